Context: an optimization exercise on an open-source flow, tuned for small area. The choices shown serve that exercise and are no tape-out recipe. The RTL was checked by simulation tests, not by an equivalence proof against the original design. Order is by start time. A run may have started before the one above it ended, and the first run may already hold edits. Not every run is shown, and edits may drop behaviour that the tests do not exercise. The clock port is modelled as an ideal driver, which makes a skipped or thinned clock tree look cheaper than it is; a real chip needs a root buffer or a tree.

$ cat flow/design.v
module hex_decoder(hex_digit, segments);
    input [3:0] hex_digit;
    output reg [6:0] segments;
    always @(*)
        case (hex_digit)
            4'h0: segments = 7'b100_0000;
            4'h1: segments = 7'b111_1001;
            4'h2: segments = 7'b010_0100;
            4'h3: segments = 7'b011_0000;
            4'h4: segments = 7'b001_1001;
            4'h5: segments = 7'b001_0010;
            4'h6: segments = 7'b000_0010;
            4'h7: segments = 7'b111_1000;
            4'h8: segments = 7'b000_0000;
            4'h9: segments = 7'b001_1000;
            4'hA: segments = 7'b000_1000;
            4'hB: segments = 7'b000_0011;
            4'hC: segments = 7'b100_0110;
            4'hD: segments = 7'b010_0001;
            4'hE: segments = 7'b000_0110;
            4'hF: segments = 7'b000_1110;   
            default: segments = 7'h7f;
        endcase
endmodule
module pulse_50000000(clock, reset, enable, pulse, q);
	input clock;
	input reset;
	input enable;
	output pulse;
	output reg [31:0] q;  
	always @(posedge clock)  
	begin
		if (reset == 1'b1)  
			q <= 32'd499;
		else if (q == 32'b00000000_00000000_00000000_00000000)
			q <= 32'd499;
		else if (enable == 1'b1)
			q <= q - 1'b1;  
	end
	assign pulse =  (q == 32'b00000000_00000000_00000000_00000000) ? 1 : 0;
endmodule
module pulse_2000mill(clock, reset, enable, pulse, q, sub);
	input clock;
	input reset;
	input enable;
	output pulse;
	input sub;
	output reg [30:0] q;  
	always @(posedge clock)  
	begin
		if (reset == 1'b1)  
			q <= 31'd20000;
		else if (q == 31'b0000000_00000000_00000000_00000000)  
			q <= 31'd20000;
		else if (enable == 1'b1)
			q <= q - 1'b1;  
		if (sub == 1'b1)
		begin
			if (q < 31'd1000)
				q <= 31'b0000000_00000000_00000000_00000000;
			else
				q <= q - 31'd1000;
		end
	end
	assign pulse =  (q == 31'b0000000_00000000_00000000_00000000) ? 1 : 0;
endmodule
module pulse_100mill(clock, reset, enable, pulse, q);
	input clock;
	input reset;
	input enable;
	output pulse;
	output reg [26:0] q;  
	always @(posedge clock)  
	begin
		if (reset == 1'b1)  
			q <= 27'd999;
		else if (q == 27'b000_00000000_00000000_00000000)  
			q <= 27'd999;
		else if (enable == 1'b1)
			q <= q - 1'b1;  
	end
	assign pulse =  (q == 27'b000_00000000_00000000_00000000) ? 1 : 0;
endmodule
module pulse_50mill(clock, reset, enable, pulse, q);
	input clock;
	input reset;
	input enable;
	output pulse;
	output reg [25:0] q;  
	always @(posedge clock)  
	begin
		if (reset == 1'b1)  
			q <= 26'd499;
		else if (q == 26'b00_00000000_00000000_00000000)  
			q <= 26'd499;
		else if (enable == 1'b1)
			q <= q - 1'b1;  
	end
	assign pulse =  (q == 26'b00_00000000_00000000_00000000) ? 1 : 0;
endmodule
module pulse_25mill(clock, reset, enable, pulse, q);
	input clock;
	input reset;
	input enable;
	output pulse;
	output reg [24:0] q;  
	always @(posedge clock)  
	begin
		if (reset == 1'b1)  
			q <= 25'd249;
		else if (q == 25'b0_00000000_00000000_00000000)  
			q <= 25'd249;
		else if (enable == 1'b1)
			q <= q - 1'b1;  
	end
	assign pulse =  (q == 25'b0_00000000_00000000_00000000) ? 1 : 0;
endmodule
module pulse_12mill500k(clock, reset, enable, pulse, q);
	input clock;
	input reset;
	input enable;
	output pulse;
	output reg [23:0] q;  
	always @(posedge clock)  
	begin
		if (reset == 1'b1)  
			q <= 24'd124;
		else if (q == 24'b00000000_00000000_00000000)  
			q <= 24'd124;
		else if (enable == 1'b1)
			q <= q - 1'b1;  
	end
	assign pulse =  (q == 24'b00000000_00000000_00000000) ? 1 : 0;
endmodule
module pulse_10mill(clock, reset, enable, pulse, q);
	input clock;
	input reset;
	input enable;
	output pulse;
	output reg [23:0] q;  
	always @(posedge clock)  
	begin
		if (reset == 1'b1)  
			q <= 24'd99;
		else if (q == 24'b00000000_00000000_00000000)  
			q <= 24'd99;
		else if (enable == 1'b1)
			q <= q - 1'b1;  
	end
	assign pulse =  (q == 24'b00000000_00000000_00000000) ? 1 : 0;
endmodule
module Panorama(SW, KEY, CLOCK_50, LEDR, HEX0, HEX1, HEX2, HEX3, HEX4, HEX5, HEX6, HEX7, LEDG);
    input [17:0] SW;
    input [3:0] KEY;
    input CLOCK_50;
    output [17:0] LEDR;
    output [6:0] HEX0, HEX1, HEX2, HEX3, HEX4, HEX5, HEX6, HEX7;
    output [7:0] LEDG;
    wire resetn;
    wire next;
    wire go;
    wire [7:0] data_result;
    assign next = ~KEY[1];
    assign resetn = KEY[0];
    assign go = ~KEY[3];
    wire [3:0] d3;
    wire [3:0] d2;
    wire [3:0] d1;
    wire [3:0] d0;
    wire [3:0] timer_tens;
    wire [3:0] timer_ones;
    wire [3:0] score_tens;
    wire [3:0] score_ones;
    part2 u0(
	.clk(CLOCK_50),
	.resetn(resetn),
	.next(next),
	.go(go),
	.check(go),
	.switches(SW[17:0]),
	.ledr(LEDR),
	.ledg(LEDG),
	.temp(),
	.temp2(),
	.hint(SW[17]),
	.timer_tens(timer_tens),
	.timer_ones(timer_ones),
	.score_tens(score_tens),
	.score_ones(score_ones),
	.d3(d3),
	.d2(d2),
	.d1(d1),
	.d0(d0)
    );
        hex_decoder H0(
        .hex_digit(d0), 
        .segments(HEX0)
        );
        hex_decoder H1(
        .hex_digit(d1), 
        .segments(HEX1)
        );
	hex_decoder H2(
	.hex_digit(d2), 
	.segments(HEX2)
	);
	hex_decoder H3(
	.hex_digit(d3), 
	.segments(HEX3)
	);
	hex_decoder H4(
	.hex_digit(timer_ones), 
	.segments(HEX4)
	);
	hex_decoder H5(
	.hex_digit(timer_tens), 
	.segments(HEX5)
	);
	hex_decoder H6(
	.hex_digit(score_ones), 
	.segments(HEX6)
	);
	hex_decoder H7(
	.hex_digit(score_tens), 
	.segments(HEX7)
	);
endmodule
module part2(
	input clk,
	input resetn,
	input next,
	input go,
	input check,
	input [17:0] switches,
	output [17:0] ledr,
	output [7:0] ledg,
	input hint,
	output [13:0] temp,
	output temp2,
	output [4:0] timer_tens,
	output [4:0] timer_ones,
	output [4:0] score_tens,
	output [4:0] score_ones,
	output [3:0] d3,
	output [3:0] d2,
	output [3:0] d1,
	output [3:0] d0
    );
	wire ld_dig3;
	wire ld_dig2;
	wire ld_dig1;
	wire ld_dig0;
	wire do_mult;
	wire chk_seq;
	wire chk_seq2;
	wire endtime;
	wire won;
	wire over;
	wire overwait;
	wire reset_digits;
	wire f_timer;
	wire f_duration;
	wire f_flash;
	wire f_check;
    control C0(
	.clk(clk),
	.resetn(resetn),
	.next(next),
	.go(go),
	.check(check),
	.endtime(endtime),
	.won(won),
	.over(over),
	.overwait(overwait),
	.f_timer(f_timer),
	.f_duration(f_duration),
	.f_flash(f_flash),
	.f_check(f_check),
	.reset_digits(reset_digits),
	.ld_dig3(ld_dig3),
	.ld_dig2(ld_dig2),
	.ld_dig1(ld_dig1),
	.ld_dig0(ld_dig0),
	.do_mult(do_mult),
	.chk_seq(chk_seq),
	.chk_seq2(chk_seq2)
    );
    datapath D0(
	.clk(clk),
	.resetn(resetn),
	.switches(switches),
	.ld_dig3(ld_dig3),
	.ld_dig2(ld_dig2),
	.ld_dig1(ld_dig1),
	.ld_dig0(ld_dig0),
	.do_mult(do_mult),
	.chk_seq(chk_seq),
	.chk_seq2(chk_seq2),
	.over(over),
	.overwait(overwait),
	.reset_digits(reset_digits),
	.f_timer(f_timer),
	.f_duration(f_duration),
	.f_flash(f_flash),
	.f_check(f_check),
	.temp(temp),
	.temp2(temp2),
	.ledr(ledr),
	.ledg(ledg),
	.hint(hint),
	.timer_tens(timer_tens),
	.timer_ones(timer_ones),
	.score_tens(score_tens),
	.score_ones(score_ones),
	.endtime(endtime),
	.won(won),
	.d3(d3),
	.d2(d2),
	.d1(d1),
	.d0(d0)
    );
 endmodule
module control(
	input clk,
	input resetn,
	input next,
	input go,
	input check,
	input endtime,
	input won,
	input f_timer,
	input f_duration,
	output reg f_flash,
	output reg f_check,
	output reg  ld_dig3,
	output reg  ld_dig2,
	output reg  ld_dig1,
	output reg  ld_dig0,
	output reg do_mult,
	output reg chk_seq,
	output reg chk_seq2,
	output reg over,
	output reg overwait,
	output reg reset_digits
    );
    reg [5:0] current_state, next_state;
    reg [5:0] current_state_flash, next_state_flash; 
    localparam  S_WAIT_DEC        = 5'd0,
                S_LOAD_DIGIT3   = 5'd1,
                S_LOAD_DIGIT2   = 5'd2,
                S_LOAD_DIGIT1   = 5'd3,
                S_LOAD_DIGIT0   = 5'd4,
		S_LOAD_DIGIT_WAIT   = 5'd5,
		S_WAIT_BIN_WAIT        = 5'd6,
		S_WAIT_BIN        = 5'd7,
		S_WAIT_BIN_CHECK = 5'd8,
		S_WAIT_BIN_CHECK_WAIT = 5'd9,
		S_GAMEOVER = 5'd10,
		S_GAMEOVER_WAIT = 5'd11,
		S_GAMEOVER_WAIT_WAIT = 5'd12,
		S_RESTART_WAIT = 5'd13;
    localparam  F_OFF        = 5'd0,
                F_ON   = 5'd1,
                F_CHECK   = 5'd2;
	wire gameover;
	assign gameover = (endtime || won);
    always@(*)
    begin: state_table 
            case (current_state)
		S_WAIT_DEC: next_state = next ? S_LOAD_DIGIT3 : (go ? S_WAIT_BIN_WAIT : S_WAIT_DEC);
                S_LOAD_DIGIT3: next_state = S_LOAD_DIGIT2;
                S_LOAD_DIGIT2: next_state = S_LOAD_DIGIT1;
                S_LOAD_DIGIT1: next_state = S_LOAD_DIGIT0;
                S_LOAD_DIGIT0: next_state = S_LOAD_DIGIT_WAIT;
                S_LOAD_DIGIT_WAIT: next_state = next ? S_LOAD_DIGIT_WAIT : S_WAIT_DEC;
                S_WAIT_BIN_WAIT: next_state = go ? S_WAIT_BIN_WAIT : S_WAIT_BIN;
		S_WAIT_BIN: next_state = gameover ? S_GAMEOVER : (check ? S_WAIT_BIN_CHECK : S_WAIT_BIN);
		S_WAIT_BIN_CHECK: next_state = gameover ? S_GAMEOVER : S_WAIT_BIN_CHECK_WAIT;
		S_WAIT_BIN_CHECK_WAIT: next_state = gameover ? S_GAMEOVER : (check ? S_WAIT_BIN_CHECK_WAIT : S_WAIT_BIN);
		S_GAMEOVER: next_state = S_GAMEOVER_WAIT;
		S_GAMEOVER_WAIT: next_state = go ? S_GAMEOVER_WAIT : S_GAMEOVER_WAIT_WAIT;
		S_GAMEOVER_WAIT_WAIT: next_state = go ? S_RESTART_WAIT : S_GAMEOVER_WAIT;
		S_RESTART_WAIT: next_state = go ? S_RESTART_WAIT : S_WAIT_DEC;
            default:     next_state = S_WAIT_DEC;
        endcase
	case (current_state_flash)
		F_OFF: next_state_flash = f_timer ? F_ON: F_OFF;
                F_ON: next_state_flash = f_duration ? F_CHECK : F_ON;
                F_CHECK: next_state_flash = F_OFF;
        default:     next_state_flash = F_OFF;
	endcase
    end
    always @(*)
    begin: enable_signals
        ld_dig3 = 1'b0;
        ld_dig2 = 1'b0;
        ld_dig1 = 1'b0;
        ld_dig0 = 1'b0;
	do_mult = 1'b0;
	chk_seq = 1'b0;
	chk_seq2 = 1'b0;
	over = 1'b0;
	overwait = 1'b0;
	reset_digits = 1'b0;
        case (current_state)
            S_LOAD_DIGIT3: begin
                ld_dig3 = 1'b1;
                end
            S_LOAD_DIGIT2: begin
                ld_dig2 = 1'b1;
                end
            S_LOAD_DIGIT1: begin
                ld_dig1 = 1'b1;
                end
            S_LOAD_DIGIT0: begin
                ld_dig0 = 1'b1;
                end
            S_WAIT_BIN_WAIT: begin
                do_mult = 1'b1;
                end
            S_WAIT_BIN: begin
                chk_seq = 1'b1;
                end
            S_WAIT_BIN_CHECK: begin
                chk_seq2 = 1'b1;
		chk_seq = 1'b1;
                end
            S_WAIT_BIN_CHECK_WAIT: begin
                chk_seq = 1'b1;
                end
            S_GAMEOVER: begin
                over = 1'b1;
                end
            S_GAMEOVER_WAIT: begin
                overwait = 1'b1;
                end
            S_GAMEOVER_WAIT_WAIT: begin
                overwait = 1'b1;
                end
            S_RESTART_WAIT: begin
                reset_digits = 1'b1;
                end
        endcase
	f_flash = 1'b0;
	f_check = 1'b0;
	case (current_state_flash)
            F_ON: begin
                f_flash = 1'b1;
                end
            F_CHECK: begin
                f_check = 1'b1;
                end
        endcase
    end
    always@(posedge clk)
    begin: state_FFs
        if(!resetn)
	begin
            current_state <= S_WAIT_DEC;
		current_state_flash <= F_OFF;
	end
        else
	begin
            current_state <= next_state;
		current_state_flash <= next_state_flash;
	end
    end  
endmodule	 
module datapath(
	input clk,
	input resetn,
	input [17:0] switches,
	input ld_dig3,
	input ld_dig2,
	input ld_dig1,
	input ld_dig0,
	input do_mult,
	input chk_seq,
	input chk_seq2,
	output [13:0] temp,
	output temp2,
	output [17:0] ledr,
	output [7:0] ledg,
	input hint,
	output [4:0] timer_tens,
	output [4:0] timer_ones,
	output [4:0] score_tens,
	output [4:0] score_ones,
	output f_timer,
	output f_duration,
	input f_flash,
	input f_check,
	output endtime,
	output won,
	input over,
	input overwait,
	input reset_digits,
	output reg [3:0] d3,
	output reg [3:0] d2,
	output reg [3:0] d1,
	output reg [3:0] d0
    );
        reg [13:0] answer;
	reg timeranout;
	reg t2000;
	reg t1000;
	reg t500;
	reg t250;
	wire [13:0] check;
	wire correct;
	wire [3:0] bin;
	assign temp = answer;
	reg result;
	reg [7:0] score;
	assign score_tens = score / 4'b1010;
	assign score_ones = score % 4'b1010;
    always@(posedge clk) begin
        if(!resetn || reset_digits) begin
            d3 <= 4'b0;
            d2 <= 4'b0; 
            d1 <= 4'b0; 
            d0 <= 4'b0;
	    timeranout <= 1'b0;
        end
	if (f_check)
	begin
		t2000 <= 1'b0;
		t1000 <= 1'b0;
		t500 <= 1'b0;
		t250 <= 1'b0;
		if (timer_tens <= 5'b00000)
			t250 <= 1'b1;
		else if (timer_tens <= 5'b00001)
			t500 <= 1'b1;
		else if (timer_tens <= 5'b00010)
			t1000 <= 1'b1;
		else if (timer_tens <= 5'b00011)
			t2000 <= 1'b1;
	end
	if (endtime)
		timeranout <= 1'b1;
	if (!resetn)
	begin
		score <= 8'b00000000;
		result <= 1'b0;
		t2000 <= 1'b1;
		t1000 <= 1'b0;
		t500 <= 1'b0;
		t250 <= 1'b0;
	end
        else begin
		if (do_mult)
			answer <= (d3 * 10'b11111_01000) + (d2 * 10'b00011_00100) + (d1 * 10'b00000_01010) + (d0 * 10'b00000_00001);
		if (bin != 4'b1111)
		begin
		    if(ld_dig3)
		        d3 <= d2;
		    if(ld_dig2)
		        d2 <= d1;
		    if(ld_dig1)
		        d1 <= d0;
		    if(ld_dig0)
			d0 <= bin;
		end
		if (over)
		begin
			result <= correct;
			if (correct && ~timeranout)
				score <= score + 1;
			else
				score <= 8'b00000000;
		end
        end
    end
	assign ledg = (result && overwait) ? 8'b11111111 : 8'b00000000;
	assign ledr[0] = (~result && overwait) || (hint && ~check[0] && chk_seq) || (~hint && f_flash && (chk_seq || chk_seq2));
	assign ledr[1] = (~result && overwait) || (hint && ~check[1] && chk_seq) || (~hint && f_flash && (chk_seq || chk_seq2));
	assign ledr[2] = (~result && overwait) || (hint && ~check[2] && chk_seq) || (~hint && f_flash && (chk_seq || chk_seq2));
	assign ledr[3] = (~result && overwait) || (hint && ~check[3] && chk_seq) || (~hint && f_flash && (chk_seq || chk_seq2));
	assign ledr[4] = (~result && overwait) || (hint && ~check[4] && chk_seq) || (~hint && f_flash && (chk_seq || chk_seq2));
	assign ledr[5] = (~result && overwait) || (hint && ~check[5] && chk_seq) || (~hint && f_flash && (chk_seq || chk_seq2));
	assign ledr[6] = (~result && overwait) || (hint && ~check[6] && chk_seq) || (~hint && f_flash && (chk_seq || chk_seq2));
	assign ledr[7] = (~result && overwait) || (hint && ~check[7] && chk_seq) || (~hint && f_flash && (chk_seq || chk_seq2));
	assign ledr[8] = (~result && overwait) || (hint && ~check[8] && chk_seq) || (~hint && f_flash && (chk_seq || chk_seq2));
	assign ledr[9] = (~result && overwait) || (hint && ~check[9] && chk_seq) || (~hint && f_flash && (chk_seq || chk_seq2));
	assign ledr[10] = (~result && overwait) || (hint && ~check[10] && chk_seq) || (~hint && f_flash && (chk_seq || chk_seq2));
	assign ledr[11] = (~result && overwait) || (hint && ~check[11] && chk_seq) || (~hint && f_flash && (chk_seq || chk_seq2));
	assign ledr[12] = (~result && overwait) || (hint && ~check[12] && chk_seq) || (~hint && f_flash && (chk_seq || chk_seq2));
	assign ledr[13] = (~result && overwait) || (hint && ~check[13] && chk_seq) || (~hint && f_flash && (chk_seq || chk_seq2));
	assign ledr[14] = (~result && overwait) || (f_flash && (chk_seq || chk_seq2));
	assign ledr[15] = (~result && overwait) || (f_flash && (chk_seq || chk_seq2));
	assign ledr[16] = (~result && overwait) || (f_flash && (chk_seq || chk_seq2));
	assign ledr[17] = (~result && overwait) || (f_flash && (chk_seq || chk_seq2));
	assign correct = (check == 14'b11111_11111_1111) && ~timeranout;
	assign check = ~(answer ^ switches[13:0]);
	assign temp2 = (correct && chk_seq);
	assign won = (correct && chk_seq2);
	sw_bin s(
		.switches(switches[9:0]),
		.bin(bin)
	);
	wire p1_wire;
	assign endtime = p1_wire;
	wire [30:0] q1;
	pulse_2000mill p1(
		.clock(clk),
		.reset(~(chk_seq || chk_seq2)),
		.enable(chk_seq || chk_seq2),
		.pulse(p1_wire),
		.sub(chk_seq2 && ~correct),
		.q(q1)
	);
	wire [5:0] timeleft = q1 / 26'd500;
	assign timer_tens = timeleft / 4'b1010;
	assign timer_ones = timeleft % 4'b1010;
	wire f2000;
	wire f1000;
	wire f500;
	wire f250;
	assign f_timer = (f2000 || f1000 || f500 || f250);
	pulse_100mill p100mill(
		.clock(clk),
		.reset(~((chk_seq || chk_seq2) && t2000)),
		.enable((chk_seq || chk_seq2) && t2000),
		.pulse(f2000),
		.q()
	);
	pulse_50mill p50mill(
		.clock(clk),
		.reset(~((chk_seq || chk_seq2) && t1000)),
		.enable((chk_seq || chk_seq2) && t1000),
		.pulse(f1000),
		.q()
	);
	pulse_25mill p25mill(
		.clock(clk),
		.reset(~((chk_seq || chk_seq2) && t500)),
		.enable((chk_seq || chk_seq2) && t500),
		.pulse(f500),
		.q()
	);
	pulse_12mill500k p12mill500k(
		.clock(clk),
		.reset(~((chk_seq || chk_seq2) && t250)),
		.enable((chk_seq || chk_seq2) && t250),
		.pulse(f250),
		.q()
	);
	pulse_10mill p10mill(
		.clock(clk),
		.reset(~((chk_seq || chk_seq2) && f_flash)),
		.enable((chk_seq || chk_seq2) && f_flash),
		.pulse(f_duration),
		.q()
	);
endmodule
module sw_bin(
	input [9:0] switches,
	output reg [3:0] bin
);
	always @(*)
    begin
        case (switches)
            10'b00000_00001: bin = 4'b0000;
            10'b00000_00010: bin = 4'b0001;
            10'b00000_00100: bin = 4'b0010;
            10'b00000_01000: bin = 4'b0011;
            10'b00000_10000: bin = 4'b0100;
            10'b00001_00000: bin = 4'b0101;
            10'b00010_00000: bin = 4'b0110;
            10'b00100_00000: bin = 4'b0111;
            10'b01000_00000: bin = 4'b1000;
            10'b10000_00000: bin = 4'b1001;
	    default: bin = 4'b1111;
        endcase
    end
endmodule
$ cat flow/run.sh
#!/bin/bash
# synth_recipe.tcl (not shown) runs the flow's synth.tcl, then flattens the netlist and writes it again
# the make line also repeats each setting of config.mk as NAME=value (left out here)
make -C /OpenROAD-flow-scripts/flow DESIGN_CONFIG=/design/flow/config.mk WORK_HOME=/design/flow/orfs CLKGATE_MAP_FILE= SYNTH_SCRIPT=/design/flow/synth_recipe.tcl finish
$ cat flow/config.mk
export PLATFORM = sky130hd
export DESIGN_NAME = Panorama
export DESIGN_NICKNAME = Panorama
export VERILOG_FILES = /design/flow/design.v
export SDC_FILE = /design/flow/constraint.sdc
export NUM_CORES = 4
export LEC_CHECK = 0
export CAP_MARGIN = 20
export CORE_MARGIN = 2
export CORE_UTILIZATION = 40
export SLEW_MARGIN = 20
$ cat flow/constraint.sdc
create_clock -name core_clock -period 25.0 [get_ports {CLOCK_50}]
set_input_delay 5.0000 -clock core_clock [delete_from_list [all_inputs] [get_ports {CLOCK_50}]]
set_output_delay 5.0000 -clock core_clock [all_outputs]
set_load 0.01 [all_outputs]
==> results of run 1 <==
-- metal layers --
metal	up-vias	part of all wire, %
met5	-	0.069
li1	10000	-
met4	6	1.9
met1	9329	46
met3	71	4.5
met2	400	47
-- registers in the layout, summed over array words and instances, names as in the netlist, 8 cells and up --
name	flops
u0.D0.p100mill.q	27
u0.D0.p10mill.q	24
u0.D0.p50mill.q	26
u0.D0.p12mill500k.q	24
u0.D0.answer	14
u0.D0.score	8
u0.D0.p1.q	31
u0.D0.p25mill.q	25
-- logic make-up (layout without fill, tap and decap cells) --
logic type | count (synthesis) | count (layout) | synth area share, %
AND/OR/NAND/NOR | 1050 | 1050 | 25.0
AO/OA/AOI/OAI | 729 | 729 | 25.6
buffers and inverters | 275 | 403 | 5.53
flip-flops | 245 | 245 | 24.0
XOR/XNOR | 213 | 213 | 8.87
adder cells (fa/ha/maj) | 130 | 130 | 8.25
multiplexers | 54 | 54 | 2.71
-- how the worst max path moves through the flow --
stage | endpoint
after floorplan | HEX4[0]
after global placement | HEX4[5]
after detailed placement | HEX4[6]
after CTS | HEX4[6]
after global routing | HEX4[6]
final | HEX4[6]
-- stage by stage --
stage | cells | hold slack [ns] | utilization (%)
detailed placement | 3447 | 0.384 | 44.0
finish | 3512 | 0.396 | 46.7
global route | 3512 | 0.430 | 46.7
global placement | 3447 | 0.378 | 44.0
CTS | 3497 | 0.398 | 46.0
floorplan | 2696 | 0.367 | -
-- what timing repair did --
action | 4_1_cts | 5_1_grt
hold buffers | 0 | 0
pin swaps | 0 | 10
gates resized for setup | 2 | 53
setup endpoints to repair | 8 | 14
setup buffers | 0 | 15
-- layout make-up --
type	instances	area, sq um
fillers	5083	27900
multi-input cells	2176	15200
flip-flops and latches	245	5080
repair buffers	200	1760
well taps	688	861
clock buffers	34	746
inverters	153	582
clock inverters	16	250
-- layout by cell type (no fill, tap or decap), types with 17 or more instances in the layout --
| cell | count |
|---|---|
| nor2_1 | 313 |
| nand2_1 | 248 |
| dfxtp_1 | 226 |
| inv_1 | 145 |
| xnor2_1 | 138 |
| o21ai_0 | 131 |
| a21oi_1 | 128 |
| ha_1 | 107 |
| clkdlybuf4s50_1 | 99 |
| buf_4 | 99 |
| nor3_1 | 86 |
| nand3_1 | 70 |
| xor2_1 | 69 |
| nor4_1 | 46 |
| and2_1 | 35 |
| mux2i_1 | 34 |
| o22ai_1 | 34 |
| a31oi_1 | 33 |
| and3_1 | 31 |
| nand2b_1 | 30 |
| or3_1 | 29 |
| o31ai_1 | 29 |
| clkbuf_16 | 27 |
| o211ai_1 | 25 |
| nor2b_1 | 23 |
| o21a_1 | 22 |
| o21ai_1 | 22 |
| a21o_1 | 21 |
| nand4_1 | 21 |
| a211oi_1 | 21 |
| or4_1 | 19 |
| or2_2 | 19 |
| fa_1 | 17 |
| edfxtp_1 | 17 |
-- synth_stat cells, types with 22 or more instances --
| cell type | instances | area (sq um) |
|---|---|---|
| o21a_1 | 22 | 165 |
| nand2b_1 | 30 | 188 |
| a21oi_1 | 130 | 651 |
| o31ai_1 | 30 | 225 |
| nor4_1 | 49 | 307 |
| o22ai_1 | 34 | 213 |
| o21ai_0 | 132 | 661 |
| dfxtp_1 | 228 | 4560 |
| nand3_1 | 70 | 350 |
| nor2_1 | 313 | 1170 |
| o211ai_1 | 25 | 188 |
| nor2b_1 | 23 | 144 |
| or3_1 | 30 | 188 |
| xor2_1 | 71 | 622 |
| xnor2_1 | 141 | 1230 |
| inv_1 | 145 | 544 |
| a211oi_1 | 23 | 173 |
| clkbuf_1 | 82 | 308 |
| nor3_1 | 88 | 440 |
| ha_1 | 107 | 1340 |
| nand2_1 | 248 | 931 |
| and2_1 | 34 | 213 |
| a31oi_1 | 35 | 219 |
| mux2i_1 | 38 | 380 |
| o21ai_1 | 22 | 110 |
| and3_1 | 31 | 194 |
==> results.py, run 1 <==
metrics = {
    "sta": {
        "fmax_mhz": 41.6,
        "setup_viol": 0,
        "drv_slew": 0,
        "min_period_over_period_pct": 96.1,
        "worst_pin_slew_ns": 1.01,
        "period_needed_ns": 24.02,
        "fin_worst_skew_ns": 0.0210,
        "setup_slack_ns": 0.977,
        "fin_setup_tns_ns": 0,
        "finalHoldViolCount": 0,
        "slew_headroom_pct": 32.1,
    },
    "place": {
        "dpl_cell_area_sq_mm": 0.0230,
        "dp_hpwl_um": 40800,
        "gp_congestion": 0.869,
        "post-place-ws_ns": 0.479,
        "portBuffers": 100,
    },
    "setup_path": {
        "cp_max_fo": 15,
        "r2r_slack_ns": 7.00,
        "timing.critical_path.buf_inv": 9,
        "cp-start-kind": "flop",
        "cp-end-kind": "output port",
        "setup.worst_path.start": "u0.D0.p1.q[4]",
        "cp_slowest_stage_delay_ns": 0.61,
        "required_ns": 20.00,
        "critPathMostFrequentCell": "buf_4",
        "cp.depth": 68,
        "cp.arrival_ns": 19.02,
        "cp_slowest_cell": "a211oi_1",
        "crit_type": "flop to output port",
        "r2r_start": "u0.D0.p1.q[4]",
        "r2r_end": "u0.D0.t1000",
        "path_delay_family": "compound AO/OA/AOI/OAI gates",
        "rr_worst_depth": 69,
    },
    "finish": {
        "postLayoutCellArea_sq_mm": 0.0244,
        "antennaDiodeCount": 0,
        "final_nets": 2950,
        "area_growth_pct": 15.8,
        "layout-drive-gt1-share_pct": 11.4,
    },
    "logic_synthesis": {
        "syn_nets": 2843,
        "synth_cell_types": 145,
        "ys.flop_type": "dfxtp_1",
        "synthCells": 2696,
        "synth.cell_area_sq_mm": 0.0211,
        "ys_seq_area_share_pct": 24.0,
        "ys_ff_latch": 245,
        "synth_edf_count": 17,
        "ys_async_sr_fraction_pct": 0,
        "yosysWarnings": 14,
        "syn_avg_cell_area_sq_um": 7.83,
    },
    "global_routing": {
        "grtUsageMet3_pct": 2.92,
        "grt-busiest-layer": "met2",
        "antenna_found_initial": 3,
        "overflow": 0,
        "track_usage_pct": 19.1,
        "grt_pass1_wl_um": 89200,
        "use_met1_pct": 24.8,
        "grt_pass1_vias": 18600,
        "gr-usage-met2_pct": 32.9,
        "grt_max_degree": 46,
    },
    "floorplanning": {
        "start_util_pct": 40.3,
        "io_pins": 105,
        "core_area_sq_mm": 0.0523,
        "die_h_um": 234,
        "die_w_um": 234,
        "std_cell_rows": 84,
        "fp.dieArea_sq_mm": 0.0546,
    },
    "cts": {
        "cts_buffer_depth": 3,
        "clock_latency_ns": 0.57,
        "root_buffer": "clkbuf_16",
        "cts_buffers": 27,
        "cts_max_level": 1,
        "cts.sinks": 245,
        "clk_pin_slew_ns": 0.06,
        "cts_tree": "built",
    },
    "min_path": {
        "hold_path_class": "flop to flop",
        "hold_end": "u0.D0.p25mill.q[0]",
        "worstHoldPathCells": 1,
        "hold_start": "u0.D0.p25mill.q[0]",
    },
    "route": {
        "drt_iter0_markers": 1374,
        "vias_per_cell": 5.65,
        "vias": 19800,
        "routedWlPerCell_um": 15.3,
        "drc": 0,
        "dr.pass1.iters": 5,
        "ant_nets": 0,
        "finalWirelength_um": 53900,
    },
    "run_status": {
        "status": "finished clean",
    },
    "run": {
        "cap_violations": 0,
    },
}
Power of run 1 is not shown: the default activity estimate is doubtful for this run.
==> run 2: changes to the inputs <==
==> flow/design.v (replaced) <==
module hex_full(h, s);
    input [3:0] h;
    output [6:0] s;
    assign s[0] = (~h[3] & ~h[2] & ~h[1] & h[0]) | (~h[3] & h[2] & ~h[1] & ~h[0]) | (h[3] & ~h[2] & h[1] & h[0]) | (h[3] & h[2] & ~h[1] & h[0]);
    assign s[1] = (~h[3] & h[2] & ~h[1] & h[0]) | (h[3] & h[2] & ~h[0]) | (h[3] & h[1] & h[0]) | (h[2] & h[1] & ~h[0]);
    assign s[2] = (~h[3] & ~h[2] & h[1] & ~h[0]) | (h[3] & h[2] & h[1]) | (h[3] & h[2] & ~h[0]);
    assign s[3] = (~h[3] & h[2] & ~h[1] & ~h[0]) | (h[3] & ~h[2] & h[1] & ~h[0]) | (~h[2] & ~h[1] & h[0]) | (h[2] & h[1] & h[0]);
    assign s[4] = (~h[3] & h[2] & ~h[1]) | (~h[3] & h[0]) | (~h[2] & ~h[1] & h[0]);
    assign s[5] = (~h[3] & ~h[2] & h[1]) | (~h[3] & ~h[2] & h[0]) | (~h[3] & h[1] & h[0]) | (h[3] & h[2] & ~h[1] & h[0]);
    assign s[6] = (~h[3] & ~h[2] & ~h[1]) | (~h[3] & h[2] & h[1] & h[0]) | (h[3] & h[2] & ~h[1] & ~h[0]);
endmodule
module hex_dec(h, s);
    input [3:0] h;
    output [6:0] s;
    assign s[0] = (~h[3] & ~h[2] & ~h[1] & h[0]) | (h[2] & ~h[1] & ~h[0]);
    assign s[1] = (h[2] & ~h[1] & h[0]) | (h[2] & h[1] & ~h[0]);
    assign s[2] = (~h[2] & h[1] & ~h[0]);
    assign s[3] = (~h[2] & ~h[1] & h[0]) | (h[2] & ~h[1] & ~h[0]) | (h[2] & h[1] & h[0]);
    assign s[4] = (h[2] & ~h[1]) | (h[0]);
    assign s[5] = (~h[3] & ~h[2] & h[0]) | (~h[2] & h[1]) | (h[1] & h[0]);
    assign s[6] = (~h[3] & ~h[2] & ~h[1]) | (h[2] & h[1] & h[0]);
endmodule
module hex_tens(h, s);
    input [2:0] h;
    output [6:0] s;
    assign s[0] = (h[2]) | (~h[1] & h[0]);
    assign s[1] = 1'b0;
    assign s[2] = (h[1] & ~h[0]);
    assign s[3] = (h[2]) | (~h[1] & h[0]);
    assign s[4] = (h[2]) | (h[0]);
    assign s[5] = (h[1]) | (h[0]);
    assign s[6] = (~h[2] & ~h[1]);
endmodule
module Panorama(SW, KEY, CLOCK_50, LEDR, HEX0, HEX1, HEX2, HEX3, HEX4, HEX5, HEX6, HEX7, LEDG);
    input [17:0] SW;
    input [3:0] KEY;
    input CLOCK_50;
    output [17:0] LEDR;
    output [6:0] HEX0, HEX1, HEX2, HEX3, HEX4, HEX5, HEX6, HEX7;
    output [7:0] LEDG;
    wire clk = CLOCK_50;
    wire resetn = KEY[0];
    wire next = ~KEY[1];
    wire go = ~KEY[3];
    wire hint = SW[17];
    localparam S_WAIT_DEC = 4'd0, S_LD3 = 4'd1, S_LD2 = 4'd2, S_LD1 = 4'd3,
               S_LD0 = 4'd4, S_LDW = 4'd5, S_BWW = 4'd6, S_WB = 4'd7,
               S_WBC = 4'd8, S_WBCW = 4'd9, S_GO = 4'd10, S_GOW = 4'd11,
               S_GOWW = 4'd12, S_RW = 4'd13;
    localparam F_OFF = 2'd0, F_ON = 2'd1, F_CHECK = 2'd2;
    reg [3:0] st;
    reg [1:0] fst;
    reg [3:0] d3, d2, d1, d0;
    reg [2:0] tt;
    reg [3:0] to;
    reg [8:0] rr;
    reg [2:0] ftn;
    reg [9:0] uc;
    reg ft;
    reg timeranout;
    reg result;
    reg [4:0] sct;
    reg [3:0] sco;
    wire chk = (st == S_WB) || (st == S_WBC) || (st == S_WBCW);
    wire chk2 = (st == S_WBC);
    wire over = (st == S_GO);
    wire overwait = (st == S_GOW) || (st == S_GOWW);
    wire reset_digits = (st == S_RW);
    wire [10:0] p3;
    assign p3[0] = (d3[0]);
    assign p3[1] = (d3[1]);
    assign p3[2] = (~d3[2] & d3[0]) | (d3[2] & ~d3[0]);
    assign p3[3] = (~d3[3] & ~d3[2] & ~d3[1] & d3[0]) | (d3[3] & ~d3[0]) | (d3[2] & d3[1]) | (d3[1] & ~d3[0]);
    assign p3[4] = (~d3[3] & ~d3[2] & d3[0]) | (~d3[2] & d3[1]) | (d3[2] & ~d3[1]);
    assign p3[5] = (d3[3]) | (d3[2]) | (d3[1]) | (d3[0]);
    assign p3[6] = (d3[3]) | (d3[2]) | (d3[1]) | (d3[0]);
    assign p3[7] = (d3[3] & ~d3[0]) | (d3[2] & ~d3[0]) | (d3[1] & ~d3[0]);
    assign p3[8] = (d3[3] & ~d3[0]) | (d3[2] & ~d3[1] & ~d3[0]) | (d3[1] & d3[0]);
    assign p3[9] = (d3[3] & ~d3[0]) | (d3[2] & d3[1]) | (d3[2] & d3[0]);
    assign p3[10] = (d3[3] & d3[0]);
    wire [7:0] p2;
    assign p2[0] = (d2[0]);
    assign p2[1] = (d2[1]);
    assign p2[2] = (d2[2]);
    assign p2[3] = (~d2[3] & d2[0]) | (d2[3] & ~d2[0]);
    assign p2[4] = (~d2[3] & ~d2[1] & d2[0]) | (d2[1] & ~d2[0]);
    assign p2[5] = (d2[3] & d2[0]) | (~d2[2] & d2[1] & ~d2[0]) | (d2[2] & ~d2[1]) | (d2[2] & d2[0]);
    assign p2[6] = (d2[3]) | (~d2[2] & d2[1] & d2[0]) | (d2[2] & ~d2[1]);
    assign p2[7] = (d2[3]) | (d2[2] & d2[1]);
    wire [5:0] p1;
    assign p1[0] = (d1[0]);
    assign p1[1] = (d1[1]);
    assign p1[2] = (~d1[2] & d1[0]) | (d1[2] & ~d1[0]);
    assign p1[3] = (d1[3]) | (~d1[2] & d1[1]) | (d1[2] & ~d1[1] & d1[0]) | (d1[1] & ~d1[0]);
    assign p1[4] = (d1[2] & ~d1[1]) | (d1[2] & ~d1[0]);
    assign p1[5] = (d1[3]) | (d1[2] & d1[1] & d1[0]);
    wire [13:0] answer = {p3, 3'b000} + {p2, 2'b00} + {p1, 1'b0} + d0;
    wire [13:0] diff = answer ^ SW[13:0];
    wire correct = (diff == 14'd0) && ~timeranout;
    wire endtime = (tt == 3'd0) && (to == 4'd0) && (rr == 9'd0);
    wire gameover = endtime || (correct && chk2);
    wire sub = chk2 && ~correct;
    wire [3:0] bin;
    assign bin[0] = SW[1] | SW[3] | SW[5] | SW[7] | SW[9];
    assign bin[1] = SW[2] | SW[3] | SW[6] | SW[7];
    assign bin[2] = SW[4] | SW[5] | SW[6] | SW[7];
    assign bin[3] = SW[8] | SW[9];
    reg any_sw, many_sw;
    integer i;
    always @(*) begin
        any_sw = 1'b0;
        many_sw = 1'b0;
        for (i = 0; i < 10; i = i + 1) begin
            many_sw = many_sw | (any_sw & SW[i]);
            any_sw = any_sw | SW[i];
        end
    end
    wire bin_ok = any_sw & ~many_sw;
    reg [3:0] st_n;
    always @(*) begin
        case (st)
            S_WAIT_DEC: st_n = next ? S_LD3 : (go ? S_BWW : S_WAIT_DEC);
            S_LD3: st_n = S_LD2;
            S_LD2: st_n = S_LD1;
            S_LD1: st_n = S_LD0;
            S_LD0: st_n = S_LDW;
            S_LDW: st_n = next ? S_LDW : S_WAIT_DEC;
            S_BWW: st_n = go ? S_BWW : S_WB;
            S_WB: st_n = gameover ? S_GO : (go ? S_WBC : S_WB);
            S_WBC: st_n = gameover ? S_GO : S_WBCW;
            S_WBCW: st_n = gameover ? S_GO : (go ? S_WBCW : S_WB);
            S_GO: st_n = S_GOW;
            S_GOW: st_n = go ? S_GOW : S_GOWW;
            S_GOWW: st_n = go ? S_RW : S_GOW;
            S_RW: st_n = go ? S_RW : S_WAIT_DEC;
            default: st_n = S_WAIT_DEC;
        endcase
    end
    always @(posedge clk)
        st <= resetn ? st_n : S_WAIT_DEC;
    always @(posedge clk) begin
        if (!resetn || reset_digits) begin
            d3 <= 4'd0;
            d2 <= 4'd0;
            d1 <= 4'd0;
            d0 <= 4'd0;
        end else if (bin_ok) begin
            if (st == S_LD3) d3 <= d2;
            if (st == S_LD2) d2 <= d1;
            if (st == S_LD1) d1 <= d0;
            if (st == S_LD0) d0 <= bin;
        end
    end
    always @(posedge clk) begin
        if (!chk || endtime) begin
            tt <= 3'd4;
            to <= 4'd0;
            rr <= 9'd0;
        end else if (rr == 9'd0) begin
            rr <= 9'd499;
            if (to == 4'd0) begin
                to <= 4'd9;
                tt <= tt - 3'd1;
            end else
                to <= to - 4'd1;
        end else
            rr <= rr - 9'd1;
        if (sub) begin
            if (tt == 3'd0 && to[3:1] == 3'd0) begin
                tt <= 3'd0;
                to <= 4'd0;
                rr <= 9'd0;
            end else if (to[3:1] == 3'd0) begin
                rr <= rr;
                to <= to + 4'd8;
                tt <= tt - 3'd1;
            end else begin
                rr <= rr;
                to <= to - 4'd2;
            end
        end
    end
    always @(posedge clk) begin
        if (endtime)
            timeranout <= 1'b1;
        else if (!resetn || reset_digits)
            timeranout <= 1'b0;
    end
    always @(posedge clk) begin
        if (!resetn) begin
            result <= 1'b0;
            sct <= 5'd0;
            sco <= 4'd0;
        end else if (over) begin
            result <= correct;
            if (!correct || (sct == 5'd25 && sco == 4'd5)) begin
                sct <= 5'd0;
                sco <= 4'd0;
            end else if (sco == 4'd9) begin
                sco <= 4'd0;
                sct <= sct + 5'd1;
            end else
                sco <= sco + 4'd1;
        end
    end
    wire f_dur = (uc == 10'd99);
    reg [9:0] uc_last;
    always @(*) begin
        case (ftn[1:0])
            2'd0: uc_last = 10'd123;
            2'd1: uc_last = 10'd248;
            2'd2: uc_last = 10'd498;
            default: uc_last = 10'd998;
        endcase
    end
    wire en = chk && !ftn[2];
    wire [2:0] ftn_n = !resetn ? 3'd3 : ((fst == F_CHECK) ? tt : ftn);
    wire fchg = (ftn_n != ftn);
    always @(posedge clk) begin
        ftn <= ftn_n;
        ft <= en && (uc == uc_last);
        if (!en || fchg || ft)
            uc <= 10'd0;
        else
            uc <= uc + 10'd1;
    end
    always @(posedge clk) begin
        if (!resetn)
            fst <= F_OFF;
        else case (fst)
            F_OFF: fst <= ft ? F_ON : F_OFF;
            F_ON: fst <= f_dur ? F_CHECK : F_ON;
            default: fst <= F_OFF;
        endcase
    end
    wire lose = ~result && overwait;
    wire flash = (fst == F_ON) && chk;
    assign LEDG = {8{result && overwait}};
    assign LEDR[13:0] = {14{lose}} | ({14{hint && chk}} & diff) | {14{~hint && flash}};
    assign LEDR[17:14] = {4{lose || flash}};
    hex_dec H0(.h(d0), .s(HEX0));
    hex_dec H1(.h(d1), .s(HEX1));
    hex_dec H2(.h(d2), .s(HEX2));
    hex_dec H3(.h(d3), .s(HEX3));
    hex_dec H4(.h(to), .s(HEX4));
    hex_tens H5(.h(tt), .s(HEX5));
    hex_dec H6(.h(sco), .s(HEX6));
    hex_full H7(.h(sct[3:0]), .s(HEX7));
endmodule
==> results.py, run 2 <==
metrics = {
    "run_status": {
        "status": "finished clean",
    },
    "route": {
        "vias_per_cell": 5.39,
        "finalWirelength_um": 13600,
        "dr.pass1.iters": 5,
        "drt_iter0_markers": 368,
        "drc": 0,
        "ant_nets": 0,
        "routedWlPerCell_um": 14.2,
        "vias": 5144,
    },
    "floorplanning": {
        "die_w_um": 121,
        "start_util_pct": 41.3,
        "fp.dieArea_sq_mm": 0.0147,
        "std_cell_rows": 42,
        "core_area_sq_mm": 0.0133,
        "die_h_um": 121,
        "io_pins": 105,
    },
    "place": {
        "dp_hpwl_um": 10400,
        "post-place-ws_ns": 13.09,
        "portBuffers": 99,
        "gp_congestion": 0.850,
    },
    "cts": {
        "cts_tree": "built",
        "cts_buffers": 9,
        "cts_resized": 0,
        "clk_pin_slew_ns": 0.05,
        "clock_latency_ns": 0.33,
        "cts_max_level": 3,
        "root_buffer": "clkbuf_16",
        "cts_buffer_depth": 2,
        "postCtsSetupBuffers": 0,
        "cts.sinks": 63,
        "ctsHoldBuffers": 0,
    },
    "logic_synthesis": {
        "synth_top_area_cell": "dfxtp_1",
        "ys_async_sr_fraction_pct": 0,
        "synthTopCellsByArea": "dfxtp_1, ha_1, edfxtp_1",
        "syn_nets": 788,
        "synthCells": 723,
        "synth_cell_types": 68,
        "synth_edf_count": 13,
        "ys_seq_area_share_pct": 25.2,
        "synth.cell_area_sq_mm": 0.00552,
        "ys_top_cells_by_count": "nor2_1, nand2_1, dfxtp_1",
        "synth_most_common_cell": "nor2_1",
        "ys.flop_type": "dfxtp_1",
        "synth_top_cell_area_share_pct": 18.1,
        "ys_ff_latch": 63,
        "syn_avg_cell_area_sq_um": 7.63,
        "yosysWarnings": 1,
    },
    "min_path": {
        "hold_start": "timeranout",
        "hold_path_class": "flop to flop",
        "worstHoldPathCells": 2,
        "hold_end": "timeranout",
    },
    "setup_path": {
        "cp_max_fo": 4,
        "rr_worst_depth": 15,
        "cp_slowest_cell": "clkdlybuf4s50_1",
        "cp_cell_sequence": "clkdlybuf4s50_1, xnor2_1, or3_1, and2_1, o21ai_0, clkdlybuf4s50_1",
        "required_ns": 20.00,
        "r2r_end": "to[1]",
        "critPathMostFrequentCell": "clkdlybuf4s50_1",
        "cp_slowest_stage_delay_ns": 0.57,
        "cp-start-kind": "input port",
        "crit_type": "input port to output port",
        "r2r_start": "d3[0]",
        "timing.critical_path.buf_inv": 2,
        "r2r_slack_ns": 19.77,
        "cp-end-kind": "output port",
        "cp.depth": 6,
        "path_delay_family": "buffers and inverters",
        "cp.arrival_ns": 6.93,
    },
    "sta": {
        "setup_slack_ns": 13.07,
        "worst_pin_slew_ns": 0.759,
        "slew_headroom_pct": 49.2,
        "fmax_mhz": 83.8,
        "period_needed_ns": 11.93,
        "fin_setup_tns_ns": 0,
        "setup_viol": 0,
        "finalHoldViolCount": 0,
        "fin_worst_skew_ns": 0.00760,
        "drv_slew": 0,
        "rsz0062_at_grt": "false",
        "min_period_over_period_pct": 47.7,
    },
    "finish": {
        "final_cell_mix": "clkdlybuf4s50_1, nor2_1, nand2_1, dfxtp_1, o21ai_0",
        "largest_reg_flops": 10,
        "final_nets": 840,
        "final_common_cell": "clkdlybuf4s50_1",
        "area_growth_pct": 21.5,
        "antennaDiodeCount": 0,
        "final.fill_count": 1304,
        "largestRegisters": "uc x10, rr x9, sct x5",
        "layout-drive-gt1-share_pct": 3.98,
        "regMostFlops": "uc",
    },
    "global_routing": {
        "antenna_found_initial": 0,
        "grt_pass1_vias": 4719,
        "overflow": 0,
        "grt_max_degree": 20,
        "track_usage_pct": 18.7,
        "grt_pass1_wl_um": 22400,
    },
    "run": {
        "cap_violations": 0,
    },
}
## run 2: cell families after synthesis
group | share of synthesized area (%)
compound gates | 18.6
xor+xnor | 7.58
fa+ha+maj | 10.9
buf+inv | 8.60
flops | 25.2
mux | 3.99
other cells | 0.0680
simple gates | 25.1
## run 2: per-layer routing
metal / global-route usage (%) / vias to the layer above / wire (um)
li1: - / 2610 / -
met3: 3.99 / 18 / 577
met5: 0 / - / 0
met1: 24.6 / 2419 / 6490
met2: 31.1 / 97 / 6290
met4: 5.03 / 0 / 206
## run 2: metrics by stage
stage               hold slack, ns  instance area, sq um  utilization, %  std cells
global placement             0.438                  6400            48.0        940
detailed placement           0.447                  6410            48.0        940
floorplan                    0.424                  5520               -        723
global route                 0.485                  6700            50.2        955
CTS                          0.455                  6700            50.2        955
finish                       0.449                  6700            50.2        955
## run 2: worst max-delay path by stage
stage           from      end  slack [ns]
6_report       SW[9]  LEDR[9]       13.07
5_1_grt        SW[9]  LEDR[9]       12.96
4_1_cts        SW[9]  LEDR[9]       13.08
3_5_place_dp   SW[9]  LEDR[9]       13.09
3_3_place_gp   SW[9]  LEDR[9]       13.08
2_1_floorplan  SW[9]  LEDR[9]       14.14
## run 2: worst reg2reg max path: stages (launching register included)
cell	delay, ns
dfxtp_1	0.69
fa_1	0.52
inv_1	0.09
fa_1	0.38
inv_1	0.06
ha_1	0.15
inv_1	0.05
fa_1	0.40
xor2_1	0.17
xnor2_1	0.16
or4_1	0.52
nor4b_1	0.47
a21boi_1	0.25
or3_1	0.54
nand2b_1	0.31
and2_1	0.21
## run 2: final cells by class
class / count / area (sq um) / area share, %
Sequential cell: 63 / 1390 / 20.8
Clock inverter: 3 / 45.0 / 0.672
Timing Repair Buffer: 99 / 991 / 14.8
Tap cell: 176 / 220 / 3.28
Multi-Input combinational cell: 562 / 3660 / 54.6
Inverter: 40 / 150 / 2.24
Clock buffer: 12 / 246 / 3.68
Power of run 2 is not shown: the default activity estimate is doubtful for this run.
==> run 3: changes to the inputs <==
==> flow/flow/run.sh (new file) <==
#!/bin/bash
# Standard ORFS layout, but the port buffers are the smallest buffer cell instead of the one
# buffer_ports picks by default; the output of the whole run goes to flow.log.
set -euo pipefail
export BUFFER_PORTS_ARGS="-buffer_cell sky130_fd_sc_hd__buf_1"
bash standard.sh finish > flow.log 2>&1
==> flow/standard.sh (new file) <==
#!/bin/bash
# synth_recipe.tcl (not shown) runs the flow's synth.tcl, then flattens the netlist and writes it again
# the make line also repeats each setting of config.mk as NAME=value (left out here)
make -C /OpenROAD-flow-scripts/flow DESIGN_CONFIG=/design/flow/config.mk WORK_HOME=/design/flow/orfs CLKGATE_MAP_FILE= SYNTH_SCRIPT=/design/flow/synth_recipe.tcl "${@:-finish}"
removed: flow/run.sh
==> results.py, run 3 <==
metrics = {
    "logic_synthesis": {
        "synth_top_area_cell": "dfxtp_1",
        "ys_seq_area_share_pct": 25.2,
        "yosysWarnings": 1,
        "synth.cell_area_sq_mm": 0.00552,
        "synthCells": 723,
        "ys_top_cells_by_count": "nor2_1, nand2_1, dfxtp_1",
        "ys.flop_type": "dfxtp_1",
        "ys_ff_latch": 63,
        "synthTopCellsByArea": "dfxtp_1, ha_1, edfxtp_1",
        "syn_avg_cell_area_sq_um": 7.63,
        "synth_most_common_cell": "nor2_1",
        "synth_edf_count": 13,
        "syn_nets": 788,
        "synth_cell_types": 68,
        "synth_top_cell_area_share_pct": 18.1,
        "ys_async_sr_fraction_pct": 0,
    },
    "finish": {
        "largestRegisters": "uc x10, rr x9, sct x5",
        "final_nets": 841,
        "regMostFlops": "uc",
        "largest_reg_flops": 10,
        "final_common_cell": "buf_1",
        "area_growth_pct": 10.8,
        "layout-drive-gt1-share_pct": 4.10,
        "antennaDiodeCount": 0,
        "final_cell_mix": "buf_1, nor2_1, nand2_1, dfxtp_1, o21ai_0",
    },
    "setup_path": {
        "crit_end": "LEDR[9]",
        "rr_worst_depth": 15,
        "cp_max_fo": 4,
        "path_delay_family": "simple AND/OR/NAND/NOR gates",
        "r2r_slack_ns": 19.80,
        "r2r_start": "d3[0]",
        "cp-end-kind": "output port",
        "timing.critical_path.buf_inv": 2,
        "cp_slowest_cell": "or3_1",
        "cp.arrival_ns": 6.18,
        "cp-start-kind": "input port",
        "crit_type": "input port to output port",
        "r2r_end": "to[1]",
        "cp_cell_sequence": "buf_1, xnor2_1, or3_1, and2_1, o21ai_0, buf_1",
        "critPathMostFrequentCell": "buf_1",
        "cp.depth": 6,
        "setup.worst_path.start": "SW[9]",
        "cp_slowest_stage_delay_ns": 0.34,
        "required_ns": 20.00,
    },
    "cts": {
        "cts_tree": "built",
        "cts_buffer_depth": 2,
        "cts.sinks": 63,
        "root_buffer": "clkbuf_16",
        "cts_resized": 0,
        "cts_max_level": 3,
        "clock_latency_ns": 0.33,
        "postCtsSetupBuffers": 0,
        "cts_buffers": 9,
        "ctsHoldBuffers": 0,
        "clk_pin_slew_ns": 0.05,
    },
    "sta": {
        "fin_setup_tns_ns": 0,
        "setup_viol": 0,
        "fin_worst_skew_ns": 0.00738,
        "drv_slew": 0,
        "fmax_mhz": 89.4,
        "slew_headroom_pct": 30.3,
        "finalHoldViolCount": 0,
        "period_needed_ns": 11.18,
        "worst_pin_slew_ns": 1.04,
        "min_period_over_period_pct": 44.7,
        "rsz0062_at_grt": "false",
    },
    "floorplanning": {
        "die_h_um": 121,
        "fp.dieArea_sq_mm": 0.0147,
        "core_area_sq_mm": 0.0133,
        "std_cell_rows": 42,
        "io_pins": 105,
        "start_util_pct": 41.3,
        "die_w_um": 121,
    },
    "route": {
        "finalWirelength_um": 13400,
        "drc": 0,
        "vias_per_cell": 5.42,
        "ant_nets": 0,
        "routedWlPerCell_um": 14.0,
        "drt_iter0_markers": 327,
        "dr.pass1.iters": 5,
        "vias": 5188,
    },
    "min_path": {
        "hold_path_class": "flop to flop",
    },
    "global_routing": {
        "grt_pass1_vias": 4689,
        "grt_max_degree": 20,
        "overflow": 0,
        "track_usage_pct": 18.4,
        "antenna_found_initial": 0,
        "grt_pass1_wl_um": 22200,
    },
    "run_status": {
        "status": "finished clean",
    },
    "place": {
        "dp_hpwl_um": 10200,
        "gp_congestion": 0.887,
        "portBuffers": 99,
    },
    "run": {
        "cap_violations": 0,
    },
}
[run 3: final cells by class]
class / count / area, sq um
sequential: 63 / 1390
multi-input combinational: 562 / 3650
fill: 1398 / 7240
clock buffer: 12 / 268
tap: 176 / 220
clock inverter: 4 / 51.3
inverter: 40 / 150
timing repair buffer: 100 / 379
[run 3: worst min-delay path: cells and delay by family (launching register included)]
| kind | cells | cell delay (ns) |
|---|---|---|
| flops | 1 | 0.30 |
| compound gates | 1 | 0.05 |
| buf+inv | 1 | 0.05 |
[run 3: routing by layer]
layer	up-vias	share of wire [%]	routed length [um]	global-route usage, %
li1	2617	-	-	-
met1	2454	47	6260	24.5
met2	106	48	6390	30.6
met3	11	4.6	616	3.20
met4	0	1.2	162	5.39
met5	-	0	0	0
[run 3: kinds of logic after synthesis]
kind of cell	Yosys count	share of synthesized area (%)
and+or+nand+nor	285	25.1
AOI/OAI and AO/OA	164	18.6
buffers and inverters	98	8.60
DFF	63	25.2
xor gates and xnor gates	46	7.58
adders and majority gates	44	10.9
muxes	22	3.99
other	1	0.0680
[run 3: metrics by stage]
stage / cells / setup slack, ns / cell area [sq um] / util [%] / hold WS (ns)
after floorplan: 723 / 14.14 / 5520 / - / 0.424
after global placement: 941 / 13.85 / 5790 / 43.4 / 0.441
after detailed placement: 941 / 13.83 / 5790 / 43.4 / 0.440
after CTS: 957 / 13.83 / 6110 / 45.8 / 0.450
after global routing: 957 / 13.72 / 6110 / 45.8 / 0.489
final: 957 / 13.82 / 6110 / 45.8 / 0.449
[run 3: worst min path at each step]
stage	from	end	slack, ns	depth (start not counted)
after floorplan	timeranout	timeranout	0.42	2
after global placement	timeranout	timeranout	0.44	2
after detailed placement	timeranout	timeranout	0.44	2
after CTS	timeranout	timeranout	0.45	2
after global routing	timeranout	timeranout	0.49	2
final	timeranout	timeranout	0.45	2
Power of run 3 is not shown: the default activity estimate is doubtful for this run.
==> run 4: changes to the inputs <==
--- a/flow/config.mk
+++ b/flow/config.mk
@@ -8,4 +8,5 @@
 export CAP_MARGIN = 20
 export CORE_MARGIN = 2
 export CORE_UTILIZATION = 40
+export CTS_BUF_LIST = sky130_fd_sc_hd__clkbuf_2 sky130_fd_sc_hd__clkbuf_4
 export SLEW_MARGIN = 20
==> results.py, run 4 <==
metrics = {
    "run_status": {
        "status": "finished clean",
    },
    "logic_synthesis": {
        "ys.flop_type": "dfxtp_1",
        "ys_ff_latch": 63,
        "synth_cell_types": 68,
        "yosysWarnings": 1,
        "synthTopCellsByArea": "dfxtp_1, ha_1, edfxtp_1",
        "synth_edf_count": 13,
        "synth_most_common_cell": "nor2_1",
        "synth.cell_area_sq_mm": 0.00552,
        "synth_top_area_cell": "dfxtp_1",
        "synthCells": 723,
        "ys_async_sr_fraction_pct": 0,
        "ys_seq_area_share_pct": 25.2,
        "syn_avg_cell_area_sq_um": 7.63,
        "syn_nets": 788,
        "synth_top_cell_area_share_pct": 18.1,
        "ys_top_cells_by_count": "nor2_1, nand2_1, dfxtp_1",
    },
    "global_routing": {
        "grt_pass1_vias": 4672,
        "overflow": 0,
        "grtUsageMet3_pct": 3.34,
        "use_met1_pct": 24.5,
        "grt_max_degree": 20,
        "gr-usage-met2_pct": 30.2,
        "grt-busiest-layer": "met2",
        "track_usage_pct": 18.3,
        "antenna_found_initial": 1,
        "grt_pass1_wl_um": 22100,
    },
    "setup_path": {
        "timing.critical_path.buf_inv": 2,
        "cp_slowest_cell": "or3_1",
        "r2r_start": "d3[0]",
        "cp_cell_sequence": "buf_1, xnor2_1, or3_1, and2_1, o21ai_0, buf_1",
        "required_ns": 20.00,
        "path_delay_family": "simple AND/OR/NAND/NOR gates",
        "cp_max_fo": 4,
        "cp-start-kind": "input port",
        "rr_worst_depth": 15,
        "r2r_end": "to[1]",
        "r2r_slack_ns": 19.79,
        "crit_type": "input port to output port",
        "cp-end-kind": "output port",
        "critPathMostFrequentCell": "buf_1",
        "cp_slowest_stage_delay_ns": 0.34,
        "cp.arrival_ns": 6.19,
    },
    "sta": {
        "finalHoldViolCount": 0,
        "setup_viol": 0,
        "fmax_mhz": 89.4,
        "drv_slew": 0,
        "slew_headroom_pct": 30.3,
        "fin_setup_tns_ns": 0,
        "min_period_over_period_pct": 44.8,
        "rsz0062_at_grt": "false",
        "fin_worst_skew_ns": 0.0187,
        "period_needed_ns": 11.19,
        "worst_pin_slew_ns": 1.04,
        "finalHoldWorstSlack_ns": 0.456,
    },
    "finish": {
        "largestRegisters": "uc x10, rr x9, sct x5",
        "final_cell_mix": "buf_1, nor2_1, nand2_1, dfxtp_1, o21ai_0",
        "layout-drive-gt1-share_pct": 4.10,
        "final_nets": 841,
        "area_growth_pct": 7.94,
        "regMostFlops": "uc",
        "largest_reg_flops": 10,
        "final_common_cell": "buf_1",
    },
    "min_path": {
        "hold_path_class": "flop to flop",
        "worstHoldPathCells": 2,
        "hold_start": "timeranout",
        "hold_end": "timeranout",
    },
    "route": {
        "dr.pass1.iters": 5,
        "ant_nets": 0,
        "finalWirelength_um": 13400,
        "vias": 5223,
        "routedWlPerCell_um": 14.0,
        "drt_iter0_markers": 342,
        "drc": 0,
        "vias_per_cell": 5.45,
    },
    "cts": {
        "clk_pin_slew_ns": 0.10,
        "cts_resized": 0,
        "cts_tree": "built",
        "clock_latency_ns": 0.42,
        "cts.sinks": 63,
        "postCtsSetupBuffers": 0,
        "cts_buffer_depth": 2,
        "ctsHoldBuffers": 0,
        "cts_buffers": 9,
        "cts_max_level": 3,
        "root_buffer": "clkbuf_4",
    },
    "floorplanning": {
        "start_util_pct": 41.3,
        "io_pins": 105,
        "core_area_sq_mm": 0.0133,
        "die_h_um": 121,
        "std_cell_rows": 42,
        "die_w_um": 121,
        "fp.dieArea_sq_mm": 0.0147,
    },
    "place": {
        "portBuffers": 99,
        "dp_hpwl_um": 10200,
        "gp_congestion": 0.887,
    },
    "run": {
        "cap_violations": 0,
    },
}
==> run 4: cell families after synthesis <==
| group | after synthesis | synth area share (%) |
|---|---|---|
| other | 1 | 0.0680 |
| adders and majority gates | 44 | 10.9 |
| muxes | 22 | 3.99 |
| AOI/OAI and AO/OA | 164 | 18.6 |
| DFF | 63 | 25.2 |
| xor gates and xnor gates | 46 | 7.58 |
| and+or+nand+nor | 285 | 25.1 |
| buffers and inverters | 98 | 8.60 |
==> run 4: metrics by stage <==
| step | setup slack [ns] | utilization [%] | area, sq um | instances |
|---|---|---|---|---|
| floorplan | 14.14 | - | 5520 | 723 |
| global placement | 13.85 | 43.4 | 5790 | 941 |
| detailed placement | 13.83 | 43.4 | 5790 | 941 |
| CTS | 13.83 | 44.6 | 5950 | 957 |
| global route | 13.72 | 44.6 | 5950 | 958 |
| finish | 13.81 | 44.6 | 5950 | 958 |
==> run 4: layout make-up <==
type | count | area (sq um)
diodes | 1 | 2.50
clock buffers | 10 | 75.1
clock inverters | 6 | 85.1
fillers | 1415 | 7390
inverters | 40 | 150
multi-input cells | 562 | 3650
flip-flops and latches | 63 | 1390
well taps | 176 | 220
repair buffers | 100 | 379
==> run 4: how the worst max path moves through the flow <==
stage	start	endpoint	slack, ns	depth (start not counted)
finish	SW[9]	LEDR[9]	13.81	6
global route	SW[9]	LEDR[9]	13.72	6
CTS	SW[9]	LEDR[9]	13.83	6
detailed placement	SW[9]	LEDR[9]	13.83	6
global placement	SW[9]	LEDR[9]	13.85	6
floorplan	SW[9]	LEDR[9]	14.14	4
==> run 4: routing by layer <==
metal	wire (um)	share of wire, %
met1	6270	47
met5	0	0
met3	605	4.5
met4	165	1.2
met2	6330	47
==> run 4: worst register-to-register path: stages (launching register included) <==
cell and delay (ns):
dfxtp_1 0.72, fa_1 0.52, inv_1 0.09, fa_1 0.39
inv_1 0.07, ha_1 0.16, inv_1 0.05, fa_1 0.39
xor2_1 0.16, xnor2_1 0.16, or4_1 0.52, nor4b_1 0.45
a21boi_1 0.25, or3_1 0.54, nand2b_1 0.30, and2_1 0.20
Power of run 4 is not shown: the default activity estimate is doubtful for this run.
==> run 5: changes to the inputs <==
--- a/flow/design.v
+++ b/flow/design.v
@@ -94,7 +94,57 @@
     assign p1[3] = (d1[3]) | (~d1[2] & d1[1]) | (d1[2] & ~d1[1] & d1[0]) | (d1[1] & ~d1[0]);
     assign p1[4] = (d1[2] & ~d1[1]) | (d1[2] & ~d1[0]);
     assign p1[5] = (d1[3]) | (d1[2] & d1[1] & d1[0]);
-    wire [13:0] answer = {p3, 3'b000} + {p2, 2'b00} + {p1, 1'b0} + d0;
+    wire ax1 = d0[2] ^ p1[1] ^ p2[0];
+    wire ax2 = (d0[2] & p1[1]) | (d0[2] & p2[0]) | (p1[1] & p2[0]);
+    wire ax3 = d0[3] ^ p1[2] ^ p2[1];
+    wire ax4 = (d0[3] & p1[2]) | (d0[3] & p2[1]) | (p1[2] & p2[1]);
+    wire ax5 = p1[3] ^ p2[2] ^ p3[1];
+    wire ax6 = (p1[3] & p2[2]) | (p1[3] & p3[1]) | (p2[2] & p3[1]);
+    wire ax7 = p1[4] ^ p2[3] ^ p3[2];
+    wire ax8 = (p1[4] & p2[3]) | (p1[4] & p3[2]) | (p2[3] & p3[2]);
+    wire ax9 = p1[5] ^ p2[4] ^ p3[3];
+    wire ax10 = (p1[5] & p2[4]) | (p1[5] & p3[3]) | (p2[4] & p3[3]);
+    wire ax11 = ax2 ^ ax3 ^ p3[0];
+    wire ax12 = (ax2 & ax3) | (ax2 & p3[0]) | (ax3 & p3[0]);
+    wire ax13 = ax10 ^ p2[5] ^ p3[4];
+    wire ax14 = (ax10 & p2[5]) | (ax10 & p3[4]) | (p2[5] & p3[4]);
+    wire ax15 = ax12 ^ ax4 ^ ax5;
+    wire ax16 = (ax12 & ax4) | (ax12 & ax5) | (ax4 & ax5);
+    wire ax17 = ax14 ^ p2[6] ^ p3[5];
+    wire ax18 = (ax14 & p2[6]) | (ax14 & p3[5]) | (p2[6] & p3[5]);
+    wire ax19 = ax16 ^ ax6 ^ ax7;
+    wire ax20 = (ax16 & ax6) | (ax16 & ax7) | (ax6 & ax7);
+    wire ax21 = ax18 ^ p2[7] ^ p3[6];
+    wire ax22 = (ax18 & p2[7]) | (ax18 & p3[6]) | (p2[7] & p3[6]);
+    wire ax23 = ax20 ^ ax8 ^ ax9;
+    wire ax24 = (ax20 & ax8) | (ax20 & ax9) | (ax8 & ax9);
+    wire ax25 = d0[1] ^ p1[0];
+    wire ax26 = d0[1] & p1[0];
+    wire ax27 = ax1 ^ ax26;
+    wire ax28 = ax1 & ax26;
+    wire ax29 = ax11 ^ ax28;
+    wire ax30 = ax11 & ax28;
+    wire ax31 = ax15 ^ ax30;
+    wire ax32 = ax15 & ax30;
+    wire ax33 = ax19 ^ ax32;
+    wire ax34 = ax19 & ax32;
+    wire ax35 = ax23 ^ ax34;
+    wire ax36 = ax23 & ax34;
+    wire ax37 = ax24 ^ ax13 ^ ax36;
+    wire ax38 = (ax24 & ax13) | (ax24 & ax36) | (ax13 & ax36);
+    wire ax39 = ax17 ^ ax38;
+    wire ax40 = ax17 & ax38;
+    wire ax41 = ax21 ^ ax40;
+    wire ax42 = ax21 & ax40;
+    wire ax43 = ax22 ^ p3[7] ^ ax42;
+    wire ax44 = (ax22 & p3[7]) | (ax22 & ax42) | (p3[7] & ax42);
+    wire ax45 = p3[8] ^ ax44;
+    wire ax46 = p3[8] & ax44;
+    wire ax47 = p3[9] ^ ax46;
+    wire ax48 = p3[9] & ax46;
+    wire ax49 = p3[10] ^ ax48;
+    wire ax50 = p3[10] & ax48;
+    wire [13:0] answer = {ax49, ax47, ax45, ax43, ax41, ax39, ax37, ax35, ax33, ax31, ax29, ax27, ax25, d0[0]};
     wire [13:0] diff = answer ^ SW[13:0];
     wire correct = (diff == 14'd0) && ~timeranout;
     wire endtime = (tt == 3'd0) && (to == 4'd0) && (rr == 9'd0);
@@ -151,20 +201,22 @@
             if (st == S_LD0) d0 <= bin;
         end
     end
+    localparam [8:0] RR_499 = 9'd388;
+    wire [8:0] rr_step = {rr[7:0], ~(rr[8] ^ rr[4])};
     always @(posedge clk) begin
         if (!chk || endtime) begin
             tt <= 3'd4;
             to <= 4'd0;
             rr <= 9'd0;
         end else if (rr == 9'd0) begin
-            rr <= 9'd499;
+            rr <= RR_499;
             if (to == 4'd0) begin
                 to <= 4'd9;
                 tt <= tt - 3'd1;
             end else
                 to <= to - 4'd1;
         end else
-            rr <= rr - 9'd1;
+            rr <= rr_step;
         if (sub) begin
             if (tt == 3'd0 && to[3:1] == 3'd0) begin
                 tt <= 3'd0;
@@ -203,26 +255,29 @@
                 sco <= sco + 4'd1;
         end
     end
-    wire f_dur = (uc == 10'd99);
+    localparam [9:0] UC_99 = 10'd761, UC_123 = 10'd687, UC_248 = 10'd343,
+                     UC_498 = 10'd598, UC_998 = 10'd345;
+    wire f_dur = (uc == UC_99);
     reg [9:0] uc_last;
     always @(*) begin
         case (ftn[1:0])
-            2'd0: uc_last = 10'd123;
-            2'd1: uc_last = 10'd248;
-            2'd2: uc_last = 10'd498;
-            default: uc_last = 10'd998;
+            2'd0: uc_last = UC_123;
+            2'd1: uc_last = UC_248;
+            2'd2: uc_last = UC_498;
+            default: uc_last = UC_998;
         endcase
     end
     wire en = chk && !ftn[2];
     wire [2:0] ftn_n = !resetn ? 3'd3 : ((fst == F_CHECK) ? tt : ftn);
     wire fchg = (ftn_n != ftn);
+    wire [9:0] uc_step = {uc[8:0], ~(uc[9] ^ uc[6])};
     always @(posedge clk) begin
         ftn <= ftn_n;
         ft <= en && (uc == uc_last);
         if (!en || fchg || ft)
             uc <= 10'd0;
         else
-            uc <= uc + 10'd1;
+            uc <= uc_step;
     end
     always @(posedge clk) begin
         if (!resetn)
--- a/flow/config.mk
+++ b/flow/config.mk
@@ -7,6 +7,6 @@
 export LEC_CHECK = 0
 export CAP_MARGIN = 20
 export CORE_MARGIN = 2
-export CORE_UTILIZATION = 40
-export CTS_BUF_LIST = sky130_fd_sc_hd__clkbuf_2 sky130_fd_sc_hd__clkbuf_4
+export CORE_UTILIZATION = 80
+export CTS_BUF_LIST = sky130_fd_sc_hd__clkbuf_2 sky130_fd_sc_hd__clkbuf_4 sky130_fd_sc_hd__clkbuf_8
 export SLEW_MARGIN = 20
==> results.py, run 5 <==
metrics = {
    "setup_path": {
        "crit_type": "flop to output port",
        "cp-end-kind": "output port",
        "rr_worst_depth": 27,
        "required_ns": 20.00,
        "r2r_start": "d1[0]",
        "cp_max_fo": 12,
        "r2r_slack_ns": 17.65,
        "cp.arrival_ns": 6.34,
        "cp-start-kind": "flop",
        "r2r_end": "to[2]",
    },
    "sta": {
        "min_period_over_period_pct": 45.4,
        "fin_worst_skew_ns": 0.0150,
        "slew_headroom_pct": 51.2,
        "rsz0062_at_grt": "false",
        "drv_slew": 0,
        "period_needed_ns": 11.34,
        "fin_setup_tns_ns": 0,
        "setup_viol": 0,
        "setup_slack_ns": 13.66,
        "finalHoldViolCount": 0,
        "worst_pin_slew_ns": 0.725,
        "fmax_mhz": 88.2,
    },
    "run": {
        "cap_violations": 0,
    },
    "finish": {
        "fin_util_pct": 88.2,
        "final_common_cell": "buf_1",
        "regMostFlops": "uc",
        "antennaDiodeCount": 0,
        "final_nets": 777,
        "largestRegisters": "uc x10, rr x9, sct x5",
        "area_growth_pct": 7.95,
        "largest_reg_flops": 10,
        "final_cell_mix": "buf_1, nor2_1, nand2_1, dfxtp_1, inv_1",
        "layout-drive-gt1-share_pct": 3.91,
        "final_cells": 793,
    },
    "logic_synthesis": {
        "synth_edf_count": 13,
        "synthCells": 654,
        "synth_top_area_cell": "dfxtp_1",
        "ys_top_cells_by_count": "nor2_1, nand2_1, dfxtp_1",
        "synth_most_common_cell": "nor2_1",
        "ys_async_sr_fraction_pct": 0,
        "ys.flop_type": "dfxtp_1",
        "yosysWarnings": 1,
        "syn_avg_cell_area_sq_um": 7.84,
        "ys_seq_area_share_pct": 27.1,
        "syn_nets": 719,
        "synthTopCellsByArea": "dfxtp_1, edfxtp_1, ha_1",
        "synth_top_cell_area_share_pct": 19.5,
        "ys_ff_latch": 63,
        "synth_cell_types": 66,
        "synth.cell_area_sq_mm": 0.00513,
    },
    "place": {
        "post-place-ws_ns": 13.93,
        "gp_congestion": 0.906,
        "dpl.cell_count": 777,
        "portBuffers": 99,
        "dp_hpwl_um": 9600,
    },
    "cts": {
        "postCtsSetupBuffers": 0,
        "cts_buffer_depth": 2,
        "clk_pin_slew_ns": 0.07,
        "ctsHoldBuffers": 0,
        "cts_buffers": 9,
        "cts_resized": 0,
        "cts_max_level": 3,
        "cts.sinks": 63,
        "root_buffer": "clkbuf_8",
        "clock_latency_ns": 0.36,
        "cts_tree": "built",
    },
    "route": {
        "ant_nets": 0,
        "vias": 5114,
        "routedWlPerCell_um": 16.9,
        "dr.pass1.iters": 5,
        "vias_per_cell": 6.45,
        "finalWirelength_um": 13400,
        "dr.max_layer_used": "met4",
        "drt_iter0_markers": 581,
        "wl_met3_um": 1120,
        "drc": 0,
        "wl_met1_um": 5260,
        "wl_met2_um": 6510,
    },
    "min_path": {
        "worstHoldPathCells": 2,
        "hold_end": "ftn[2]",
        "hold_path_class": "flop to flop",
        "hold_start": "ftn[2]",
    },
    "global_routing": {
        "grt_pass1_wl_um": 22200,
        "grt_max_degree": 25,
        "grt_pass1_vias": 4710,
        "antenna_found_initial": 0,
        "overflow": 0,
        "track_usage_pct": 38.5,
    },
    "floorplanning": {
        "std_cell_rows": 29,
        "fp.dieArea_sq_mm": 0.00707,
        "die_h_um": 84.1,
        "core_area_sq_mm": 0.00628,
        "start_util_pct": 81.7,
        "io_pins": 105,
        "die_w_um": 84.1,
    },
    "run_status": {
        "status": "finished clean",
    },
}
## run 5: cell families after synthesis
| kind of cell | Yosys count | share of synthesized area, % |
|---|---|---|
| compound gates | 146 | 18.2 |
| xor+xnor | 34 | 5.81 |
| fa+ha+maj | 44 | 12.7 |
| buf+inv | 99 | 8.39 |
| flops | 63 | 27.1 |
| mux | 19 | 3.71 |
| other cells | 1 | 0.0731 |
| simple gates | 248 | 24.0 |
## run 5: layout make-up
class | count | area [sq um]
multi-input combinational | 492 | 3310
sequential | 63 | 1390
fill | 347 | 741
timing repair buffer | 100 | 377
inverter | 46 | 173
clock buffer | 11 | 139
tap | 77 | 96.3
clock inverter | 4 | 47.5
## run 5: per-layer routing
| layer | vias to the layer above | global-route usage, % |
|---|---|---|
| li1 | 2374 | - |
| met1 | 2333 | 48.2 |
| met2 | 337 | 63.1 |
| met3 | 70 | 9.00 |
| met4 | 0 | 17.4 |
| met5 | - | 0 |
## run 5: worst max path at each step
| stage | start | endpoint | cells past startpoint |
|---|---|---|---|
| floorplan | SW[13] | LEDR[13] | 4 |
| global placement | SW[6] | LEDR[6] | 5 |
| detailed placement | SW[6] | LEDR[6] | 5 |
| CTS | d1[0] | LEDR[13] | 26 |
| global route | d1[0] | LEDR[13] | 26 |
| finish | d1[0] | LEDR[13] | 26 |
## run 5: metrics by stage
stage               hold slack, ns  area, sq um
floorplan                    0.438         5130
global placement             0.447         5340
detailed placement           0.453         5340
CTS                          0.463         5530
global route                 0.483         5540
finish                       0.465         5540
## run 5: worst max-delay path, stage by stage, from the launching register on
cell     delay, ns
dfxtp_1       0.59
inv_1         0.14
ha_1          0.35
fa_1          0.50
inv_1         0.12
fa_1          0.21
inv_1         0.07
fa_1          0.44
fa_1          0.47
fa_1          0.50
inv_1         0.09
ha_1          0.15
inv_1         0.05
fa_1          0.36
inv_1         0.07
ha_1          0.16
ha_1          0.14
inv_1         0.05
fa_1          0.34
inv_1         0.08
ha_1          0.15
ha_1          0.16
xor2_1        0.17
xnor2_1       0.18
inv_1         0.08
o21ai_0       0.17
buf_1         0.17
Power of run 5 is not shown: the default activity estimate is doubtful for this run.
==> run 6: changes to the inputs <==
--- a/flow/config.mk
+++ b/flow/config.mk
@@ -7,6 +7,6 @@
 export LEC_CHECK = 0
 export CAP_MARGIN = 20
 export CORE_MARGIN = 2
-export CORE_UTILIZATION = 80
+export CORE_UTILIZATION = 60
 export CTS_BUF_LIST = sky130_fd_sc_hd__clkbuf_2 sky130_fd_sc_hd__clkbuf_4 sky130_fd_sc_hd__clkbuf_8
 export SLEW_MARGIN = 20
==> results.py, run 6 <==
metrics = {
    "setup_path": {
        "cp_slowest_cell": "dfxtp_1",
        "path_delay_family": "adder cells",
        "cp-end-kind": "output port",
        "cp.arrival_ns": 6.21,
        "cp-start-kind": "flop",
        "rr_worst_depth": 27,
        "r2r_start": "d1[0]",
        "cp_max_fo": 12,
        "cp_slowest_stage_delay_ns": 0.59,
        "timing.critical_path.buf_inv": 10,
        "setup.worst_path.start": "d1[0]",
        "required_ns": 20.00,
        "cp.depth": 26,
        "crit_type": "flop to output port",
        "critPathMostFrequentCell": "inv_1",
    },
    "sta": {
        "fmax_mhz": 89.2,
        "rsz0062_at_grt": "false",
        "slew_headroom_pct": 48.6,
        "fin_setup_tns_ns": 0,
        "setup_viol": 0,
        "fin_worst_skew_ns": 0.0125,
        "drv_slew": 0,
        "finalHoldViolCount": 0,
        "min_period_over_period_pct": 44.8,
        "worst_pin_slew_ns": 0.760,
        "period_needed_ns": 11.21,
    },
    "logic_synthesis": {
        "syn_avg_cell_area_sq_um": 7.84,
        "synth_top_area_cell": "dfxtp_1",
        "ys.flop_type": "dfxtp_1",
        "synth.cell_area_sq_mm": 0.00513,
        "synth_mux_area_share_pct": 3.71,
        "synthCells": 654,
        "ys_top_cells_by_count": "nor2_1, nand2_1, dfxtp_1",
        "synth_cell_types": 66,
        "synth_top_cell_area_share_pct": 19.5,
        "ys_seq_area_share_pct": 27.1,
        "synthSimpleGateAreaFrac_pct": 24.0,
        "synthTopCellsByArea": "dfxtp_1, edfxtp_1, ha_1",
        "synthXorXnorAreaFrac_pct": 5.81,
        "syn_nets": 719,
        "synth_most_common_cell": "nor2_1",
        "yosysWarnings": 1,
        "synth_edf_count": 13,
        "synth-compound-area-share_pct": 18.2,
        "synth_top_family_by_area": "simple AND/OR/NAND/NOR gates",
        "synthAdderAreaFrac_pct": 12.7,
        "ys_ff_latch": 63,
        "ys_async_sr_fraction_pct": 0,
    },
    "finish": {
        "final_nets": 776,
        "final_cells": 821,
        "postLayoutCellArea_sq_mm": 0.00557,
        "ff_latch_area_sq_mm": 0.00139,
        "largestRegisters": "uc x10, rr x9, sct x5",
        "final.fill_count": 758,
        "final_cell_mix": "buf_1, nor2_1, nand2_1, dfxtp_1, inv_1",
        "largest_reg_flops": 10,
        "layout-drive-gt1-share_pct": 4.05,
        "area_growth_pct": 8.61,
        "multi_input_area_sq_mm": 0.00332,
        "regMostFlops": "uc",
        "final_common_cell": "buf_1",
        "antennaDiodeCount": 0,
    },
    "route": {
        "dr.pass1.iters": 6,
        "drt_iter0_markers": 276,
        "finalWirelength_um": 12100,
        "routedWlPerCell_um": 14.7,
        "ant_nets": 0,
        "vias": 4748,
        "drc": 0,
        "vias_per_cell": 5.78,
    },
    "floorplanning": {
        "std_cell_rows": 33,
        "core_area_sq_mm": 0.00826,
        "die_h_um": 96.5,
        "start_util_pct": 62.1,
        "io_pins": 105,
        "fp.dieArea_sq_mm": 0.00930,
        "die_w_um": 96.5,
    },
    "cts": {
        "cts_max_level": 3,
        "cts_buffers": 9,
        "postCtsSetupBuffers": 0,
        "cts_tree": "built",
        "root_buffer": "clkbuf_8",
        "clock_latency_ns": 0.35,
        "cts.sinks": 63,
        "clk_pin_slew_ns": 0.08,
        "ctsHoldBuffers": 0,
        "cts_buffer_depth": 2,
        "cts_resized": 0,
    },
    "run_status": {
        "status": "finished clean",
    },
    "global_routing": {
        "grt_max_degree": 25,
        "overflow": 0,
        "track_usage_pct": 26.3,
        "grt_pass1_wl_um": 19300,
        "antenna_found_initial": 0,
        "grt_pass1_vias": 4131,
    },
    "place": {
        "portBuffers": 99,
        "gp_congestion": 0.832,
        "dpl_cell_area_sq_mm": 0.00537,
        "dp_hpwl_um": 9270,
        "dpl.cell_count": 805,
    },
    "min_path": {
        "hold_start": "ftn[2]",
        "hold_path_class": "flop to flop",
        "worstHoldPathCells": 2,
    },
    "run": {
        "cap_violations": 0,
    },
}
-- run 6: path summary, 6_finish.rpt --
check             endpoint  slack (ns)
setup / recovery  LEDR[13]       13.79
hold / removal      ftn[2]        0.47
setup reg to reg     to[2]       17.82
hold reg to reg     ftn[2]        0.47
-- run 6: cells by family after synthesis --
family	count (synthesis)
adder cells (fa/ha/maj)	44
flip-flops	63
other	1
XOR/XNOR	34
multiplexers	19
buffers and inverters	99
AO/OA/AOI/OAI	146
AND/OR/NAND/NOR	248
-- run 6: per-layer routing --
layer,up-vias,GRT usage (%),part of all wire (%)
li1,2379,-,-
met1,2189,34.8,46
met2,151,42.3,46
met3,29,5.20,5.4
met4,0,10.4,2.9
met5,-,0,0
-- run 6: area by class of cell --
type / count / share of cell area (%)
Inverter: 46 / 3.10
Tap cell: 105 / 2.36
Timing Repair Buffer: 99 / 6.67
Sequential cell: 63 / 25.0
Multi-Input combinational cell: 492 / 59.6
Clock inverter: 7 / 1.08
Clock buffer: 9 / 2.22
-- run 6: per-stage QoR --
step           utilization, %  hold slack, ns  worst slack, ns
3_5_place_dp             65.1           0.464            13.99
2_1_floorplan               -           0.438            14.32
4_1_cts                  67.3           0.478            13.78
5_1_grt                  67.5           0.503            13.45
3_3_place_gp             65.1           0.448            13.98
6_report                 67.5           0.470            13.79
-- run 6: worst register-to-register path: cells and delay by family (launching register included) --
| kind | cells | cell delay (ns) |
|---|---|---|
| flip-flops | 1 | 0.59 |
| buffers and inverters | 8 | 0.59 |
| adder cells (fa/ha/maj) | 13 | 3.89 |
| XOR/XNOR | 1 | 0.24 |
| AND/OR/NAND/NOR | 3 | 0.96 |
| AO/OA/AOI/OAI | 2 | 0.71 |
Power of run 6 is not shown: the default activity estimate is doubtful for this run.
==> run 7: changes to the inputs <==
--- a/flow/design.v
+++ b/flow/design.v
@@ -94,56 +94,55 @@
     assign p1[3] = (d1[3]) | (~d1[2] & d1[1]) | (d1[2] & ~d1[1] & d1[0]) | (d1[1] & ~d1[0]);
     assign p1[4] = (d1[2] & ~d1[1]) | (d1[2] & ~d1[0]);
     assign p1[5] = (d1[3]) | (d1[2] & d1[1] & d1[0]);
-    wire ax1 = d0[2] ^ p1[1] ^ p2[0];
-    wire ax2 = (d0[2] & p1[1]) | (d0[2] & p2[0]) | (p1[1] & p2[0]);
-    wire ax3 = d0[3] ^ p1[2] ^ p2[1];
-    wire ax4 = (d0[3] & p1[2]) | (d0[3] & p2[1]) | (p1[2] & p2[1]);
-    wire ax5 = p1[3] ^ p2[2] ^ p3[1];
-    wire ax6 = (p1[3] & p2[2]) | (p1[3] & p3[1]) | (p2[2] & p3[1]);
-    wire ax7 = p1[4] ^ p2[3] ^ p3[2];
-    wire ax8 = (p1[4] & p2[3]) | (p1[4] & p3[2]) | (p2[3] & p3[2]);
-    wire ax9 = p1[5] ^ p2[4] ^ p3[3];
-    wire ax10 = (p1[5] & p2[4]) | (p1[5] & p3[3]) | (p2[4] & p3[3]);
-    wire ax11 = ax2 ^ ax3 ^ p3[0];
-    wire ax12 = (ax2 & ax3) | (ax2 & p3[0]) | (ax3 & p3[0]);
-    wire ax13 = ax10 ^ p2[5] ^ p3[4];
-    wire ax14 = (ax10 & p2[5]) | (ax10 & p3[4]) | (p2[5] & p3[4]);
-    wire ax15 = ax12 ^ ax4 ^ ax5;
-    wire ax16 = (ax12 & ax4) | (ax12 & ax5) | (ax4 & ax5);
-    wire ax17 = ax14 ^ p2[6] ^ p3[5];
-    wire ax18 = (ax14 & p2[6]) | (ax14 & p3[5]) | (p2[6] & p3[5]);
-    wire ax19 = ax16 ^ ax6 ^ ax7;
-    wire ax20 = (ax16 & ax6) | (ax16 & ax7) | (ax6 & ax7);
-    wire ax21 = ax18 ^ p2[7] ^ p3[6];
-    wire ax22 = (ax18 & p2[7]) | (ax18 & p3[6]) | (p2[7] & p3[6]);
-    wire ax23 = ax20 ^ ax8 ^ ax9;
-    wire ax24 = (ax20 & ax8) | (ax20 & ax9) | (ax8 & ax9);
+    wire ax1 = d0[3] ^ p1[2];
+    wire ax2 = d0[3] & p1[2];
+    wire ax3 = p1[3] ^ p2[2];
+    wire ax4 = p1[3] & p2[2];
+    wire ax5 = p1[4] ^ p2[3];
+    wire ax6 = p1[4] & p2[3];
+    wire ax7 = p1[5] ^ p2[4];
+    wire ax8 = p1[5] & p2[4];
+    wire ax9 = d0[2] ^ p1[1];
+    wire ax10 = d0[2] & p1[1];
+    wire ax11 = ax1 ^ p2[1] ^ p3[0];
+    wire ax12 = (ax1 & p2[1]) | (ax1 & p3[0]) | (p2[1] & p3[0]);
+    wire ax13 = ax2 ^ ax3 ^ p3[1];
+    wire ax14 = (ax2 & ax3) | (ax2 & p3[1]) | (ax3 & p3[1]);
+    wire ax15 = ax4 ^ ax5 ^ p3[2];
+    wire ax16 = (ax4 & ax5) | (ax4 & p3[2]) | (ax5 & p3[2]);
+    wire ax17 = ax6 ^ ax7 ^ p3[3];
+    wire ax18 = (ax6 & ax7) | (ax6 & p3[3]) | (ax7 & p3[3]);
+    wire ax19 = ax8 ^ p2[5] ^ p3[4];
+    wire ax20 = (ax8 & p2[5]) | (ax8 & p3[4]) | (p2[5] & p3[4]);
+    wire ax21 = p2[6] ^ p3[5];
+    wire ax22 = p2[6] & p3[5];
+    wire ax23 = p2[7] ^ p3[6];
+    wire ax24 = p2[7] & p3[6];
     wire ax25 = d0[1] ^ p1[0];
     wire ax26 = d0[1] & p1[0];
-    wire ax27 = ax1 ^ ax26;
-    wire ax28 = ax1 & ax26;
-    wire ax29 = ax11 ^ ax28;
-    wire ax30 = ax11 & ax28;
-    wire ax31 = ax15 ^ ax30;
-    wire ax32 = ax15 & ax30;
-    wire ax33 = ax19 ^ ax32;
-    wire ax34 = ax19 & ax32;
-    wire ax35 = ax23 ^ ax34;
-    wire ax36 = ax23 & ax34;
-    wire ax37 = ax24 ^ ax13 ^ ax36;
-    wire ax38 = (ax24 & ax13) | (ax24 & ax36) | (ax13 & ax36);
-    wire ax39 = ax17 ^ ax38;
-    wire ax40 = ax17 & ax38;
-    wire ax41 = ax21 ^ ax40;
-    wire ax42 = ax21 & ax40;
-    wire ax43 = ax22 ^ p3[7] ^ ax42;
-    wire ax44 = (ax22 & p3[7]) | (ax22 & ax42) | (p3[7] & ax42);
+    wire ax27 = ax9 ^ p2[0] ^ ax26;
+    wire ax28 = (ax9 & p2[0]) | (ax9 & ax26) | (p2[0] & ax26);
+    wire ax29 = ax10 ^ ax11 ^ ax28;
+    wire ax30 = (ax10 & ax11) | (ax10 & ax28) | (ax11 & ax28);
+    wire ax31 = ax12 ^ ax13 ^ ax30;
+    wire ax32 = (ax12 & ax13) | (ax12 & ax30) | (ax13 & ax30);
+    wire ax33 = ax14 ^ ax15 ^ ax32;
+    wire ax34 = (ax14 & ax15) | (ax14 & ax32) | (ax15 & ax32);
+    wire ax35 = ax16 ^ ax17 ^ ax34;
+    wire ax36 = (ax16 & ax17) | (ax16 & ax34) | (ax17 & ax34);
+    wire ax37 = ax18 ^ ax19 ^ ax36;
+    wire ax38 = (ax18 & ax19) | (ax18 & ax36) | (ax19 & ax36);
+    wire ax39 = ax20 ^ ax21 ^ ax38;
+    wire ax40 = (ax20 & ax21) | (ax20 & ax38) | (ax21 & ax38);
+    wire ax41 = ax22 ^ ax23 ^ ax40;
+    wire ax42 = (ax22 & ax23) | (ax22 & ax40) | (ax23 & ax40);
+    wire ax43 = ax24 ^ p3[7] ^ ax42;
+    wire ax44 = (ax24 & p3[7]) | (ax24 & ax42) | (p3[7] & ax42);
     wire ax45 = p3[8] ^ ax44;
     wire ax46 = p3[8] & ax44;
     wire ax47 = p3[9] ^ ax46;
     wire ax48 = p3[9] & ax46;
     wire ax49 = p3[10] ^ ax48;
-    wire ax50 = p3[10] & ax48;
     wire [13:0] answer = {ax49, ax47, ax45, ax43, ax41, ax39, ax37, ax35, ax33, ax31, ax29, ax27, ax25, d0[0]};
     wire [13:0] diff = answer ^ SW[13:0];
     wire correct = (diff == 14'd0) && ~timeranout;
==> flow/flow/run.sh (replaced) <==
#!/bin/bash
# The standard ORFS layout (standard.sh) with two changes:
#  - synthesis maps the logic with an area-oriented ABC script (flow/synth.tcl, flow/area.abc);
#  - port buffers are the smallest buffer cell instead of the one buffer_ports picks by default.
# The output of the whole run goes to flow.log (ORFS keeps each step's log under orfs/logs).
set -euo pipefail
export FLOW_WORK="$PWD"
export FLOW_ABC_SCRIPT="$PWD/flow/area.abc"
export BUFFER_PORTS_ARGS="-buffer_cell sky130_fd_sc_hd__buf_1"
bash standard.sh SYNTH_SCRIPT="$PWD/flow/synth.tcl" finish > flow.log 2>&1
==> flow/flow/area.abc (new file) <==
&get -n
&st
&deepsyn -T 30
&put
dch
amap
==> flow/flow/synth.tcl (new file) <==
# The standard synthesis (synth_recipe.tcl, sourced unchanged) with one difference: the
# combinational mapping runs ABC with flow/area.abc (area-oriented) in place of ORFS's speed
# script. Registers are mapped before ABC runs, so they are the standard synthesis's own.
proc abc {args} {
  set i [lsearch -exact $args -script]
  if {$i >= 0} { set args [lreplace $args [expr {$i + 1}] [expr {$i + 1}] $::env(FLOW_ABC_SCRIPT)] }
  yosys abc {*}$args
}
source $::env(FLOW_WORK)/synth_recipe.tcl
==> results.py, run 7 <==
metrics = {
    "route": {
        "dr.pass1.iters": 4,
        "finalWirelength_um": 11100,
        "vias": 4529,
        "drc": 0,
        "ant_nets": 0,
        "drt_iter0_markers": 190,
        "vias_per_cell": 5.54,
        "routedWlPerCell_um": 13.6,
    },
    "floorplanning": {
        "die_h_um": 90.7,
        "die_w_um": 90.7,
        "io_pins": 105,
        "start_util_pct": 62.2,
        "fp.dieArea_sq_mm": 0.00822,
        "core_area_sq_mm": 0.00725,
        "std_cell_rows": 31,
    },
    "setup_path": {
        "setup.worst_path.start": "SW[17]",
        "cp-end-kind": "output port",
        "cp_max_fo": 15,
        "cp_slowest_stage_delay_ns": 0.56,
        "cp_slowest_cell": "nand2b_1",
        "r2r_start": "d1[1]",
        "cp.arrival_ns": 6.39,
        "cp-start-kind": "input port",
        "required_ns": 20.00,
        "cp_cell_sequence": "buf_1, nand2_1, nand2b_1, o21a_1, buf_1",
        "crit_type": "input port to output port",
        "critPathMostFrequentCell": "buf_1",
    },
    "finish": {
        "largest_reg_flops": 10,
        "final_common_cell": "nor2_1",
        "final_cell_mix": "nor2_1, clkinv_1, buf_1, dfxtp_1, o21ai_0",
        "final_nets": 778,
        "final.fill_count": 606,
        "area_growth_pct": 13.9,
        "ff_latch_area_sq_mm": 0.00139,
        "fin_util_pct": 70.8,
        "regMostFlops": "uc",
        "layout-drive-gt1-share_pct": 2.09,
        "largestRegisters": "uc x10, rr x9, sct x5",
        "antennaDiodeCount": 0,
        "multi_input_area_sq_mm": 0.00263,
        "final_cells": 817,
    },
    "place": {
        "portBuffers": 99,
        "gp_congestion": 0.916,
        "post-place-ws_ns": 13.65,
        "dpl.cell_count": 801,
        "dp_hpwl_um": 8780,
    },
    "sta": {
        "fmax_mhz": 87.8,
        "setup_viol": 0,
        "finalHoldViolCount": 0,
        "period_needed_ns": 11.39,
        "worst_pin_slew_ns": 0.846,
        "fin_setup_tns_ns": 0,
        "fin_worst_skew_ns": 0.0121,
        "slew_headroom_pct": 43.0,
        "setup_slack_ns": 13.61,
        "rsz0062_at_grt": "false",
        "drv_slew": 0,
        "min_period_over_period_pct": 45.6,
    },
    "min_path": {
        "hold_start": "uc[2]",
        "hold_path_class": "flop to flop",
    },
    "logic_synthesis": {
        "ys_seq_area_share_pct": 30.9,
        "ys_async_sr_fraction_pct": 0,
        "synth_top_area_cell": "dfxtp_1",
        "ys_top_cells_by_count": "nor2_1, clkinv_1, dfxtp_1",
        "synth_cell_types": 42,
        "synthCells": 615,
        "synth_edf_count": 13,
        "synthTopCellsByArea": "dfxtp_1, nor2_1, clkinv_1",
        "syn_avg_cell_area_sq_um": 7.33,
        "yosysWarnings": 1,
        "synth.cell_area_sq_mm": 0.00451,
        "syn_nets": 680,
        "ys_ff_latch": 63,
        "synth_top_cell_area_share_pct": 22.2,
        "ys.flop_type": "dfxtp_1",
        "synth_most_common_cell": "nor2_1",
    },
    "cts": {
        "cts_max_level": 3,
        "ctsHoldBuffers": 0,
        "clock_latency_ns": 0.35,
        "clk_pin_slew_ns": 0.07,
        "cts_buffers": 9,
        "cts_resized": 0,
        "cts_buffer_depth": 2,
        "root_buffer": "clkbuf_8",
        "cts.sinks": 63,
        "cts_tree": "built",
        "postCtsSetupBuffers": 0,
    },
    "global_routing": {
        "overflow": 0,
        "grt_pass1_wl_um": 18400,
        "grt_max_degree": 16,
        "antenna_found_initial": 0,
        "track_usage_pct": 27.4,
        "grt_pass1_vias": 4249,
    },
    "run_status": {
        "status": "finished clean",
    },
    "run": {
        "cap_violations": 0,
    },
}
## run 7: layout make-up
type / instances / area share (%)
Timing Repair Buffer: 99 / 7.24
Clock buffer: 9 / 2.41
Inverter: 105 / 7.68
Tap cell: 99 / 2.41
Multi-Input combinational cell: 435 / 51.3
Clock inverter: 7 / 1.88
Sequential cell: 63 / 27.1
## run 7: worst paths after layout
| check | end | slack [ns] | depth (start not counted) |
|---|---|---|---|
| max | LEDR[1] | 13.61 | 5 |
| min | uc[3] | 0.44 | 2 |
| max reg2reg | tt[2] | 17.09 | 31 |
| min reg2reg | uc[3] | 0.44 | 2 |
## run 7: layer usage
metal / track usage (%) / up-vias / routed length (um)
met5: 0 / - / 0
met4: 10.3 / 0 / 233
met3: 6.18 / 20 / 685
met2: 46.0 / 162 / 5160
met1: 34.4 / 2066 / 4990
li1: - / 2281 / -
## run 7: kinds of logic (layout without fill, tap and decap cells)
logic type | after synthesis | after routing | share of synthesized area, %
AO/OA/AOI/OAI | 146 | 146 | 20.5
adder cells (fa/ha/maj) | 42 | 42 | 14.0
buffers and inverters | 117 | 220 | 10.7
flip-flops | 63 | 63 | 30.9
other | 1 | 1 | 0.0832
AND/OR/NAND/NOR | 246 | 246 | 23.8
## run 7: through the flow
step	instance area, sq um	hold WS, ns
finish	5130	0.439
detailed placement	4910	0.433
global route	5130	0.473
global placement	4910	0.428
CTS	5130	0.445
floorplan	4510	0.418
## run 7: critical path: cells and delay by family
family | cells | cell delay (ns)
AO/OA/AOI/OAI | 1 | 0.24
buffers and inverters | 2 | 0.26
AND/OR/NAND/NOR | 2 | 0.88
Power of run 7 is not shown: the default activity estimate is doubtful for this run.
==> run 8: changes to the inputs <==
==> flow/flow/run.sh (replaced) <==
#!/bin/bash
# The standard ORFS layout (standard.sh) with these changes:
#  - synthesis: adders are not extracted into adder cells and ABC maps the logic with an
#    area-oriented script (flow/synth.tcl, flow/area.abc); registers are unchanged;
#  - port buffers are the smallest buffer cell instead of the one buffer_ports picks;
#  - clock tree synthesis adds no dummy loads and uses small clock buffers.
# The output of the whole run goes to flow.log (ORFS keeps each step's log under orfs/logs).
set -euo pipefail
export FLOW_WORK="$PWD"
export FLOW_ABC_SCRIPT="$PWD/flow/area.abc"
export BUFFER_PORTS_ARGS="-buffer_cell sky130_fd_sc_hd__buf_1"
export CTS_ARGS="-sink_clustering_enable -repair_clock_nets -dont_use_dummy_load -buf_list {sky130_fd_sc_hd__clkbuf_2 sky130_fd_sc_hd__clkbuf_4 sky130_fd_sc_hd__clkbuf_8}"
bash standard.sh SYNTH_SCRIPT="$PWD/flow/synth.tcl" finish > flow.log 2>&1
==> flow/flow/synth.tcl (replaced) <==
# The standard synthesis (the same steps as synth_recipe.tcl) with two differences in the
# combinational logic only:
#  - Yosys's extract_fa is skipped, so adders stay plain gates that ABC can optimise freely;
#  - ABC maps the logic with flow/area.abc (area-oriented) instead of ORFS's speed script.
# Registers are mapped by the standard steps before ABC runs, so they are the standard
# synthesis's own (same names, count and cell types).
proc synth {args} { yosys synth -nofsm -noshare {*}$args }
proc extract_fa {args} { puts "extract_fa skipped" }
proc abc {args} {
  set i [lsearch -exact $args -script]
  if {$i >= 0} { set args [lreplace $args [expr {$i + 1}] [expr {$i + 1}] $::env(FLOW_ABC_SCRIPT)] }
  yosys abc {*}$args
}
source $::env(SCRIPTS_DIR)/synth.tcl
# left out here: clear keep_hierarchy, flatten, clean up, hide names made inside functions, write 1_2_yosys.v
==> results.py, run 8 <==
metrics = {
    "cts": {
        "cts_buffer_depth": 2,
        "cts_tree": "built",
        "cts_max_level": 3,
        "cts_buffers": 9,
        "cts_resized": 0,
        "cts.sinks": 63,
        "postCtsSetupBuffers": 0,
        "clk_pin_slew_ns": 0.07,
        "root_buffer": "clkbuf_8",
        "ctsHoldBuffers": 0,
        "clock_latency_ns": 0.34,
    },
    "route": {
        "finalWirelength_um": 11200,
        "routedWlPerCell_um": 13.3,
        "ant_nets": 0,
        "drc": 0,
        "drt_iter0_markers": 171,
        "vias_per_cell": 5.65,
        "dr.pass1.iters": 5,
        "vias": 4768,
    },
    "global_routing": {
        "grt_max_degree": 16,
        "overflow": 0,
        "grt_pass1_wl_um": 18300,
        "track_usage_pct": 29.6,
        "antenna_found_initial": 0,
        "grt_pass1_vias": 4242,
    },
    "floorplanning": {
        "die_w_um": 87.8,
        "start_util_pct": 62.1,
        "std_cell_rows": 30,
        "io_pins": 105,
        "core_area_sq_mm": 0.00679,
        "die_h_um": 87.8,
        "fp.dieArea_sq_mm": 0.00772,
    },
    "logic_synthesis": {
        "synth.cell_area_sq_mm": 0.00422,
        "synth_edf_count": 13,
        "synthXorXnorAreaFrac_pct": 0.415,
        "synthAdderAreaFrac_pct": 0,
        "synth_top_cell_area_share_pct": 23.7,
        "ys_top_cells_by_count": "nor2_1, clkinv_1, o21ai_0",
        "yosysWarnings": 1,
        "synth_top_area_cell": "dfxtp_1",
        "synthSimpleGateAreaFrac_pct": 28.7,
        "ys.flop_type": "dfxtp_1",
        "syn_nets": 674,
        "synth_most_common_cell": "nor2_1",
        "ys_seq_area_share_pct": 33.0,
        "syn_avg_cell_area_sq_um": 6.48,
        "synth-compound-area-share_pct": 27.5,
        "synthTopCellsByArea": "dfxtp_1, nor2_1, edfxtp_1",
        "synth_mux_area_share_pct": 0,
        "ys_async_sr_fraction_pct": 0,
        "ys_ff_latch": 63,
        "synth_top_family_by_area": "simple AND/OR/NAND/NOR gates",
        "synthCells": 651,
        "synth_cell_types": 39,
    },
    "finish": {
        "largestRegisters": "uc x10, rr x9, sct x5",
        "largest_reg_flops": 10,
        "final.fill_count": 629,
        "final_cell_mix": "nor2_1, buf_1, clkinv_1, o21ai_0, nand2_1",
        "final_common_cell": "nor2_1",
        "antennaDiodeCount": 0,
        "multi_input_area_sq_mm": 0.00239,
        "regMostFlops": "uc",
        "ff_latch_area_sq_mm": 0.00139,
        "area_growth_pct": 12.6,
        "layout-drive-gt1-share_pct": 1.34,
        "final_nets": 773,
    },
    "setup_path": {
        "r2r_end": "to[3]",
        "cp_max_fo": 6,
        "cp.arrival_ns": 6.21,
        "cp-end-kind": "output port",
        "r2r_start": "d1[0]",
        "path_delay_family": "compound AO/OA/AOI/OAI gates",
        "timing.critical_path.buf_inv": 2,
        "rr_worst_depth": 30,
        "cp_slowest_cell": "a221oi_1",
        "cp-start-kind": "input port",
        "r2r_slack_ns": 18.45,
        "cp_slowest_stage_delay_ns": 0.27,
        "critPathMostFrequentCell": "buf_1",
        "crit_type": "input port to output port",
        "required_ns": 20.00,
        "cp_cell_sequence": "buf_1, nor3_1, a221oi_1, nor2_1, a21oi_1, o21ai_0, buf_1",
    },
    "sta": {
        "slew_headroom_pct": 32.9,
        "finalHoldViolCount": 0,
        "min_period_over_period_pct": 44.8,
        "fin_worst_skew_ns": 0.0181,
        "fmax_mhz": 89.2,
        "setup_viol": 0,
        "worst_pin_slew_ns": 0.995,
        "setup_slack_ns": 13.79,
        "period_needed_ns": 11.21,
        "rsz0062_at_grt": "false",
        "fin_setup_tns_ns": 0,
        "drv_slew": 0,
    },
    "place": {
        "post-place-ws_ns": 13.82,
        "portBuffers": 99,
        "gp_congestion": 0.942,
        "dp_hpwl_um": 8740,
    },
    "min_path": {
        "hold_end": "uc[8]",
        "worstHoldPathCells": 2,
        "hold_path_class": "flop to flop",
        "hold_start": "uc[7]",
    },
    "run": {
        "cap_violations": 0,
    },
    "run_status": {
        "status": "finished clean",
    },
}
run 8: cell count changes after synthesis, sizes merged, moves of 13 or more:
cell and change:
o21ai +33, fa -14, ha -28, nand2 +44, clkinv -13
run 8: kinds of logic after synthesis:
family,count (synthesis)
AO/OA/AOI/OAI,195
XOR/XNOR,2
buffers and inverters,104
flip-flops,63
other,1
AND/OR/NAND/NOR,286
run 8: cell type report:
cell class | instances | area share, %
timing repair buffer | 100 | 7.98
inverter | 92 | 7.27
clock buffer | 9 | 2.61
tap | 96 | 2.53
sequential | 63 | 29.3
multi-input combinational | 484 | 50.3
run 8: worst max-delay path by stage:
stage / from / to / depth (start not counted)
after detailed placement: SW[3] / LEDR[3] / 7
after global placement: SW[3] / LEDR[3] / 7
after global routing: SW[8] / LEDR[8] / 8
after floorplan: SW[17] / LEDR[0] / 3
final: SW[3] / LEDR[3] / 7
after CTS: SW[3] / LEDR[3] / 7
run 8: worst reg2reg max path, delay by kind of cell, from the launching register on:
| family | cells | cell delay, ns |
|---|---|---|
| AND/OR/NAND/NOR | 13 | 1.94 |
| buffers and inverters | 4 | 0.95 |
| flip-flops | 1 | 0.46 |
| AO/OA/AOI/OAI | 13 | 2.97 |
run 8: layer usage:
metal	vias to the layer above	GRT usage [%]	wire [um]
li1	2455	-	-
met1	2132	35.5	4840
met2	156	52.8	5520
met3	25	4.24	617
met4	0	12.4	252
met5	-	0	0
run 8: per-stage QoR:
stage / cell area [sq um] / utilization [%] / hold slack (ns) / std cells
final: 4750 / 69.9 / 0.439 / 844
after global routing: 4750 / 69.9 / 0.459 / 844
after CTS: 4750 / 69.9 / 0.443 / 844
after detailed placement: 4630 / 68.1 / 0.432 / 835
after global placement: 4630 / 68.1 / 0.429 / 835
after floorplan: 4220 / - / 0.418 / 651
Power of run 8 is not shown: the default activity estimate is doubtful for this run.
==> run 9: changes to the inputs <==
--- a/flow/flow/run.sh
+++ b/flow/flow/run.sh
@@ -9,5 +9,5 @@
 export FLOW_WORK="$PWD"
 export FLOW_ABC_SCRIPT="$PWD/flow/area.abc"
 export BUFFER_PORTS_ARGS="-buffer_cell sky130_fd_sc_hd__buf_1"
-export CTS_ARGS="-sink_clustering_enable -repair_clock_nets -dont_use_dummy_load -buf_list {sky130_fd_sc_hd__clkbuf_2 sky130_fd_sc_hd__clkbuf_4 sky130_fd_sc_hd__clkbuf_8}"
+export CTS_ARGS="-sink_clustering_enable -repair_clock_nets -dont_use_dummy_load -sink_clustering_size 64 -sink_clustering_max_diameter 500 -buf_list {sky130_fd_sc_hd__clkbuf_16}"
 bash standard.sh SYNTH_SCRIPT="$PWD/flow/synth.tcl" finish > flow.log 2>&1
==> results.py, run 9 <==
metrics = {
    "route": {
        "drc": 0,
        "vias_per_cell": 5.62,
        "routedWlPerCell_um": 13.4,
        "vias": 4746,
        "drt_iter0_markers": 180,
        "dr.pass1.iters": 5,
        "ant_nets": 0,
        "finalWirelength_um": 11300,
    },
    "logic_synthesis": {
        "syn_nets": 674,
        "ys_ff_latch": 63,
        "synth_edf_count": 13,
        "synth_top_area_cell": "dfxtp_1",
        "synthAdderAreaFrac_pct": 0,
        "synth_top_family_by_area": "simple AND/OR/NAND/NOR gates",
        "synth.cell_area_sq_mm": 0.00422,
        "syn_avg_cell_area_sq_um": 6.48,
        "synthTopCellsByArea": "dfxtp_1, nor2_1, edfxtp_1",
        "synthXorXnorAreaFrac_pct": 0.415,
        "ys_async_sr_fraction_pct": 0,
        "ys_seq_area_share_pct": 33.0,
        "synth_top_cell_area_share_pct": 23.7,
        "synthCells": 651,
        "synth_most_common_cell": "nor2_1",
        "synth-compound-area-share_pct": 27.5,
        "yosysWarnings": 1,
        "synth_cell_types": 39,
        "synthSimpleGateAreaFrac_pct": 28.7,
        "synth_mux_area_share_pct": 0,
        "ys.flop_type": "dfxtp_1",
        "ys_top_cells_by_count": "nor2_1, clkinv_1, o21ai_0",
    },
    "sta": {
        "fin_worst_skew_ns": 0.0133,
        "setup_viol": 0,
        "finalHoldViolCount": 0,
        "period_needed_ns": 11.20,
        "drv_slew": 0,
        "rsz0062_at_grt": "false",
        "worst_pin_slew_ns": 1.02,
        "fmax_mhz": 89.3,
        "fin_setup_tns_ns": 0,
        "slew_headroom_pct": 31.4,
        "min_period_over_period_pct": 44.8,
    },
    "setup_path": {
        "cp.arrival_ns": 6.20,
        "critPathMostFrequentCell": "buf_1",
        "r2r_end": "to[3]",
        "required_ns": 20.00,
        "cp-start-kind": "input port",
        "crit_type": "input port to output port",
        "cp-end-kind": "output port",
        "cp_cell_sequence": "buf_1, nor3_1, a221oi_1, nor2_1, a21oi_1, o21ai_0, buf_1",
        "cp_slowest_stage_delay_ns": 0.27,
        "timing.critical_path.buf_inv": 2,
        "path_delay_family": "compound AO/OA/AOI/OAI gates",
        "rr_worst_depth": 30,
        "r2r_slack_ns": 18.35,
        "r2r_start": "d1[0]",
        "cp_slowest_cell": "a221oi_1",
        "cp_max_fo": 6,
    },
    "finish": {
        "largest_reg_flops": 10,
        "layout-drive-gt1-share_pct": 1.34,
        "largestRegisters": "uc x10, rr x9, sct x5",
        "antennaDiodeCount": 0,
        "final_nets": 773,
        "final_common_cell": "nor2_1",
        "area_growth_pct": 15.0,
        "regMostFlops": "uc",
        "final_cell_mix": "nor2_1, buf_1, clkinv_1, o21ai_0, nand2_1",
    },
    "floorplanning": {
        "std_cell_rows": 30,
        "io_pins": 105,
        "die_h_um": 87.8,
        "fp.dieArea_sq_mm": 0.00772,
        "die_w_um": 87.8,
        "core_area_sq_mm": 0.00679,
        "start_util_pct": 62.1,
    },
    "min_path": {
        "hold_end": "uc[8]",
        "hold_path_class": "flop to flop",
        "worstHoldPathCells": 2,
        "hold_start": "uc[7]",
    },
    "cts": {
        "ctsHoldBuffers": 0,
        "cts.sinks": 63,
        "cts_max_level": 3,
        "clock_latency_ns": 0.33,
        "cts_tree": "built",
        "cts_resized": 0,
        "postCtsSetupBuffers": 0,
        "root_buffer": "clkbuf_16",
        "clk_pin_slew_ns": 0.06,
        "cts_buffer_depth": 2,
        "cts_buffers": 9,
    },
    "global_routing": {
        "antenna_found_initial": 0,
        "track_usage_pct": 30.0,
        "grt_pass1_vias": 4305,
        "overflow": 0,
        "grt_max_degree": 16,
        "grt_pass1_wl_um": 18500,
    },
    "run_status": {
        "status": "finished clean",
    },
    "place": {
        "portBuffers": 99,
        "gp_congestion": 0.942,
        "dp_hpwl_um": 8740,
    },
    "run": {
        "cap_violations": 0,
    },
}
[run 9: per-layer routing]
metal / vias to the layer above / global-route usage (%) / share of wire (%)
li1: 2449 / - / -
met1: 2113 / 35.7 / 42
met2: 166 / 54.3 / 50
met3: 18 / 5.37 / 6.2
met4: 0 / 10.2 / 1.7
met5: - / 0 / 0
[run 9: cell families (layout without fill, tap and decap cells)]
family	count (synthesis)	after routing
flops	63	63
other cells	1	1
simple gates	286	286
buf+inv	104	201
compound gates	195	195
xor+xnor	2	2
[run 9: worst max-delay path by stage]
| stage | from | to | slack [ns] | cells past startpoint |
|---|---|---|---|---|
| after CTS | SW[3] | LEDR[3] | 13.82 | 7 |
| after floorplan | SW[17] | LEDR[0] | 14.11 | 3 |
| final | SW[3] | LEDR[3] | 13.80 | 7 |
| after global routing | SW[8] | LEDR[8] | 13.70 | 8 |
| after detailed placement | SW[3] | LEDR[3] | 13.82 | 7 |
| after global placement | SW[3] | LEDR[3] | 13.83 | 7 |
[run 9: worst register-to-register path, delay by kind of cell, from the launching register on]
family	cells	cell delay [ns]
AO/OA/AOI/OAI	13	3.01
AND/OR/NAND/NOR	13	1.98
buffers and inverters	4	0.97
flip-flops	1	0.46
[run 9: stage by stage]
| stage | utilization (%) | instance area (sq um) | setup WS [ns] | std cells | hold slack (ns) |
|---|---|---|---|---|---|
| floorplan | - | 4220 | 14.11 | 651 | 0.418 |
| global placement | 68.1 | 4630 | 13.83 | 835 | 0.429 |
| detailed placement | 68.1 | 4630 | 13.82 | 835 | 0.432 |
| CTS | 71.4 | 4850 | 13.82 | 844 | 0.440 |
| global route | 71.4 | 4850 | 13.70 | 844 | 0.456 |
| finish | 71.4 | 4850 | 13.80 | 844 | 0.438 |
[run 9: layout make-up]
class / instances / area (sq um)
multi-input combinational: 484 / 2390
fill: 608 / 1940
sequential: 63 / 1390
timing repair buffer: 100 / 379
inverter: 92 / 345
clock buffer: 9 / 225
tap: 96 / 120
Power of run 9 is not shown: the default activity estimate is doubtful for this run.
==> run 10: changes to the inputs <==
--- a/flow/flow/run.sh
+++ b/flow/flow/run.sh
@@ -9,5 +9,5 @@
 export FLOW_WORK="$PWD"
 export FLOW_ABC_SCRIPT="$PWD/flow/area.abc"
 export BUFFER_PORTS_ARGS="-buffer_cell sky130_fd_sc_hd__buf_1"
-export CTS_ARGS="-sink_clustering_enable -repair_clock_nets -dont_use_dummy_load -sink_clustering_size 64 -sink_clustering_max_diameter 500 -buf_list {sky130_fd_sc_hd__clkbuf_16}"
+export CTS_ARGS="-sink_clustering_enable -repair_clock_nets -dont_use_dummy_load -sink_clustering_size 32 -sink_clustering_max_diameter 300 -buf_list {sky130_fd_sc_hd__clkbuf_8}"
 bash standard.sh SYNTH_SCRIPT="$PWD/flow/synth.tcl" finish > flow.log 2>&1
==> results.py, run 10 <==
metrics = {
    "place": {
        "dp_hpwl_um": 8740,
        "gp_congestion": 0.942,
        "portBuffers": 99,
        "post-place-ws_ns": 13.82,
    },
    "logic_synthesis": {
        "syn_nets": 674,
        "synth_top_cell_area_share_pct": 23.7,
        "synth_cell_types": 39,
        "synth_most_common_cell": "nor2_1",
        "synthCells": 651,
        "syn_avg_cell_area_sq_um": 6.48,
        "synth.cell_area_sq_mm": 0.00422,
        "yosysWarnings": 1,
        "ys_seq_area_share_pct": 33.0,
        "synth_top_area_cell": "dfxtp_1",
        "ys.flop_type": "dfxtp_1",
        "ys_async_sr_fraction_pct": 0,
        "synth_edf_count": 13,
        "ys_ff_latch": 63,
        "ys_top_cells_by_count": "nor2_1, clkinv_1, o21ai_0",
        "synthTopCellsByArea": "dfxtp_1, nor2_1, edfxtp_1",
    },
    "sta": {
        "fmax_mhz": 89.2,
        "drv_slew": 0,
        "setup_viol": 0,
        "worst_pin_slew_ns": 0.995,
        "fin_worst_skew_ns": 0.0181,
        "period_needed_ns": 11.21,
        "finalHoldViolCount": 0,
        "rsz0062_at_grt": "false",
        "fin_setup_tns_ns": 0,
        "finalHoldWorstSlack_ns": 0.439,
        "min_period_over_period_pct": 44.8,
        "setup_slack_ns": 13.79,
        "slew_headroom_pct": 32.9,
    },
    "cts": {
        "cts.sinks": 63,
        "cts_buffers": 9,
        "postCtsSetupBuffers": 0,
        "ctsHoldBuffers": 0,
        "clk_pin_slew_ns": 0.07,
        "cts_tree": "built",
        "cts_max_level": 3,
        "clock_latency_ns": 0.34,
        "cts_resized": 0,
        "root_buffer": "clkbuf_8",
        "cts_buffer_depth": 2,
    },
    "route": {
        "vias": 4768,
        "drt_iter0_markers": 171,
        "drc": 0,
        "dr.pass1.iters": 5,
        "finalWirelength_um": 11200,
        "ant_nets": 0,
        "routedWlPerCell_um": 13.3,
        "vias_per_cell": 5.65,
    },
    "finish": {
        "final_cell_mix": "nor2_1, buf_1, clkinv_1, o21ai_0, nand2_1",
        "antennaDiodeCount": 0,
        "final_nets": 773,
        "largest_reg_flops": 10,
        "final_common_cell": "nor2_1",
        "layout-drive-gt1-share_pct": 1.34,
        "fin_util_pct": 69.9,
        "regMostFlops": "uc",
        "largestRegisters": "uc x10, rr x9, sct x5",
        "area_growth_pct": 12.6,
    },
    "min_path": {
        "hold_path_class": "flop to flop",
        "worstHoldPathCells": 2,
        "hold_start": "uc[7]",
    },
    "setup_path": {
        "rr_worst_depth": 30,
        "cp_slowest_cell": "a221oi_1",
        "crit_type": "input port to output port",
        "cp_slowest_stage_delay_ns": 0.27,
        "cp-start-kind": "input port",
        "cp.arrival_ns": 6.21,
        "cp_max_fo": 6,
        "setup.worst_path.start": "SW[3]",
        "critPathMostFrequentCell": "buf_1",
        "cp-end-kind": "output port",
        "timing.critical_path.buf_inv": 2,
        "path_delay_family": "compound AO/OA/AOI/OAI gates",
        "cp.depth": 7,
        "r2r_start": "d1[0]",
        "cp_cell_sequence": "buf_1, nor3_1, a221oi_1, nor2_1, a21oi_1, o21ai_0, buf_1",
        "required_ns": 20.00,
    },
    "floorplanning": {
        "io_pins": 105,
        "core_area_sq_mm": 0.00679,
        "start_util_pct": 62.1,
        "std_cell_rows": 30,
        "die_w_um": 87.8,
        "fp.dieArea_sq_mm": 0.00772,
        "die_h_um": 87.8,
    },
    "run_status": {
        "status": "finished clean",
    },
    "global_routing": {
        "track_usage_pct": 29.6,
        "grt_max_degree": 16,
        "grt_pass1_wl_um": 18300,
        "antenna_found_initial": 0,
        "grt_pass1_vias": 4242,
        "overflow": 0,
    },
    "run": {
        "cap_violations": 0,
    },
}
## run 10: cell counts after synthesis
Identical to the previous run, type by type.
## run 10: tightest hold or removal path: stages, from the launching register on
cell and delay (ns):
dfxtp_1 0.31, clkinv_1 0.05, nor2_1 0.04
## run 10: kinds of logic (layout without fill, tap and decap cells)
logic type	after synthesis	in the layout	synth area share, %
simple gates	286	286	28.7
xor+xnor	2	2	0.415
buf+inv	104	201	10.3
compound gates	195	195	27.5
flops	63	63	33.0
other cells	1	1	0.0889
## run 10: layout make-up
class,count,area [sq um]
sequential,63,1390
fill,629,2040
clock buffer,9,124
multi-input combinational,484,2390
inverter,92,345
tap,96,120
timing repair buffer,100,379
## run 10: final timing paths
check                           slack (ns)      end
worst max register to register       18.45    to[3]
worst max-delay path                 13.79  LEDR[3]
worst min register to register        0.44    uc[8]
worst min-delay path                  0.44    uc[8]
## run 10: per-layer routing
metal  wire length [um]  part of all wire [%]  up-vias  global-route usage [%]
li1                   -                     -     2455                       -
met1               4840                    43     2132                    35.5
met2               5520                    49      156                    52.8
met3                617                   5.5       25                    4.24
met4                252                   2.2        0                    12.4
met5                  0                     0        -                       0
## run 10: stage by stage
stage          cells  area, sq um
6_report         844         4750
5_1_grt          844         4750
4_1_cts          844         4750
3_5_place_dp     835         4630
3_3_place_gp     835         4630
2_1_floorplan    651         4220
Power of run 10 is not shown: the default activity estimate is doubtful for this run.
==> run 11: changes to the inputs <==
--- a/flow/flow/run.sh
+++ b/flow/flow/run.sh
@@ -9,5 +9,5 @@
 export FLOW_WORK="$PWD"
 export FLOW_ABC_SCRIPT="$PWD/flow/area.abc"
 export BUFFER_PORTS_ARGS="-buffer_cell sky130_fd_sc_hd__buf_1"
-export CTS_ARGS="-sink_clustering_enable -repair_clock_nets -dont_use_dummy_load -sink_clustering_size 32 -sink_clustering_max_diameter 300 -buf_list {sky130_fd_sc_hd__clkbuf_8}"
+export CTS_ARGS="-sink_clustering_enable -repair_clock_nets -dont_use_dummy_load -buf_list {sky130_fd_sc_hd__clkbuf_4}"
 bash standard.sh SYNTH_SCRIPT="$PWD/flow/synth.tcl" finish > flow.log 2>&1
==> results.py, run 11 <==
metrics = {
    "logic_synthesis": {
        "synth_edf_count": 13,
        "syn_nets": 674,
        "ys_seq_area_share_pct": 33.0,
        "synth_top_cell_area_share_pct": 23.7,
        "synth.cell_area_sq_mm": 0.00422,
        "ys.flop_type": "dfxtp_1",
        "synth_cell_types": 39,
        "synth_most_common_cell": "nor2_1",
        "syn_avg_cell_area_sq_um": 6.48,
        "ys_async_sr_fraction_pct": 0,
        "synthCells": 651,
        "yosysWarnings": 1,
        "synth_top_area_cell": "dfxtp_1",
        "ys_top_cells_by_count": "nor2_1, clkinv_1, o21ai_0",
        "synthTopCellsByArea": "dfxtp_1, nor2_1, edfxtp_1",
        "ys_ff_latch": 63,
    },
    "cts": {
        "ctsHoldBuffers": 0,
        "cts_resized": 0,
        "cts_buffers": 9,
        "cts_tree": "built",
        "postCtsSetupBuffers": 0,
        "clock_latency_ns": 0.42,
        "cts_buffer_depth": 2,
        "clk_pin_slew_ns": 0.11,
        "root_buffer": "clkbuf_4",
        "cts.sinks": 63,
        "cts_max_level": 3,
    },
    "place": {
        "portBuffers": 99,
        "gp_congestion": 0.942,
        "dp_hpwl_um": 8740,
    },
    "setup_path": {
        "cp_slowest_stage_delay_ns": 0.27,
        "crit_type": "input port to output port",
        "timing.critical_path.buf_inv": 2,
        "cp-end-kind": "output port",
        "cp_max_fo": 6,
        "cp_slowest_cell": "a221oi_1",
        "r2r_end": "to[3]",
        "cp.arrival_ns": 6.21,
        "required_ns": 20.00,
        "r2r_start": "d1[0]",
        "crit_end": "LEDR[3]",
        "r2r_slack_ns": 18.43,
        "cp_cell_sequence": "buf_1, nor3_1, a221oi_1, nor2_1, a21oi_1, o21ai_0, buf_1",
        "critPathMostFrequentCell": "buf_1",
        "path_delay_family": "compound AO/OA/AOI/OAI gates",
        "setup.worst_path.start": "SW[3]",
        "rr_worst_depth": 30,
        "cp-start-kind": "input port",
        "cp.depth": 7,
    },
    "global_routing": {
        "grt_max_degree": 16,
        "overflow": 0,
        "grt_pass1_wl_um": 18300,
        "antenna_found_initial": 0,
        "grt_pass1_vias": 4234,
        "track_usage_pct": 29.6,
    },
    "floorplanning": {
        "fp.dieArea_sq_mm": 0.00772,
        "start_util_pct": 62.1,
        "core_area_sq_mm": 0.00679,
        "std_cell_rows": 30,
        "die_w_um": 87.8,
        "die_h_um": 87.8,
        "io_pins": 105,
    },
    "finish": {
        "largest_reg_flops": 10,
        "largestRegisters": "uc x10, rr x9, sct x5",
        "fin_util_pct": 69.1,
        "final_common_cell": "nor2_1",
        "area_growth_pct": 11.3,
        "final_nets": 773,
        "layout-drive-gt1-share_pct": 1.34,
        "final_cell_mix": "nor2_1, buf_1, clkinv_1, o21ai_0, nand2_1",
        "regMostFlops": "uc",
        "antennaDiodeCount": 0,
    },
    "sta": {
        "fmax_mhz": 89.2,
        "worst_pin_slew_ns": 1.00,
        "fin_setup_tns_ns": 0,
        "finalHoldViolCount": 0,
        "rsz0062_at_grt": "false",
        "slew_headroom_pct": 32.5,
        "period_needed_ns": 11.21,
        "drv_slew": 0,
        "setup_viol": 0,
        "min_period_over_period_pct": 44.9,
        "fin_worst_skew_ns": 0.0296,
    },
    "min_path": {
        "hold_start": "uc[7]",
        "hold_path_class": "flop to flop",
    },
    "route": {
        "routedWlPerCell_um": 13.2,
        "ant_nets": 0,
        "drc": 0,
        "drt_iter0_markers": 167,
        "vias_per_cell": 5.65,
        "dr.pass1.iters": 5,
        "finalWirelength_um": 11200,
        "vias": 4769,
    },
    "run_status": {
        "status": "finished clean",
    },
    "run": {
        "cap_violations": 0,
    },
}
## run 11: cell counts after synthesis
No cell type changed its count.
## run 11: worst min-delay path by stage
stage                     slack [ns]     to  cells past startpoint
after floorplan                 0.42  uc[5]                      2
after CTS                       0.45  uc[8]                      2
after detailed placement        0.43  uc[8]                      2
final                           0.44  uc[8]                      2
after global placement          0.43  uc[9]                      2
after global routing            0.46  uc[8]                      2
## run 11: worst reg2reg max path: cells and delay by family (launching register included)
| family | cells | cell delay [ns] |
|---|---|---|
| AO/OA/AOI/OAI | 13 | 2.97 |
| AND/OR/NAND/NOR | 13 | 1.95 |
| buffers and inverters | 4 | 0.94 |
| flip-flops | 1 | 0.48 |
## run 11: cell type report
cell class | instances | area, sq um
Tap cell | 96 | 120
Fill cell | 635 | 2100
Multi-Input combinational cell | 484 | 2390
Inverter | 92 | 345
Sequential cell | 63 | 1390
Timing Repair Buffer | 100 | 379
Clock buffer | 9 | 67.6
## run 11: kinds of logic (layout without fill, tap and decap cells)
group	after synthesis	after routing	share of synthesized area (%)
AOI/OAI and AO/OA	195	195	27.5
DFF	63	63	33.0
and+or+nand+nor	286	286	28.7
other	1	1	0.0889
xor gates and xnor gates	2	2	0.415
buffers and inverters	104	201	10.3
## run 11: routing by layer
layer / part of all wire (%) / global-route usage (%)
met2: 49 / 52.9
met4: 2.3 / 11.9
met5: 0 / 0
met1: 43 / 35.5
met3: 5.7 / 4.34
## run 11: metrics by stage
step                setup WS (ns)  std cells  hold slack, ns  area, sq um
global placement            13.83        835           0.429         4630
CTS                         13.82        844           0.449         4690
finish                      13.79        844           0.444         4690
detailed placement          13.82        835           0.432         4630
floorplan                   14.11        651           0.418         4220
global route                13.69        844           0.465         4690
Power of run 11 is not shown: the default activity estimate is doubtful for this run.
==> run 12: changes to the inputs <==
--- a/flow/config.mk
+++ b/flow/config.mk
@@ -7,6 +7,6 @@
 export LEC_CHECK = 0
 export CAP_MARGIN = 20
 export CORE_MARGIN = 2
-export CORE_UTILIZATION = 60
+export CORE_UTILIZATION = 75
 export CTS_BUF_LIST = sky130_fd_sc_hd__clkbuf_2 sky130_fd_sc_hd__clkbuf_4 sky130_fd_sc_hd__clkbuf_8
 export SLEW_MARGIN = 20
==> results.py, run 12 <==
metrics = {
    "run_status": {
        "status": "finished clean",
    },
    "setup_path": {
        "path_delay_family": "compound AO/OA/AOI/OAI gates",
        "cp_slowest_cell": "a21oi_1",
        "r2r_end": "rr[3]",
        "rr_worst_depth": 27,
        "required_ns": 20.00,
        "cp_max_fo": 4,
        "critPathMostFrequentCell": "buf_1",
        "cp_slowest_stage_delay_ns": 0.34,
        "r2r_start": "d0[1]",
        "cp-end-kind": "output port",
        "cp-start-kind": "input port",
        "cp_cell_sequence": "buf_1, clkinv_1, o22ai_1, nor2_1, a21oi_1, o21a_1, buf_1",
        "r2r_slack_ns": 18.41,
        "cp.arrival_ns": 6.24,
        "timing.critical_path.buf_inv": 3,
        "crit_type": "input port to output port",
    },
    "route": {
        "routedWlPerCell_um": 14.1,
        "vias_per_cell": 6.16,
        "dr.pass1.iters": 7,
        "drc": 0,
        "vias": 4970,
        "drt_iter0_markers": 543,
        "ant_nets": 0,
        "finalWirelength_um": 11400,
    },
    "global_routing": {
        "track_usage_pct": 37.6,
        "grt_pass1_vias": 4405,
        "overflow": 0,
        "grt-busiest-layer": "met2",
        "gr-usage-met2_pct": 64.9,
        "grt_max_degree": 15,
        "grt_pass1_wl_um": 18900,
        "use_met1_pct": 43.7,
        "grtUsageMet3_pct": 7.16,
        "antenna_found_initial": 0,
    },
    "sta": {
        "setup_viol": 0,
        "fmax_mhz": 89.0,
        "fin_setup_tns_ns": 0,
        "drv_slew": 0,
        "rsz0062_at_grt": "false",
        "worst_pin_slew_ns": 0.875,
        "period_needed_ns": 11.24,
        "slew_headroom_pct": 41.2,
        "min_period_over_period_pct": 44.9,
        "fin_worst_skew_ns": 0.0274,
        "finalHoldViolCount": 0,
    },
    "cts": {
        "clk_pin_slew_ns": 0.09,
        "cts_buffer_depth": 2,
        "postCtsSetupBuffers": 0,
        "cts_buffers": 9,
        "cts.sinks": 63,
        "cts_max_level": 3,
        "clock_latency_ns": 0.43,
        "ctsHoldBuffers": 0,
        "cts_resized": 0,
        "root_buffer": "clkbuf_4",
        "cts_tree": "built",
    },
    "floorplanning": {
        "fp.dieArea_sq_mm": 0.00622,
        "core_area_sq_mm": 0.00547,
        "die_w_um": 78.8,
        "die_h_um": 78.8,
        "start_util_pct": 76.8,
        "std_cell_rows": 27,
        "io_pins": 105,
    },
    "logic_synthesis": {
        "synth.cell_area_sq_mm": 0.00420,
        "synth_edf_count": 13,
        "syn_nets": 662,
        "synthCells": 639,
        "ys.flop_type": "dfxtp_1",
        "ys_ff_latch": 63,
        "synthTopCellsByArea": "dfxtp_1, nor2_1, edfxtp_1",
        "synth_cell_types": 44,
        "ys_top_cells_by_count": "nor2_1, clkinv_1, a21oi_1",
        "yosysWarnings": 1,
        "synth_top_area_cell": "dfxtp_1",
        "synth_most_common_cell": "nor2_1",
        "synth_top_cell_area_share_pct": 23.8,
        "ys_async_sr_fraction_pct": 0,
        "syn_avg_cell_area_sq_um": 6.58,
        "ys_seq_area_share_pct": 33.1,
    },
    "finish": {
        "fin_util_pct": 84.8,
        "final_cell_mix": "nor2_1, buf_1, clkinv_1, a21oi_1, nand2_1",
        "area_growth_pct": 10.5,
        "final_nets": 760,
        "regMostFlops": "uc",
        "layout-drive-gt1-share_pct": 1.22,
        "largest_reg_flops": 10,
        "largestRegisters": "uc x10, rr x9, sct x5",
        "final_cells": 807,
        "antennaDiodeCount": 0,
        "final_common_cell": "nor2_1",
    },
    "place": {
        "dpl.cell_count": 798,
        "dp_hpwl_um": 8660,
        "portBuffers": 99,
        "gp_congestion": 0.956,
    },
    "min_path": {
        "hold_end": "uc[8]",
        "worstHoldPathCells": 2,
        "hold_start": "uc[7]",
        "hold_path_class": "flop to flop",
    },
    "run": {
        "cap_violations": 0,
    },
}
==> run 12: how the worst max path moves through the flow <==
stage / slack, ns / startpoint / to / cells after the start
after floorplan: 14.18 / SW[17] / LEDR[0] / 3
after global placement: 13.89 / SW[17] / LEDR[2] / 5
after detailed placement: 13.81 / SW[17] / LEDR[10] / 5
after CTS: 13.81 / SW[17] / LEDR[10] / 5
after global routing: 13.66 / SW[17] / LEDR[10] / 5
final: 13.76 / SW[1] / LEDR[1] / 7
==> run 12: area by class of cell <==
type	count	area, sq um
Tap cell	72	90.1
Fill cell	374	832
Clock buffer	9	67.6
Sequential cell	63	1390
Timing Repair Buffer	99	372
Multi-Input combinational cell	474	2380
Inverter	90	338
==> run 12: cells by family (layout without fill, tap and decap cells) <==
group	after synthesis	count (layout)	synth area share, %
flops	63	63	33.1
simple gates	274	274	27.7
other cells	1	1	0.0893
buf+inv	102	198	10.2
xor+xnor	5	5	1.04
compound gates	194	194	27.9
==> run 12: worst reg2reg max path, delay by kind of cell (launching register included) <==
kind / cells / cell delay [ns]
simple gates: 14 / 3.02
compound gates: 9 / 2.12
buf+inv: 4 / 0.82
flops: 1 / 0.47
==> run 12: through the flow <==
stage	cell area (sq um)	hold WS (ns)	setup WS, ns
detailed placement	4570	0.445	13.81
floorplan	4200	0.418	14.18
global placement	4570	0.430	13.89
finish	4640	0.460	13.76
global route	4640	0.487	13.66
CTS	4640	0.464	13.81
==> run 12: layer usage <==
metal	vias up	share of wire [%]
li1	2409	-
met1	2185	38
met2	314	49
met3	62	8.9
met4	0	4.6
met5	-	0
Power of run 12 is not shown: the default activity estimate is doubtful for this run.
==> run 13: changes to the inputs <==
--- a/flow/flow/run.sh
+++ b/flow/flow/run.sh
@@ -9,5 +9,5 @@
 export FLOW_WORK="$PWD"
 export FLOW_ABC_SCRIPT="$PWD/flow/area.abc"
 export BUFFER_PORTS_ARGS="-buffer_cell sky130_fd_sc_hd__buf_1"
-export CTS_ARGS="-sink_clustering_enable -repair_clock_nets -dont_use_dummy_load -buf_list {sky130_fd_sc_hd__clkbuf_4}"
+export CTS_ARGS="-sink_clustering_enable -repair_clock_nets -dont_use_dummy_load -sink_buffer_max_cap_derate 0.6 -buf_list {sky130_fd_sc_hd__clkbuf_4}"
 bash standard.sh SYNTH_SCRIPT="$PWD/flow/synth.tcl" finish > flow.log 2>&1
--- a/flow/config.mk
+++ b/flow/config.mk
@@ -7,6 +7,6 @@
 export LEC_CHECK = 0
 export CAP_MARGIN = 20
 export CORE_MARGIN = 2
-export CORE_UTILIZATION = 75
+export CORE_UTILIZATION = 60
 export CTS_BUF_LIST = sky130_fd_sc_hd__clkbuf_2 sky130_fd_sc_hd__clkbuf_4 sky130_fd_sc_hd__clkbuf_8
 export SLEW_MARGIN = 20
==> results.py, run 13 <==
metrics = {
    "sta": {
        "fmax_mhz": 89.5,
        "setup_viol": 0,
        "finalHoldViolCount": 0,
        "period_needed_ns": 11.17,
        "rsz0062_at_grt": "false",
        "min_period_over_period_pct": 44.7,
        "fin_setup_tns_ns": 0,
        "fin_worst_skew_ns": 0.0235,
        "worst_pin_slew_ns": 0.817,
        "slew_headroom_pct": 45.0,
        "drv_slew": 0,
    },
    "route": {
        "vias_per_cell": 5.67,
        "drc": 0,
        "vias": 4713,
        "ant_nets": 0,
        "finalWirelength_um": 11100,
        "routedWlPerCell_um": 13.4,
        "dr.pass1.iters": 5,
        "drt_iter0_markers": 387,
    },
    "setup_path": {
        "r2r_start": "d1[0]",
        "cp.arrival_ns": 6.17,
        "path_delay_family": "simple AND/OR/NAND/NOR gates",
        "cp_slowest_cell": "or2_0",
        "crit_type": "input port to output port",
        "cp-start-kind": "input port",
        "required_ns": 20.00,
        "timing.critical_path.buf_inv": 2,
        "r2r_slack_ns": 18.68,
        "r2r_end": "to[3]",
        "cp_slowest_stage_delay_ns": 0.55,
        "cp_max_fo": 14,
        "critPathMostFrequentCell": "buf_1",
        "cp_cell_sequence": "buf_1, nor2b_1, or2_0, o21a_1, buf_1",
        "cp-end-kind": "output port",
        "rr_worst_depth": 28,
    },
    "logic_synthesis": {
        "synthCells": 639,
        "synth_edf_count": 13,
        "ys.flop_type": "dfxtp_1",
        "ys_ff_latch": 63,
        "synth_cell_types": 44,
        "syn_avg_cell_area_sq_um": 6.58,
        "yosysWarnings": 1,
        "ys_seq_area_share_pct": 33.1,
        "synth.cell_area_sq_mm": 0.00420,
        "synth_top_cell_area_share_pct": 23.8,
        "ys_top_cells_by_count": "nor2_1, clkinv_1, a21oi_1",
        "ys_async_sr_fraction_pct": 0,
        "syn_nets": 662,
        "synthTopCellsByArea": "dfxtp_1, nor2_1, edfxtp_1",
        "synth_most_common_cell": "nor2_1",
        "synth_top_area_cell": "dfxtp_1",
    },
    "finish": {
        "area_growth_pct": 11.2,
        "final_common_cell": "nor2_1",
        "regMostFlops": "uc",
        "final_cell_mix": "nor2_1, buf_1, clkinv_1, a21oi_1, nand2_1",
        "largest_reg_flops": 10,
        "final.fill_count": 590,
        "largestRegisters": "uc x10, rr x9, sct x5",
        "final_nets": 760,
        "layout-drive-gt1-share_pct": 1.22,
        "antennaDiodeCount": 0,
    },
    "global_routing": {
        "track_usage_pct": 28.7,
        "grt_pass1_wl_um": 17500,
        "overflow": 0,
        "antenna_found_initial": 0,
        "grt_max_degree": 15,
        "grt_pass1_vias": 4049,
    },
    "floorplanning": {
        "die_h_um": 87.7,
        "core_area_sq_mm": 0.00679,
        "std_cell_rows": 30,
        "start_util_pct": 61.8,
        "io_pins": 105,
        "fp.dieArea_sq_mm": 0.00769,
        "die_w_um": 87.7,
    },
    "min_path": {
        "hold_path_class": "flop to flop",
        "hold_start": "uc[1]",
        "hold_end": "uc[2]",
        "worstHoldPathCells": 2,
    },
    "cts": {
        "postCtsSetupBuffers": 0,
        "cts_buffer_depth": 2,
        "cts_buffers": 9,
        "root_buffer": "clkbuf_4",
        "clock_latency_ns": 0.41,
        "cts.sinks": 63,
        "ctsHoldBuffers": 0,
        "cts_resized": 0,
        "cts_max_level": 3,
        "cts_tree": "built",
        "clk_pin_slew_ns": 0.11,
    },
    "run_status": {
        "status": "finished clean",
    },
    "run": {
        "cap_violations": 0,
    },
    "place": {
        "gp_congestion": 0.979,
        "portBuffers": 99,
        "dp_hpwl_um": 8700,
    },
}
-- run 13: worst max path at each step --
stage,startpoint,endpoint,slack (ns),cells past startpoint
floorplan,SW[17],LEDR[0],14.18,3
global placement,SW[11],LEDR[11],13.90,6
detailed placement,SW[17],LEDR[7],13.84,5
CTS,SW[17],LEDR[7],13.83,5
global route,SW[17],LEDR[9],13.70,5
finish,SW[17],LEDR[7],13.83,5
-- run 13: area by class of cell --
type	instances	area, sq um	share of cell area (%)
repair buffers	99	372	7.96
well taps	96	120	2.57
inverters	90	338	7.23
flip-flops and latches	63	1390	29.8
multi-input cells	474	2380	51.0
clock buffers	9	67.6	1.45
-- run 13: worst min-delay path: cells and delay by family, from the launching register on --
| kind | cells | cell delay (ns) |
|---|---|---|
| simple gates | 1 | 0.04 |
| flops | 1 | 0.33 |
| buf+inv | 1 | 0.06 |
-- run 13: per-layer routing --
layer  vias to the layer above  share of wire, %  global-route usage, %
met2                       195                47                   48.1
met3                        44               6.2                   5.00
met4                         0               3.9                   15.7
met1                      2056                43                   34.9
li1                       2418                 -                      -
met5                         -                 0                      0
-- run 13: stage by stage --
step | hold WS [ns] | std cells | utilization, % | setup slack [ns] | cell area (sq um)
after floorplan | 0.418 | 639 | - | 14.18 | 4200
after global placement | 0.434 | 822 | 67.8 | 13.90 | 4600
after detailed placement | 0.436 | 822 | 67.8 | 13.84 | 4600
after CTS | 0.460 | 831 | 68.7 | 13.83 | 4670
after global routing | 0.480 | 831 | 68.7 | 13.70 | 4670
final | 0.455 | 831 | 68.7 | 13.83 | 4670
-- run 13: cell families after synthesis --
kind of cell	Yosys count	share of synthesized area, %
XOR/XNOR	5	1.04
flip-flops	63	33.1
AO/OA/AOI/OAI	194	27.9
other	1	0.0893
AND/OR/NAND/NOR	274	27.7
buffers and inverters	102	10.2
Power of run 13 is not shown: the default activity estimate is doubtful for this run.
==> run 14: changes to the inputs <==
--- a/flow/flow/run.sh
+++ b/flow/flow/run.sh
@@ -9,5 +9,5 @@
 export FLOW_WORK="$PWD"
 export FLOW_ABC_SCRIPT="$PWD/flow/area.abc"
 export BUFFER_PORTS_ARGS="-buffer_cell sky130_fd_sc_hd__buf_1"
-export CTS_ARGS="-sink_clustering_enable -repair_clock_nets -dont_use_dummy_load -sink_buffer_max_cap_derate 0.6 -buf_list {sky130_fd_sc_hd__clkbuf_4}"
+export CTS_ARGS="-sink_clustering_enable -repair_clock_nets -dont_use_dummy_load -sink_buffer_max_cap_derate 0.3 -buf_list {sky130_fd_sc_hd__clkbuf_4}"
 bash standard.sh SYNTH_SCRIPT="$PWD/flow/synth.tcl" finish > flow.log 2>&1
==> results.py, run 14 <==
metrics = {
    "setup_path": {
        "required_ns": 20.00,
        "cp_slowest_stage_delay_ns": 0.55,
        "cp.arrival_ns": 6.17,
        "cp_max_fo": 14,
        "crit_type": "input port to output port",
        "cp_cell_sequence": "buf_1, nor2b_1, or2_0, o21a_1, buf_1",
        "cp_slowest_cell": "or2_0",
        "cp-start-kind": "input port",
        "critPathMostFrequentCell": "buf_1",
        "cp-end-kind": "output port",
    },
    "global_routing": {
        "overflow": 0,
        "track_usage_pct": 28.7,
        "grt_pass1_vias": 4049,
        "grt_max_degree": 15,
        "antenna_found_initial": 0,
        "grt_pass1_wl_um": 17500,
    },
    "floorplanning": {
        "io_pins": 105,
        "die_w_um": 87.7,
        "fp.dieArea_sq_mm": 0.00769,
        "std_cell_rows": 30,
        "start_util_pct": 61.8,
        "die_h_um": 87.7,
        "core_area_sq_mm": 0.00679,
    },
    "finish": {
        "largestRegisters": "uc x10, rr x9, sct x5",
        "final.fill_count": 590,
        "regMostFlops": "uc",
        "layout-drive-gt1-share_pct": 1.22,
        "final_nets": 760,
        "area_growth_pct": 11.2,
        "antennaDiodeCount": 0,
        "largest_reg_flops": 10,
        "final_common_cell": "nor2_1",
        "final_cell_mix": "nor2_1, buf_1, clkinv_1, a21oi_1, nand2_1",
    },
    "logic_synthesis": {
        "ys_ff_latch": 63,
        "synthTopCellsByArea": "dfxtp_1, nor2_1, edfxtp_1",
        "ys_top_cells_by_count": "nor2_1, clkinv_1, a21oi_1",
        "ys_async_sr_fraction_pct": 0,
        "synthCells": 639,
        "ys_seq_area_share_pct": 33.1,
        "synth_edf_count": 13,
        "yosysWarnings": 1,
        "syn_avg_cell_area_sq_um": 6.58,
        "synth.cell_area_sq_mm": 0.00420,
        "synth_top_cell_area_share_pct": 23.8,
        "synth_top_area_cell": "dfxtp_1",
        "ys.flop_type": "dfxtp_1",
        "synth_cell_types": 44,
        "synth_most_common_cell": "nor2_1",
        "syn_nets": 662,
    },
    "cts": {
        "cts.sinks": 63,
        "clock_latency_ns": 0.41,
        "cts_tree": "built",
        "ctsHoldBuffers": 0,
        "cts_resized": 0,
        "cts_buffer_depth": 2,
        "root_buffer": "clkbuf_4",
        "cts_max_level": 3,
        "cts_buffers": 9,
        "clk_pin_slew_ns": 0.11,
        "postCtsSetupBuffers": 0,
    },
    "place": {
        "gp_congestion": 0.979,
        "portBuffers": 99,
        "dp_hpwl_um": 8700,
    },
    "min_path": {
        "hold_path_class": "flop to flop",
    },
    "sta": {
        "period_needed_ns": 11.17,
        "fmax_mhz": 89.5,
        "rsz0062_at_grt": "false",
        "drv_slew": 0,
        "min_period_over_period_pct": 44.7,
        "setup_viol": 0,
        "worst_pin_slew_ns": 0.817,
        "fin_setup_tns_ns": 0,
        "fin_worst_skew_ns": 0.0235,
        "slew_headroom_pct": 45.0,
        "finalHoldViolCount": 0,
    },
    "route": {
        "drt_iter0_markers": 387,
        "finalWirelength_um": 11100,
        "vias": 4713,
        "routedWlPerCell_um": 13.4,
        "dr.pass1.iters": 5,
        "vias_per_cell": 5.67,
        "drc": 0,
        "ant_nets": 0,
    },
    "run": {
        "cap_violations": 0,
    },
    "run_status": {
        "status": "finished clean",
    },
}
==> run 14: cell counts in the layout (fill, tap and decap cells not counted) <==
No cell type changed its count.
==> run 14: path summary, 6_finish.rpt <==
| path | from | end | slack (ns) | depth (start not counted) |
|---|---|---|---|---|
| setup reg to reg | d1[0] | to[3] | 18.68 | 28 |
| hold reg to reg | uc[1] | uc[2] | 0.46 | 2 |
| setup / recovery | SW[17] | LEDR[7] | 13.83 | 5 |
| hold / removal | uc[1] | uc[2] | 0.46 | 2 |
==> run 14: layer usage <==
layer | share of wire, % | wire [um] | up-vias | track usage (%)
met1 | 43 | 4720 | 2056 | 34.9
met5 | 0 | 0 | - | 0
met4 | 3.9 | 435 | 0 | 15.7
met2 | 47 | 5250 | 195 | 48.1
li1 | - | - | 2418 | -
met3 | 6.2 | 689 | 44 | 5.00
==> run 14: per-stage QoR <==
stage                     hold WS, ns  cells  util [%]  cell area, sq um  setup slack, ns
after floorplan                 0.418    639         -              4200            14.18
after global placement          0.434    822      67.8              4600            13.90
after detailed placement        0.436    822      67.8              4600            13.84
after CTS                       0.460    831      68.7              4670            13.83
after global routing            0.480    831      68.7              4670            13.70
final                           0.455    831      68.7              4670            13.83
==> run 14: cells by family after synthesis <==
kind of cell	Yosys count	synth area share [%]
and+or+nand+nor	274	27.7
buffers and inverters	102	10.2
xor gates and xnor gates	5	1.04
DFF	63	33.1
AOI/OAI and AO/OA	194	27.9
other	1	0.0893
==> run 14: layout make-up <==
class                           count  area [sq um]  share of cell area, %
Clock buffer                        9          67.6                   1.45
Inverter                           90           338                   7.23
Multi-Input combinational cell    474          2380                   51.0
Sequential cell                    63          1390                   29.8
Tap cell                           96           120                   2.57
Timing Repair Buffer               99           372                   7.96
==> run 14: worst max-delay path, delay by kind of cell <==
family,cells,cell delay (ns)
compound gates,1,0.25
simple gates,2,0.70
buf+inv,2,0.22
Power of run 14 is not shown: the default activity estimate is doubtful for this run.
==> run 15: changes to the inputs <==
--- a/flow/flow/run.sh
+++ b/flow/flow/run.sh
@@ -9,5 +9,5 @@
 export FLOW_WORK="$PWD"
 export FLOW_ABC_SCRIPT="$PWD/flow/area.abc"
 export BUFFER_PORTS_ARGS="-buffer_cell sky130_fd_sc_hd__buf_1"
-export CTS_ARGS="-sink_clustering_enable -repair_clock_nets -dont_use_dummy_load -sink_buffer_max_cap_derate 0.3 -buf_list {sky130_fd_sc_hd__clkbuf_4}"
+export CTS_ARGS="-sink_clustering_enable -repair_clock_nets -dont_use_dummy_load -root_buf sky130_fd_sc_hd__clkbuf_8 -buf_list {sky130_fd_sc_hd__clkbuf_4}"
 bash standard.sh SYNTH_SCRIPT="$PWD/flow/synth.tcl" finish > flow.log 2>&1
==> results.py, run 15 <==
metrics = {
    "logic_synthesis": {
        "synth.cell_area_sq_mm": 0.00420,
        "synthTopCellsByArea": "dfxtp_1, nor2_1, edfxtp_1",
        "ys_ff_latch": 63,
        "synthCells": 639,
        "synth_top_cell_area_share_pct": 23.8,
        "ys_top_cells_by_count": "nor2_1, clkinv_1, a21oi_1",
        "syn_avg_cell_area_sq_um": 6.58,
        "synth_top_area_cell": "dfxtp_1",
        "ys_seq_area_share_pct": 33.1,
        "syn_nets": 662,
        "ys_async_sr_fraction_pct": 0,
        "synth_most_common_cell": "nor2_1",
        "synth_cell_types": 44,
        "synth_edf_count": 13,
        "ys.flop_type": "dfxtp_1",
        "yosysWarnings": 1,
    },
    "cts": {
        "clock_latency_ns": 0.34,
        "cts_max_level": 3,
        "cts_buffers": 9,
        "cts_buffer_depth": 2,
        "cts_tree": "built",
        "root_buffer": "clkbuf_8",
        "clk_pin_slew_ns": 0.08,
        "cts_resized": 0,
        "cts.sinks": 63,
        "ctsHoldBuffers": 0,
        "postCtsSetupBuffers": 0,
    },
    "sta": {
        "rsz0062_at_grt": "false",
        "slew_headroom_pct": 42.8,
        "finalHoldViolCount": 0,
        "fin_setup_tns_ns": 0,
        "setup_viol": 0,
        "drv_slew": 0,
        "fin_worst_skew_ns": 0.0154,
        "min_period_over_period_pct": 44.7,
        "period_needed_ns": 11.19,
        "fmax_mhz": 89.4,
        "finalHoldWorstSlack_ns": 0.454,
        "worst_pin_slew_ns": 0.850,
        "setup_slack_ns": 13.81,
    },
    "floorplanning": {
        "std_cell_rows": 30,
        "fp.dieArea_sq_mm": 0.00769,
        "io_pins": 105,
        "die_w_um": 87.7,
        "die_h_um": 87.7,
        "core_area_sq_mm": 0.00679,
        "start_util_pct": 61.8,
    },
    "finish": {
        "final_cell_mix": "nor2_1, buf_1, clkinv_1, a21oi_1, nand2_1",
        "antennaDiodeCount": 0,
        "largestRegisters": "uc x10, rr x9, sct x5",
        "ff_latch_area_sq_mm": 0.00139,
        "final_nets": 760,
        "final.fill_count": 585,
        "regMostFlops": "uc",
        "final_cells": 831,
        "layout-drive-gt1-share_pct": 1.22,
        "final_common_cell": "nor2_1",
        "largest_reg_flops": 10,
        "area_growth_pct": 12.5,
        "multi_input_area_sq_mm": 0.00238,
    },
    "setup_path": {
        "r2r_end": "rr[6]",
        "rr_worst_depth": 29,
        "crit_type": "input port to output port",
        "setup.worst_path.start": "SW[17]",
        "r2r_slack_ns": 18.73,
        "required_ns": 20.00,
        "cp.arrival_ns": 6.19,
        "crit_end": "LEDR[7]",
        "cp-end-kind": "output port",
        "r2r_start": "d1[0]",
        "cp_max_fo": 14,
        "cp-start-kind": "input port",
    },
    "global_routing": {
        "grt_pass1_vias": 4017,
        "antenna_found_initial": 0,
        "grt_pass1_wl_um": 17500,
        "grt_max_degree": 15,
        "overflow": 0,
        "track_usage_pct": 28.8,
    },
    "run": {
        "cap_violations": 0,
    },
    "route": {
        "drc": 0,
        "dr.pass1.iters": 5,
        "routedWlPerCell_um": 13.4,
        "vias": 4743,
        "drt_iter0_markers": 286,
        "vias_per_cell": 5.71,
        "ant_nets": 0,
        "finalWirelength_um": 11100,
    },
    "place": {
        "portBuffers": 99,
        "dpl.cell_count": 822,
        "post-place-ws_ns": 13.84,
        "gp_congestion": 0.979,
        "dp_hpwl_um": 8700,
    },
    "min_path": {
        "hold_path_class": "flop to flop",
    },
    "run_status": {
        "status": "finished clean",
    },
}
run 15: changes by cell type in the layout (fill, tap and decap cells not counted):
cell and change:
clkbuf_4 -9, clkbuf_8 +9
run 15: per-stage QoR:
| step | utilization (%) | cell area [sq um] |
|---|---|---|
| finish | 69.6 | 4730 |
| global route | 69.6 | 4730 |
| CTS | 69.6 | 4730 |
| detailed placement | 67.8 | 4600 |
| global placement | 67.8 | 4600 |
| floorplan | - | 4200 |
run 15: area by class of cell:
| type | count | area share, % |
|---|---|---|
| Tap cell | 96 | 2.54 |
| Timing Repair Buffer | 99 | 7.86 |
| Clock buffer | 9 | 2.62 |
| Multi-Input combinational cell | 474 | 50.4 |
| Sequential cell | 63 | 29.4 |
| Inverter | 90 | 7.15 |
run 15: how the worst min path moves through the flow:
stage	cells after the start	startpoint	slack, ns	to
3_5_place_dp	2	uc[5]	0.44	uc[6]
2_1_floorplan	2	uc[7]	0.42	uc[8]
5_1_grt	2	uc[3]	0.47	uc[4]
4_1_cts	2	uc[5]	0.45	uc[6]
3_3_place_gp	2	uc[7]	0.43	uc[8]
6_report	2	uc[5]	0.45	uc[6]
run 15: logic make-up (layout without fill, tap and decap cells):
logic type	count (synthesis)	in the layout	share of synthesized area [%]
and+or+nand+nor	274	274	27.7
AOI/OAI and AO/OA	194	194	27.9
buffers and inverters	102	198	10.2
DFF	63	63	33.1
xor gates and xnor gates	5	5	1.04
other	1	1	0.0893
run 15: per-layer routing:
metal | part of all wire, % | vias up | GRT usage, %
met5 | 0 | - | 0
met4 | 4.0 | 0 | 15.5
met3 | 6.1 | 48 | 4.81
met2 | 47 | 199 | 48.9
met1 | 42 | 2082 | 34.7
li1 | - | 2414 | -
run 15: worst max-delay path, stage by stage:
cell and delay [ns]:
buf_1 0.06, nor2b_1 0.15, or2_0 0.57, o21a_1 0.24, buf_1 0.16
Power of run 15 is not shown: the default activity estimate is doubtful for this run.
==> run 16: changes to the inputs <==
--- a/flow/flow/run.sh
+++ b/flow/flow/run.sh
@@ -9,5 +9,5 @@
 export FLOW_WORK="$PWD"
 export FLOW_ABC_SCRIPT="$PWD/flow/area.abc"
 export BUFFER_PORTS_ARGS="-buffer_cell sky130_fd_sc_hd__buf_1"
-export CTS_ARGS="-sink_clustering_enable -repair_clock_nets -dont_use_dummy_load -root_buf sky130_fd_sc_hd__clkbuf_8 -buf_list {sky130_fd_sc_hd__clkbuf_4}"
+export CTS_ARGS="-sink_clustering_enable -repair_clock_nets -dont_use_dummy_load -root_buf sky130_fd_sc_hd__clkbuf_8 -tree_buf sky130_fd_sc_hd__clkbuf_4 -buf_list {sky130_fd_sc_hd__clkbuf_4}"
 bash standard.sh SYNTH_SCRIPT="$PWD/flow/synth.tcl" finish > flow.log 2>&1
==> results.py, run 16 <==
metrics = {
    "finish": {
        "antennaDiodeCount": 0,
        "final_common_cell": "nor2_1",
        "area_growth_pct": 12.5,
        "largestRegisters": "uc x10, rr x9, sct x5",
        "regMostFlops": "uc",
        "ff_latch_area_sq_mm": 0.00139,
        "largest_reg_flops": 10,
        "final_nets": 760,
        "final.fill_count": 585,
        "layout-drive-gt1-share_pct": 1.22,
        "fin_util_pct": 69.6,
        "final_cell_mix": "nor2_1, buf_1, clkinv_1, a21oi_1, nand2_1",
        "multi_input_area_sq_mm": 0.00238,
        "final_cells": 831,
    },
    "logic_synthesis": {
        "synth_mux_area_share_pct": 0,
        "synthCells": 639,
        "ys.flop_type": "dfxtp_1",
        "synthTopCellsByArea": "dfxtp_1, nor2_1, edfxtp_1",
        "ys_top_cells_by_count": "nor2_1, clkinv_1, a21oi_1",
        "synth-compound-area-share_pct": 27.9,
        "yosysWarnings": 1,
        "ys_seq_area_share_pct": 33.1,
        "synth_top_area_cell": "dfxtp_1",
        "syn_nets": 662,
        "synthXorXnorAreaFrac_pct": 1.04,
        "synth.cell_area_sq_mm": 0.00420,
        "ys_async_sr_fraction_pct": 0,
        "synthSimpleGateAreaFrac_pct": 27.7,
        "syn_avg_cell_area_sq_um": 6.58,
        "synth_top_family_by_area": "compound AO/OA/AOI/OAI gates",
        "ys_ff_latch": 63,
        "synth_cell_types": 44,
        "synth_edf_count": 13,
        "synthAdderAreaFrac_pct": 0,
        "synth_most_common_cell": "nor2_1",
        "synth_top_cell_area_share_pct": 23.8,
    },
    "sta": {
        "drv_slew": 0,
        "slew_headroom_pct": 42.8,
        "fin_setup_tns_ns": 0,
        "setup_slack_ns": 13.81,
        "fin_worst_skew_ns": 0.0154,
        "rsz0062_at_grt": "false",
        "setup_viol": 0,
        "finalHoldViolCount": 0,
        "period_needed_ns": 11.19,
        "worst_pin_slew_ns": 0.850,
        "min_period_over_period_pct": 44.7,
        "fmax_mhz": 89.4,
    },
    "place": {
        "dpl.cell_count": 822,
        "post-place-ws_ns": 13.84,
        "dp_hpwl_um": 8700,
        "portBuffers": 99,
        "gp_congestion": 0.979,
    },
    "floorplanning": {
        "die_w_um": 87.7,
        "start_util_pct": 61.8,
        "die_h_um": 87.7,
        "fp.dieArea_sq_mm": 0.00769,
        "std_cell_rows": 30,
        "io_pins": 105,
        "core_area_sq_mm": 0.00679,
    },
    "global_routing": {
        "antenna_found_initial": 0,
        "overflow": 0,
        "grt_pass1_wl_um": 17500,
        "grt_max_degree": 15,
        "grt_pass1_vias": 4017,
        "track_usage_pct": 28.8,
    },
    "route": {
        "ant_nets": 0,
        "finalWirelength_um": 11100,
        "vias": 4743,
        "routedWlPerCell_um": 13.4,
        "vias_per_cell": 5.71,
        "dr.pass1.iters": 5,
        "drc": 0,
        "drt_iter0_markers": 286,
    },
    "setup_path": {
        "cp_slowest_stage_delay_ns": 0.57,
        "required_ns": 20.00,
        "cp.arrival_ns": 6.19,
        "crit_type": "input port to output port",
        "cp_cell_sequence": "buf_1, nor2b_1, or2_0, o21a_1, buf_1",
        "cp_max_fo": 14,
        "critPathMostFrequentCell": "buf_1",
        "rr_worst_depth": 29,
        "r2r_start": "d1[0]",
        "cp_slowest_cell": "or2_0",
        "cp-end-kind": "output port",
        "setup.worst_path.start": "SW[17]",
        "cp-start-kind": "input port",
    },
    "cts": {
        "cts_max_level": 3,
        "cts_resized": 0,
        "cts_buffer_depth": 2,
        "ctsHoldBuffers": 0,
        "root_buffer": "clkbuf_8",
        "postCtsSetupBuffers": 0,
        "cts_tree": "built",
        "cts_buffers": 9,
        "clock_latency_ns": 0.34,
        "clk_pin_slew_ns": 0.08,
        "cts.sinks": 63,
    },
    "run_status": {
        "status": "finished clean",
    },
    "min_path": {
        "hold_start": "uc[5]",
        "hold_path_class": "flop to flop",
        "worstHoldPathCells": 2,
    },
    "run": {
        "cap_violations": 0,
    },
}
## run 16: cell counts after synthesis
No cell type changed its count.
## run 16: worst paths after layout
kind,endpoint,slack (ns)
worst max-delay path,LEDR[7],13.81
worst min-delay path,uc[6],0.45
worst max register to register,rr[6],18.73
worst min register to register,uc[6],0.45
## run 16: stage by stage
step | area, sq um | hold WS, ns
6_report | 4730 | 0.454
5_1_grt | 4730 | 0.474
4_1_cts | 4730 | 0.454
3_5_place_dp | 4600 | 0.436
3_3_place_gp | 4600 | 0.434
2_1_floorplan | 4200 | 0.418
## run 16: cell type report
class                      count  area share (%)
inverter                      90            7.15
multi-input combinational    474            50.4
timing repair buffer          99            7.86
tap                           96            2.54
clock buffer                   9            2.62
sequential                    63            29.4
## run 16: critical path, delay by kind of cell
kind	cells	cell delay, ns
buf+inv	2	0.22
simple gates	2	0.72
compound gates	1	0.24
## run 16: metal layers
| metal | share of wire [%] | wire length, um | vias to the layer above | global-route usage [%] |
|---|---|---|---|---|
| met3 | 6.1 | 679 | 48 | 4.81 |
| met4 | 4.0 | 447 | 0 | 15.5 |
| met2 | 47 | 5290 | 199 | 48.9 |
| met5 | 0 | 0 | - | 0 |
| li1 | - | - | 2414 | - |
| met1 | 42 | 4730 | 2082 | 34.7 |
## run 16: cell families (layout without fill, tap and decap cells)
group	after synthesis	in the layout
buf+inv	102	198
simple gates	274	274
flops	63	63
compound gates	194	194
other cells	1	1
xor+xnor	5	5
Power of run 16 is not shown: the default activity estimate is doubtful for this run.
==> run 17: changes to the inputs <==
--- a/flow/design.v
+++ b/flow/design.v
@@ -43,29 +43,26 @@
     wire next = ~KEY[1];
     wire go = ~KEY[3];
     wire hint = SW[17];
-    localparam S_WAIT_DEC = 4'd0, S_LD3 = 4'd1, S_LD2 = 4'd2, S_LD1 = 4'd3,
-               S_LD0 = 4'd4, S_LDW = 4'd5, S_BWW = 4'd6, S_WB = 4'd7,
-               S_WBC = 4'd8, S_WBCW = 4'd9, S_GO = 4'd10, S_GOW = 4'd11,
-               S_GOWW = 4'd12, S_RW = 4'd13;
-    localparam F_OFF = 2'd0, F_ON = 2'd1, F_CHECK = 2'd2;
+    localparam S_WAIT_DEC = 4'd0, S_LD3 = 4'd1, S_LD2 = 4'd3, S_LD1 = 4'd2, S_LD0 = 4'd6, S_LDW = 4'd7, S_BWW = 4'd5, S_WB = 4'd12, S_WBC = 4'd13, S_WBCW = 4'd15, S_GO = 4'd14, S_GOW = 4'd10, S_GOWW = 4'd11, S_RW = 4'd8;
+    localparam F_OFF = 2'd0, F_ON = 2'd1, F_CHECK = 2'd2, F_STOP = 2'd3;
     reg [3:0] st;
     reg [1:0] fst;
     reg [3:0] d3, d2, d1, d0;
     reg [2:0] tt;
     reg [3:0] to;
     reg [8:0] rr;
-    reg [2:0] ftn;
+    reg [1:0] ftn;
     reg [9:0] uc;
     reg ft;
     reg timeranout;
     reg result;
     reg [4:0] sct;
     reg [3:0] sco;
-    wire chk = (st == S_WB) || (st == S_WBC) || (st == S_WBCW);
-    wire chk2 = (st == S_WBC);
-    wire over = (st == S_GO);
-    wire overwait = (st == S_GOW) || (st == S_GOWW);
-    wire reset_digits = (st == S_RW);
+    wire chk = (st[3] & st[2] & ~st[1]) | (st[3] & st[2] & st[0]);
+    wire chk2 = (st[3] & ~st[1] & st[0]);
+    wire over = (st[3] & st[2] & st[1] & ~st[0]);
+    wire overwait = (st[3] & ~st[2] & st[1]);
+    wire reset_digits = (st[3] & ~st[2] & ~st[1]);
     wire [10:0] p3;
     assign p3[0] = (d3[0]);
     assign p3[1] = (d3[1]);
@@ -194,10 +191,10 @@
             d1 <= 4'd0;
             d0 <= 4'd0;
         end else if (bin_ok) begin
-            if (st == S_LD3) d3 <= d2;
-            if (st == S_LD2) d2 <= d1;
-            if (st == S_LD1) d1 <= d0;
-            if (st == S_LD0) d0 <= bin;
+            if ((~st[2] & ~st[1] & st[0])) d3 <= d2;
+            if ((~st[3] & ~st[2] & st[1] & st[0])) d2 <= d1;
+            if ((~st[3] & ~st[2] & st[1] & ~st[0])) d1 <= d0;
+            if ((~st[3] & st[2] & ~st[0])) d0 <= bin;
         end
     end
     localparam [8:0] RR_499 = 9'd388;
@@ -259,19 +256,22 @@
     wire f_dur = (uc == UC_99);
     reg [9:0] uc_last;
     always @(*) begin
-        case (ftn[1:0])
+        case (ftn)
             2'd0: uc_last = UC_123;
             2'd1: uc_last = UC_248;
             2'd2: uc_last = UC_498;
             default: uc_last = UC_998;
         endcase
     end
-    wire en = chk && !ftn[2];
-    wire [2:0] ftn_n = !resetn ? 3'd3 : ((fst == F_CHECK) ? tt : ftn);
-    wire fchg = (ftn_n != ftn);
+    wire en = chk && (fst != F_STOP);
+    wire check = (fst == F_CHECK);
+    wire fchg = !resetn ? (ftn != 2'd3 || fst == F_STOP) : (check && tt != {1'b0, ftn});
     wire [9:0] uc_step = {uc[8:0], ~(uc[9] ^ uc[6])};
     always @(posedge clk) begin
-        ftn <= ftn_n;
+        if (!resetn)
+            ftn <= 2'd3;
+        else if (check)
+            ftn <= tt[1:0];
         ft <= en && (uc == uc_last);
         if (!en || fchg || ft)
             uc <= 10'd0;
@@ -284,7 +284,8 @@
         else case (fst)
             F_OFF: fst <= ft ? F_ON : F_OFF;
             F_ON: fst <= f_dur ? F_CHECK : F_ON;
-            default: fst <= F_OFF;
+            F_CHECK: fst <= tt[2] ? F_STOP : F_OFF;
+            default: fst <= F_STOP;
         endcase
     end
     wire lose = ~result && overwait;
--- a/flow/flow/run.sh
+++ b/flow/flow/run.sh
@@ -9,5 +9,5 @@
 export FLOW_WORK="$PWD"
 export FLOW_ABC_SCRIPT="$PWD/flow/area.abc"
 export BUFFER_PORTS_ARGS="-buffer_cell sky130_fd_sc_hd__buf_1"
-export CTS_ARGS="-sink_clustering_enable -repair_clock_nets -dont_use_dummy_load -root_buf sky130_fd_sc_hd__clkbuf_8 -tree_buf sky130_fd_sc_hd__clkbuf_4 -buf_list {sky130_fd_sc_hd__clkbuf_4}"
+export CTS_ARGS="-sink_clustering_enable -repair_clock_nets -dont_use_dummy_load -buf_list {sky130_fd_sc_hd__clkbuf_2 sky130_fd_sc_hd__clkbuf_4 sky130_fd_sc_hd__clkbuf_8}"
 bash standard.sh SYNTH_SCRIPT="$PWD/flow/synth.tcl" finish > flow.log 2>&1
==> results.py, run 17 <==
metrics = {
    "run_status": {
        "status": "finished clean",
    },
    "route": {
        "vias_per_cell": 5.83,
        "dr.pass1.iters": 6,
        "finalWirelength_um": 11200,
        "drc": 0,
        "routedWlPerCell_um": 13.7,
        "drt_iter0_markers": 261,
        "ant_nets": 0,
        "vias": 4765,
    },
    "setup_path": {
        "cp_cell_sequence": "buf_1, o21ai_0, nor2_1, a21oi_1, nor2_1, a21oi_1, a21oi_1, o21ai_0, buf_1",
        "cp-end-kind": "output port",
        "cp_max_fo": 4,
        "r2r_slack_ns": 18.44,
        "r2r_end": "rr[0]",
        "cp_slowest_stage_delay_ns": 0.30,
        "required_ns": 20.00,
        "rr_worst_depth": 35,
        "crit_type": "input port to output port",
        "setup.worst_path.start": "SW[4]",
        "cp_slowest_cell": "o21ai_0",
        "cp.arrival_ns": 6.34,
        "r2r_start": "d1[2]",
        "cp-start-kind": "input port",
        "critPathMostFrequentCell": "a21oi_1",
    },
    "global_routing": {
        "grt_pass1_wl_um": 17800,
        "overflow": 0,
        "track_usage_pct": 29.1,
        "grt_pass1_vias": 4041,
        "grt_max_degree": 16,
        "antenna_found_initial": 0,
    },
    "finish": {
        "layout-drive-gt1-share_pct": 1.36,
        "final_common_cell": "nor2_1",
        "antennaDiodeCount": 0,
        "largest_reg_flops": 10,
        "final_nets": 762,
        "final_cell_mix": "nor2_1, buf_1, clkinv_1, o21ai_0, dfxtp_1",
        "final_cells": 817,
        "regMostFlops": "uc",
        "area_growth_pct": 12.3,
        "largestRegisters": "uc x10, rr x9, sct x5",
    },
    "sta": {
        "setup_viol": 0,
        "slew_headroom_pct": 32.9,
        "worst_pin_slew_ns": 0.996,
        "fin_worst_skew_ns": 0.0149,
        "rsz0062_at_grt": "false",
        "period_needed_ns": 11.34,
        "fmax_mhz": 88.2,
        "finalHoldViolCount": 0,
        "fin_setup_tns_ns": 0,
        "drv_slew": 0,
        "min_period_over_period_pct": 45.4,
    },
    "min_path": {
        "hold_end": "uc[5]",
        "hold_start": "uc[4]",
        "hold_path_class": "flop to flop",
        "worstHoldPathCells": 2,
    },
    "floorplanning": {
        "core_area_sq_mm": 0.00676,
        "std_cell_rows": 30,
        "io_pins": 105,
        "fp.dieArea_sq_mm": 0.00762,
        "die_h_um": 87.3,
        "die_w_um": 87.3,
        "start_util_pct": 61.6,
    },
    "logic_synthesis": {
        "synthCells": 640,
        "synth_most_common_cell": "nor2_1",
        "ys.flop_type": "dfxtp_1",
        "ys_async_sr_fraction_pct": 0,
        "synth_top_area_cell": "dfxtp_1",
        "syn_avg_cell_area_sq_um": 6.50,
        "ys_ff_latch": 62,
        "synth_top_cell_area_share_pct": 23.6,
        "synthTopCellsByArea": "dfxtp_1, nor2_1, o21ai_0",
        "yosysWarnings": 1,
        "synth.cell_area_sq_mm": 0.00416,
        "ys_top_cells_by_count": "nor2_1, clkinv_1, o21ai_0",
        "ys_seq_area_share_pct": 33.0,
        "synth_cell_types": 45,
        "synth_edf_count": 13,
        "syn_nets": 663,
    },
    "cts": {
        "cts_max_level": 3,
        "postCtsSetupBuffers": 0,
        "cts.sinks": 62,
        "ctsHoldBuffers": 0,
        "cts_tree": "built",
        "cts_buffers": 9,
        "cts_buffer_depth": 2,
        "clk_pin_slew_ns": 0.07,
        "root_buffer": "clkbuf_8",
        "clock_latency_ns": 0.34,
        "cts_resized": 0,
    },
    "run": {
        "cap_violations": 0,
    },
    "place": {
        "dpl.cell_count": 808,
        "gp_congestion": 0.925,
        "dp_hpwl_um": 8640,
        "portBuffers": 99,
    },
}
## run 17: cell count changes in the layout (fill, tap and decap cells not counted), sizes merged, moves of 3 or more
cell / previous run / this run
a31oi: 12 / 6
nand2: 51 / 41
clkinv: 90 / 94
and3: 1 / 4
nand3: 5 / 11
or3: 5 / 2
o21a: 17 / 7
o221ai: 0 / 5
o21ai: 48 / 81
a21oi: 56 / 41
xnor2: 4 / 1
## run 17: how the worst max path moves through the flow
stage          endpoint  slack, ns  cells after the start
2_1_floorplan   LEDR[4]      14.04                      7
6_report        LEDR[4]      13.66                      9
4_1_cts         LEDR[4]      13.71                      9
5_1_grt         LEDR[4]      13.54                      9
3_3_place_gp    LEDR[4]      13.70                      9
3_5_place_dp    LEDR[4]      13.71                      9
## run 17: cell families after synthesis
kind of cell	synth area share, %
xor+xnor	0.211
simple gates	28.2
other cells	0.0901
compound gates	27.9
buf+inv	10.6
flops	33.0
## run 17: final cells by class
cell class | instances | area, sq um
clock buffers | 9 | 124
fillers | 608 | 2080
inverters | 94 | 353
multi-input cells | 472 | 2350
flip-flops and latches | 62 | 1370
well taps | 80 | 100
repair buffers | 100 | 379
## run 17: metrics by stage
stage	instance area (sq um)	hold WS, ns	utilization, %	worst slack [ns]
after global routing	4670	0.483	69.2	13.54
after global placement	4550	0.447	67.3	13.70
after floorplan	4160	0.430	-	14.04
after detailed placement	4550	0.449	67.3	13.71
final	4670	0.447	69.2	13.66
after CTS	4670	0.446	69.2	13.71
## run 17: per-layer routing
layer / wire [um] / GRT usage, %
met1: 4890 / 36.4
met4: 210 / 9.09
met3: 702 / 4.27
met2: 5410 / 51.4
met5: 0 / 0
## run 17: critical path, delay by kind of cell
kind,cells,cell delay [ns]
AOI/OAI and AO/OA,5,0.91
and+or+nand+nor,2,0.12
buffers and inverters,2,0.31
Power of run 17 is not shown: the default activity estimate is doubtful for this run.
==> run 18: changes to the inputs <==
==> flow/flow/run.sh (replaced) <==
#!/bin/bash
# The standard ORFS layout (standard.sh) with these changes:
#  - synthesis: adders are not extracted into adder cells and ABC maps the logic with an
#    area-oriented script (flow/synth.tcl, flow/area.abc); registers are unchanged;
#  - port buffers are the smallest buffer cell instead of the one buffer_ports picks;
#  - clock tree synthesis adds no dummy loads and builds the tree from clkbuf_4 cells, after
#    which the root buffer alone is made a clkbuf_8 (flow/root_buf.tcl).
# Each tool's output goes to a log here: flow_to_cts.log, root_buf.log, flow_finish.log
# (ORFS also keeps each step's log under orfs/logs).
set -euo pipefail
export FLOW_WORK="$PWD"
export FLOW_ABC_SCRIPT="$PWD/flow/area.abc"
export BUFFER_PORTS_ARGS="-buffer_cell sky130_fd_sc_hd__buf_1"
export CTS_ARGS="-sink_clustering_enable -repair_clock_nets -dont_use_dummy_load -buf_list {sky130_fd_sc_hd__clkbuf_4}"
bash standard.sh SYNTH_SCRIPT="$PWD/flow/synth.tcl" cts > flow_to_cts.log 2>&1
export FLOW_CTS_ODB="$PWD/orfs/results/sky130hd/Panorama/base/4_cts.odb"
openroad -no_init -exit "$PWD/flow/root_buf.tcl" > root_buf.log 2>&1
bash standard.sh SYNTH_SCRIPT="$PWD/flow/synth.tcl" finish > flow_finish.log 2>&1
==> flow/flow/root_buf.tcl (new file) <==
# After clock tree synthesis: give the clock tree's root buffer (the one cell the clock port
# drives) a stronger clkbuf, so the small leaf buffers get a sharp input edge, then legalise
# the placement again. Reads and rewrites ORFS's 4_cts.odb.
set odb $::env(FLOW_CTS_ODB)
read_db $odb
set block [ord::get_db_block]
set clk [$block findNet CLOCK_50]
set master [[ord::get_db] findMaster sky130_fd_sc_hd__clkbuf_8]
foreach it [$clk getITerms] {
  if {[$it isInputSignal]} {
    set inst [$it getInst]
    puts "root buffer [$inst getName]: [[$inst getMaster] getName] -> sky130_fd_sc_hd__clkbuf_8"
    $inst swapMaster $master
  }
}
detailed_placement
check_placement -verbose
write_db $odb
==> results.py, run 18 <==
metrics = {
    "sta": {
        "fin_setup_tns_ns": 0,
        "period_needed_ns": 11.29,
        "drv_slew": 0,
        "slew_headroom_pct": 39.0,
        "fin_worst_skew_ns": 0.0238,
        "worst_pin_slew_ns": 0.907,
        "finalHoldViolCount": 0,
        "rsz0062_at_grt": "false",
        "min_period_over_period_pct": 45.2,
        "setup_viol": 0,
        "fmax_mhz": 88.6,
    },
    "finish": {
        "ff_latch_area_sq_mm": 0.00137,
        "area_growth_pct": 11.2,
        "layout-drive-gt1-share_pct": 1.35,
        "regMostFlops": "uc",
        "largestRegisters": "uc x10, rr x9, sct x5",
        "final_cell_mix": "nor2_1, clkinv_1, buf_1, o21ai_0, dfxtp_1",
        "largest_reg_flops": 10,
        "final_nets": 766,
        "final.fill_count": 646,
        "final_common_cell": "nor2_1",
        "multi_input_area_sq_mm": 0.00230,
        "antennaDiodeCount": 0,
    },
    "cts": {
        "cts.sinks": 62,
        "postCtsSetupBuffers": 0,
        "cts_max_level": 3,
        "ctsHoldBuffers": 0,
        "clk_pin_slew_ns": 0.09,
        "cts_resized": 0,
        "cts_buffers": 9,
        "cts_tree": "built",
        "cts_buffer_depth": 2,
        "clock_latency_ns": 0.35,
        "root_buffer": "clkbuf_4",
    },
    "run": {
        "cap_violations": 0,
    },
    "place": {
        "gp_congestion": 0.962,
        "dp_hpwl_um": 8740,
        "portBuffers": 99,
    },
    "setup_path": {
        "r2r_end": "rr[0]",
        "required_ns": 20.00,
        "cp.arrival_ns": 6.29,
        "rr_worst_depth": 34,
        "cp-end-kind": "output port",
        "cp_slowest_cell": "o21ai_0",
        "cp_slowest_stage_delay_ns": 0.27,
        "cp_max_fo": 3,
        "r2r_start": "d1[0]",
        "setup.worst_path.start": "SW[4]",
        "cp_cell_sequence": "buf_1, clkinv_1, o22ai_1, nor2_1, a21oi_1, clkinv_1, o21ai_0, buf_1",
        "crit_type": "input port to output port",
        "cp-start-kind": "input port",
        "r2r_slack_ns": 18.30,
    },
    "logic_synthesis": {
        "synth_mux_area_share_pct": 0,
        "synth_top_cell_area_share_pct": 23.6,
        "synthXorXnorAreaFrac_pct": 0.211,
        "syn_nets": 667,
        "synth_edf_count": 13,
        "synthCells": 644,
        "ys_async_sr_fraction_pct": 0,
        "synthTopCellsByArea": "dfxtp_1, nor2_1, clkinv_1",
        "synth-compound-area-share_pct": 28.2,
        "synth_most_common_cell": "nor2_1",
        "synth_top_family_by_area": "compound AO/OA/AOI/OAI gates",
        "synth_top_area_cell": "dfxtp_1",
        "synth_cell_types": 41,
        "ys_seq_area_share_pct": 33.1,
        "synth.cell_area_sq_mm": 0.00415,
        "ys_ff_latch": 62,
        "ys.flop_type": "dfxtp_1",
        "syn_avg_cell_area_sq_um": 6.44,
        "synthSimpleGateAreaFrac_pct": 26.8,
        "yosysWarnings": 1,
        "synthAdderAreaFrac_pct": 0,
        "ys_top_cells_by_count": "nor2_1, clkinv_1, o21ai_0",
    },
    "floorplanning": {
        "io_pins": 105,
        "die_w_um": 87.2,
        "std_cell_rows": 30,
        "fp.dieArea_sq_mm": 0.00760,
        "die_h_um": 87.2,
        "start_util_pct": 61.4,
        "core_area_sq_mm": 0.00676,
    },
    "route": {
        "finalWirelength_um": 11000,
        "vias": 4762,
        "ant_nets": 0,
        "drc": 0,
        "dr.pass1.iters": 6,
        "routedWlPerCell_um": 13.4,
        "vias_per_cell": 5.80,
        "drt_iter0_markers": 245,
    },
    "run_status": {
        "status": "finished clean",
    },
    "global_routing": {
        "track_usage_pct": 28.7,
        "grt_pass1_vias": 3981,
        "grt-busiest-layer": "met2",
        "antenna_found_initial": 0,
        "use_met1_pct": 36.7,
        "grt_max_degree": 16,
        "gr-usage-met2_pct": 49.3,
        "overflow": 0,
        "grtUsageMet3_pct": 5.50,
        "grt_pass1_wl_um": 17400,
    },
    "min_path": {
        "hold_end": "uc[3]",
        "worstHoldPathCells": 2,
        "hold_path_class": "flop to flop",
        "hold_start": "uc[2]",
    },
}
==> run 18: cell types whose count changed in the layout (fill, tap and decap cells not counted), sizes merged, moves of 4 or more <==
cell,before,now
a211oi,5,12
a21oi,41,48
clkinv,94,104
nand2,41,45
nor2,157,167
o21ai,81,67
or2,10,3
==> run 18: cell families (layout without fill, tap and decap cells) <==
kind of cell              count (synthesis)  count (layout)
AOI/OAI and AO/OA                       195             195
and+or+nand+nor                         269             269
xor gates and xnor gates                  1               1
DFF                                      62              62
other                                     1               1
buffers and inverters                   116             213
==> run 18: worst max-delay path, delay by kind of cell <==
family	cells	cell delay [ns]
buf+inv	4	0.52
simple gates	1	0.06
compound gates	3	0.71
==> run 18: routing by layer <==
layer | part of all wire (%) | up-vias
met3 | 6.6 | 23
met1 | 44 | 2149
li1 | - | 2427
met4 | 2.0 | 0
met2 | 47 | 163
met5 | 0 | -
==> run 18: cell type report <==
| class | instances | area share, % |
|---|---|---|
| Clock buffer | 9 | 1.60 |
| Timing Repair Buffer | 100 | 8.22 |
| Tap cell | 80 | 2.17 |
| Multi-Input combinational cell | 466 | 49.8 |
| Inverter | 104 | 8.46 |
| Sequential cell | 62 | 29.7 |
==> run 18: worst max path at each step <==
stage                          end  slack, ns  depth (start not counted)
final                      LEDR[4]      13.71                          8
after global routing      LEDR[12]      13.58                         29
after CTS                  LEDR[4]      13.75                          8
after detailed placement   LEDR[4]      13.75                          8
after global placement     LEDR[4]      13.73                          8
after floorplan           LEDR[11]      14.18                          7
==> run 18: metrics by stage <==
step	setup slack (ns)	cell area, sq um	std cells	utilization [%]	hold WS, ns
2_1_floorplan	14.18	4150	644	-	0.414
3_3_place_gp	13.73	4540	812	67.2	0.422
3_5_place_dp	13.75	4540	812	67.2	0.434
4_1_cts	13.75	4610	821	68.2	0.447
5_1_grt	13.58	4610	821	68.3	0.472
6_report	13.71	4610	821	68.3	0.443
Power of run 18 is not shown: the default activity estimate is doubtful for this run.
==> run 19: changes to the inputs <==
--- a/flow/design.v
+++ b/flow/design.v
@@ -199,34 +199,29 @@
     end
     localparam [8:0] RR_499 = 9'd388;
     wire [8:0] rr_step = {rr[7:0], ~(rr[8] ^ rr[4])};
+    wire s_lt2 = (tt == 3'd0) && (to[3:1] == 3'd0);
+    wire t_zero = sub && s_lt2;                  
+    wire t_load = (!chk || endtime) && !t_zero;  
+    wire t_clr = t_load || t_zero;
+    wire rr_hold = sub && !s_lt2;
+    wire rr_zero = (rr == 9'd0);
+    wire [8:0] rr_n = ~{9{t_clr}} & (({9{rr_hold}} & rr) |
+                                     ({9{!rr_hold && rr_zero}} & RR_499) |
+                                     ({9{!rr_hold && !rr_zero}} & rr_step));
+    wire to_lt2 = (to[3:1] == 3'd0);
+    wire tt_dec = sub ? to_lt2 : (rr_zero && to == 4'd0);
+    wire [2:0] tt_n = ({3{t_load}} & 3'd4) |
+                      ({3{!t_clr && tt_dec}} & (tt - 3'd1)) |
+                      ({3{!t_clr && !tt_dec}} & tt);
     always @(posedge clk) begin
-        if (!chk || endtime) begin
-            tt <= 3'd4;
+        rr <= rr_n;
+        tt <= tt_n;
+        if (t_clr)
             to <= 4'd0;
-            rr <= 9'd0;
-        end else if (rr == 9'd0) begin
-            rr <= RR_499;
-            if (to == 4'd0) begin
-                to <= 4'd9;
-                tt <= tt - 3'd1;
-            end else
-                to <= to - 4'd1;
-        end else
-            rr <= rr_step;
-        if (sub) begin
-            if (tt == 3'd0 && to[3:1] == 3'd0) begin
-                tt <= 3'd0;
-                to <= 4'd0;
-                rr <= 9'd0;
-            end else if (to[3:1] == 3'd0) begin
-                rr <= rr;
-                to <= to + 4'd8;
-                tt <= tt - 3'd1;
-            end else begin
-                rr <= rr;
-                to <= to - 4'd2;
-            end
-        end
+        else if (sub)
+            to <= to_lt2 ? to + 4'd8 : to - 4'd2;
+        else if (rr_zero)
+            to <= (to == 4'd0) ? 4'd9 : to - 4'd1;
     end
     always @(posedge clk) begin
         if (endtime)
==> results.py, run 19 <==
metrics = {
    "logic_synthesis": {
        "ys.flop_type": "dfxtp_1",
        "synth_cell_types": 45,
        "synth_edf_count": 0,
        "ys_async_sr_fraction_pct": 0,
        "synth_most_common_cell": "nor2_1",
        "synth_top_cell_area_share_pct": 30.5,
        "ys_seq_area_share_pct": 30.5,
        "yosysWarnings": 1,
        "ys_ff_latch": 62,
        "syn_nets": 663,
        "synthTopCellsByArea": "dfxtp_1, nor2_1, clkinv_1",
        "syn_avg_cell_area_sq_um": 6.35,
        "synth.cell_area_sq_mm": 0.00407,
        "synth_top_area_cell": "dfxtp_1",
        "synthCells": 640,
        "ys_top_cells_by_count": "nor2_1, clkinv_1, dfxtp_1",
    },
    "setup_path": {
        "cp_cell_sequence": "buf_1, nor2_1, a21oi_1, clkinv_1, o22ai_1, or2_0, a31oi_1, o21ai_0, buf_1",
        "r2r_slack_ns": 18.97,
        "cp.arrival_ns": 6.32,
        "required_ns": 20.00,
        "cp_slowest_stage_delay_ns": 0.23,
        "cp_max_fo": 3,
        "crit_type": "input port to output port",
        "cp-start-kind": "input port",
        "critPathMostFrequentCell": "buf_1",
        "cp_slowest_cell": "o21ai_0",
        "cp-end-kind": "output port",
    },
    "place": {
        "portBuffers": 99,
        "gp_congestion": 0.952,
        "dp_hpwl_um": 8430,
    },
    "sta": {
        "drv_slew": 0,
        "setup_viol": 0,
        "finalHoldViolCount": 0,
        "fmax_mhz": 88.3,
        "slew_headroom_pct": 55.1,
        "period_needed_ns": 11.32,
        "rsz0062_at_grt": "false",
        "fin_setup_tns_ns": 0,
        "fin_worst_skew_ns": 0.0330,
        "worst_pin_slew_ns": 0.669,
        "min_period_over_period_pct": 45.3,
    },
    "route": {
        "drc": 0,
        "dr.pass1.iters": 6,
        "vias_per_cell": 5.77,
        "vias": 4710,
        "ant_nets": 0,
        "drt_iter0_markers": 277,
        "routedWlPerCell_um": 13.1,
        "finalWirelength_um": 10700,
    },
    "cts": {
        "cts_buffer_depth": 2,
        "clock_latency_ns": 0.34,
        "postCtsSetupBuffers": 0,
        "cts_max_level": 3,
        "cts_tree": "built",
        "root_buffer": "clkbuf_4",
        "clk_pin_slew_ns": 0.10,
        "cts.sinks": 62,
        "cts_buffers": 9,
        "cts_resized": 0,
        "ctsHoldBuffers": 0,
    },
    "floorplanning": {
        "fp.dieArea_sq_mm": 0.00745,
        "io_pins": 105,
        "start_util_pct": 60.9,
        "die_w_um": 86.3,
        "core_area_sq_mm": 0.00668,
        "std_cell_rows": 30,
        "die_h_um": 86.3,
    },
    "finish": {
        "regMostFlops": "uc",
        "final_cell_mix": "nor2_1, buf_1, clkinv_1, dfxtp_1, o21ai_0",
        "antennaDiodeCount": 0,
        "largestRegisters": "uc x10, rr x9, sct x5",
        "final_common_cell": "nor2_1",
        "final_nets": 761,
        "area_growth_pct": 11.2,
        "layout-drive-gt1-share_pct": 1.22,
        "largest_reg_flops": 10,
    },
    "global_routing": {
        "grt_pass1_wl_um": 17600,
        "track_usage_pct": 28.9,
        "grt_max_degree": 16,
        "grt_pass1_vias": 4031,
        "overflow": 0,
        "antenna_found_initial": 0,
    },
    "min_path": {
        "hold_path_class": "flop to flop",
    },
    "run": {
        "cap_violations": 0,
    },
    "run_status": {
        "status": "finished clean",
    },
}
==> run 19: changes by cell type in the layout (fill, tap and decap cells not counted), moves of 8 or more <==
| cell | previous run | this run |
|---|---|---|
| nor2_1 | 167 | 152 |
| dfxtp_1 | 49 | 62 |
| edfxtp_1 | 13 | 0 |
| nor3_1 | 26 | 37 |
| o21ai_0 | 67 | 57 |
| a21oi_1 | 48 | 40 |
==> run 19: per-stage QoR <==
stage	cells	setup WS (ns)	instance area, sq um	util [%]	hold WS (ns)
global route	816	13.50	4520	67.7	0.468
floorplan	640	14.07	4070	-	0.417
detailed placement	807	13.73	4450	66.6	0.431
finish	816	13.68	4520	67.7	0.444
CTS	816	13.72	4520	67.6	0.446
global placement	807	13.75	4450	66.6	0.427
==> run 19: cells by family after synthesis <==
kind of cell	after synthesis	synth area share, %
xor+xnor	1	0.215
simple gates	281	29.6
other cells	1	0.0922
compound gates	185	28.3
flops	62	30.5
buf+inv	110	11.3
==> run 19: metal layers <==
layer	track usage (%)	part of all wire (%)	wire, um
met1	37.8	45	4830
met2	47.8	46	4940
met3	5.05	6.9	735
met4	10.7	1.9	199
met5	0	0	0
==> run 19: worst paths after layout <==
| kind | startpoint | to | depth (start not counted) |
|---|---|---|---|
| worst min-delay path | uc[2] | uc[3] | 2 |
| worst max-delay path | SW[11] | LEDR[11] | 9 |
| worst max register to register | d1[2] | to[0] | 30 |
| worst min register to register | uc[2] | uc[3] | 2 |
==> run 19: area by class of cell <==
type                       count  area [sq um]
clock buffer                   9          73.8
fill                         631          2160
multi-input combinational    468          2370
sequential                    62          1240
inverter                      98           368
tap                           80           100
timing repair buffer          99           372
==> run 19: worst max-delay path, delay by kind of cell <==
family	cells	cell delay (ns)
AO/OA/AOI/OAI	4	0.69
AND/OR/NAND/NOR	2	0.19
buffers and inverters	3	0.44
Power of run 19 is not shown: the default activity estimate is doubtful for this run.
==> run 20: changes to the inputs <==
--- a/flow/design.v
+++ b/flow/design.v
@@ -246,8 +246,8 @@
                 sco <= sco + 4'd1;
         end
     end
-    localparam [9:0] UC_99 = 10'd761, UC_123 = 10'd687, UC_248 = 10'd343,
-                     UC_498 = 10'd598, UC_998 = 10'd345;
+    localparam [9:0] UC_0 = 10'd735, UC_99 = 10'd615, UC_123 = 10'd800, UC_248 = 10'd544,
+                     UC_498 = 10'd552, UC_998 = 10'd608;
     wire f_dur = (uc == UC_99);
     reg [9:0] uc_last;
     always @(*) begin
@@ -269,7 +269,7 @@
             ftn <= tt[1:0];
         ft <= en && (uc == uc_last);
         if (!en || fchg || ft)
-            uc <= 10'd0;
+            uc <= UC_0;
         else
             uc <= uc_step;
     end
==> results.py, run 20 <==
metrics = {
    "logic_synthesis": {
        "synth_cell_types": 44,
        "ys_ff_latch": 62,
        "synth_most_common_cell": "nor2_1",
        "ys.flop_type": "dfxtp_1",
        "syn_nets": 646,
        "synth_top_area_cell": "dfxtp_1",
        "synthCells": 623,
        "syn_avg_cell_area_sq_um": 6.50,
        "synthTopCellsByArea": "dfxtp_1, nor2_1, clkinv_1",
        "synth.cell_area_sq_mm": 0.00405,
        "ys_top_cells_by_count": "nor2_1, clkinv_1, nand2_1",
        "synth_top_cell_area_share_pct": 30.7,
        "synth_edf_count": 0,
        "ys_async_sr_fraction_pct": 0,
        "yosysWarnings": 1,
        "ys_seq_area_share_pct": 30.7,
    },
    "finish": {
        "largest_reg_flops": 10,
        "ff_latch_area_sq_mm": 0.00124,
        "area_growth_pct": 11.2,
        "final_nets": 744,
        "antennaDiodeCount": 0,
        "largestRegisters": "uc x10, rr x9, sct x5",
        "fin_util_pct": 70.1,
        "final_cell_mix": "nor2_1, buf_1, clkinv_1, nand2_1, dfxtp_1",
        "multi_input_area_sq_mm": 0.00236,
        "final_common_cell": "nor2_1",
        "regMostFlops": "uc",
        "final.fill_count": 613,
        "layout-drive-gt1-share_pct": 1.25,
    },
    "setup_path": {
        "setup.worst_path.start": "SW[17]",
        "crit_type": "input port to output port",
        "cp.arrival_ns": 6.27,
        "cp-end-kind": "output port",
        "r2r_start": "d1[0]",
        "crit_end": "LEDR[6]",
        "rr_worst_depth": 30,
        "cp-start-kind": "input port",
        "required_ns": 20.00,
        "r2r_end": "to[2]",
        "r2r_slack_ns": 18.38,
        "cp_max_fo": 15,
    },
    "cts": {
        "cts.sinks": 62,
        "cts_max_level": 3,
        "clk_pin_slew_ns": 0.11,
        "ctsHoldBuffers": 0,
        "cts_resized": 0,
        "cts_buffers": 9,
        "postCtsSetupBuffers": 0,
        "clock_latency_ns": 0.35,
        "cts_tree": "built",
        "cts_buffer_depth": 2,
        "root_buffer": "clkbuf_4",
    },
    "route": {
        "drt_iter0_markers": 312,
        "routedWlPerCell_um": 13.6,
        "ant_nets": 0,
        "vias": 4670,
        "finalWirelength_um": 10800,
        "drc": 0,
        "dr.pass1.iters": 5,
        "vias_per_cell": 5.87,
    },
    "min_path": {
        "hold_path_class": "flop to flop",
    },
    "sta": {
        "fmax_mhz": 88.7,
        "worst_pin_slew_ns": 0.906,
        "setup_slack_ns": 13.73,
        "rsz0062_at_grt": "false",
        "period_needed_ns": 11.27,
        "setup_viol": 0,
        "min_period_over_period_pct": 45.1,
        "finalHoldWorstSlack_ns": 0.439,
        "fin_worst_skew_ns": 0.0244,
        "finalHoldViolCount": 0,
        "slew_headroom_pct": 39.1,
        "drv_slew": 0,
        "fin_setup_tns_ns": 0,
    },
    "floorplanning": {
        "fp.dieArea_sq_mm": 0.00742,
        "start_util_pct": 63.0,
        "die_h_um": 86.1,
        "std_cell_rows": 29,
        "die_w_um": 86.1,
        "io_pins": 105,
        "core_area_sq_mm": 0.00642,
    },
    "run": {
        "cap_violations": 0,
    },
    "place": {
        "post-place-ws_ns": 13.77,
        "gp_congestion": 1.01,
        "dp_hpwl_um": 8460,
        "portBuffers": 99,
    },
    "global_routing": {
        "grt_pass1_wl_um": 17900,
        "grt_max_degree": 16,
        "overflow": 0,
        "track_usage_pct": 29.5,
        "antenna_found_initial": 0,
        "grt_pass1_vias": 4105,
    },
    "run_status": {
        "status": "finished clean",
    },
}
-- run 20: cell families (layout without fill, tap and decap cells) --
family | Yosys count | in the layout | share of synthesized area (%)
other cells | 1 | 1 | 0.0926
xor+xnor | 3 | 3 | 0.649
simple gates | 266 | 266 | 28.3
compound gates | 185 | 185 | 29.4
flops | 62 | 62 | 30.7
buf+inv | 106 | 202 | 10.9
-- run 20: metrics by stage --
| step | instances | area [sq um] |
|---|---|---|
| 6_report | 796 | 4500 |
| 5_1_grt | 796 | 4500 |
| 4_1_cts | 796 | 4490 |
| 3_5_place_dp | 787 | 4430 |
| 3_3_place_gp | 787 | 4430 |
| 2_1_floorplan | 623 | 4050 |
-- run 20: worst min path at each step --
stage | cells past startpoint | start | end
after global placement | 2 | uc[4] | uc[5]
final | 2 | uc[4] | uc[5]
after detailed placement | 2 | uc[4] | uc[5]
after global routing | 2 | uc[4] | uc[5]
after CTS | 2 | uc[4] | uc[5]
after floorplan | 2 | uc[4] | uc[5]
-- run 20: layout make-up --
cell class	count	share of cell area [%]
clock buffer	9	1.64
inverter	94	7.84
multi-input combinational	455	52.5
sequential	62	27.6
tap	77	2.14
timing repair buffer	99	8.26
-- run 20: critical path, cell delays in order --
cell and delay, ns:
buf_1 0.09, nand2_1 0.28, nand2b_1 0.50, o21a_1 0.23, buf_1 0.16
-- run 20: per-layer routing --
layer	wire [um]	track usage (%)	share of wire [%]
met2	5300	51.1	49
met1	4640	37.4	43
met4	213	9.67	2.0
met5	0	0	0
met3	682	4.43	6.3
Power of run 20 is not shown: the default activity estimate is doubtful for this run.
==> run 21: changes to the inputs <==
--- a/flow/flow/run.sh
+++ b/flow/flow/run.sh
@@ -4,7 +4,8 @@
 #    area-oriented script (flow/synth.tcl, flow/area.abc); registers are unchanged;
 #  - port buffers are the smallest buffer cell instead of the one buffer_ports picks;
 #  - clock tree synthesis adds no dummy loads and builds the tree from clkbuf_4 cells, after
-#    which the root buffer alone is made a clkbuf_8 (flow/root_buf.tcl).
+#    which its eight leaves are merged into four clkbuf_8 driven straight from the clock port
+#    and the root buffer is dropped (flow/root_buf.tcl).
 # Each tool's output goes to a log here: flow_to_cts.log, root_buf.log, flow_finish.log
 # (ORFS also keeps each step's log under orfs/logs).
 set -euo pipefail
==> flow/flow/root_buf.tcl (replaced) <==
set odb $::env(FLOW_CTS_ODB)
read_db $odb
set block [ord::get_db_block]
set clk [$block findNet CLOCK_50]
set buf8 [[ord::get_db] findMaster sky130_fd_sc_hd__clkbuf_8]
proc out_net {inst} {
  foreach it [$inst getITerms] { if {[$it isOutputSignal]} { return [$it getNet] } }
  return ""
}
proc in_iterm {inst} {
  foreach it [$inst getITerms] { if {[$it isInputSignal]} { return $it } }
  return ""
}
set root ""
foreach it [$clk getITerms] { if {[$it isInputSignal]} { set root [$it getInst] } }
set rootnet [out_net $root]
set leaves {}
foreach it [$rootnet getITerms] {
  if {[$it isInputSignal]} { lappend leaves [$it getInst] }
}
puts "root [$root getName] with [llength $leaves] leaves"
# pair leaves greedily by distance
set left $leaves
while {[llength $left] > 1} {
  set a [lindex $left 0]
  set ax [lindex [$a getLocation] 0]; set ay [lindex [$a getLocation] 1]
  set best ""; set bd 1e18
  foreach b [lrange $left 1 end] {
    set d [expr {abs([lindex [$b getLocation] 0] - $ax) + abs([lindex [$b getLocation] 1] - $ay)}]
    if {$d < $bd} { set bd $d; set best $b }
  }
  set anet [out_net $a]
  set bnet [out_net $best]
  foreach st [$bnet getITerms] {
    if {[$st isInputSignal]} { $st disconnect; $st connect $anet }
  }
  puts "merged [$best getName] into [$a getName]"
  odb::dbInst_destroy $best
  odb::dbNet_destroy $bnet
  $a swapMaster $buf8
  set ai [in_iterm $a]
  $ai disconnect
  $ai connect $clk
  set i [lsearch -exact $left $best]
  set left [lreplace $left $i $i]
  set left [lrange $left 1 end]
}
foreach a $left {
  set ai [in_iterm $a]
  $ai disconnect
  $ai connect $clk
}
odb::dbInst_destroy $root
odb::dbNet_destroy $rootnet
set n 0
foreach it [$clk getITerms] { incr n }
puts "clock port drives $n cell pins"
detailed_placement
check_placement -verbose
write_db $odb
==> results.py, run 21 <==
metrics = {
    "min_path": {
        "hold_path_class": "flop to flop",
    },
    "sta": {
        "drv_slew": 0,
        "fin_worst_skew_ns": 0.0191,
        "worst_pin_slew_ns": 0.899,
        "fin_setup_tns_ns": 0,
        "fmax_mhz": 88.5,
        "setup_viol": 0,
        "rsz0062_at_grt": "false",
        "finalHoldViolCount": 0,
        "period_needed_ns": 11.30,
        "slew_headroom_pct": 39.6,
        "min_period_over_period_pct": 45.2,
    },
    "global_routing": {
        "overflow": 0,
        "grt_max_degree": 21,
        "grt_pass1_wl_um": 17700,
        "antenna_found_initial": 0,
        "grt_pass1_vias": 4075,
        "track_usage_pct": 28.8,
    },
    "finish": {
        "largest_reg_flops": 10,
        "final_cell_mix": "nor2_1, buf_1, clkinv_1, nand2_1, dfxtp_1",
        "layout-drive-gt1-share_pct": 0.560,
        "area_growth_pct": 10.7,
        "final_common_cell": "nor2_1",
        "largestRegisters": "uc x10, rr x9, sct x5",
        "antennaDiodeCount": 0,
        "final_nets": 739,
        "regMostFlops": "uc",
        "final.fill_count": 615,
    },
    "route": {
        "finalWirelength_um": 10700,
        "vias": 4637,
        "ant_nets": 0,
        "routedWlPerCell_um": 13.5,
        "drt_iter0_markers": 238,
        "vias_per_cell": 5.86,
        "drc": 0,
        "dr.pass1.iters": 5,
    },
    "setup_path": {
        "cp-start-kind": "input port",
        "r2r_end": "to[2]",
        "rr_worst_depth": 30,
        "cp-end-kind": "output port",
        "cp_max_fo": 15,
        "required_ns": 20.00,
        "setup.worst_path.start": "SW[17]",
        "r2r_slack_ns": 18.42,
        "crit_type": "input port to output port",
        "crit_end": "LEDR[5]",
        "cp.arrival_ns": 6.30,
        "r2r_start": "d1[0]",
    },
    "cts": {
        "cts.sinks": 62,
        "ctsHoldBuffers": 0,
        "cts_resized": 0,
        "postCtsSetupBuffers": 0,
        "clk_pin_slew_ns": 0.12,
        "clock_latency_ns": 0.17,
    },
    "logic_synthesis": {
        "ys_ff_latch": 62,
        "yosysWarnings": 1,
        "syn_avg_cell_area_sq_um": 6.50,
        "ys_async_sr_fraction_pct": 0,
        "synth_most_common_cell": "nor2_1",
        "synthTopCellsByArea": "dfxtp_1, nor2_1, clkinv_1",
        "syn_nets": 646,
        "synthCells": 623,
        "ys_top_cells_by_count": "nor2_1, clkinv_1, nand2_1",
        "synth_cell_types": 44,
        "synth.cell_area_sq_mm": 0.00405,
        "synth_top_cell_area_share_pct": 30.7,
        "synth_edf_count": 0,
        "ys.flop_type": "dfxtp_1",
        "ys_seq_area_share_pct": 30.7,
        "synth_top_area_cell": "dfxtp_1",
    },
    "floorplanning": {
        "io_pins": 105,
        "core_area_sq_mm": 0.00642,
        "std_cell_rows": 29,
        "fp.dieArea_sq_mm": 0.00742,
        "die_h_um": 86.1,
        "die_w_um": 86.1,
        "start_util_pct": 63.0,
    },
    "run": {
        "cap_violations": 0,
    },
    "run_status": {
        "status": "finished clean",
    },
    "place": {
        "portBuffers": 99,
        "dp_hpwl_um": 8460,
        "gp_congestion": 1.01,
    },
}
==> run 21: changes by cell type in the layout (fill, tap and decap cells not counted) <==
cell,previous run,this run
clkbuf_8,1,4
clkbuf_4,8,0
==> run 21: cell families (layout without fill, tap and decap cells) <==
family / count (synthesis) / in the layout / share of synthesized area, %
compound gates: 185 / 185 / 29.4
buf+inv: 106 / 197 / 10.9
flops: 62 / 62 / 30.7
simple gates: 266 / 266 / 28.3
other cells: 1 / 1 / 0.0926
xor+xnor: 3 / 3 / 0.649
==> run 21: critical path, cell delays in order <==
cell      delay, ns
buf_1          0.09
nand2_1        0.30
nand2b_1       0.51
o21a_1         0.24
buf_1          0.16
==> run 21: final cells by class <==
type / instances / area [sq um] / area share (%)
timing repair buffer: 99 / 372 / 8.29
tap: 77 / 96.3 / 2.15
sequential: 62 / 1240 / 27.7
multi-input combinational: 455 / 2360 / 52.8
inverter: 94 / 353 / 7.87
clock buffer: 4 / 55.1 / 1.23
==> run 21: through the flow <==
stage | cell area [sq um] | setup WS, ns | util, % | hold slack [ns] | std cells
4_1_cts | 4490 | 13.77 | 70.0 | 0.440 | 796
6_report | 4480 | 13.70 | 69.8 | 0.440 | 791
2_1_floorplan | 4050 | 14.23 | - | 0.403 | 623
5_1_grt | 4480 | 13.63 | 69.8 | 0.450 | 791
3_3_place_gp | 4430 | 13.79 | 68.9 | 0.418 | 787
3_5_place_dp | 4430 | 13.77 | 68.9 | 0.421 | 787
==> run 21: how the worst min path moves through the flow <==
| stage | to | cells after the start | start |
|---|---|---|---|
| 6_report | uc[5] | 2 | uc[4] |
| 5_1_grt | uc[5] | 2 | uc[4] |
| 4_1_cts | uc[5] | 2 | uc[4] |
| 3_5_place_dp | uc[5] | 2 | uc[4] |
| 3_3_place_gp | uc[5] | 2 | uc[4] |
| 2_1_floorplan | uc[5] | 2 | uc[4] |
==> run 21: metal layers <==
layer,track usage [%],up-vias,share of wire (%)
met1,36.6,2102,43
met4,8.51,0,1.9
met5,0,-,0
li1,-,2347,-
met2,51.2,163,49
met3,3.46,25,5.6
Power of run 21 is not shown: the default activity estimate is doubtful for this run.

## what the ideal ports hide
Ports are ideal in the flow. The routed layouts listed here were re-timed in OpenROAD. Step 1 sets driving cells, clkbuf_16 on the clock port and buf_2 on the other inputs (assumed; they add their load-dependent delay and slew). Step 2 adds t to the input delays and takes it off the output delays; t is the mean of the earliest and latest rising clock arrival at the registers after step 1. Input paths then give back, and output paths get back, about the clock's delay inside the block. Three values: ideal, step 1, step 2; two values: the first two.
run	t, ns	slack for setup (ns)	worst register clock-pin slew, ns	worst data-port slew with drivers (ns)
run 1	0.613	0.977 / 0.923 / 1.536	0.07 / 0.07	0.07
run 2	0.362	13.069 / 13.041 / 13.041	0.06 / 0.06	0.05
run 3	0.370	13.816 / 13.793 / 13.793	0.06 / 0.06	0.06
run 4	0.446	13.809 / 13.786 / 13.786	0.12 / 0.12	0.05
run 5	0.383	13.661 / 13.629 / 13.878	0.08 / 0.08	0.04
run 6	0.376	13.790 / 13.758 / 13.922	0.09 / 0.09	0.04
run 7	0.378	13.610 / 13.588 / 13.588	0.08 / 0.08	0.04
run 8	0.364	13.793 / 13.770 / 13.770	0.07 / 0.07	0.04
run 9	0.358	13.801 / 13.778 / 13.778	0.06 / 0.06	0.04
run 10	0.364	13.793 / 13.770 / 13.770	0.07 / 0.07	0.04
run 11	0.435	13.785 / 13.762 / 13.762	0.11 / 0.11	0.04
run 12	0.440	13.764 / 13.739 / 13.739	0.11 / 0.11	0.04
run 13	0.430	13.827 / 13.795 / 13.795	0.11 / 0.11	0.03
run 14	0.430	13.827 / 13.795 / 13.795	0.11 / 0.11	0.03
run 15	0.368	13.813 / 13.780 / 13.780	0.08 / 0.08	0.04
run 16	0.368	13.813 / 13.780 / 13.780	0.08 / 0.08	0.04
run 17	0.363	13.657 / 13.638 / 13.638	0.07 / 0.07	0.05
run 18	0.363	13.707 / 13.671 / 13.671	0.11 / 0.11	0.06
run 19	0.356	13.675 / 13.644 / 13.644	0.11 / 0.11	0.04
run 20	0.364	13.732 / 13.707 / 13.707	0.11 / 0.11	0.04
run 21	0.222	13.699 / 13.674 / 13.674	0.12 / 0.12	0.04
After both steps setup and hold are still met in every run listed. For run 18, which loses most, drivers alone change the setup slack by -0.036 ns; drivers and shift together by -0.036 ns.
